Context: an optimization exercise on an open-source flow, tuned for small area. The choices shown serve that exercise and are no tape-out recipe. Where RTL was checked, it was by simulation tests only, not by an equivalence proof against the original. The runs stand in the order in which they began. Some may have run side by side, so a run need not build on the results above it, and the first need not be the original design. Some runs may be left out. An edit can pass the tests and still lose a function that they never use. Function not checked in run 1: the RTL went through the layout flow alone. No activity file was given, so power comes from the tool's default toggle rates.

`flow/run.sh`:
```
#!/bin/bash
# synth_recipe.tcl (not shown) runs the flow's synth.tcl, then flattens the netlist and writes it again
# the make line also repeats each setting of config.mk as NAME=value (left out here)
make -C /OpenROAD-flow-scripts/flow DESIGN_CONFIG=/design/flow/config.mk WORK_HOME=/design/flow/orfs CLKGATE_MAP_FILE= SYNTH_SCRIPT=/design/flow/synth_recipe.tcl finish
```
`flow/constraint.sdc`:
```
create_clock -name core_clock -period 10.0 [get_ports {clk}]
set_input_delay 2.0000 -clock core_clock [delete_from_list [all_inputs] [get_ports {clk}]]
set_output_delay 2.0000 -clock core_clock [all_outputs]
set_load 0.01 [all_outputs]
```
`flow/design.v`:
```
module DFFR(
    clk,
    rst_n,
    d,
    q
);
parameter WIDTH = 1;
input wire clk;
input wire rst_n;
input wire [WIDTH-1:0]d;
output reg [WIDTH-1:0]q;
always@(posedge clk or negedge rst_n)begin
    if(~rst_n)begin
        q <= {WIDTH{1'b0}};
    end
    else begin
        q <= d;
    end
end
endmodule
module DFFE(
    clk,
    d,
    en,
    q
);
parameter WIDTH = 1;
input wire clk;
input wire en;
input wire [WIDTH-1:0]d;
output reg [WIDTH-1:0]q;
always@(posedge clk)begin
    if(en) begin
        q <= d;
    end
end
endmodule
module DFFRE(
    clk,
    rst_n,
    d,
    en,
    q
);
parameter WIDTH = 1;
input wire clk;
input wire rst_n;
input wire en;
input wire [WIDTH-1:0]d;
output reg [WIDTH-1:0]q;
always@(posedge clk or negedge rst_n)begin
    if(~rst_n)begin
        q <= {WIDTH{1'b0}};
    end
    else if(en) begin
        q <= d;
    end
end
endmodule
module DFFSE(
    clk,
    rst_n,
    d,
    en,
    q
);
parameter WIDTH = 1;
input wire clk;
input wire rst_n;
input wire en;
input wire [WIDTH-1:0]d;
output reg [WIDTH-1:0]q;
always@(posedge clk or negedge rst_n)begin
    if(~rst_n)begin
        q <= {WIDTH{1'b1}};
    end
    else if(en) begin
        q <= d;
    end
end
endmodule
module pe (
    clk,
    rst_n,
    in0_vld,
    in0_data,
    in1_vld,
    in1_data,
    pe_en,
    out0_vld,
    out0_data,
    out1_vld,
    out1_data,
    pe_doing,
    c1_vld,
    c1_data
);
    input clk;
    input rst_n;
    input in0_vld;
    input [7:0] in0_data;
    input in1_vld;
    input [7:0] in1_data;
    input pe_en;
    output out0_vld;
    output [7:0] out0_data;
    output out1_vld ;
    output [7:0] out1_data;
    output pe_doing;
    output c1_vld;
    output [15:0] c1_data;
    wire multi_vld;
    wire multi_busy = 1'b0;
    wire c0_vld;
    wire [15:0] c0_data;
    assign multi_vld = in0_vld & in1_vld & pe_en;
    assign c0_vld = multi_vld;
    assign c0_data = {{8{in0_data[7]}}, in0_data} * {{8{in1_data[7]}}, in1_data};
    DFFR #(.WIDTH(1)) 
    ff_c1_vld(
        .clk(clk),
        .rst_n(rst_n),
        .d(c0_vld),
        .q(c1_vld)
    );
    DFFE #(.WIDTH(16)) 
    ff_c1_data(
        .clk(clk),
        .en(c0_vld),
        .d(c0_data),
        .q(c1_data)
    );
    DFFR #(.WIDTH(1)) 
    ff_out0_vld(
        .clk(clk),
        .rst_n(rst_n),
        .d(in0_vld),
        .q(out0_vld)
    );
    DFFE #(.WIDTH(8)) 
    ff_out0_data(
        .clk(clk),
        .en(in0_vld),
        .d(in0_data),
        .q(out0_data)
    );
    DFFR #(.WIDTH(1)) 
    ff_out1_vld(
        .clk(clk),
        .rst_n(rst_n),
        .d(in1_vld),
        .q(out1_vld)
    );
    DFFE #(.WIDTH(8)) 
    ff_out1_data(
        .clk(clk),
        .en(in1_vld),
        .d(in1_data),
        .q(out1_data)
    );
    assign pe_doing = multi_busy;
endmodule
module acc(
    clk,
    rst_n,
    acc_clr,
    acc_vld,
    acc_data,
    load_vld,
    load_data,
    out_data_int16,
    out_data_int8
);
    input clk;
    input rst_n;
    input acc_clr;
    input acc_vld;
    input [15:0] acc_data;
    input load_vld;
    input [15:0] load_data;
    output [15:0] out_data_int16;
    output [7:0] out_data_int8;
    wire out_data_int16_en;
    wire [15:0] out_data_int16_nxt;
    wire [15:0] acc_sum_raw;
    wire acc_sum_of;
    wire acc_sum_uf;
    wire [15:0] acc_sum_qual;
    wire int8_direct_use_allow;
    wire int8_cast_pos_max;
    wire int8_cast_neg_min;
    assign acc_sum_raw = out_data_int16 + acc_data;
    assign acc_sum_of = ~out_data_int16[15] & ~acc_data[15] & acc_sum_raw[15];
    assign acc_sum_uf = out_data_int16[15] & acc_data[15] & ~acc_sum_raw[15];
    assign acc_sum_qual = acc_sum_of ? 16'h7fff :
                          acc_sum_uf ? 16'h8000 :
                          acc_sum_raw;
    assign out_data_int16_en = acc_clr | load_vld | acc_vld;
    assign out_data_int16_nxt = acc_clr ? 16'h0000 :
                                load_vld ? load_data :
                                acc_sum_qual;
    DFFRE #(.WIDTH(16))
    ff_out_data_int16(
        .clk(clk),
        .rst_n(rst_n),
        .en(out_data_int16_en),
        .d(out_data_int16_nxt),
        .q(out_data_int16)
    );
    assign int8_direct_use_allow = (&out_data_int16[15:7]) | ~(|out_data_int16[15:7]);
    assign int8_cast_pos_max = ~out_data_int16[15] & (|out_data_int16[15:7]);
    assign int8_cast_neg_min = out_data_int16[15] & ~(&out_data_int16[15:7]);
    assign out_data_int8 = {8{int8_direct_use_allow}} & out_data_int16[7:0]
                         | {8{int8_cast_pos_max}} & 8'h7f
                         | {8{int8_cast_neg_min}} & 8'h80;
endmodule
module mxu (
    clk,
    rst_n,
    start_vld,
    lsu_mxu_vld,
    lsu_mxu_conv_vld,
    lsu_mxu_clr,
    lsu_mxu_iram_vld,
    lsu_mxu_iram_pld,
    lsu_mxu_wram_vld,
    lsu_mxu_wram_pld,
    lsu_mxu_pool_vld,
    lsu_mxu_pool_size,
    lsu_mxu_act_vld,
    lsu_mxu_act_type,
    lsu_mxu_wfi,
    mxu_lsu_int8_row0_data,
    mxu_lsu_int16_row0_data,
    mxu_lsu_int8_row1_data,
    mxu_lsu_int16_row1_data,
    mxu_lsu_int8_row2_data,
    mxu_lsu_int16_row2_data,
    mxu_lsu_int8_row3_data,
    mxu_lsu_int16_row3_data,
    mxu_lsu_int8_row4_data,
    mxu_lsu_int16_row4_data,
    mxu_lsu_int8_row5_data,
    mxu_lsu_int16_row5_data,
    mxu_lsu_int8_row6_data,
    mxu_lsu_int16_row6_data,
    mxu_lsu_int8_row7_data,
    mxu_lsu_int16_row7_data,
    mxu_lsu_data_rdy,
    mxu_lsu_rdy,
    wfi
);
    input clk;
    input rst_n;
    input start_vld;
    input lsu_mxu_vld;
    input lsu_mxu_conv_vld;
    input lsu_mxu_clr;
    input [7:0] lsu_mxu_iram_vld;
    input [63:0] lsu_mxu_iram_pld;
    input [7:0] lsu_mxu_wram_vld;
    input [63:0] lsu_mxu_wram_pld;
    input lsu_mxu_pool_vld;
    input [1:0] lsu_mxu_pool_size;
    input lsu_mxu_act_vld;
    input [1:0] lsu_mxu_act_type;
    input lsu_mxu_wfi;
    output [63:0] mxu_lsu_int8_row0_data;
    output [127:0] mxu_lsu_int16_row0_data;
    output [63:0] mxu_lsu_int8_row1_data;
    output [127:0] mxu_lsu_int16_row1_data;
    output [63:0] mxu_lsu_int8_row2_data;
    output [127:0] mxu_lsu_int16_row2_data;
    output [63:0] mxu_lsu_int8_row3_data;
    output [127:0] mxu_lsu_int16_row3_data;
    output [63:0] mxu_lsu_int8_row4_data;
    output [127:0] mxu_lsu_int16_row4_data;
    output [63:0] mxu_lsu_int8_row5_data;
    output [127:0] mxu_lsu_int16_row5_data;
    output [63:0] mxu_lsu_int8_row6_data;
    output [127:0] mxu_lsu_int16_row6_data;
    output [63:0] mxu_lsu_int8_row7_data;
    output [127:0] mxu_lsu_int16_row7_data;
    output mxu_lsu_data_rdy;
    output mxu_lsu_rdy;
    output wfi;
    wire lsu_mxu_vld_qual;
    wire mxu_vld;
    wire mxu_vld_nxt;
    wire mxu_done;
    wire acc_clr_qual;
    wire [7:0] c1_vld [7:0];
    wire [127:0] c1_data [7:0];
    wire mxu_act_vld;
    wire [7:0] act_vld [7:0];
    wire [127:0] act_data [7:0];
    wire act_busy;
    wire mxu_conv_awake_cnt_en;
    wire [2:0] mxu_conv_awake_cnt;
    wire [2:0] mxu_conv_awake_cnt_nxt;
    wire [2:0] mxu_conv_awake_cnt_minus;
    wire wfi_en;
    wire wfi_nxt;
    wire [7:0] sys_arr_row_data_rdy;
    wire [7:0] sys_arr_row_busy;
    wire [7:0] pe_doing [7:0];
    wire [127:0] int16_data [7:0];
    wire [63:0] int8_data [7:0];
    assign sys_arr_row_data_rdy[0] = ~(|c1_vld[0]) & ~(|act_vld[0]) & ~(|pe_doing[0]);
    assign sys_arr_row_busy[0] = (|c1_vld[0]) | (|pe_doing[0]);
    assign sys_arr_row_data_rdy[1] = ~(|c1_vld[1]) & ~(|act_vld[1]) & ~(|pe_doing[1]);
    assign sys_arr_row_busy[1] = (|c1_vld[1]) | (|pe_doing[1]);
    assign sys_arr_row_data_rdy[2] = ~(|c1_vld[2]) & ~(|act_vld[2]) & ~(|pe_doing[2]);
    assign sys_arr_row_busy[2] = (|c1_vld[2]) | (|pe_doing[2]);
    assign sys_arr_row_data_rdy[3] = ~(|c1_vld[3]) & ~(|act_vld[3]) & ~(|pe_doing[3]);
    assign sys_arr_row_busy[3] = (|c1_vld[3]) | (|pe_doing[3]);
    assign sys_arr_row_data_rdy[4] = ~(|c1_vld[4]) & ~(|act_vld[4]) & ~(|pe_doing[4]);
    assign sys_arr_row_busy[4] = (|c1_vld[4]) | (|pe_doing[4]);
    assign sys_arr_row_data_rdy[5] = ~(|c1_vld[5]) & ~(|act_vld[5]) & ~(|pe_doing[5]);
    assign sys_arr_row_busy[5] = (|c1_vld[5]) | (|pe_doing[5]);
    assign sys_arr_row_data_rdy[6] = ~(|c1_vld[6]) & ~(|act_vld[6]) & ~(|pe_doing[6]);
    assign sys_arr_row_busy[6] = (|c1_vld[6]) | (|pe_doing[6]);
    assign sys_arr_row_data_rdy[7] = ~(|c1_vld[7]) & ~(|act_vld[7]) & ~(|pe_doing[7]);
    assign sys_arr_row_busy[7] = (|c1_vld[7]) | (|pe_doing[7]);
    assign lsu_mxu_vld_qual = lsu_mxu_vld & mxu_lsu_rdy;
    assign mxu_vld_nxt = lsu_mxu_vld_qual | mxu_vld & ~mxu_done;
    assign mxu_done = ~(|mxu_conv_awake_cnt) & ~(|sys_arr_row_busy);
    assign mxu_lsu_rdy = mxu_done | ~mxu_vld;
    assign mxu_lsu_data_rdy = (&sys_arr_row_data_rdy) & ~act_busy;
    DFFR #(.WIDTH(1))
    ff_mxu_vld(
        .clk(clk),
        .rst_n(rst_n),
        .d(mxu_vld_nxt),
        .q(mxu_vld)
    );
    assign acc_clr_qual = lsu_mxu_clr & lsu_mxu_vld_qual & lsu_mxu_conv_vld;
    assign mxu_act_vld = lsu_mxu_act_vld & lsu_mxu_vld_qual;
    assign mxu_conv_awake_cnt_en = (|mxu_conv_awake_cnt) | lsu_mxu_vld_qual & lsu_mxu_conv_vld;
    assign mxu_conv_awake_cnt_minus = mxu_conv_awake_cnt - 3'b1;
    assign mxu_conv_awake_cnt_nxt = (|({lsu_mxu_iram_vld, lsu_mxu_wram_vld})) ? 3'b111 : mxu_conv_awake_cnt_minus;
    DFFRE #(.WIDTH(3))
    ff_mxu_conv_awake_cnt(
        .clk(clk),
        .rst_n(rst_n),
        .en(mxu_conv_awake_cnt_en),
        .d(mxu_conv_awake_cnt_nxt),
        .q(mxu_conv_awake_cnt)
    );
    assign wfi_en = lsu_mxu_vld_qual | start_vld;
    assign wfi_nxt = ~start_vld & lsu_mxu_wfi;
    DFFSE #(.WIDTH(1))
    ff_wfi(
        .clk(clk),
        .rst_n(rst_n),
        .en(wfi_en),
        .d(wfi_nxt),
        .q(wfi)
    );
    wire [7:0] sys_arr_row0_vld;
    wire [63:0] sys_arr_row0_data;
    wire [7:0] sys_arr_row1_vld;
    wire [63:0] sys_arr_row1_data;
    wire [7:0] sys_arr_row2_vld;
    wire [63:0] sys_arr_row2_data;
    wire [7:0] sys_arr_row3_vld;
    wire [63:0] sys_arr_row3_data;
    wire [7:0] sys_arr_row4_vld;
    wire [63:0] sys_arr_row4_data;
    wire [7:0] sys_arr_row5_vld;
    wire [63:0] sys_arr_row5_data;
    wire [7:0] sys_arr_row6_vld;
    wire [63:0] sys_arr_row6_data;
    wire [7:0] sys_arr_row7_vld;
    wire [63:0] sys_arr_row7_data;
    wire [7:0] sys_arr_row8_vld;
    wire [63:0] sys_arr_row8_data;
    wire [7:0] sys_arr_col0_vld;
    wire [63:0] sys_arr_col0_data;
    wire [7:0] sys_arr_col1_vld;
    wire [63:0] sys_arr_col1_data;
    wire [7:0] sys_arr_col2_vld;
    wire [63:0] sys_arr_col2_data;
    wire [7:0] sys_arr_col3_vld;
    wire [63:0] sys_arr_col3_data;
    wire [7:0] sys_arr_col4_vld;
    wire [63:0] sys_arr_col4_data;
    wire [7:0] sys_arr_col5_vld;
    wire [63:0] sys_arr_col5_data;
    wire [7:0] sys_arr_col6_vld;
    wire [63:0] sys_arr_col6_data;
    wire [7:0] sys_arr_col7_vld;
    wire [63:0] sys_arr_col7_data;
    wire [7:0] sys_arr_col8_vld;
    wire [63:0] sys_arr_col8_data;
    assign sys_arr_row0_vld  = lsu_mxu_iram_vld;
    assign sys_arr_row0_data = lsu_mxu_iram_pld;
    assign sys_arr_col0_vld  = lsu_mxu_wram_vld;
    assign sys_arr_col0_data = lsu_mxu_wram_pld;
    pe u_pe_row0_col0 (
        .clk(clk),
        .rst_n(rst_n),
        .in0_vld(sys_arr_row0_vld[0]),
        .in0_data(sys_arr_row0_data[7:0]),
        .in1_vld(sys_arr_col0_vld[0]),
        .in1_data(sys_arr_col0_data[7:0]),
        .pe_en(mxu_vld),
        .out0_vld(sys_arr_row1_vld[0]),
        .out0_data(sys_arr_row1_data[7:0]),
        .out1_vld(sys_arr_col1_vld[0]),
        .out1_data(sys_arr_col1_data[7:0]),
        .pe_doing(pe_doing[0][0]),
        .c1_vld(c1_vld[0][0]),
        .c1_data(c1_data[0][15:0])
    );
    pe u_pe_row0_col1 (
        .clk(clk),
        .rst_n(rst_n),
        .in0_vld(sys_arr_row0_vld[1]),
        .in0_data(sys_arr_row0_data[15:8]),
        .in1_vld(sys_arr_col1_vld[0]),
        .in1_data(sys_arr_col1_data[7:0]),
        .pe_en(mxu_vld),
        .out0_vld(sys_arr_row1_vld[1]),
        .out0_data(sys_arr_row1_data[15:8]),
        .out1_vld(sys_arr_col2_vld[0]),
        .out1_data(sys_arr_col2_data[7:0]),
        .pe_doing(pe_doing[0][1]),
        .c1_vld(c1_vld[0][1]),
        .c1_data(c1_data[0][31:16])
    );
    pe u_pe_row0_col2 (
        .clk(clk),
        .rst_n(rst_n),
        .in0_vld(sys_arr_row0_vld[2]),
        .in0_data(sys_arr_row0_data[23:16]),
        .in1_vld(sys_arr_col2_vld[0]),
        .in1_data(sys_arr_col2_data[7:0]),
        .pe_en(mxu_vld),
        .out0_vld(sys_arr_row1_vld[2]),
        .out0_data(sys_arr_row1_data[23:16]),
        .out1_vld(sys_arr_col3_vld[0]),
        .out1_data(sys_arr_col3_data[7:0]),
        .pe_doing(pe_doing[0][2]),
        .c1_vld(c1_vld[0][2]),
        .c1_data(c1_data[0][47:32])
    );
    pe u_pe_row0_col3 (
        .clk(clk),
        .rst_n(rst_n),
        .in0_vld(sys_arr_row0_vld[3]),
        .in0_data(sys_arr_row0_data[31:24]),
        .in1_vld(sys_arr_col3_vld[0]),
        .in1_data(sys_arr_col3_data[7:0]),
        .pe_en(mxu_vld),
        .out0_vld(sys_arr_row1_vld[3]),
        .out0_data(sys_arr_row1_data[31:24]),
        .out1_vld(sys_arr_col4_vld[0]),
        .out1_data(sys_arr_col4_data[7:0]),
        .pe_doing(pe_doing[0][3]),
        .c1_vld(c1_vld[0][3]),
        .c1_data(c1_data[0][63:48])
    );
    pe u_pe_row0_col4 (
        .clk(clk),
        .rst_n(rst_n),
        .in0_vld(sys_arr_row0_vld[4]),
        .in0_data(sys_arr_row0_data[39:32]),
        .in1_vld(sys_arr_col4_vld[0]),
        .in1_data(sys_arr_col4_data[7:0]),
        .pe_en(mxu_vld),
        .out0_vld(sys_arr_row1_vld[4]),
        .out0_data(sys_arr_row1_data[39:32]),
        .out1_vld(sys_arr_col5_vld[0]),
        .out1_data(sys_arr_col5_data[7:0]),
        .pe_doing(pe_doing[0][4]),
        .c1_vld(c1_vld[0][4]),
        .c1_data(c1_data[0][79:64])
    );
    pe u_pe_row0_col5 (
        .clk(clk),
        .rst_n(rst_n),
        .in0_vld(sys_arr_row0_vld[5]),
        .in0_data(sys_arr_row0_data[47:40]),
        .in1_vld(sys_arr_col5_vld[0]),
        .in1_data(sys_arr_col5_data[7:0]),
        .pe_en(mxu_vld),
        .out0_vld(sys_arr_row1_vld[5]),
        .out0_data(sys_arr_row1_data[47:40]),
        .out1_vld(sys_arr_col6_vld[0]),
        .out1_data(sys_arr_col6_data[7:0]),
        .pe_doing(pe_doing[0][5]),
        .c1_vld(c1_vld[0][5]),
        .c1_data(c1_data[0][95:80])
    );
    pe u_pe_row0_col6 (
        .clk(clk),
        .rst_n(rst_n),
        .in0_vld(sys_arr_row0_vld[6]),
        .in0_data(sys_arr_row0_data[55:48]),
        .in1_vld(sys_arr_col6_vld[0]),
        .in1_data(sys_arr_col6_data[7:0]),
        .pe_en(mxu_vld),
        .out0_vld(sys_arr_row1_vld[6]),
        .out0_data(sys_arr_row1_data[55:48]),
        .out1_vld(sys_arr_col7_vld[0]),
        .out1_data(sys_arr_col7_data[7:0]),
        .pe_doing(pe_doing[0][6]),
        .c1_vld(c1_vld[0][6]),
        .c1_data(c1_data[0][111:96])
    );
    pe u_pe_row0_col7 (
        .clk(clk),
        .rst_n(rst_n),
        .in0_vld(sys_arr_row0_vld[7]),
        .in0_data(sys_arr_row0_data[63:56]),
        .in1_vld(sys_arr_col7_vld[0]),
        .in1_data(sys_arr_col7_data[7:0]),
        .pe_en(mxu_vld),
        .out0_vld(sys_arr_row1_vld[7]),
        .out0_data(sys_arr_row1_data[63:56]),
        .out1_vld(sys_arr_col8_vld[0]),
        .out1_data(sys_arr_col8_data[7:0]),
        .pe_doing(pe_doing[0][7]),
        .c1_vld(c1_vld[0][7]),
        .c1_data(c1_data[0][127:112])
    );
    pe u_pe_row1_col0 (
        .clk(clk),
        .rst_n(rst_n),
        .in0_vld(sys_arr_row1_vld[0]),
        .in0_data(sys_arr_row1_data[7:0]),
        .in1_vld(sys_arr_col0_vld[1]),
        .in1_data(sys_arr_col0_data[15:8]),
        .pe_en(mxu_vld),
        .out0_vld(sys_arr_row2_vld[0]),
        .out0_data(sys_arr_row2_data[7:0]),
        .out1_vld(sys_arr_col1_vld[1]),
        .out1_data(sys_arr_col1_data[15:8]),
        .pe_doing(pe_doing[1][0]),
        .c1_vld(c1_vld[1][0]),
        .c1_data(c1_data[1][15:0])
    );
    pe u_pe_row1_col1 (
        .clk(clk),
        .rst_n(rst_n),
        .in0_vld(sys_arr_row1_vld[1]),
        .in0_data(sys_arr_row1_data[15:8]),
        .in1_vld(sys_arr_col1_vld[1]),
        .in1_data(sys_arr_col1_data[15:8]),
        .pe_en(mxu_vld),
        .out0_vld(sys_arr_row2_vld[1]),
        .out0_data(sys_arr_row2_data[15:8]),
        .out1_vld(sys_arr_col2_vld[1]),
        .out1_data(sys_arr_col2_data[15:8]),
        .pe_doing(pe_doing[1][1]),
        .c1_vld(c1_vld[1][1]),
        .c1_data(c1_data[1][31:16])
    );
    pe u_pe_row1_col2 (
        .clk(clk),
        .rst_n(rst_n),
        .in0_vld(sys_arr_row1_vld[2]),
        .in0_data(sys_arr_row1_data[23:16]),
        .in1_vld(sys_arr_col2_vld[1]),
        .in1_data(sys_arr_col2_data[15:8]),
        .pe_en(mxu_vld),
        .out0_vld(sys_arr_row2_vld[2]),
        .out0_data(sys_arr_row2_data[23:16]),
        .out1_vld(sys_arr_col3_vld[1]),
        .out1_data(sys_arr_col3_data[15:8]),
        .pe_doing(pe_doing[1][2]),
        .c1_vld(c1_vld[1][2]),
        .c1_data(c1_data[1][47:32])
    );
    pe u_pe_row1_col3 (
        .clk(clk),
        .rst_n(rst_n),
        .in0_vld(sys_arr_row1_vld[3]),
        .in0_data(sys_arr_row1_data[31:24]),
        .in1_vld(sys_arr_col3_vld[1]),
        .in1_data(sys_arr_col3_data[15:8]),
        .pe_en(mxu_vld),
        .out0_vld(sys_arr_row2_vld[3]),
        .out0_data(sys_arr_row2_data[31:24]),
        .out1_vld(sys_arr_col4_vld[1]),
        .out1_data(sys_arr_col4_data[15:8]),
        .pe_doing(pe_doing[1][3]),
        .c1_vld(c1_vld[1][3]),
        .c1_data(c1_data[1][63:48])
    );
    pe u_pe_row1_col4 (
        .clk(clk),
        .rst_n(rst_n),
        .in0_vld(sys_arr_row1_vld[4]),
        .in0_data(sys_arr_row1_data[39:32]),
        .in1_vld(sys_arr_col4_vld[1]),
        .in1_data(sys_arr_col4_data[15:8]),
        .pe_en(mxu_vld),
        .out0_vld(sys_arr_row2_vld[4]),
        .out0_data(sys_arr_row2_data[39:32]),
        .out1_vld(sys_arr_col5_vld[1]),
        .out1_data(sys_arr_col5_data[15:8]),
        .pe_doing(pe_doing[1][4]),
        .c1_vld(c1_vld[1][4]),
        .c1_data(c1_data[1][79:64])
    );
    pe u_pe_row1_col5 (
        .clk(clk),
        .rst_n(rst_n),
        .in0_vld(sys_arr_row1_vld[5]),
        .in0_data(sys_arr_row1_data[47:40]),
        .in1_vld(sys_arr_col5_vld[1]),
        .in1_data(sys_arr_col5_data[15:8]),
        .pe_en(mxu_vld),
        .out0_vld(sys_arr_row2_vld[5]),
        .out0_data(sys_arr_row2_data[47:40]),
        .out1_vld(sys_arr_col6_vld[1]),
        .out1_data(sys_arr_col6_data[15:8]),
        .pe_doing(pe_doing[1][5]),
        .c1_vld(c1_vld[1][5]),
        .c1_data(c1_data[1][95:80])
    );
    pe u_pe_row1_col6 (
        .clk(clk),
        .rst_n(rst_n),
        .in0_vld(sys_arr_row1_vld[6]),
        .in0_data(sys_arr_row1_data[55:48]),
        .in1_vld(sys_arr_col6_vld[1]),
        .in1_data(sys_arr_col6_data[15:8]),
        .pe_en(mxu_vld),
        .out0_vld(sys_arr_row2_vld[6]),
        .out0_data(sys_arr_row2_data[55:48]),
        .out1_vld(sys_arr_col7_vld[1]),
        .out1_data(sys_arr_col7_data[15:8]),
        .pe_doing(pe_doing[1][6]),
        .c1_vld(c1_vld[1][6]),
        .c1_data(c1_data[1][111:96])
    );
    pe u_pe_row1_col7 (
        .clk(clk),
        .rst_n(rst_n),
        .in0_vld(sys_arr_row1_vld[7]),
        .in0_data(sys_arr_row1_data[63:56]),
        .in1_vld(sys_arr_col7_vld[1]),
        .in1_data(sys_arr_col7_data[15:8]),
        .pe_en(mxu_vld),
        .out0_vld(sys_arr_row2_vld[7]),
        .out0_data(sys_arr_row2_data[63:56]),
        .out1_vld(sys_arr_col8_vld[1]),
        .out1_data(sys_arr_col8_data[15:8]),
        .pe_doing(pe_doing[1][7]),
        .c1_vld(c1_vld[1][7]),
        .c1_data(c1_data[1][127:112])
    );
    pe u_pe_row2_col0 (
        .clk(clk),
        .rst_n(rst_n),
        .in0_vld(sys_arr_row2_vld[0]),
        .in0_data(sys_arr_row2_data[7:0]),
        .in1_vld(sys_arr_col0_vld[2]),
        .in1_data(sys_arr_col0_data[23:16]),
        .pe_en(mxu_vld),
        .out0_vld(sys_arr_row3_vld[0]),
        .out0_data(sys_arr_row3_data[7:0]),
        .out1_vld(sys_arr_col1_vld[2]),
        .out1_data(sys_arr_col1_data[23:16]),
        .pe_doing(pe_doing[2][0]),
        .c1_vld(c1_vld[2][0]),
        .c1_data(c1_data[2][15:0])
    );
    pe u_pe_row2_col1 (
        .clk(clk),
        .rst_n(rst_n),
        .in0_vld(sys_arr_row2_vld[1]),
        .in0_data(sys_arr_row2_data[15:8]),
        .in1_vld(sys_arr_col1_vld[2]),
        .in1_data(sys_arr_col1_data[23:16]),
        .pe_en(mxu_vld),
        .out0_vld(sys_arr_row3_vld[1]),
        .out0_data(sys_arr_row3_data[15:8]),
        .out1_vld(sys_arr_col2_vld[2]),
        .out1_data(sys_arr_col2_data[23:16]),
        .pe_doing(pe_doing[2][1]),
        .c1_vld(c1_vld[2][1]),
        .c1_data(c1_data[2][31:16])
    );
    pe u_pe_row2_col2 (
        .clk(clk),
        .rst_n(rst_n),
        .in0_vld(sys_arr_row2_vld[2]),
        .in0_data(sys_arr_row2_data[23:16]),
        .in1_vld(sys_arr_col2_vld[2]),
        .in1_data(sys_arr_col2_data[23:16]),
        .pe_en(mxu_vld),
        .out0_vld(sys_arr_row3_vld[2]),
        .out0_data(sys_arr_row3_data[23:16]),
        .out1_vld(sys_arr_col3_vld[2]),
        .out1_data(sys_arr_col3_data[23:16]),
        .pe_doing(pe_doing[2][2]),
        .c1_vld(c1_vld[2][2]),
        .c1_data(c1_data[2][47:32])
    );
    pe u_pe_row2_col3 (
        .clk(clk),
        .rst_n(rst_n),
        .in0_vld(sys_arr_row2_vld[3]),
        .in0_data(sys_arr_row2_data[31:24]),
        .in1_vld(sys_arr_col3_vld[2]),
        .in1_data(sys_arr_col3_data[23:16]),
        .pe_en(mxu_vld),
        .out0_vld(sys_arr_row3_vld[3]),
        .out0_data(sys_arr_row3_data[31:24]),
        .out1_vld(sys_arr_col4_vld[2]),
        .out1_data(sys_arr_col4_data[23:16]),
        .pe_doing(pe_doing[2][3]),
        .c1_vld(c1_vld[2][3]),
        .c1_data(c1_data[2][63:48])
    );
    pe u_pe_row2_col4 (
        .clk(clk),
        .rst_n(rst_n),
        .in0_vld(sys_arr_row2_vld[4]),
        .in0_data(sys_arr_row2_data[39:32]),
        .in1_vld(sys_arr_col4_vld[2]),
        .in1_data(sys_arr_col4_data[23:16]),
        .pe_en(mxu_vld),
        .out0_vld(sys_arr_row3_vld[4]),
        .out0_data(sys_arr_row3_data[39:32]),
        .out1_vld(sys_arr_col5_vld[2]),
        .out1_data(sys_arr_col5_data[23:16]),
        .pe_doing(pe_doing[2][4]),
        .c1_vld(c1_vld[2][4]),
        .c1_data(c1_data[2][79:64])
    );
    pe u_pe_row2_col5 (
        .clk(clk),
        .rst_n(rst_n),
        .in0_vld(sys_arr_row2_vld[5]),
        .in0_data(sys_arr_row2_data[47:40]),
        .in1_vld(sys_arr_col5_vld[2]),
        .in1_data(sys_arr_col5_data[23:16]),
        .pe_en(mxu_vld),
        .out0_vld(sys_arr_row3_vld[5]),
        .out0_data(sys_arr_row3_data[47:40]),
        .out1_vld(sys_arr_col6_vld[2]),
        .out1_data(sys_arr_col6_data[23:16]),
        .pe_doing(pe_doing[2][5]),
        .c1_vld(c1_vld[2][5]),
        .c1_data(c1_data[2][95:80])
    );
    pe u_pe_row2_col6 (
        .clk(clk),
        .rst_n(rst_n),
        .in0_vld(sys_arr_row2_vld[6]),
        .in0_data(sys_arr_row2_data[55:48]),
        .in1_vld(sys_arr_col6_vld[2]),
        .in1_data(sys_arr_col6_data[23:16]),
        .pe_en(mxu_vld),
        .out0_vld(sys_arr_row3_vld[6]),
        .out0_data(sys_arr_row3_data[55:48]),
        .out1_vld(sys_arr_col7_vld[2]),
        .out1_data(sys_arr_col7_data[23:16]),
        .pe_doing(pe_doing[2][6]),
        .c1_vld(c1_vld[2][6]),
        .c1_data(c1_data[2][111:96])
    );
    pe u_pe_row2_col7 (
        .clk(clk),
        .rst_n(rst_n),
        .in0_vld(sys_arr_row2_vld[7]),
        .in0_data(sys_arr_row2_data[63:56]),
        .in1_vld(sys_arr_col7_vld[2]),
        .in1_data(sys_arr_col7_data[23:16]),
        .pe_en(mxu_vld),
        .out0_vld(sys_arr_row3_vld[7]),
        .out0_data(sys_arr_row3_data[63:56]),
        .out1_vld(sys_arr_col8_vld[2]),
        .out1_data(sys_arr_col8_data[23:16]),
        .pe_doing(pe_doing[2][7]),
        .c1_vld(c1_vld[2][7]),
        .c1_data(c1_data[2][127:112])
    );
    pe u_pe_row3_col0 (
        .clk(clk),
        .rst_n(rst_n),
        .in0_vld(sys_arr_row3_vld[0]),
        .in0_data(sys_arr_row3_data[7:0]),
        .in1_vld(sys_arr_col0_vld[3]),
        .in1_data(sys_arr_col0_data[31:24]),
        .pe_en(mxu_vld),
        .out0_vld(sys_arr_row4_vld[0]),
        .out0_data(sys_arr_row4_data[7:0]),
        .out1_vld(sys_arr_col1_vld[3]),
        .out1_data(sys_arr_col1_data[31:24]),
        .pe_doing(pe_doing[3][0]),
        .c1_vld(c1_vld[3][0]),
        .c1_data(c1_data[3][15:0])
    );
    pe u_pe_row3_col1 (
        .clk(clk),
        .rst_n(rst_n),
        .in0_vld(sys_arr_row3_vld[1]),
        .in0_data(sys_arr_row3_data[15:8]),
        .in1_vld(sys_arr_col1_vld[3]),
        .in1_data(sys_arr_col1_data[31:24]),
        .pe_en(mxu_vld),
        .out0_vld(sys_arr_row4_vld[1]),
        .out0_data(sys_arr_row4_data[15:8]),
        .out1_vld(sys_arr_col2_vld[3]),
        .out1_data(sys_arr_col2_data[31:24]),
        .pe_doing(pe_doing[3][1]),
        .c1_vld(c1_vld[3][1]),
        .c1_data(c1_data[3][31:16])
    );
    pe u_pe_row3_col2 (
        .clk(clk),
        .rst_n(rst_n),
        .in0_vld(sys_arr_row3_vld[2]),
        .in0_data(sys_arr_row3_data[23:16]),
        .in1_vld(sys_arr_col2_vld[3]),
        .in1_data(sys_arr_col2_data[31:24]),
        .pe_en(mxu_vld),
        .out0_vld(sys_arr_row4_vld[2]),
        .out0_data(sys_arr_row4_data[23:16]),
        .out1_vld(sys_arr_col3_vld[3]),
        .out1_data(sys_arr_col3_data[31:24]),
        .pe_doing(pe_doing[3][2]),
        .c1_vld(c1_vld[3][2]),
        .c1_data(c1_data[3][47:32])
    );
    pe u_pe_row3_col3 (
        .clk(clk),
        .rst_n(rst_n),
        .in0_vld(sys_arr_row3_vld[3]),
        .in0_data(sys_arr_row3_data[31:24]),
        .in1_vld(sys_arr_col3_vld[3]),
        .in1_data(sys_arr_col3_data[31:24]),
        .pe_en(mxu_vld),
        .out0_vld(sys_arr_row4_vld[3]),
        .out0_data(sys_arr_row4_data[31:24]),
        .out1_vld(sys_arr_col4_vld[3]),
        .out1_data(sys_arr_col4_data[31:24]),
        .pe_doing(pe_doing[3][3]),
        .c1_vld(c1_vld[3][3]),
        .c1_data(c1_data[3][63:48])
    );
    pe u_pe_row3_col4 (
        .clk(clk),
        .rst_n(rst_n),
        .in0_vld(sys_arr_row3_vld[4]),
        .in0_data(sys_arr_row3_data[39:32]),
        .in1_vld(sys_arr_col4_vld[3]),
        .in1_data(sys_arr_col4_data[31:24]),
        .pe_en(mxu_vld),
        .out0_vld(sys_arr_row4_vld[4]),
        .out0_data(sys_arr_row4_data[39:32]),
        .out1_vld(sys_arr_col5_vld[3]),
        .out1_data(sys_arr_col5_data[31:24]),
        .pe_doing(pe_doing[3][4]),
        .c1_vld(c1_vld[3][4]),
        .c1_data(c1_data[3][79:64])
    );
    pe u_pe_row3_col5 (
        .clk(clk),
        .rst_n(rst_n),
        .in0_vld(sys_arr_row3_vld[5]),
        .in0_data(sys_arr_row3_data[47:40]),
        .in1_vld(sys_arr_col5_vld[3]),
        .in1_data(sys_arr_col5_data[31:24]),
        .pe_en(mxu_vld),
        .out0_vld(sys_arr_row4_vld[5]),
        .out0_data(sys_arr_row4_data[47:40]),
        .out1_vld(sys_arr_col6_vld[3]),
        .out1_data(sys_arr_col6_data[31:24]),
        .pe_doing(pe_doing[3][5]),
        .c1_vld(c1_vld[3][5]),
        .c1_data(c1_data[3][95:80])
    );
    pe u_pe_row3_col6 (
        .clk(clk),
        .rst_n(rst_n),
        .in0_vld(sys_arr_row3_vld[6]),
        .in0_data(sys_arr_row3_data[55:48]),
        .in1_vld(sys_arr_col6_vld[3]),
        .in1_data(sys_arr_col6_data[31:24]),
        .pe_en(mxu_vld),
        .out0_vld(sys_arr_row4_vld[6]),
        .out0_data(sys_arr_row4_data[55:48]),
        .out1_vld(sys_arr_col7_vld[3]),
        .out1_data(sys_arr_col7_data[31:24]),
        .pe_doing(pe_doing[3][6]),
        .c1_vld(c1_vld[3][6]),
        .c1_data(c1_data[3][111:96])
    );
    pe u_pe_row3_col7 (
        .clk(clk),
        .rst_n(rst_n),
        .in0_vld(sys_arr_row3_vld[7]),
        .in0_data(sys_arr_row3_data[63:56]),
        .in1_vld(sys_arr_col7_vld[3]),
        .in1_data(sys_arr_col7_data[31:24]),
        .pe_en(mxu_vld),
        .out0_vld(sys_arr_row4_vld[7]),
        .out0_data(sys_arr_row4_data[63:56]),
        .out1_vld(sys_arr_col8_vld[3]),
        .out1_data(sys_arr_col8_data[31:24]),
        .pe_doing(pe_doing[3][7]),
        .c1_vld(c1_vld[3][7]),
        .c1_data(c1_data[3][127:112])
    );
    pe u_pe_row4_col0 (
        .clk(clk),
        .rst_n(rst_n),
        .in0_vld(sys_arr_row4_vld[0]),
        .in0_data(sys_arr_row4_data[7:0]),
        .in1_vld(sys_arr_col0_vld[4]),
        .in1_data(sys_arr_col0_data[39:32]),
        .pe_en(mxu_vld),
        .out0_vld(sys_arr_row5_vld[0]),
        .out0_data(sys_arr_row5_data[7:0]),
        .out1_vld(sys_arr_col1_vld[4]),
        .out1_data(sys_arr_col1_data[39:32]),
        .pe_doing(pe_doing[4][0]),
        .c1_vld(c1_vld[4][0]),
        .c1_data(c1_data[4][15:0])
    );
    pe u_pe_row4_col1 (
        .clk(clk),
        .rst_n(rst_n),
        .in0_vld(sys_arr_row4_vld[1]),
        .in0_data(sys_arr_row4_data[15:8]),
        .in1_vld(sys_arr_col1_vld[4]),
        .in1_data(sys_arr_col1_data[39:32]),
        .pe_en(mxu_vld),
        .out0_vld(sys_arr_row5_vld[1]),
        .out0_data(sys_arr_row5_data[15:8]),
        .out1_vld(sys_arr_col2_vld[4]),
        .out1_data(sys_arr_col2_data[39:32]),
        .pe_doing(pe_doing[4][1]),
        .c1_vld(c1_vld[4][1]),
        .c1_data(c1_data[4][31:16])
    );
    pe u_pe_row4_col2 (
        .clk(clk),
        .rst_n(rst_n),
        .in0_vld(sys_arr_row4_vld[2]),
        .in0_data(sys_arr_row4_data[23:16]),
        .in1_vld(sys_arr_col2_vld[4]),
        .in1_data(sys_arr_col2_data[39:32]),
        .pe_en(mxu_vld),
        .out0_vld(sys_arr_row5_vld[2]),
        .out0_data(sys_arr_row5_data[23:16]),
        .out1_vld(sys_arr_col3_vld[4]),
        .out1_data(sys_arr_col3_data[39:32]),
        .pe_doing(pe_doing[4][2]),
        .c1_vld(c1_vld[4][2]),
        .c1_data(c1_data[4][47:32])
    );
    pe u_pe_row4_col3 (
        .clk(clk),
        .rst_n(rst_n),
        .in0_vld(sys_arr_row4_vld[3]),
        .in0_data(sys_arr_row4_data[31:24]),
        .in1_vld(sys_arr_col3_vld[4]),
        .in1_data(sys_arr_col3_data[39:32]),
        .pe_en(mxu_vld),
        .out0_vld(sys_arr_row5_vld[3]),
        .out0_data(sys_arr_row5_data[31:24]),
        .out1_vld(sys_arr_col4_vld[4]),
        .out1_data(sys_arr_col4_data[39:32]),
        .pe_doing(pe_doing[4][3]),
        .c1_vld(c1_vld[4][3]),
        .c1_data(c1_data[4][63:48])
    );
    pe u_pe_row4_col4 (
        .clk(clk),
        .rst_n(rst_n),
        .in0_vld(sys_arr_row4_vld[4]),
        .in0_data(sys_arr_row4_data[39:32]),
        .in1_vld(sys_arr_col4_vld[4]),
        .in1_data(sys_arr_col4_data[39:32]),
        .pe_en(mxu_vld),
        .out0_vld(sys_arr_row5_vld[4]),
        .out0_data(sys_arr_row5_data[39:32]),
        .out1_vld(sys_arr_col5_vld[4]),
        .out1_data(sys_arr_col5_data[39:32]),
        .pe_doing(pe_doing[4][4]),
        .c1_vld(c1_vld[4][4]),
        .c1_data(c1_data[4][79:64])
    );
    pe u_pe_row4_col5 (
        .clk(clk),
        .rst_n(rst_n),
        .in0_vld(sys_arr_row4_vld[5]),
        .in0_data(sys_arr_row4_data[47:40]),
        .in1_vld(sys_arr_col5_vld[4]),
        .in1_data(sys_arr_col5_data[39:32]),
        .pe_en(mxu_vld),
        .out0_vld(sys_arr_row5_vld[5]),
        .out0_data(sys_arr_row5_data[47:40]),
        .out1_vld(sys_arr_col6_vld[4]),
        .out1_data(sys_arr_col6_data[39:32]),
        .pe_doing(pe_doing[4][5]),
        .c1_vld(c1_vld[4][5]),
        .c1_data(c1_data[4][95:80])
    );
    pe u_pe_row4_col6 (
        .clk(clk),
        .rst_n(rst_n),
        .in0_vld(sys_arr_row4_vld[6]),
        .in0_data(sys_arr_row4_data[55:48]),
        .in1_vld(sys_arr_col6_vld[4]),
        .in1_data(sys_arr_col6_data[39:32]),
        .pe_en(mxu_vld),
        .out0_vld(sys_arr_row5_vld[6]),
        .out0_data(sys_arr_row5_data[55:48]),
        .out1_vld(sys_arr_col7_vld[4]),
        .out1_data(sys_arr_col7_data[39:32]),
        .pe_doing(pe_doing[4][6]),
        .c1_vld(c1_vld[4][6]),
        .c1_data(c1_data[4][111:96])
    );
    pe u_pe_row4_col7 (
        .clk(clk),
        .rst_n(rst_n),
        .in0_vld(sys_arr_row4_vld[7]),
        .in0_data(sys_arr_row4_data[63:56]),
        .in1_vld(sys_arr_col7_vld[4]),
        .in1_data(sys_arr_col7_data[39:32]),
        .pe_en(mxu_vld),
        .out0_vld(sys_arr_row5_vld[7]),
        .out0_data(sys_arr_row5_data[63:56]),
        .out1_vld(sys_arr_col8_vld[4]),
        .out1_data(sys_arr_col8_data[39:32]),
        .pe_doing(pe_doing[4][7]),
        .c1_vld(c1_vld[4][7]),
        .c1_data(c1_data[4][127:112])
    );
    pe u_pe_row5_col0 (
        .clk(clk),
        .rst_n(rst_n),
        .in0_vld(sys_arr_row5_vld[0]),
        .in0_data(sys_arr_row5_data[7:0]),
        .in1_vld(sys_arr_col0_vld[5]),
        .in1_data(sys_arr_col0_data[47:40]),
        .pe_en(mxu_vld),
        .out0_vld(sys_arr_row6_vld[0]),
        .out0_data(sys_arr_row6_data[7:0]),
        .out1_vld(sys_arr_col1_vld[5]),
        .out1_data(sys_arr_col1_data[47:40]),
        .pe_doing(pe_doing[5][0]),
        .c1_vld(c1_vld[5][0]),
        .c1_data(c1_data[5][15:0])
    );
    pe u_pe_row5_col1 (
        .clk(clk),
        .rst_n(rst_n),
        .in0_vld(sys_arr_row5_vld[1]),
        .in0_data(sys_arr_row5_data[15:8]),
        .in1_vld(sys_arr_col1_vld[5]),
        .in1_data(sys_arr_col1_data[47:40]),
        .pe_en(mxu_vld),
        .out0_vld(sys_arr_row6_vld[1]),
        .out0_data(sys_arr_row6_data[15:8]),
        .out1_vld(sys_arr_col2_vld[5]),
        .out1_data(sys_arr_col2_data[47:40]),
        .pe_doing(pe_doing[5][1]),
        .c1_vld(c1_vld[5][1]),
        .c1_data(c1_data[5][31:16])
    );
    pe u_pe_row5_col2 (
        .clk(clk),
        .rst_n(rst_n),
        .in0_vld(sys_arr_row5_vld[2]),
        .in0_data(sys_arr_row5_data[23:16]),
        .in1_vld(sys_arr_col2_vld[5]),
        .in1_data(sys_arr_col2_data[47:40]),
        .pe_en(mxu_vld),
        .out0_vld(sys_arr_row6_vld[2]),
        .out0_data(sys_arr_row6_data[23:16]),
        .out1_vld(sys_arr_col3_vld[5]),
        .out1_data(sys_arr_col3_data[47:40]),
        .pe_doing(pe_doing[5][2]),
        .c1_vld(c1_vld[5][2]),
        .c1_data(c1_data[5][47:32])
    );
    pe u_pe_row5_col3 (
        .clk(clk),
        .rst_n(rst_n),
        .in0_vld(sys_arr_row5_vld[3]),
        .in0_data(sys_arr_row5_data[31:24]),
        .in1_vld(sys_arr_col3_vld[5]),
        .in1_data(sys_arr_col3_data[47:40]),
        .pe_en(mxu_vld),
        .out0_vld(sys_arr_row6_vld[3]),
        .out0_data(sys_arr_row6_data[31:24]),
        .out1_vld(sys_arr_col4_vld[5]),
        .out1_data(sys_arr_col4_data[47:40]),
        .pe_doing(pe_doing[5][3]),
        .c1_vld(c1_vld[5][3]),
        .c1_data(c1_data[5][63:48])
    );
    pe u_pe_row5_col4 (
        .clk(clk),
        .rst_n(rst_n),
        .in0_vld(sys_arr_row5_vld[4]),
        .in0_data(sys_arr_row5_data[39:32]),
        .in1_vld(sys_arr_col4_vld[5]),
        .in1_data(sys_arr_col4_data[47:40]),
        .pe_en(mxu_vld),
        .out0_vld(sys_arr_row6_vld[4]),
        .out0_data(sys_arr_row6_data[39:32]),
        .out1_vld(sys_arr_col5_vld[5]),
        .out1_data(sys_arr_col5_data[47:40]),
        .pe_doing(pe_doing[5][4]),
        .c1_vld(c1_vld[5][4]),
        .c1_data(c1_data[5][79:64])
    );
    pe u_pe_row5_col5 (
        .clk(clk),
        .rst_n(rst_n),
        .in0_vld(sys_arr_row5_vld[5]),
        .in0_data(sys_arr_row5_data[47:40]),
        .in1_vld(sys_arr_col5_vld[5]),
        .in1_data(sys_arr_col5_data[47:40]),
        .pe_en(mxu_vld),
        .out0_vld(sys_arr_row6_vld[5]),
        .out0_data(sys_arr_row6_data[47:40]),
        .out1_vld(sys_arr_col6_vld[5]),
        .out1_data(sys_arr_col6_data[47:40]),
        .pe_doing(pe_doing[5][5]),
        .c1_vld(c1_vld[5][5]),
        .c1_data(c1_data[5][95:80])
    );
    pe u_pe_row5_col6 (
        .clk(clk),
        .rst_n(rst_n),
        .in0_vld(sys_arr_row5_vld[6]),
        .in0_data(sys_arr_row5_data[55:48]),
        .in1_vld(sys_arr_col6_vld[5]),
        .in1_data(sys_arr_col6_data[47:40]),
        .pe_en(mxu_vld),
        .out0_vld(sys_arr_row6_vld[6]),
        .out0_data(sys_arr_row6_data[55:48]),
        .out1_vld(sys_arr_col7_vld[5]),
        .out1_data(sys_arr_col7_data[47:40]),
        .pe_doing(pe_doing[5][6]),
        .c1_vld(c1_vld[5][6]),
        .c1_data(c1_data[5][111:96])
    );
    pe u_pe_row5_col7 (
        .clk(clk),
        .rst_n(rst_n),
        .in0_vld(sys_arr_row5_vld[7]),
        .in0_data(sys_arr_row5_data[63:56]),
        .in1_vld(sys_arr_col7_vld[5]),
        .in1_data(sys_arr_col7_data[47:40]),
        .pe_en(mxu_vld),
        .out0_vld(sys_arr_row6_vld[7]),
        .out0_data(sys_arr_row6_data[63:56]),
        .out1_vld(sys_arr_col8_vld[5]),
        .out1_data(sys_arr_col8_data[47:40]),
        .pe_doing(pe_doing[5][7]),
        .c1_vld(c1_vld[5][7]),
        .c1_data(c1_data[5][127:112])
    );
    pe u_pe_row6_col0 (
        .clk(clk),
        .rst_n(rst_n),
        .in0_vld(sys_arr_row6_vld[0]),
        .in0_data(sys_arr_row6_data[7:0]),
        .in1_vld(sys_arr_col0_vld[6]),
        .in1_data(sys_arr_col0_data[55:48]),
        .pe_en(mxu_vld),
        .out0_vld(sys_arr_row7_vld[0]),
        .out0_data(sys_arr_row7_data[7:0]),
        .out1_vld(sys_arr_col1_vld[6]),
        .out1_data(sys_arr_col1_data[55:48]),
        .pe_doing(pe_doing[6][0]),
        .c1_vld(c1_vld[6][0]),
        .c1_data(c1_data[6][15:0])
    );
    pe u_pe_row6_col1 (
        .clk(clk),
        .rst_n(rst_n),
        .in0_vld(sys_arr_row6_vld[1]),
        .in0_data(sys_arr_row6_data[15:8]),
        .in1_vld(sys_arr_col1_vld[6]),
        .in1_data(sys_arr_col1_data[55:48]),
        .pe_en(mxu_vld),
        .out0_vld(sys_arr_row7_vld[1]),
        .out0_data(sys_arr_row7_data[15:8]),
        .out1_vld(sys_arr_col2_vld[6]),
        .out1_data(sys_arr_col2_data[55:48]),
        .pe_doing(pe_doing[6][1]),
        .c1_vld(c1_vld[6][1]),
        .c1_data(c1_data[6][31:16])
    );
    pe u_pe_row6_col2 (
        .clk(clk),
        .rst_n(rst_n),
        .in0_vld(sys_arr_row6_vld[2]),
        .in0_data(sys_arr_row6_data[23:16]),
        .in1_vld(sys_arr_col2_vld[6]),
        .in1_data(sys_arr_col2_data[55:48]),
        .pe_en(mxu_vld),
        .out0_vld(sys_arr_row7_vld[2]),
        .out0_data(sys_arr_row7_data[23:16]),
        .out1_vld(sys_arr_col3_vld[6]),
        .out1_data(sys_arr_col3_data[55:48]),
        .pe_doing(pe_doing[6][2]),
        .c1_vld(c1_vld[6][2]),
        .c1_data(c1_data[6][47:32])
    );
    pe u_pe_row6_col3 (
        .clk(clk),
        .rst_n(rst_n),
        .in0_vld(sys_arr_row6_vld[3]),
        .in0_data(sys_arr_row6_data[31:24]),
        .in1_vld(sys_arr_col3_vld[6]),
        .in1_data(sys_arr_col3_data[55:48]),
        .pe_en(mxu_vld),
        .out0_vld(sys_arr_row7_vld[3]),
        .out0_data(sys_arr_row7_data[31:24]),
        .out1_vld(sys_arr_col4_vld[6]),
        .out1_data(sys_arr_col4_data[55:48]),
        .pe_doing(pe_doing[6][3]),
        .c1_vld(c1_vld[6][3]),
        .c1_data(c1_data[6][63:48])
    );
    pe u_pe_row6_col4 (
        .clk(clk),
        .rst_n(rst_n),
        .in0_vld(sys_arr_row6_vld[4]),
        .in0_data(sys_arr_row6_data[39:32]),
        .in1_vld(sys_arr_col4_vld[6]),
        .in1_data(sys_arr_col4_data[55:48]),
        .pe_en(mxu_vld),
        .out0_vld(sys_arr_row7_vld[4]),
        .out0_data(sys_arr_row7_data[39:32]),
        .out1_vld(sys_arr_col5_vld[6]),
        .out1_data(sys_arr_col5_data[55:48]),
        .pe_doing(pe_doing[6][4]),
        .c1_vld(c1_vld[6][4]),
        .c1_data(c1_data[6][79:64])
    );
    pe u_pe_row6_col5 (
        .clk(clk),
        .rst_n(rst_n),
        .in0_vld(sys_arr_row6_vld[5]),
        .in0_data(sys_arr_row6_data[47:40]),
        .in1_vld(sys_arr_col5_vld[6]),
        .in1_data(sys_arr_col5_data[55:48]),
        .pe_en(mxu_vld),
        .out0_vld(sys_arr_row7_vld[5]),
        .out0_data(sys_arr_row7_data[47:40]),
        .out1_vld(sys_arr_col6_vld[6]),
        .out1_data(sys_arr_col6_data[55:48]),
        .pe_doing(pe_doing[6][5]),
        .c1_vld(c1_vld[6][5]),
        .c1_data(c1_data[6][95:80])
    );
    pe u_pe_row6_col6 (
        .clk(clk),
        .rst_n(rst_n),
        .in0_vld(sys_arr_row6_vld[6]),
        .in0_data(sys_arr_row6_data[55:48]),
        .in1_vld(sys_arr_col6_vld[6]),
        .in1_data(sys_arr_col6_data[55:48]),
        .pe_en(mxu_vld),
        .out0_vld(sys_arr_row7_vld[6]),
        .out0_data(sys_arr_row7_data[55:48]),
        .out1_vld(sys_arr_col7_vld[6]),
        .out1_data(sys_arr_col7_data[55:48]),
        .pe_doing(pe_doing[6][6]),
        .c1_vld(c1_vld[6][6]),
        .c1_data(c1_data[6][111:96])
    );
    pe u_pe_row6_col7 (
        .clk(clk),
        .rst_n(rst_n),
        .in0_vld(sys_arr_row6_vld[7]),
        .in0_data(sys_arr_row6_data[63:56]),
        .in1_vld(sys_arr_col7_vld[6]),
        .in1_data(sys_arr_col7_data[55:48]),
        .pe_en(mxu_vld),
        .out0_vld(sys_arr_row7_vld[7]),
        .out0_data(sys_arr_row7_data[63:56]),
        .out1_vld(sys_arr_col8_vld[6]),
        .out1_data(sys_arr_col8_data[55:48]),
        .pe_doing(pe_doing[6][7]),
        .c1_vld(c1_vld[6][7]),
        .c1_data(c1_data[6][127:112])
    );
    pe u_pe_row7_col0 (
        .clk(clk),
        .rst_n(rst_n),
        .in0_vld(sys_arr_row7_vld[0]),
        .in0_data(sys_arr_row7_data[7:0]),
        .in1_vld(sys_arr_col0_vld[7]),
        .in1_data(sys_arr_col0_data[63:56]),
        .pe_en(mxu_vld),
        .out0_vld(sys_arr_row8_vld[0]),
        .out0_data(sys_arr_row8_data[7:0]),
        .out1_vld(sys_arr_col1_vld[7]),
        .out1_data(sys_arr_col1_data[63:56]),
        .pe_doing(pe_doing[7][0]),
        .c1_vld(c1_vld[7][0]),
        .c1_data(c1_data[7][15:0])
    );
    pe u_pe_row7_col1 (
        .clk(clk),
        .rst_n(rst_n),
        .in0_vld(sys_arr_row7_vld[1]),
        .in0_data(sys_arr_row7_data[15:8]),
        .in1_vld(sys_arr_col1_vld[7]),
        .in1_data(sys_arr_col1_data[63:56]),
        .pe_en(mxu_vld),
        .out0_vld(sys_arr_row8_vld[1]),
        .out0_data(sys_arr_row8_data[15:8]),
        .out1_vld(sys_arr_col2_vld[7]),
        .out1_data(sys_arr_col2_data[63:56]),
        .pe_doing(pe_doing[7][1]),
        .c1_vld(c1_vld[7][1]),
        .c1_data(c1_data[7][31:16])
    );
    pe u_pe_row7_col2 (
        .clk(clk),
        .rst_n(rst_n),
        .in0_vld(sys_arr_row7_vld[2]),
        .in0_data(sys_arr_row7_data[23:16]),
        .in1_vld(sys_arr_col2_vld[7]),
        .in1_data(sys_arr_col2_data[63:56]),
        .pe_en(mxu_vld),
        .out0_vld(sys_arr_row8_vld[2]),
        .out0_data(sys_arr_row8_data[23:16]),
        .out1_vld(sys_arr_col3_vld[7]),
        .out1_data(sys_arr_col3_data[63:56]),
        .pe_doing(pe_doing[7][2]),
        .c1_vld(c1_vld[7][2]),
        .c1_data(c1_data[7][47:32])
    );
    pe u_pe_row7_col3 (
        .clk(clk),
        .rst_n(rst_n),
        .in0_vld(sys_arr_row7_vld[3]),
        .in0_data(sys_arr_row7_data[31:24]),
        .in1_vld(sys_arr_col3_vld[7]),
        .in1_data(sys_arr_col3_data[63:56]),
        .pe_en(mxu_vld),
        .out0_vld(sys_arr_row8_vld[3]),
        .out0_data(sys_arr_row8_data[31:24]),
        .out1_vld(sys_arr_col4_vld[7]),
        .out1_data(sys_arr_col4_data[63:56]),
        .pe_doing(pe_doing[7][3]),
        .c1_vld(c1_vld[7][3]),
        .c1_data(c1_data[7][63:48])
    );
    pe u_pe_row7_col4 (
        .clk(clk),
        .rst_n(rst_n),
        .in0_vld(sys_arr_row7_vld[4]),
        .in0_data(sys_arr_row7_data[39:32]),
        .in1_vld(sys_arr_col4_vld[7]),
        .in1_data(sys_arr_col4_data[63:56]),
        .pe_en(mxu_vld),
        .out0_vld(sys_arr_row8_vld[4]),
        .out0_data(sys_arr_row8_data[39:32]),
        .out1_vld(sys_arr_col5_vld[7]),
        .out1_data(sys_arr_col5_data[63:56]),
        .pe_doing(pe_doing[7][4]),
        .c1_vld(c1_vld[7][4]),
        .c1_data(c1_data[7][79:64])
    );
    pe u_pe_row7_col5 (
        .clk(clk),
        .rst_n(rst_n),
        .in0_vld(sys_arr_row7_vld[5]),
        .in0_data(sys_arr_row7_data[47:40]),
        .in1_vld(sys_arr_col5_vld[7]),
        .in1_data(sys_arr_col5_data[63:56]),
        .pe_en(mxu_vld),
        .out0_vld(sys_arr_row8_vld[5]),
        .out0_data(sys_arr_row8_data[47:40]),
        .out1_vld(sys_arr_col6_vld[7]),
        .out1_data(sys_arr_col6_data[63:56]),
        .pe_doing(pe_doing[7][5]),
        .c1_vld(c1_vld[7][5]),
        .c1_data(c1_data[7][95:80])
    );
    pe u_pe_row7_col6 (
        .clk(clk),
        .rst_n(rst_n),
        .in0_vld(sys_arr_row7_vld[6]),
        .in0_data(sys_arr_row7_data[55:48]),
        .in1_vld(sys_arr_col6_vld[7]),
        .in1_data(sys_arr_col6_data[63:56]),
        .pe_en(mxu_vld),
        .out0_vld(sys_arr_row8_vld[6]),
        .out0_data(sys_arr_row8_data[55:48]),
        .out1_vld(sys_arr_col7_vld[7]),
        .out1_data(sys_arr_col7_data[63:56]),
        .pe_doing(pe_doing[7][6]),
        .c1_vld(c1_vld[7][6]),
        .c1_data(c1_data[7][111:96])
    );
    pe u_pe_row7_col7 (
        .clk(clk),
        .rst_n(rst_n),
        .in0_vld(sys_arr_row7_vld[7]),
        .in0_data(sys_arr_row7_data[63:56]),
        .in1_vld(sys_arr_col7_vld[7]),
        .in1_data(sys_arr_col7_data[63:56]),
        .pe_en(mxu_vld),
        .out0_vld(sys_arr_row8_vld[7]),
        .out0_data(sys_arr_row8_data[63:56]),
        .out1_vld(sys_arr_col8_vld[7]),
        .out1_data(sys_arr_col8_data[63:56]),
        .pe_doing(pe_doing[7][7]),
        .c1_vld(c1_vld[7][7]),
        .c1_data(c1_data[7][127:112])
    );
    acc u_acc_row0_col0 (
        .clk(clk),
        .rst_n(rst_n),
        .acc_clr(acc_clr_qual),
        .acc_vld(c1_vld[0][0]),
        .acc_data(c1_data[0][15:0]),
        .load_vld(act_vld[0][0]),
        .load_data(act_data[0][15:0]),
        .out_data_int16(mxu_lsu_int16_row0_data[15:0]),
        .out_data_int8(mxu_lsu_int8_row0_data[7:0])
    );
    acc u_acc_row0_col1 (
        .clk(clk),
        .rst_n(rst_n),
        .acc_clr(acc_clr_qual),
        .acc_vld(c1_vld[0][1]),
        .acc_data(c1_data[0][31:16]),
        .load_vld(act_vld[0][1]),
        .load_data(act_data[0][31:16]),
        .out_data_int16(mxu_lsu_int16_row0_data[31:16]),
        .out_data_int8(mxu_lsu_int8_row0_data[15:8])
    );
    acc u_acc_row0_col2 (
        .clk(clk),
        .rst_n(rst_n),
        .acc_clr(acc_clr_qual),
        .acc_vld(c1_vld[0][2]),
        .acc_data(c1_data[0][47:32]),
        .load_vld(act_vld[0][2]),
        .load_data(act_data[0][47:32]),
        .out_data_int16(mxu_lsu_int16_row0_data[47:32]),
        .out_data_int8(mxu_lsu_int8_row0_data[23:16])
    );
    acc u_acc_row0_col3 (
        .clk(clk),
        .rst_n(rst_n),
        .acc_clr(acc_clr_qual),
        .acc_vld(c1_vld[0][3]),
        .acc_data(c1_data[0][63:48]),
        .load_vld(act_vld[0][3]),
        .load_data(act_data[0][63:48]),
        .out_data_int16(mxu_lsu_int16_row0_data[63:48]),
        .out_data_int8(mxu_lsu_int8_row0_data[31:24])
    );
    acc u_acc_row0_col4 (
        .clk(clk),
        .rst_n(rst_n),
        .acc_clr(acc_clr_qual),
        .acc_vld(c1_vld[0][4]),
        .acc_data(c1_data[0][79:64]),
        .load_vld(act_vld[0][4]),
        .load_data(act_data[0][79:64]),
        .out_data_int16(mxu_lsu_int16_row0_data[79:64]),
        .out_data_int8(mxu_lsu_int8_row0_data[39:32])
    );
    acc u_acc_row0_col5 (
        .clk(clk),
        .rst_n(rst_n),
        .acc_clr(acc_clr_qual),
        .acc_vld(c1_vld[0][5]),
        .acc_data(c1_data[0][95:80]),
        .load_vld(act_vld[0][5]),
        .load_data(act_data[0][95:80]),
        .out_data_int16(mxu_lsu_int16_row0_data[95:80]),
        .out_data_int8(mxu_lsu_int8_row0_data[47:40])
    );
    acc u_acc_row0_col6 (
        .clk(clk),
        .rst_n(rst_n),
        .acc_clr(acc_clr_qual),
        .acc_vld(c1_vld[0][6]),
        .acc_data(c1_data[0][111:96]),
        .load_vld(act_vld[0][6]),
        .load_data(act_data[0][111:96]),
        .out_data_int16(mxu_lsu_int16_row0_data[111:96]),
        .out_data_int8(mxu_lsu_int8_row0_data[55:48])
    );
    acc u_acc_row0_col7 (
        .clk(clk),
        .rst_n(rst_n),
        .acc_clr(acc_clr_qual),
        .acc_vld(c1_vld[0][7]),
        .acc_data(c1_data[0][127:112]),
        .load_vld(act_vld[0][7]),
        .load_data(act_data[0][127:112]),
        .out_data_int16(mxu_lsu_int16_row0_data[127:112]),
        .out_data_int8(mxu_lsu_int8_row0_data[63:56])
    );
    acc u_acc_row1_col0 (
        .clk(clk),
        .rst_n(rst_n),
        .acc_clr(acc_clr_qual),
        .acc_vld(c1_vld[1][0]),
        .acc_data(c1_data[1][15:0]),
        .load_vld(act_vld[1][0]),
        .load_data(act_data[1][15:0]),
        .out_data_int16(mxu_lsu_int16_row1_data[15:0]),
        .out_data_int8(mxu_lsu_int8_row1_data[7:0])
    );
    acc u_acc_row1_col1 (
        .clk(clk),
        .rst_n(rst_n),
        .acc_clr(acc_clr_qual),
        .acc_vld(c1_vld[1][1]),
        .acc_data(c1_data[1][31:16]),
        .load_vld(act_vld[1][1]),
        .load_data(act_data[1][31:16]),
        .out_data_int16(mxu_lsu_int16_row1_data[31:16]),
        .out_data_int8(mxu_lsu_int8_row1_data[15:8])
    );
    acc u_acc_row1_col2 (
        .clk(clk),
        .rst_n(rst_n),
        .acc_clr(acc_clr_qual),
        .acc_vld(c1_vld[1][2]),
        .acc_data(c1_data[1][47:32]),
        .load_vld(act_vld[1][2]),
        .load_data(act_data[1][47:32]),
        .out_data_int16(mxu_lsu_int16_row1_data[47:32]),
        .out_data_int8(mxu_lsu_int8_row1_data[23:16])
    );
    acc u_acc_row1_col3 (
        .clk(clk),
        .rst_n(rst_n),
        .acc_clr(acc_clr_qual),
        .acc_vld(c1_vld[1][3]),
        .acc_data(c1_data[1][63:48]),
        .load_vld(act_vld[1][3]),
        .load_data(act_data[1][63:48]),
        .out_data_int16(mxu_lsu_int16_row1_data[63:48]),
        .out_data_int8(mxu_lsu_int8_row1_data[31:24])
    );
    acc u_acc_row1_col4 (
        .clk(clk),
        .rst_n(rst_n),
        .acc_clr(acc_clr_qual),
        .acc_vld(c1_vld[1][4]),
        .acc_data(c1_data[1][79:64]),
        .load_vld(act_vld[1][4]),
        .load_data(act_data[1][79:64]),
        .out_data_int16(mxu_lsu_int16_row1_data[79:64]),
        .out_data_int8(mxu_lsu_int8_row1_data[39:32])
    );
    acc u_acc_row1_col5 (
        .clk(clk),
        .rst_n(rst_n),
        .acc_clr(acc_clr_qual),
        .acc_vld(c1_vld[1][5]),
        .acc_data(c1_data[1][95:80]),
        .load_vld(act_vld[1][5]),
        .load_data(act_data[1][95:80]),
        .out_data_int16(mxu_lsu_int16_row1_data[95:80]),
        .out_data_int8(mxu_lsu_int8_row1_data[47:40])
    );
    acc u_acc_row1_col6 (
        .clk(clk),
        .rst_n(rst_n),
        .acc_clr(acc_clr_qual),
        .acc_vld(c1_vld[1][6]),
        .acc_data(c1_data[1][111:96]),
        .load_vld(act_vld[1][6]),
        .load_data(act_data[1][111:96]),
        .out_data_int16(mxu_lsu_int16_row1_data[111:96]),
        .out_data_int8(mxu_lsu_int8_row1_data[55:48])
    );
    acc u_acc_row1_col7 (
        .clk(clk),
        .rst_n(rst_n),
        .acc_clr(acc_clr_qual),
        .acc_vld(c1_vld[1][7]),
        .acc_data(c1_data[1][127:112]),
        .load_vld(act_vld[1][7]),
        .load_data(act_data[1][127:112]),
        .out_data_int16(mxu_lsu_int16_row1_data[127:112]),
        .out_data_int8(mxu_lsu_int8_row1_data[63:56])
    );
    acc u_acc_row2_col0 (
        .clk(clk),
        .rst_n(rst_n),
        .acc_clr(acc_clr_qual),
        .acc_vld(c1_vld[2][0]),
        .acc_data(c1_data[2][15:0]),
        .load_vld(act_vld[2][0]),
        .load_data(act_data[2][15:0]),
        .out_data_int16(mxu_lsu_int16_row2_data[15:0]),
        .out_data_int8(mxu_lsu_int8_row2_data[7:0])
    );
    acc u_acc_row2_col1 (
        .clk(clk),
        .rst_n(rst_n),
        .acc_clr(acc_clr_qual),
        .acc_vld(c1_vld[2][1]),
        .acc_data(c1_data[2][31:16]),
        .load_vld(act_vld[2][1]),
        .load_data(act_data[2][31:16]),
        .out_data_int16(mxu_lsu_int16_row2_data[31:16]),
        .out_data_int8(mxu_lsu_int8_row2_data[15:8])
    );
    acc u_acc_row2_col2 (
        .clk(clk),
        .rst_n(rst_n),
        .acc_clr(acc_clr_qual),
        .acc_vld(c1_vld[2][2]),
        .acc_data(c1_data[2][47:32]),
        .load_vld(act_vld[2][2]),
        .load_data(act_data[2][47:32]),
        .out_data_int16(mxu_lsu_int16_row2_data[47:32]),
        .out_data_int8(mxu_lsu_int8_row2_data[23:16])
    );
    acc u_acc_row2_col3 (
        .clk(clk),
        .rst_n(rst_n),
        .acc_clr(acc_clr_qual),
        .acc_vld(c1_vld[2][3]),
        .acc_data(c1_data[2][63:48]),
        .load_vld(act_vld[2][3]),
        .load_data(act_data[2][63:48]),
        .out_data_int16(mxu_lsu_int16_row2_data[63:48]),
        .out_data_int8(mxu_lsu_int8_row2_data[31:24])
    );
    acc u_acc_row2_col4 (
        .clk(clk),
        .rst_n(rst_n),
        .acc_clr(acc_clr_qual),
        .acc_vld(c1_vld[2][4]),
        .acc_data(c1_data[2][79:64]),
        .load_vld(act_vld[2][4]),
        .load_data(act_data[2][79:64]),
        .out_data_int16(mxu_lsu_int16_row2_data[79:64]),
        .out_data_int8(mxu_lsu_int8_row2_data[39:32])
    );
    acc u_acc_row2_col5 (
        .clk(clk),
        .rst_n(rst_n),
        .acc_clr(acc_clr_qual),
        .acc_vld(c1_vld[2][5]),
        .acc_data(c1_data[2][95:80]),
        .load_vld(act_vld[2][5]),
        .load_data(act_data[2][95:80]),
        .out_data_int16(mxu_lsu_int16_row2_data[95:80]),
        .out_data_int8(mxu_lsu_int8_row2_data[47:40])
    );
    acc u_acc_row2_col6 (
        .clk(clk),
        .rst_n(rst_n),
        .acc_clr(acc_clr_qual),
        .acc_vld(c1_vld[2][6]),
        .acc_data(c1_data[2][111:96]),
        .load_vld(act_vld[2][6]),
        .load_data(act_data[2][111:96]),
        .out_data_int16(mxu_lsu_int16_row2_data[111:96]),
        .out_data_int8(mxu_lsu_int8_row2_data[55:48])
    );
    acc u_acc_row2_col7 (
        .clk(clk),
        .rst_n(rst_n),
        .acc_clr(acc_clr_qual),
        .acc_vld(c1_vld[2][7]),
        .acc_data(c1_data[2][127:112]),
        .load_vld(act_vld[2][7]),
        .load_data(act_data[2][127:112]),
        .out_data_int16(mxu_lsu_int16_row2_data[127:112]),
        .out_data_int8(mxu_lsu_int8_row2_data[63:56])
    );
    acc u_acc_row3_col0 (
        .clk(clk),
        .rst_n(rst_n),
        .acc_clr(acc_clr_qual),
        .acc_vld(c1_vld[3][0]),
        .acc_data(c1_data[3][15:0]),
        .load_vld(act_vld[3][0]),
        .load_data(act_data[3][15:0]),
        .out_data_int16(mxu_lsu_int16_row3_data[15:0]),
        .out_data_int8(mxu_lsu_int8_row3_data[7:0])
    );
    acc u_acc_row3_col1 (
        .clk(clk),
        .rst_n(rst_n),
        .acc_clr(acc_clr_qual),
        .acc_vld(c1_vld[3][1]),
        .acc_data(c1_data[3][31:16]),
        .load_vld(act_vld[3][1]),
        .load_data(act_data[3][31:16]),
        .out_data_int16(mxu_lsu_int16_row3_data[31:16]),
        .out_data_int8(mxu_lsu_int8_row3_data[15:8])
    );
    acc u_acc_row3_col2 (
        .clk(clk),
        .rst_n(rst_n),
        .acc_clr(acc_clr_qual),
        .acc_vld(c1_vld[3][2]),
        .acc_data(c1_data[3][47:32]),
        .load_vld(act_vld[3][2]),
        .load_data(act_data[3][47:32]),
        .out_data_int16(mxu_lsu_int16_row3_data[47:32]),
        .out_data_int8(mxu_lsu_int8_row3_data[23:16])
    );
    acc u_acc_row3_col3 (
        .clk(clk),
        .rst_n(rst_n),
        .acc_clr(acc_clr_qual),
        .acc_vld(c1_vld[3][3]),
        .acc_data(c1_data[3][63:48]),
        .load_vld(act_vld[3][3]),
        .load_data(act_data[3][63:48]),
        .out_data_int16(mxu_lsu_int16_row3_data[63:48]),
        .out_data_int8(mxu_lsu_int8_row3_data[31:24])
    );
    acc u_acc_row3_col4 (
        .clk(clk),
        .rst_n(rst_n),
        .acc_clr(acc_clr_qual),
        .acc_vld(c1_vld[3][4]),
        .acc_data(c1_data[3][79:64]),
        .load_vld(act_vld[3][4]),
        .load_data(act_data[3][79:64]),
        .out_data_int16(mxu_lsu_int16_row3_data[79:64]),
        .out_data_int8(mxu_lsu_int8_row3_data[39:32])
    );
    acc u_acc_row3_col5 (
        .clk(clk),
        .rst_n(rst_n),
        .acc_clr(acc_clr_qual),
        .acc_vld(c1_vld[3][5]),
        .acc_data(c1_data[3][95:80]),
        .load_vld(act_vld[3][5]),
        .load_data(act_data[3][95:80]),
        .out_data_int16(mxu_lsu_int16_row3_data[95:80]),
        .out_data_int8(mxu_lsu_int8_row3_data[47:40])
    );
    acc u_acc_row3_col6 (
        .clk(clk),
        .rst_n(rst_n),
        .acc_clr(acc_clr_qual),
        .acc_vld(c1_vld[3][6]),
        .acc_data(c1_data[3][111:96]),
        .load_vld(act_vld[3][6]),
        .load_data(act_data[3][111:96]),
        .out_data_int16(mxu_lsu_int16_row3_data[111:96]),
        .out_data_int8(mxu_lsu_int8_row3_data[55:48])
    );
    acc u_acc_row3_col7 (
        .clk(clk),
        .rst_n(rst_n),
        .acc_clr(acc_clr_qual),
        .acc_vld(c1_vld[3][7]),
        .acc_data(c1_data[3][127:112]),
        .load_vld(act_vld[3][7]),
        .load_data(act_data[3][127:112]),
        .out_data_int16(mxu_lsu_int16_row3_data[127:112]),
        .out_data_int8(mxu_lsu_int8_row3_data[63:56])
    );
    acc u_acc_row4_col0 (
        .clk(clk),
        .rst_n(rst_n),
        .acc_clr(acc_clr_qual),
        .acc_vld(c1_vld[4][0]),
        .acc_data(c1_data[4][15:0]),
        .load_vld(act_vld[4][0]),
        .load_data(act_data[4][15:0]),
        .out_data_int16(mxu_lsu_int16_row4_data[15:0]),
        .out_data_int8(mxu_lsu_int8_row4_data[7:0])
    );
    acc u_acc_row4_col1 (
        .clk(clk),
        .rst_n(rst_n),
        .acc_clr(acc_clr_qual),
        .acc_vld(c1_vld[4][1]),
        .acc_data(c1_data[4][31:16]),
        .load_vld(act_vld[4][1]),
        .load_data(act_data[4][31:16]),
        .out_data_int16(mxu_lsu_int16_row4_data[31:16]),
        .out_data_int8(mxu_lsu_int8_row4_data[15:8])
    );
    acc u_acc_row4_col2 (
        .clk(clk),
        .rst_n(rst_n),
        .acc_clr(acc_clr_qual),
        .acc_vld(c1_vld[4][2]),
        .acc_data(c1_data[4][47:32]),
        .load_vld(act_vld[4][2]),
        .load_data(act_data[4][47:32]),
        .out_data_int16(mxu_lsu_int16_row4_data[47:32]),
        .out_data_int8(mxu_lsu_int8_row4_data[23:16])
    );
    acc u_acc_row4_col3 (
        .clk(clk),
        .rst_n(rst_n),
        .acc_clr(acc_clr_qual),
        .acc_vld(c1_vld[4][3]),
        .acc_data(c1_data[4][63:48]),
        .load_vld(act_vld[4][3]),
        .load_data(act_data[4][63:48]),
        .out_data_int16(mxu_lsu_int16_row4_data[63:48]),
        .out_data_int8(mxu_lsu_int8_row4_data[31:24])
    );
    acc u_acc_row4_col4 (
        .clk(clk),
        .rst_n(rst_n),
        .acc_clr(acc_clr_qual),
        .acc_vld(c1_vld[4][4]),
        .acc_data(c1_data[4][79:64]),
        .load_vld(act_vld[4][4]),
        .load_data(act_data[4][79:64]),
        .out_data_int16(mxu_lsu_int16_row4_data[79:64]),
        .out_data_int8(mxu_lsu_int8_row4_data[39:32])
    );
    acc u_acc_row4_col5 (
        .clk(clk),
        .rst_n(rst_n),
        .acc_clr(acc_clr_qual),
        .acc_vld(c1_vld[4][5]),
        .acc_data(c1_data[4][95:80]),
        .load_vld(act_vld[4][5]),
        .load_data(act_data[4][95:80]),
        .out_data_int16(mxu_lsu_int16_row4_data[95:80]),
        .out_data_int8(mxu_lsu_int8_row4_data[47:40])
    );
    acc u_acc_row4_col6 (
        .clk(clk),
        .rst_n(rst_n),
        .acc_clr(acc_clr_qual),
        .acc_vld(c1_vld[4][6]),
        .acc_data(c1_data[4][111:96]),
        .load_vld(act_vld[4][6]),
        .load_data(act_data[4][111:96]),
        .out_data_int16(mxu_lsu_int16_row4_data[111:96]),
        .out_data_int8(mxu_lsu_int8_row4_data[55:48])
    );
    acc u_acc_row4_col7 (
        .clk(clk),
        .rst_n(rst_n),
        .acc_clr(acc_clr_qual),
        .acc_vld(c1_vld[4][7]),
        .acc_data(c1_data[4][127:112]),
        .load_vld(act_vld[4][7]),
        .load_data(act_data[4][127:112]),
        .out_data_int16(mxu_lsu_int16_row4_data[127:112]),
        .out_data_int8(mxu_lsu_int8_row4_data[63:56])
    );
    acc u_acc_row5_col0 (
        .clk(clk),
        .rst_n(rst_n),
        .acc_clr(acc_clr_qual),
        .acc_vld(c1_vld[5][0]),
        .acc_data(c1_data[5][15:0]),
        .load_vld(act_vld[5][0]),
        .load_data(act_data[5][15:0]),
        .out_data_int16(mxu_lsu_int16_row5_data[15:0]),
        .out_data_int8(mxu_lsu_int8_row5_data[7:0])
    );
    acc u_acc_row5_col1 (
        .clk(clk),
        .rst_n(rst_n),
        .acc_clr(acc_clr_qual),
        .acc_vld(c1_vld[5][1]),
        .acc_data(c1_data[5][31:16]),
        .load_vld(act_vld[5][1]),
        .load_data(act_data[5][31:16]),
        .out_data_int16(mxu_lsu_int16_row5_data[31:16]),
        .out_data_int8(mxu_lsu_int8_row5_data[15:8])
    );
    acc u_acc_row5_col2 (
        .clk(clk),
        .rst_n(rst_n),
        .acc_clr(acc_clr_qual),
        .acc_vld(c1_vld[5][2]),
        .acc_data(c1_data[5][47:32]),
        .load_vld(act_vld[5][2]),
        .load_data(act_data[5][47:32]),
        .out_data_int16(mxu_lsu_int16_row5_data[47:32]),
        .out_data_int8(mxu_lsu_int8_row5_data[23:16])
    );
    acc u_acc_row5_col3 (
        .clk(clk),
        .rst_n(rst_n),
        .acc_clr(acc_clr_qual),
        .acc_vld(c1_vld[5][3]),
        .acc_data(c1_data[5][63:48]),
        .load_vld(act_vld[5][3]),
        .load_data(act_data[5][63:48]),
        .out_data_int16(mxu_lsu_int16_row5_data[63:48]),
        .out_data_int8(mxu_lsu_int8_row5_data[31:24])
    );
    acc u_acc_row5_col4 (
        .clk(clk),
        .rst_n(rst_n),
        .acc_clr(acc_clr_qual),
        .acc_vld(c1_vld[5][4]),
        .acc_data(c1_data[5][79:64]),
        .load_vld(act_vld[5][4]),
        .load_data(act_data[5][79:64]),
        .out_data_int16(mxu_lsu_int16_row5_data[79:64]),
        .out_data_int8(mxu_lsu_int8_row5_data[39:32])
    );
    acc u_acc_row5_col5 (
        .clk(clk),
        .rst_n(rst_n),
        .acc_clr(acc_clr_qual),
        .acc_vld(c1_vld[5][5]),
        .acc_data(c1_data[5][95:80]),
        .load_vld(act_vld[5][5]),
        .load_data(act_data[5][95:80]),
        .out_data_int16(mxu_lsu_int16_row5_data[95:80]),
        .out_data_int8(mxu_lsu_int8_row5_data[47:40])
    );
    acc u_acc_row5_col6 (
        .clk(clk),
        .rst_n(rst_n),
        .acc_clr(acc_clr_qual),
        .acc_vld(c1_vld[5][6]),
        .acc_data(c1_data[5][111:96]),
        .load_vld(act_vld[5][6]),
        .load_data(act_data[5][111:96]),
        .out_data_int16(mxu_lsu_int16_row5_data[111:96]),
        .out_data_int8(mxu_lsu_int8_row5_data[55:48])
    );
    acc u_acc_row5_col7 (
        .clk(clk),
        .rst_n(rst_n),
        .acc_clr(acc_clr_qual),
        .acc_vld(c1_vld[5][7]),
        .acc_data(c1_data[5][127:112]),
        .load_vld(act_vld[5][7]),
        .load_data(act_data[5][127:112]),
        .out_data_int16(mxu_lsu_int16_row5_data[127:112]),
        .out_data_int8(mxu_lsu_int8_row5_data[63:56])
    );
    acc u_acc_row6_col0 (
        .clk(clk),
        .rst_n(rst_n),
        .acc_clr(acc_clr_qual),
        .acc_vld(c1_vld[6][0]),
        .acc_data(c1_data[6][15:0]),
        .load_vld(act_vld[6][0]),
        .load_data(act_data[6][15:0]),
        .out_data_int16(mxu_lsu_int16_row6_data[15:0]),
        .out_data_int8(mxu_lsu_int8_row6_data[7:0])
    );
    acc u_acc_row6_col1 (
        .clk(clk),
        .rst_n(rst_n),
        .acc_clr(acc_clr_qual),
        .acc_vld(c1_vld[6][1]),
        .acc_data(c1_data[6][31:16]),
        .load_vld(act_vld[6][1]),
        .load_data(act_data[6][31:16]),
        .out_data_int16(mxu_lsu_int16_row6_data[31:16]),
        .out_data_int8(mxu_lsu_int8_row6_data[15:8])
    );
    acc u_acc_row6_col2 (
        .clk(clk),
        .rst_n(rst_n),
        .acc_clr(acc_clr_qual),
        .acc_vld(c1_vld[6][2]),
        .acc_data(c1_data[6][47:32]),
        .load_vld(act_vld[6][2]),
        .load_data(act_data[6][47:32]),
        .out_data_int16(mxu_lsu_int16_row6_data[47:32]),
        .out_data_int8(mxu_lsu_int8_row6_data[23:16])
    );
    acc u_acc_row6_col3 (
        .clk(clk),
        .rst_n(rst_n),
        .acc_clr(acc_clr_qual),
        .acc_vld(c1_vld[6][3]),
        .acc_data(c1_data[6][63:48]),
        .load_vld(act_vld[6][3]),
        .load_data(act_data[6][63:48]),
        .out_data_int16(mxu_lsu_int16_row6_data[63:48]),
        .out_data_int8(mxu_lsu_int8_row6_data[31:24])
    );
    acc u_acc_row6_col4 (
        .clk(clk),
        .rst_n(rst_n),
        .acc_clr(acc_clr_qual),
        .acc_vld(c1_vld[6][4]),
        .acc_data(c1_data[6][79:64]),
        .load_vld(act_vld[6][4]),
        .load_data(act_data[6][79:64]),
        .out_data_int16(mxu_lsu_int16_row6_data[79:64]),
        .out_data_int8(mxu_lsu_int8_row6_data[39:32])
    );
    acc u_acc_row6_col5 (
        .clk(clk),
        .rst_n(rst_n),
        .acc_clr(acc_clr_qual),
        .acc_vld(c1_vld[6][5]),
        .acc_data(c1_data[6][95:80]),
        .load_vld(act_vld[6][5]),
        .load_data(act_data[6][95:80]),
        .out_data_int16(mxu_lsu_int16_row6_data[95:80]),
        .out_data_int8(mxu_lsu_int8_row6_data[47:40])
    );
    acc u_acc_row6_col6 (
        .clk(clk),
        .rst_n(rst_n),
        .acc_clr(acc_clr_qual),
        .acc_vld(c1_vld[6][6]),
        .acc_data(c1_data[6][111:96]),
        .load_vld(act_vld[6][6]),
        .load_data(act_data[6][111:96]),
        .out_data_int16(mxu_lsu_int16_row6_data[111:96]),
        .out_data_int8(mxu_lsu_int8_row6_data[55:48])
    );
    acc u_acc_row6_col7 (
        .clk(clk),
        .rst_n(rst_n),
        .acc_clr(acc_clr_qual),
        .acc_vld(c1_vld[6][7]),
        .acc_data(c1_data[6][127:112]),
        .load_vld(act_vld[6][7]),
        .load_data(act_data[6][127:112]),
        .out_data_int16(mxu_lsu_int16_row6_data[127:112]),
        .out_data_int8(mxu_lsu_int8_row6_data[63:56])
    );
    acc u_acc_row7_col0 (
        .clk(clk),
        .rst_n(rst_n),
        .acc_clr(acc_clr_qual),
        .acc_vld(c1_vld[7][0]),
        .acc_data(c1_data[7][15:0]),
        .load_vld(act_vld[7][0]),
        .load_data(act_data[7][15:0]),
        .out_data_int16(mxu_lsu_int16_row7_data[15:0]),
        .out_data_int8(mxu_lsu_int8_row7_data[7:0])
    );
    acc u_acc_row7_col1 (
        .clk(clk),
        .rst_n(rst_n),
        .acc_clr(acc_clr_qual),
        .acc_vld(c1_vld[7][1]),
        .acc_data(c1_data[7][31:16]),
        .load_vld(act_vld[7][1]),
        .load_data(act_data[7][31:16]),
        .out_data_int16(mxu_lsu_int16_row7_data[31:16]),
        .out_data_int8(mxu_lsu_int8_row7_data[15:8])
    );
    acc u_acc_row7_col2 (
        .clk(clk),
        .rst_n(rst_n),
        .acc_clr(acc_clr_qual),
        .acc_vld(c1_vld[7][2]),
        .acc_data(c1_data[7][47:32]),
        .load_vld(act_vld[7][2]),
        .load_data(act_data[7][47:32]),
        .out_data_int16(mxu_lsu_int16_row7_data[47:32]),
        .out_data_int8(mxu_lsu_int8_row7_data[23:16])
    );
    acc u_acc_row7_col3 (
        .clk(clk),
        .rst_n(rst_n),
        .acc_clr(acc_clr_qual),
        .acc_vld(c1_vld[7][3]),
        .acc_data(c1_data[7][63:48]),
        .load_vld(act_vld[7][3]),
        .load_data(act_data[7][63:48]),
        .out_data_int16(mxu_lsu_int16_row7_data[63:48]),
        .out_data_int8(mxu_lsu_int8_row7_data[31:24])
    );
    acc u_acc_row7_col4 (
        .clk(clk),
        .rst_n(rst_n),
        .acc_clr(acc_clr_qual),
        .acc_vld(c1_vld[7][4]),
        .acc_data(c1_data[7][79:64]),
        .load_vld(act_vld[7][4]),
        .load_data(act_data[7][79:64]),
        .out_data_int16(mxu_lsu_int16_row7_data[79:64]),
        .out_data_int8(mxu_lsu_int8_row7_data[39:32])
    );
    acc u_acc_row7_col5 (
        .clk(clk),
        .rst_n(rst_n),
        .acc_clr(acc_clr_qual),
        .acc_vld(c1_vld[7][5]),
        .acc_data(c1_data[7][95:80]),
        .load_vld(act_vld[7][5]),
        .load_data(act_data[7][95:80]),
        .out_data_int16(mxu_lsu_int16_row7_data[95:80]),
        .out_data_int8(mxu_lsu_int8_row7_data[47:40])
    );
    acc u_acc_row7_col6 (
        .clk(clk),
        .rst_n(rst_n),
        .acc_clr(acc_clr_qual),
        .acc_vld(c1_vld[7][6]),
        .acc_data(c1_data[7][111:96]),
        .load_vld(act_vld[7][6]),
        .load_data(act_data[7][111:96]),
        .out_data_int16(mxu_lsu_int16_row7_data[111:96]),
        .out_data_int8(mxu_lsu_int8_row7_data[55:48])
    );
    acc u_acc_row7_col7 (
        .clk(clk),
        .rst_n(rst_n),
        .acc_clr(acc_clr_qual),
        .acc_vld(c1_vld[7][7]),
        .acc_data(c1_data[7][127:112]),
        .load_vld(act_vld[7][7]),
        .load_data(act_data[7][127:112]),
        .out_data_int16(mxu_lsu_int16_row7_data[127:112]),
        .out_data_int8(mxu_lsu_int8_row7_data[63:56])
    );
    assign act_busy = mxu_act_vld;
    assign act_vld[0] = {8{mxu_act_vld}};
    assign act_data[0][15:0] = mxu_lsu_int16_row0_data[15] ? 16'b0 : mxu_lsu_int16_row0_data[15:0];
    assign act_data[0][31:16] = mxu_lsu_int16_row0_data[31] ? 16'b0 : mxu_lsu_int16_row0_data[31:16];
    assign act_data[0][47:32] = mxu_lsu_int16_row0_data[47] ? 16'b0 : mxu_lsu_int16_row0_data[47:32];
    assign act_data[0][63:48] = mxu_lsu_int16_row0_data[63] ? 16'b0 : mxu_lsu_int16_row0_data[63:48];
    assign act_data[0][79:64] = mxu_lsu_int16_row0_data[79] ? 16'b0 : mxu_lsu_int16_row0_data[79:64];
    assign act_data[0][95:80] = mxu_lsu_int16_row0_data[95] ? 16'b0 : mxu_lsu_int16_row0_data[95:80];
    assign act_data[0][111:96] = mxu_lsu_int16_row0_data[111] ? 16'b0 : mxu_lsu_int16_row0_data[111:96];
    assign act_data[0][127:112] = mxu_lsu_int16_row0_data[127] ? 16'b0 : mxu_lsu_int16_row0_data[127:112];
    assign act_vld[1] = {8{mxu_act_vld}};
    assign act_data[1][15:0] = mxu_lsu_int16_row1_data[15] ? 16'b0 : mxu_lsu_int16_row1_data[15:0];
    assign act_data[1][31:16] = mxu_lsu_int16_row1_data[31] ? 16'b0 : mxu_lsu_int16_row1_data[31:16];
    assign act_data[1][47:32] = mxu_lsu_int16_row1_data[47] ? 16'b0 : mxu_lsu_int16_row1_data[47:32];
    assign act_data[1][63:48] = mxu_lsu_int16_row1_data[63] ? 16'b0 : mxu_lsu_int16_row1_data[63:48];
    assign act_data[1][79:64] = mxu_lsu_int16_row1_data[79] ? 16'b0 : mxu_lsu_int16_row1_data[79:64];
    assign act_data[1][95:80] = mxu_lsu_int16_row1_data[95] ? 16'b0 : mxu_lsu_int16_row1_data[95:80];
    assign act_data[1][111:96] = mxu_lsu_int16_row1_data[111] ? 16'b0 : mxu_lsu_int16_row1_data[111:96];
    assign act_data[1][127:112] = mxu_lsu_int16_row1_data[127] ? 16'b0 : mxu_lsu_int16_row1_data[127:112];
    assign act_vld[2] = {8{mxu_act_vld}};
    assign act_data[2][15:0] = mxu_lsu_int16_row2_data[15] ? 16'b0 : mxu_lsu_int16_row2_data[15:0];
    assign act_data[2][31:16] = mxu_lsu_int16_row2_data[31] ? 16'b0 : mxu_lsu_int16_row2_data[31:16];
    assign act_data[2][47:32] = mxu_lsu_int16_row2_data[47] ? 16'b0 : mxu_lsu_int16_row2_data[47:32];
    assign act_data[2][63:48] = mxu_lsu_int16_row2_data[63] ? 16'b0 : mxu_lsu_int16_row2_data[63:48];
    assign act_data[2][79:64] = mxu_lsu_int16_row2_data[79] ? 16'b0 : mxu_lsu_int16_row2_data[79:64];
    assign act_data[2][95:80] = mxu_lsu_int16_row2_data[95] ? 16'b0 : mxu_lsu_int16_row2_data[95:80];
    assign act_data[2][111:96] = mxu_lsu_int16_row2_data[111] ? 16'b0 : mxu_lsu_int16_row2_data[111:96];
    assign act_data[2][127:112] = mxu_lsu_int16_row2_data[127] ? 16'b0 : mxu_lsu_int16_row2_data[127:112];
    assign act_vld[3] = {8{mxu_act_vld}};
    assign act_data[3][15:0] = mxu_lsu_int16_row3_data[15] ? 16'b0 : mxu_lsu_int16_row3_data[15:0];
    assign act_data[3][31:16] = mxu_lsu_int16_row3_data[31] ? 16'b0 : mxu_lsu_int16_row3_data[31:16];
    assign act_data[3][47:32] = mxu_lsu_int16_row3_data[47] ? 16'b0 : mxu_lsu_int16_row3_data[47:32];
    assign act_data[3][63:48] = mxu_lsu_int16_row3_data[63] ? 16'b0 : mxu_lsu_int16_row3_data[63:48];
    assign act_data[3][79:64] = mxu_lsu_int16_row3_data[79] ? 16'b0 : mxu_lsu_int16_row3_data[79:64];
    assign act_data[3][95:80] = mxu_lsu_int16_row3_data[95] ? 16'b0 : mxu_lsu_int16_row3_data[95:80];
    assign act_data[3][111:96] = mxu_lsu_int16_row3_data[111] ? 16'b0 : mxu_lsu_int16_row3_data[111:96];
    assign act_data[3][127:112] = mxu_lsu_int16_row3_data[127] ? 16'b0 : mxu_lsu_int16_row3_data[127:112];
    assign act_vld[4] = {8{mxu_act_vld}};
    assign act_data[4][15:0] = mxu_lsu_int16_row4_data[15] ? 16'b0 : mxu_lsu_int16_row4_data[15:0];
    assign act_data[4][31:16] = mxu_lsu_int16_row4_data[31] ? 16'b0 : mxu_lsu_int16_row4_data[31:16];
    assign act_data[4][47:32] = mxu_lsu_int16_row4_data[47] ? 16'b0 : mxu_lsu_int16_row4_data[47:32];
    assign act_data[4][63:48] = mxu_lsu_int16_row4_data[63] ? 16'b0 : mxu_lsu_int16_row4_data[63:48];
    assign act_data[4][79:64] = mxu_lsu_int16_row4_data[79] ? 16'b0 : mxu_lsu_int16_row4_data[79:64];
    assign act_data[4][95:80] = mxu_lsu_int16_row4_data[95] ? 16'b0 : mxu_lsu_int16_row4_data[95:80];
    assign act_data[4][111:96] = mxu_lsu_int16_row4_data[111] ? 16'b0 : mxu_lsu_int16_row4_data[111:96];
    assign act_data[4][127:112] = mxu_lsu_int16_row4_data[127] ? 16'b0 : mxu_lsu_int16_row4_data[127:112];
    assign act_vld[5] = {8{mxu_act_vld}};
    assign act_data[5][15:0] = mxu_lsu_int16_row5_data[15] ? 16'b0 : mxu_lsu_int16_row5_data[15:0];
    assign act_data[5][31:16] = mxu_lsu_int16_row5_data[31] ? 16'b0 : mxu_lsu_int16_row5_data[31:16];
    assign act_data[5][47:32] = mxu_lsu_int16_row5_data[47] ? 16'b0 : mxu_lsu_int16_row5_data[47:32];
    assign act_data[5][63:48] = mxu_lsu_int16_row5_data[63] ? 16'b0 : mxu_lsu_int16_row5_data[63:48];
    assign act_data[5][79:64] = mxu_lsu_int16_row5_data[79] ? 16'b0 : mxu_lsu_int16_row5_data[79:64];
    assign act_data[5][95:80] = mxu_lsu_int16_row5_data[95] ? 16'b0 : mxu_lsu_int16_row5_data[95:80];
    assign act_data[5][111:96] = mxu_lsu_int16_row5_data[111] ? 16'b0 : mxu_lsu_int16_row5_data[111:96];
    assign act_data[5][127:112] = mxu_lsu_int16_row5_data[127] ? 16'b0 : mxu_lsu_int16_row5_data[127:112];
    assign act_vld[6] = {8{mxu_act_vld}};
    assign act_data[6][15:0] = mxu_lsu_int16_row6_data[15] ? 16'b0 : mxu_lsu_int16_row6_data[15:0];
    assign act_data[6][31:16] = mxu_lsu_int16_row6_data[31] ? 16'b0 : mxu_lsu_int16_row6_data[31:16];
    assign act_data[6][47:32] = mxu_lsu_int16_row6_data[47] ? 16'b0 : mxu_lsu_int16_row6_data[47:32];
    assign act_data[6][63:48] = mxu_lsu_int16_row6_data[63] ? 16'b0 : mxu_lsu_int16_row6_data[63:48];
    assign act_data[6][79:64] = mxu_lsu_int16_row6_data[79] ? 16'b0 : mxu_lsu_int16_row6_data[79:64];
    assign act_data[6][95:80] = mxu_lsu_int16_row6_data[95] ? 16'b0 : mxu_lsu_int16_row6_data[95:80];
    assign act_data[6][111:96] = mxu_lsu_int16_row6_data[111] ? 16'b0 : mxu_lsu_int16_row6_data[111:96];
    assign act_data[6][127:112] = mxu_lsu_int16_row6_data[127] ? 16'b0 : mxu_lsu_int16_row6_data[127:112];
    assign act_vld[7] = {8{mxu_act_vld}};
    assign act_data[7][15:0] = mxu_lsu_int16_row7_data[15] ? 16'b0 : mxu_lsu_int16_row7_data[15:0];
    assign act_data[7][31:16] = mxu_lsu_int16_row7_data[31] ? 16'b0 : mxu_lsu_int16_row7_data[31:16];
    assign act_data[7][47:32] = mxu_lsu_int16_row7_data[47] ? 16'b0 : mxu_lsu_int16_row7_data[47:32];
    assign act_data[7][63:48] = mxu_lsu_int16_row7_data[63] ? 16'b0 : mxu_lsu_int16_row7_data[63:48];
    assign act_data[7][79:64] = mxu_lsu_int16_row7_data[79] ? 16'b0 : mxu_lsu_int16_row7_data[79:64];
    assign act_data[7][95:80] = mxu_lsu_int16_row7_data[95] ? 16'b0 : mxu_lsu_int16_row7_data[95:80];
    assign act_data[7][111:96] = mxu_lsu_int16_row7_data[111] ? 16'b0 : mxu_lsu_int16_row7_data[111:96];
    assign act_data[7][127:112] = mxu_lsu_int16_row7_data[127] ? 16'b0 : mxu_lsu_int16_row7_data[127:112];
endmodule
```
`flow/config.mk`:
```
export PLATFORM = sky130hd
export DESIGN_NAME = mxu
export DESIGN_NICKNAME = mxu
export VERILOG_FILES = /design/flow/design.v
export SDC_FILE = /design/flow/constraint.sdc
export NUM_CORES = 4
export LEC_CHECK = 0
export CAP_MARGIN = 20
export CORE_MARGIN = 2
export CORE_UTILIZATION = 40
export SLEW_MARGIN = 20
```
==> results.txt, run 1 <==
Status: complete, no violations
Synthesis-to-layout area growth: 13.6%
Share of the synthesized area in the top cell type: 22.8%
DRC: 0
Slew HR: 26.2%
Hold/Removal Path Class: reg -> reg
Syn nets: 38390
WL final: 941 mm
Count of pins over their slew limit: 0
Count of state elements after synthesis: 3125
Initial core utilization: 40.1%
Crit share post-route: 76.1%
Top cells by area, synth: fa_1 (23%), edfxtp_1 (18%), ha_1 (12%), dfrtp_1 (9.6%), inv_1 (7.2%)
Worst EP required: 8.00 ns
All-Layer GR Usage: 23.5%
Most frequent cells in the layout: inv_1 (6014), fa_1 (3584), ha_1 (2946)
Flop-to-flop setup slack: 3.36 ns
Post-synth EDFFs: 1920
Sequential cell area: 87800 sq um
PD cells: 288 nW/um^2
Finished Cell Area: 358000 sq um
Clock skew: 0.0947 ns
Post-CTS Resized: 0
CP max stage cell: clkdlybuf4s50_1
Share of cells above drive strength 1: 3.03%
Buffers & Inverters on Critical Path: 1
Hold-fix buffers, CTS: 0
Vias in the first global route: 240392
Port-buffer cells: 1690
Crit-path cells: nor4_2, nand4_1, or4_4, o21ai_4, clkdlybuf4s50_1
Chip Height: 892 microns
Worst stage delay on the critical path: 1.00 ns
Max-Cap Viols: 0
Cell family with most CP delay: simple AND/OR/NAND/NOR gates
CTS tree: built
First-pass GRT wire length: 1450 mm
1st-pass router iterations: 6
Unrepaired setup endpoints after global routing: false
Syn Inst Count: 31703
Number of buffers created by CTS: 391
Root buf cell: clkbuf_16
Post-layout minimum cycle time: 7.61 ns
CP Launch Type: flop
Vias: 231094
Peak VDD IR: 0.000204 V
Met3 WL: 56.7 mm
Worst EP arrival: 5.61 ns
Worst Tran Pin Value: 1.10 ns
H-tree levels: 5
CP startpoint: u_pe_row6_col0.ff_c1_vld.q
Post-synth ARST share: 38.6%
Maximum clock path buffer count: 4
Leakage: 164 nW
DIE AREA: 795000 sq um
Crit end category: output pin
Largest net degree at the start of global routing: 112
R2r endpoint: u_acc_row1_col3.ff_out_data_int16.q[12]
Congestion Overflow GR: 0
Core Area: 787000 sq um
Fmax: 131 MHz
Setup crit end: mxu_lsu_rdy
Area leader, netlist: fa_1
Dpl cell area: 344000 sq um
Std-Cell Rows: 326
WS Path Type: reg -> out
I/O pin total: 1696
Per-cell routed wire length: 21.2 microns
Commonest non-fill, non-tap cell in the layout: inv_1
Distinct cell type count after synthesis: 93
Uppermost routed layer: met5
Netlist Area Pre-Place: 315000 sq um
Met2 wire length: 449 mm
Antenna-violating nets left: 0
Clock Sink Count: 3125
Post-DP HPWL: 769 mm
DR iter-0 viols: 14085
Clock latency (worst-skew pair): 1.09 ns
Synth warnings: 7
Clk pin slew, worst setup/hold paths: 0.06 ns
Final setup fails: 0
Via/cell ratio: 5.21
Main synth FF type: edfxtp_1
Worst setup margin: 2.39 ns
Layout Nets: 40171
Hold violation total from the final report: 0
Post-Place Setup Slack: 2.43 ns
M1 WL: 379 mm
# fillers: 73637
Routability cong.: 0.918
Multi-input logic area: 203000 sq um
Post-CTS setup buffer count: 0
Reg-to-Reg Start: u_pe_row6_col0.ff_c1_vld.q
Antenna violations before repair: 91
Seq/Total Area, Yosys: 27.9%
Synth Area per Inst: 9.94 sq um
WHS Path Cells: 2
Final setup TNS: 0 ns
Critical path depth: 5
Die width: 892 microns
Reg2Reg Depth: 11
CP max FO: 7
-- per-layer routing --
metal  vias to the layer above  global-route usage (%)
met5                         -                       0
met4                        52                    11.8
met3                      1450                    4.25
li1                     107727                       -
met1                    116234                    29.0
met2                      5631                    39.6
-- worst min path at each step --
| stage | from | to | slack [ns] |
|---|---|---|---|
| finish | ff_wfi.q | ff_wfi.q | 0.48 |
| global route | ff_wfi.q | ff_wfi.q | 0.49 |
| CTS | ff_wfi.q | ff_wfi.q | 0.48 |
| detailed placement | ff_wfi.q | ff_wfi.q | 0.47 |
| global placement | ff_wfi.q | ff_wfi.q | 0.46 |
| floorplan | u_pe_row4_col5.ff_c1_vld.q | u_acc_row4_col5.ff_out_data_int16.q[15] | 0.47 |
-- Yosys cell counts (63+ instances only) --
master     number
inv_1        6014
fa_1         3584
ha_1         2946
and2_1       2766
nand2_1      2242
edfxtp_1     1920
a21oi_1      1519
o21ai_0      1380
xnor2_1      1357
dfrtp_1      1204
nor2_1       1059
a21o_1        826
nor2b_1       623
nand3_1       374
nor3_1        285
clkbuf_1      250
nand4_1       236
a21boi_0      224
nand2b_1      212
xor2_1        189
nor4_1        179
o21a_1        172
and3_1        155
o21bai_1      134
o21ai_1       132
a221o_1       115
o2111ai_1     104
o31ai_1        91
o211ai_1       89
a31oi_1        88
buf_2          86
mux2i_1        86
mux2_2         71
or3_1          71
o22ai_1        63
-- where the power goes --
| group | internal (mW) | switching (mW) |
|---|---|---|
| clock network | 8.78 | 6.31 |
| registers | 18.7 | 6.13 |
| logic | 29.0 | 34.4 |
-- area by class of cell --
| type | count | area share (%) |
|---|---|---|
| Timing Repair Buffer | 1779 | 4.96 |
| Clock buffer | 494 | 2.95 |
| Multi-Input combinational cell | 22173 | 56.7 |
| Inverter | 6014 | 6.30 |
| Antenna cell | 50 | 0.0349 |
| Sequential cell | 3125 | 24.5 |
| Tap cell | 10496 | 3.67 |
| Clock inverter | 245 | 0.849 |
-- per-stage QoR --
step	util, %	instances	total power [mW]	hold WS, ns
3_3_place_gp	43.8	43585	86.7	0.465
2_1_floorplan	-	31703	66.3	0.466
4_1_cts	45.5	44324	104	0.477
6_report	45.5	44376	103	0.477
5_1_grt	45.5	44352	112	0.491
3_5_place_dp	43.8	43585	87.9	0.468
-- worst min-delay path, delay by kind of cell, from the launching register on --
family | cells | cell delay (ns)
flops | 1 | 0.37
simple gates | 1 | 0.05
compound gates | 1 | 0.05
-- logic make-up after synthesis --
group / count (synthesis) / synth area share (%)
flip-flops: 3125 / 27.9
XOR/XNOR: 1546 / 4.30
AO/OA/AOI/OAI: 5570 / 11.3
AND/OR/NAND/NOR: 8370 / 13.8
multiplexers: 157 / 0.527
buffers and inverters: 6405 / 7.76
adder cells (fa/ha/maj): 6530 / 34.5
==> inputs of run 2 (changes only) <==
==> flow/design.v (replaced) <==
module DFFR(
    clk,
    rst_n,
    d,
    q
);
parameter WIDTH = 1;
input wire clk;
input wire rst_n;
input wire [WIDTH-1:0]d;
output reg [WIDTH-1:0]q;
always@(posedge clk or negedge rst_n)begin
    if(~rst_n)begin
        q <= {WIDTH{1'b0}};
    end
    else begin
        q <= d;
    end
end
endmodule
module DFFE(
    clk,
    d,
    en,
    q
);
parameter WIDTH = 1;
input wire clk;
input wire en;
input wire [WIDTH-1:0]d;
output reg [WIDTH-1:0]q;
always@(posedge clk)begin
    if(en) begin
        q <= d;
    end
end
endmodule
module DFFRE(
    clk,
    rst_n,
    d,
    en,
    q
);
parameter WIDTH = 1;
input wire clk;
input wire rst_n;
input wire en;
input wire [WIDTH-1:0]d;
output reg [WIDTH-1:0]q;
always@(posedge clk or negedge rst_n)begin
    if(~rst_n)begin
        q <= {WIDTH{1'b0}};
    end
    else if(en) begin
        q <= d;
    end
end
endmodule
module DFFSE(
    clk,
    rst_n,
    d,
    en,
    q
);
parameter WIDTH = 1;
input wire clk;
input wire rst_n;
input wire en;
input wire [WIDTH-1:0]d;
output reg [WIDTH-1:0]q;
always@(posedge clk or negedge rst_n)begin
    if(~rst_n)begin
        q <= {WIDTH{1'b1}};
    end
    else if(en) begin
        q <= d;
    end
end
endmodule
module pe (
    acc_q,
    add_en,
    in0_data,
    in1_data,
    sum_qual
);
    input [15:0] acc_q;
    input add_en;
    input [7:0] in0_data;
    input [7:0] in1_data;
    output [15:0] sum_qual;
    wire [7:0] a = in0_data & {8{add_en}};
    wire [7:0] b = in1_data;
    wire [16:0] sum_raw;
    wire pp1;
    wire pp2;
    wire pp3;
    wire pp4;
    wire pp5;
    wire pp6;
    wire pp7;
    wire pp8;
    wire pp9;
    wire pp10;
    wire pp11;
    wire pp12;
    wire pp13;
    wire pp14;
    wire pp15;
    wire pp16;
    wire pp17;
    wire pp18;
    wire pp19;
    wire pp20;
    wire pp21;
    wire pp22;
    wire pp23;
    wire pp24;
    wire pp25;
    wire pp26;
    wire pp27;
    wire pp28;
    wire pp29;
    wire pp30;
    wire pp31;
    wire pp32;
    wire pp33;
    wire pp34;
    wire pp35;
    wire pp36;
    wire pp37;
    wire pp38;
    wire pp39;
    wire pp40;
    wire pp41;
    wire pp42;
    wire pp43;
    wire pp44;
    wire pp45;
    wire pp46;
    wire pp47;
    wire pp48;
    wire pp49;
    wire pp50;
    wire pp51;
    wire pp52;
    wire pp53;
    wire pp54;
    wire pp55;
    wire pp56;
    wire pp57;
    wire pp58;
    wire pp59;
    wire pp60;
    wire pp61;
    wire pp62;
    wire pp63;
    wire pp64;
    wire pp65;
    wire s66;
    wire c67;
    wire s68;
    wire c69;
    wire s70;
    wire c71;
    wire s72;
    wire c73;
    wire s74;
    wire c75;
    wire s76;
    wire c77;
    wire s78;
    wire c79;
    wire s80;
    wire c81;
    wire s82;
    wire c83;
    wire s84;
    wire c85;
    wire s86;
    wire c87;
    wire s88;
    wire c89;
    wire s90;
    wire c91;
    wire s92;
    wire c93;
    wire s94;
    wire c95;
    wire s96;
    wire c97;
    wire s98;
    wire c99;
    wire s100;
    wire c101;
    wire s102;
    wire c103;
    wire s104;
    wire c105;
    wire s106;
    wire c107;
    wire s108;
    wire c109;
    wire s110;
    wire c111;
    wire s112;
    wire c113;
    wire s114;
    wire c115;
    wire s116;
    wire c117;
    wire s118;
    wire c119;
    wire s120;
    wire c121;
    wire s122;
    wire c123;
    wire s124;
    wire c125;
    wire s126;
    wire c127;
    wire s128;
    wire c129;
    wire s130;
    wire c131;
    wire s132;
    wire c133;
    wire s134;
    wire c135;
    wire s136;
    wire c137;
    wire s138;
    wire c139;
    wire s140;
    wire c141;
    wire s142;
    wire c143;
    wire s144;
    wire c145;
    wire s146;
    wire c147;
    wire s148;
    wire c149;
    wire s150;
    wire c151;
    wire s152;
    wire c153;
    wire s154;
    wire c155;
    wire s156;
    wire c157;
    wire s158;
    wire c159;
    wire s160;
    wire c161;
    wire s162;
    wire c163;
    wire s164;
    wire c165;
    wire s166;
    wire c167;
    wire s168;
    wire c169;
    wire s170;
    wire c171;
    wire s172;
    wire c173;
    wire s174;
    wire c175;
    wire s176;
    wire c177;
    wire s178;
    wire c179;
    wire s180;
    wire c181;
    wire s182;
    wire c183;
    wire s184;
    wire c185;
    wire s186;
    wire c187;
    wire s188;
    wire c189;
    wire s190;
    wire c191;
    wire s192;
    wire c193;
    wire s194;
    wire c195;
    wire s196;
    wire c197;
    wire s198;
    wire c199;
    wire s200;
    wire c201;
    wire s202;
    wire c203;
    wire s204;
    wire c205;
    wire s206;
    wire c207;
    wire s208;
    wire c209;
    wire s210;
    wire c211;
    wire s212;
    wire c213;
    wire s214;
    wire c215;
    wire s216;
    wire c217;
    wire s218;
    wire c219;
    wire s220;
    wire c221;
    wire s222;
    wire c223;
    wire s224;
    wire c225;
    assign pp1 = a[0] & b[0];
    assign pp2 = a[0] & b[1];
    assign pp3 = a[0] & b[2];
    assign pp4 = a[0] & b[3];
    assign pp5 = a[0] & b[4];
    assign pp6 = a[0] & b[5];
    assign pp7 = a[0] & b[6];
    assign pp8 = ~(a[0] & b[7]);
    assign pp9 = a[1] & b[0];
    assign pp10 = a[1] & b[1];
    assign pp11 = a[1] & b[2];
    assign pp12 = a[1] & b[3];
    assign pp13 = a[1] & b[4];
    assign pp14 = a[1] & b[5];
    assign pp15 = a[1] & b[6];
    assign pp16 = ~(a[1] & b[7]);
    assign pp17 = a[2] & b[0];
    assign pp18 = a[2] & b[1];
    assign pp19 = a[2] & b[2];
    assign pp20 = a[2] & b[3];
    assign pp21 = a[2] & b[4];
    assign pp22 = a[2] & b[5];
    assign pp23 = a[2] & b[6];
    assign pp24 = ~(a[2] & b[7]);
    assign pp25 = a[3] & b[0];
    assign pp26 = a[3] & b[1];
    assign pp27 = a[3] & b[2];
    assign pp28 = a[3] & b[3];
    assign pp29 = a[3] & b[4];
    assign pp30 = a[3] & b[5];
    assign pp31 = a[3] & b[6];
    assign pp32 = ~(a[3] & b[7]);
    assign pp33 = a[4] & b[0];
    assign pp34 = a[4] & b[1];
    assign pp35 = a[4] & b[2];
    assign pp36 = a[4] & b[3];
    assign pp37 = a[4] & b[4];
    assign pp38 = a[4] & b[5];
    assign pp39 = a[4] & b[6];
    assign pp40 = ~(a[4] & b[7]);
    assign pp41 = a[5] & b[0];
    assign pp42 = a[5] & b[1];
    assign pp43 = a[5] & b[2];
    assign pp44 = a[5] & b[3];
    assign pp45 = a[5] & b[4];
    assign pp46 = a[5] & b[5];
    assign pp47 = a[5] & b[6];
    assign pp48 = ~(a[5] & b[7]);
    assign pp49 = a[6] & b[0];
    assign pp50 = a[6] & b[1];
    assign pp51 = a[6] & b[2];
    assign pp52 = a[6] & b[3];
    assign pp53 = a[6] & b[4];
    assign pp54 = a[6] & b[5];
    assign pp55 = a[6] & b[6];
    assign pp56 = ~(a[6] & b[7]);
    assign pp57 = ~(a[7] & b[0]);
    assign pp58 = ~(a[7] & b[1]);
    assign pp59 = a[7] & b[1];
    assign pp60 = ~(a[7] & b[2]);
    assign pp61 = ~(a[7] & b[3]);
    assign pp62 = ~(a[7] & b[4]);
    assign pp63 = ~(a[7] & b[5]);
    assign pp64 = ~(a[7] & b[6]);
    assign pp65 = a[7] & b[7];
    assign s66 = pp6 ^ pp13;
    assign c67 = pp6 & pp13;
    assign s68 = pp7 ^ pp14 ^ pp21;
    assign c69 = (pp7 & pp14) | (pp21 & (pp7 ^ pp14));
    assign s70 = pp28 ^ pp35;
    assign c71 = pp28 & pp35;
    assign s72 = pp8 ^ pp15 ^ pp22;
    assign c73 = (pp8 & pp15) | (pp22 & (pp8 ^ pp15));
    assign s74 = pp29 ^ pp36 ^ pp43;
    assign c75 = (pp29 & pp36) | (pp43 & (pp29 ^ pp36));
    assign s76 = pp50 ^ pp57;
    assign c77 = pp50 & pp57;
    assign s78 = pp16 ^ pp23 ^ pp30;
    assign c79 = (pp16 & pp23) | (pp30 & (pp16 ^ pp23));
    assign s80 = pp37 ^ pp44 ^ pp51;
    assign c81 = (pp37 & pp44) | (pp51 & (pp37 ^ pp44));
    assign s82 = pp59 ^ acc_q[8];
    assign c83 = pp59 & acc_q[8];
    assign s84 = pp24 ^ pp31 ^ pp38;
    assign c85 = (pp24 & pp31) | (pp38 & (pp24 ^ pp31));
    assign s86 = pp45 ^ pp52 ^ pp58;
    assign c87 = (pp45 & pp52) | (pp58 & (pp45 ^ pp52));
    assign s88 = pp60 ^ acc_q[9];
    assign c89 = pp60 & acc_q[9];
    assign s90 = pp32 ^ pp39 ^ pp46;
    assign c91 = (pp32 & pp39) | (pp46 & (pp32 ^ pp39));
    assign s92 = pp53 ^ pp61;
    assign c93 = pp53 & pp61;
    assign s94 = pp40 ^ pp47;
    assign c95 = pp40 & pp47;
    assign s96 = pp4 ^ pp11;
    assign c97 = pp4 & pp11;
    assign s98 = pp5 ^ pp12 ^ pp19;
    assign c99 = (pp5 & pp12) | (pp19 & (pp5 ^ pp12));
    assign s100 = pp26 ^ pp33;
    assign c101 = pp26 & pp33;
    assign s102 = pp20 ^ pp27 ^ pp34;
    assign c103 = (pp20 & pp27) | (pp34 & (pp20 ^ pp27));
    assign s104 = pp41 ^ acc_q[5] ^ s66;
    assign c105 = (pp41 & acc_q[5]) | (s66 & (pp41 ^ acc_q[5]));
    assign s106 = pp42 ^ pp49 ^ acc_q[6];
    assign c107 = (pp42 & pp49) | (acc_q[6] & (pp42 ^ pp49));
    assign s108 = s68 ^ s70 ^ c67;
    assign c109 = (s68 & s70) | (c67 & (s68 ^ s70));
    assign s110 = acc_q[7] ^ s72 ^ s74;
    assign c111 = (acc_q[7] & s72) | (s74 & (acc_q[7] ^ s72));
    assign s112 = s76 ^ c69 ^ c71;
    assign c113 = (s76 & c69) | (c71 & (s76 ^ c69));
    assign s114 = s78 ^ s80 ^ s82;
    assign c115 = (s78 & s80) | (s82 & (s78 ^ s80));
    assign s116 = c73 ^ c75 ^ c77;
    assign c117 = (c73 & c75) | (c77 & (c73 ^ c75));
    assign s118 = s84 ^ s86 ^ s88;
    assign c119 = (s84 & s86) | (s88 & (s84 ^ s86));
    assign s120 = c79 ^ c81 ^ c83;
    assign c121 = (c79 & c81) | (c83 & (c79 ^ c81));
    assign s122 = acc_q[10] ^ s90 ^ s92;
    assign c123 = (acc_q[10] & s90) | (s92 & (acc_q[10] ^ s90));
    assign s124 = c85 ^ c87 ^ c89;
    assign c125 = (c85 & c87) | (c89 & (c85 ^ c87));
    assign s126 = pp54 ^ pp62 ^ acc_q[11];
    assign c127 = (pp54 & pp62) | (acc_q[11] & (pp54 ^ pp62));
    assign s128 = s94 ^ c91 ^ c93;
    assign c129 = (s94 & c91) | (c93 & (s94 ^ c91));
    assign s130 = pp48 ^ pp55 ^ pp63;
    assign c131 = (pp48 & pp55) | (pp63 & (pp48 ^ pp55));
    assign s132 = acc_q[12] ^ c95;
    assign c133 = acc_q[12] & c95;
    assign s134 = pp56 ^ pp64;
    assign c135 = pp56 & pp64;
    assign s136 = pp3 ^ pp10;
    assign c137 = pp3 & pp10;
    assign s138 = pp18 ^ pp25 ^ acc_q[3];
    assign c139 = (pp18 & pp25) | (acc_q[3] & (pp18 ^ pp25));
    assign s140 = acc_q[4] ^ s98 ^ s100;
    assign c141 = (acc_q[4] & s98) | (s100 & (acc_q[4] ^ s98));
    assign s142 = s102 ^ s104 ^ c99;
    assign c143 = (s102 & s104) | (c99 & (s102 ^ s104));
    assign s144 = s106 ^ s108 ^ c103;
    assign c145 = (s106 & s108) | (c103 & (s106 ^ s108));
    assign s146 = s110 ^ s112 ^ c107;
    assign c147 = (s110 & s112) | (c107 & (s110 ^ s112));
    assign s148 = s114 ^ s116 ^ c111;
    assign c149 = (s114 & s116) | (c111 & (s114 ^ s116));
    assign s150 = s118 ^ s120 ^ c115;
    assign c151 = (s118 & s120) | (c115 & (s118 ^ s120));
    assign s152 = s122 ^ s124 ^ c119;
    assign c153 = (s122 & s124) | (c119 & (s122 ^ s124));
    assign s154 = s126 ^ s128 ^ c123;
    assign c155 = (s126 & s128) | (c123 & (s126 ^ s128));
    assign s156 = s130 ^ s132 ^ c127;
    assign c157 = (s130 & s132) | (c127 & (s130 ^ s132));
    assign s158 = acc_q[13] ^ s134 ^ c131;
    assign c159 = (acc_q[13] & s134) | (c131 & (acc_q[13] ^ s134));
    assign s160 = pp65 ^ acc_q[14];
    assign c161 = pp65 & acc_q[14];
    assign s162 = pp2 ^ pp9;
    assign c163 = pp2 & pp9;
    assign s164 = pp17 ^ acc_q[2] ^ s136;
    assign c165 = (pp17 & acc_q[2]) | (s136 & (pp17 ^ acc_q[2]));
    assign s166 = s96 ^ s138 ^ c137;
    assign c167 = (s96 & s138) | (c137 & (s96 ^ s138));
    assign s168 = c97 ^ s140 ^ c139;
    assign c169 = (c97 & s140) | (c139 & (c97 ^ s140));
    assign s170 = c101 ^ s142 ^ c141;
    assign c171 = (c101 & s142) | (c141 & (c101 ^ s142));
    assign s172 = c105 ^ s144 ^ c143;
    assign c173 = (c105 & s144) | (c143 & (c105 ^ s144));
    assign s174 = c109 ^ s146 ^ c145;
    assign c175 = (c109 & s146) | (c145 & (c109 ^ s146));
    assign s176 = c113 ^ s148 ^ c147;
    assign c177 = (c113 & s148) | (c147 & (c113 ^ s148));
    assign s178 = c117 ^ s150 ^ c149;
    assign c179 = (c117 & s150) | (c149 & (c117 ^ s150));
    assign s180 = c121 ^ s152 ^ c151;
    assign c181 = (c121 & s152) | (c151 & (c121 ^ s152));
    assign s182 = c125 ^ s154 ^ c153;
    assign c183 = (c125 & s154) | (c153 & (c125 ^ s154));
    assign s184 = c129 ^ s156 ^ c155;
    assign c185 = (c129 & s156) | (c155 & (c129 ^ s156));
    assign s186 = c133 ^ s158 ^ c157;
    assign c187 = (c133 & s158) | (c157 & (c133 ^ s158));
    assign s188 = c135 ^ s160 ^ c159;
    assign c189 = (c135 & s160) | (c159 & (c135 ^ s160));
    assign s190 = ~acc_q[15] ^ c161;
    assign c191 = ~acc_q[15] & c161;
    assign s192 = pp1 ^ acc_q[0];
    assign c193 = pp1 & acc_q[0];
    assign s194 = acc_q[1] ^ s162 ^ c193;
    assign c195 = (acc_q[1] & s162) | (c193 & (acc_q[1] ^ s162));
    assign s196 = s164 ^ c163 ^ c195;
    assign c197 = (s164 & c163) | (c195 & (s164 ^ c163));
    assign s198 = s166 ^ c165 ^ c197;
    assign c199 = (s166 & c165) | (c197 & (s166 ^ c165));
    assign s200 = s168 ^ c167 ^ c199;
    assign c201 = (s168 & c167) | (c199 & (s168 ^ c167));
    assign s202 = s170 ^ c169 ^ c201;
    assign c203 = (s170 & c169) | (c201 & (s170 ^ c169));
    assign s204 = s172 ^ c171 ^ c203;
    assign c205 = (s172 & c171) | (c203 & (s172 ^ c171));
    assign s206 = s174 ^ c173 ^ c205;
    assign c207 = (s174 & c173) | (c205 & (s174 ^ c173));
    assign s208 = s176 ^ c175 ^ c207;
    assign c209 = (s176 & c175) | (c207 & (s176 ^ c175));
    assign s210 = s178 ^ c177 ^ c209;
    assign c211 = (s178 & c177) | (c209 & (s178 ^ c177));
    assign s212 = s180 ^ c179 ^ c211;
    assign c213 = (s180 & c179) | (c211 & (s180 ^ c179));
    assign s214 = s182 ^ c181 ^ c213;
    assign c215 = (s182 & c181) | (c213 & (s182 ^ c181));
    assign s216 = s184 ^ c183 ^ c215;
    assign c217 = (s184 & c183) | (c215 & (s184 ^ c183));
    assign s218 = s186 ^ c185 ^ c217;
    assign c219 = (s186 & c185) | (c217 & (s186 ^ c185));
    assign s220 = s188 ^ c187 ^ c219;
    assign c221 = (s188 & c187) | (c219 & (s188 ^ c187));
    assign s222 = s190 ^ c189 ^ c221;
    assign c223 = (s190 & c189) | (c221 & (s190 ^ c189));
    assign s224 = 1'b1 ^ c191 ^ c223;
    assign c225 = (1'b1 & c191) | (c223 & (1'b1 ^ c191));
    assign sum_raw[0] = s192;
    assign sum_raw[1] = s194;
    assign sum_raw[2] = s196;
    assign sum_raw[3] = s198;
    assign sum_raw[4] = s200;
    assign sum_raw[5] = s202;
    assign sum_raw[6] = s204;
    assign sum_raw[7] = s206;
    assign sum_raw[8] = s208;
    assign sum_raw[9] = s210;
    assign sum_raw[10] = s212;
    assign sum_raw[11] = s214;
    assign sum_raw[12] = s216;
    assign sum_raw[13] = s218;
    assign sum_raw[14] = s220;
    assign sum_raw[15] = s222;
    assign sum_raw[16] = s224;
    assign sum_qual = (sum_raw[16:15] == 2'b01) ? 16'h7fff :
                      (sum_raw[16:15] == 2'b10) ? 16'h8000 :
                      sum_raw[15:0];
endmodule
module acc(
    clk,
    rst_n,
    acc_clr,
    acc_vld,
    load_vld,
    in0_data,
    in1_data,
    out_data_int16,
    out_data_int8
);
    input clk;
    input rst_n;
    input acc_clr;
    input acc_vld;
    input load_vld;
    input [7:0] in0_data;
    input [7:0] in1_data;
    output reg [15:0] out_data_int16;
    output [7:0] out_data_int8;
    wire [15:0] sum_qual;
    wire int8_direct_use_allow;
    pe u_pe (
        .acc_q(out_data_int16),
        .add_en(acc_vld & ~load_vld),
        .in0_data(in0_data),
        .in1_data(in1_data),
        .sum_qual(sum_qual)
    );
    always @(posedge clk or negedge rst_n) begin
        if (~rst_n)
            out_data_int16 <= 16'h0000;
        else if (acc_clr | load_vld & out_data_int16[15])
            out_data_int16 <= 16'h0000;
        else
            out_data_int16 <= sum_qual;
    end
    assign int8_direct_use_allow = (&out_data_int16[15:7]) | ~(|out_data_int16[15:7]);
    assign out_data_int8 = int8_direct_use_allow ? out_data_int16[7:0] :
                           out_data_int16[15] ? 8'h80 : 8'h7f;
endmodule
module mxu (
    clk,
    rst_n,
    start_vld,
    lsu_mxu_vld,
    lsu_mxu_conv_vld,
    lsu_mxu_clr,
    lsu_mxu_iram_vld,
    lsu_mxu_iram_pld,
    lsu_mxu_wram_vld,
    lsu_mxu_wram_pld,
    lsu_mxu_pool_vld,
    lsu_mxu_pool_size,
    lsu_mxu_act_vld,
    lsu_mxu_act_type,
    lsu_mxu_wfi,
    mxu_lsu_int8_row0_data,
    mxu_lsu_int16_row0_data,
    mxu_lsu_int8_row1_data,
    mxu_lsu_int16_row1_data,
    mxu_lsu_int8_row2_data,
    mxu_lsu_int16_row2_data,
    mxu_lsu_int8_row3_data,
    mxu_lsu_int16_row3_data,
    mxu_lsu_int8_row4_data,
    mxu_lsu_int16_row4_data,
    mxu_lsu_int8_row5_data,
    mxu_lsu_int16_row5_data,
    mxu_lsu_int8_row6_data,
    mxu_lsu_int16_row6_data,
    mxu_lsu_int8_row7_data,
    mxu_lsu_int16_row7_data,
    mxu_lsu_data_rdy,
    mxu_lsu_rdy,
    wfi
);
    input clk;
    input rst_n;
    input start_vld;
    input lsu_mxu_vld;
    input lsu_mxu_conv_vld;
    input lsu_mxu_clr;
    input [7:0] lsu_mxu_iram_vld;
    input [63:0] lsu_mxu_iram_pld;
    input [7:0] lsu_mxu_wram_vld;
    input [63:0] lsu_mxu_wram_pld;
    input lsu_mxu_pool_vld;
    input [1:0] lsu_mxu_pool_size;
    input lsu_mxu_act_vld;
    input [1:0] lsu_mxu_act_type;
    input lsu_mxu_wfi;
    output [63:0] mxu_lsu_int8_row0_data;
    output [127:0] mxu_lsu_int16_row0_data;
    output [63:0] mxu_lsu_int8_row1_data;
    output [127:0] mxu_lsu_int16_row1_data;
    output [63:0] mxu_lsu_int8_row2_data;
    output [127:0] mxu_lsu_int16_row2_data;
    output [63:0] mxu_lsu_int8_row3_data;
    output [127:0] mxu_lsu_int16_row3_data;
    output [63:0] mxu_lsu_int8_row4_data;
    output [127:0] mxu_lsu_int16_row4_data;
    output [63:0] mxu_lsu_int8_row5_data;
    output [127:0] mxu_lsu_int16_row5_data;
    output [63:0] mxu_lsu_int8_row6_data;
    output [127:0] mxu_lsu_int16_row6_data;
    output [63:0] mxu_lsu_int8_row7_data;
    output [127:0] mxu_lsu_int16_row7_data;
    output mxu_lsu_data_rdy;
    output mxu_lsu_rdy;
    output wfi;
    genvar r, c;
    wire lsu_mxu_vld_qual;
    wire mxu_done;
    wire acc_clr_qual;
    wire mxu_act_vld;
    wire any_c1_vld;
    reg mxu_vld;
    reg mxu_vld_d;
    reg any_c1_vld_q;
    reg [2:0] mxu_conv_awake_cnt;
    reg wfi_q;
    reg [7:0] iram_vld_q [1:8];
    reg [63:0] iram_pld_q [1:8];
    reg [7:0] wram_vld_q [1:8];
    reg [63:0] wram_pld_q [1:8];
    integer k;
    always @(posedge clk or negedge rst_n) begin
        if (~rst_n) begin
            for (k = 1; k <= 8; k = k + 1) begin
                iram_vld_q[k] <= 8'h00;
                wram_vld_q[k] <= 8'h00;
            end
        end else begin
            iram_vld_q[1] <= lsu_mxu_iram_vld;
            wram_vld_q[1] <= lsu_mxu_wram_vld;
            for (k = 2; k <= 8; k = k + 1) begin
                iram_vld_q[k] <= iram_vld_q[k-1];
                wram_vld_q[k] <= wram_vld_q[k-1];
            end
        end
    end
    always @(posedge clk) begin
        iram_pld_q[1] <= lsu_mxu_iram_pld;
        wram_pld_q[1] <= lsu_mxu_wram_pld;
        for (k = 2; k <= 8; k = k + 1) begin
            iram_pld_q[k] <= iram_pld_q[k-1];
            wram_pld_q[k] <= wram_pld_q[k-1];
        end
    end
    assign lsu_mxu_vld_qual = lsu_mxu_vld & mxu_lsu_rdy;
    assign mxu_done = ~(|mxu_conv_awake_cnt) & ~any_c1_vld;
    assign mxu_lsu_rdy = mxu_done | ~mxu_vld;
    assign mxu_lsu_data_rdy = ~any_c1_vld & ~mxu_act_vld;
    assign acc_clr_qual = lsu_mxu_clr & lsu_mxu_vld_qual & lsu_mxu_conv_vld;
    assign mxu_act_vld = lsu_mxu_act_vld & lsu_mxu_vld_qual;
    assign wfi = wfi_q;
    always @(posedge clk or negedge rst_n) begin
        if (~rst_n) begin
            mxu_vld <= 1'b0;
            mxu_vld_d <= 1'b0;
            any_c1_vld_q <= 1'b0;
            mxu_conv_awake_cnt <= 3'b000;
            wfi_q <= 1'b1;
        end else begin
            mxu_vld <= lsu_mxu_vld_qual | mxu_vld & ~mxu_done;
            mxu_vld_d <= mxu_vld;
            any_c1_vld_q <= |c0_vld;
            if ((|mxu_conv_awake_cnt) | lsu_mxu_vld_qual & lsu_mxu_conv_vld)
                mxu_conv_awake_cnt <= (|{lsu_mxu_iram_vld, lsu_mxu_wram_vld}) ? 3'b111 : mxu_conv_awake_cnt - 3'b001;
            if (lsu_mxu_vld_qual | start_vld)
                wfi_q <= ~start_vld & lsu_mxu_wfi;
        end
    end
    wire [63:0] c0_vld;
    wire [63:0] c1_vld;
    wire [127:0] int16_data [0:7];
    wire [63:0] int8_data [0:7];
    generate
        for (r = 0; r < 8; r = r + 1) begin : g_row
            for (c = 0; c < 8; c = c + 1) begin : g_col
                if (r == 0 && c == 0) begin : g_c0_in
                    assign c0_vld[8*r+c] = lsu_mxu_iram_vld[c] & lsu_mxu_wram_vld[r] & mxu_vld;
                end else if (r == 0) begin : g_c0_top
                    assign c0_vld[8*r+c] = lsu_mxu_iram_vld[c] & wram_vld_q[c][r] & mxu_vld;
                end else if (c == 0) begin : g_c0_left
                    assign c0_vld[8*r+c] = iram_vld_q[r][c] & lsu_mxu_wram_vld[r] & mxu_vld;
                end else begin : g_c0_mid
                    assign c0_vld[8*r+c] = iram_vld_q[r][c] & wram_vld_q[c][r] & mxu_vld;
                end
                assign c1_vld[8*r+c] = iram_vld_q[r+1][c] & wram_vld_q[c+1][r] & mxu_vld_d;
                acc u_acc (
                    .clk(clk),
                    .rst_n(rst_n),
                    .acc_clr(acc_clr_qual),
                    .acc_vld(c1_vld[8*r+c]),
                    .load_vld(mxu_act_vld),
                    .in0_data(iram_pld_q[r+1][8*c+7:8*c]),
                    .in1_data(wram_pld_q[c+1][8*r+7:8*r]),
                    .out_data_int16(int16_data[r][16*c+15:16*c]),
                    .out_data_int8(int8_data[r][8*c+7:8*c])
                );
            end
        end
    endgenerate
    assign any_c1_vld = any_c1_vld_q;
    assign mxu_lsu_int16_row0_data = int16_data[0];
    assign mxu_lsu_int16_row1_data = int16_data[1];
    assign mxu_lsu_int16_row2_data = int16_data[2];
    assign mxu_lsu_int16_row3_data = int16_data[3];
    assign mxu_lsu_int16_row4_data = int16_data[4];
    assign mxu_lsu_int16_row5_data = int16_data[5];
    assign mxu_lsu_int16_row6_data = int16_data[6];
    assign mxu_lsu_int16_row7_data = int16_data[7];
    assign mxu_lsu_int8_row0_data = int8_data[0];
    assign mxu_lsu_int8_row1_data = int8_data[1];
    assign mxu_lsu_int8_row2_data = int8_data[2];
    assign mxu_lsu_int8_row3_data = int8_data[3];
    assign mxu_lsu_int8_row4_data = int8_data[4];
    assign mxu_lsu_int8_row5_data = int8_data[5];
    assign mxu_lsu_int8_row6_data = int8_data[6];
    assign mxu_lsu_int8_row7_data = int8_data[7];
endmodule
==> flow/flow/run.sh (new file) <==
#!/bin/bash
# The standard layout (standard.sh, ORFS from synthesis to finish)
# with two changes, none of which touches the registers:
#  - Yosys's synth skips its early ABC pass (-noabc), so the carry-save
#    adder trees written in rtl/pe.v reach extract_fa as written; the later
#    ABC mapping of the remaining logic still runs;
#  - the port buffers are buf_1 cells;
# Every tool's output goes to a log file in this folder.
set -euo pipefail
bash standard.sh \
  SYNTH_ARGS=-noabc \
  "BUFFER_PORTS_ARGS=-buffer_cell sky130_fd_sc_hd__buf_1" \
  finish > make_finish.log 2>&1
==> flow/standard.sh (new file) <==
#!/bin/bash
# synth_recipe.tcl (not shown) runs the flow's synth.tcl, then flattens the netlist and writes it again
# the make line also repeats each setting of config.mk as NAME=value (left out here)
make -C /OpenROAD-flow-scripts/flow DESIGN_CONFIG=/design/flow/config.mk WORK_HOME=/design/flow/orfs CLKGATE_MAP_FILE= SYNTH_SCRIPT=/design/flow/synth_recipe.tcl "${@:-finish}"
--- a/flow/config.mk
+++ b/flow/config.mk
@@ -5,7 +5,9 @@
 export SDC_FILE = /design/flow/constraint.sdc
 export NUM_CORES = 4
 export LEC_CHECK = 0
+export ABC_AREA = 1
 export CAP_MARGIN = 20
 export CORE_MARGIN = 2
-export CORE_UTILIZATION = 40
+export CORE_UTILIZATION = 55
+export PLACE_DENSITY = 0.65
 export SLEW_MARGIN = 20
removed: flow/run.sh
==> run 2 against run 1 <==
Against the previous run:
- still clean on timing, DRC and antenna
- worst setup slack got worse by 2.2 ns
- register-to-register slack got worse by 2.7 ns
- first-iteration DRC count is 2.9% lower
- clock power is 32% lower
- design area shrank 39%
- area after synthesis fell by 39%
- clock skew is 0.048 ns lower
- critical path type is now in -> reg
- largest cell class unchanged
- largest power group unchanged
==> results.txt, run 2 <==
DIE AREA: 353000 sq um (-56%)
Synth Area per Inst: 10.4 sq um (+4.7%)
Peak VDD IR: 0.000397 V (+95%)
Routability cong.: 1.04 (+13%)
H-tree levels: 5 (unchanged)
GR met2 Demand/Resource: 59.3% (+20 points)
Final setup TNS: 0 ns (unchanged)
GR peak layer: met2
First-pass GRT wire length: 1020 mm (-30%)
Slew HR: 24.0% (-2.2 points)
CP max stage cell: fa_1
Count of state elements after synthesis: 2183 (-30%)
Crit share post-route: 97.7% (+22 points)
Placed Cells: 25091 (-42%)
Fmax: 102 MHz (-22%)
Largest net degree at the start of global routing: 145 (+29%)
Area leader, netlist: fa_1
Congestion Overflow GR: 0 (unchanged)
Layout Nets: 25998 (-35%)
CTS tree: built
Share of the synthesized area in the top cell type: 42.1% (+19 points)
DR iter-0 viols: 13670 (-2.9%)
Antenna violations before repair: 59 (-35%)
Clock latency (worst-skew pair): 0.96 ns (-0.13 ns)
Syn Inst Count: 18406 (-42%)
Vias: 147510 (-36%)
Hold violation total from the final report: 0 (unchanged)
Dpl cell area: 209000 sq um (-39%)
Post-synth EDFFs: 0 (-100%)
Leakage: 105 nW (-36%)
Final setup fails: 0 (unchanged)
Worst setup margin: 0.232 ns (-2.15 ns)
Post-Place Setup Slack: -1.02 ns (-3.45 ns)
Share of cells above drive strength 1: 8.38% (+5.4 points)
Sw Ratio: 49.4% (+4.1 points)
Worst path most repeated cell: fa_1
Per-cell routed wire length: 26.8 microns (+27%)
CP max FO: 24 (+17)
Unrepaired setup endpoints after global routing: true
PD cells: 353 nW/um^2 (+22%)
Synth warnings: 10 (+3)
Buffers & Inverters on Critical Path: 8 (+7)
Sequential power share: 22.5% (-1.5 points)
WL final: 688 mm (-27%)
Hold/Removal Path Class: reg -> reg
Most frequent cells in the layout: nor2_1 (4316), fa_1 (4032), inv_1 (1700)
Syn nets: 23620 (-38%)
Via/cell ratio: 5.76 (+11%)
Top post-synthesis cells by count: nor2_1 (4430), fa_1 (4032), inv_1 (1700)
Worst EP arrival: 10.56 ns (+4.95 ns)
Post-synth ARST share: 53.1% (+15 points)
Main synth FF type: dfrtp_1
Crit end category: flop
Hold-fix buffers, CTS: 0 (unchanged)
Clock skew: 0.0466 ns (-0.0481 ns)
GR Layer Usage met3: 11.1% (+6.9 points)
Largest Register: g_row.g_col.u_acc.out_data_int16
Max FFs per register: 1024
Total power: 77.3 mW (-25%)
DRC: 0 (unchanged)
Clk pin slew, worst setup/hold paths: 0.06 ns (about the same)
Post-CTS setup buffer count: 0 (unchanged)
Number of buffers created by CTS: 268 (-31%)
Cell family with most CP delay: adder cells
Seq/Total Area, Yosys: 25.8% (-2.0 points)
Finished Cell Area: 219000 sq um (-39%)
Antenna-violating nets left: 0 (unchanged)
I/O pin total: 1696 (unchanged)
CP Launch Type: input pin
Clock Power Share: 13.3% (-1.3 points)
Vias in the first global route: 154229 (-36%)
Count leader, synth: nor2_1
All-Layer GR Usage: 39.7% (+16 points)
Pint: 39.1 mW (-31%)
Synthesis-to-layout area growth: 14.3%
Gate power share: 64.2% (+2.8 points)
Root buf cell: clkbuf_16
Commonest non-fill, non-tap cell in the layout: nor2_1
Chip Height: 594 microns (-33%)
Max-Cap Viols: 0 (unchanged)
Fin util: 63.2% (+18 points)
1st-pass router iterations: 7 (+1)
Flop-to-flop setup slack: 0.67 ns (-2.69 ns)
Distinct cell type count after synthesis: 28 (-70%)
Std-Cell Rows: 216 (-34%)
Worst Tran Pin Value: 1.14 ns (+0.0372 ns)
Netlist Area Pre-Place: 192000 sq um (-39%)
Sequential cell area: 49500 sq um (-44%)
Multi-input logic area: 134000 sq um (-34%)
Port-buffer cells: 1690 (unchanged)
Largest regs: g_row.g_col.u_acc.out_data_int16 (1024), iram_pld_q (512), wram_pld_q (512)
# fillers: 29132 (-60%)
Core Area: 346000 sq um (-56%)
Worst EP required: 10.79 ns (+2.79 ns)
Hold Worst Slack: 0.347 ns (-0.130 ns)
Worst stage delay on the critical path: 0.48 ns (-0.52 ns)
Clock Sink Count: 2183 (-30%)
Post-layout minimum cycle time: 9.77 ns (+2.15 ns)
Top cells by area, synth: fa_1 (42%), dfrtp_1 (15%), dfxtp_1 (11%), nor2_1 (8.7%), ha_1 (6.7%)
Count of pins over their slew limit: 0 (unchanged)
Post-Layout Cell Count: 25625 (-42%)
Initial core utilization: 55.3% (+15 points)
Maximum clock path buffer count: 4 (unchanged)
Die width: 594 microns (-33%)
GRT met1 Usage: 48.4% (+19 points)
Post-DP HPWL: 572 mm (-26%)
WS Path Type: in -> reg
Status: complete, no violations
Switching Power: 38.2 mW (-18%)
-- run 2: cell families (layout without fill, tap and decap cells) --
logic type	count (synthesis)	in the layout	share of synthesized area, %
compound gates	990	990	2.59
xor+xnor	65	65	0.297
fa+ha+maj	5057	5057	48.8
buf+inv	2290	4891	4.79
flops	2183	2183	25.8
other cells	0	40	0
simple gates	7821	7821	17.6
-- run 2: final cells by class --
type	count	area share, %
antenna	40	0.0457
clock buffer	365	3.50
clock inverter	128	0.681
inverter	1703	2.92
multi-input combinational	13933	61.1
sequential	2183	22.6
tap	4578	2.61
timing repair buffer	2695	6.57
-- run 2: final timing paths --
path                                        from                                   endpoint  depth (start not counted)
min                            wram_pld_q[6][60]                          wram_pld_q[7][60]                          0
max in group asynchronous                  rst_n  g_row[1].g_col[2].u_acc.out_data_int16[2]                          3
min in group asynchronous                  rst_n  g_row[4].g_col[6].u_acc.out_data_int16[1]                          1
max                              lsu_mxu_act_vld  g_row[7].g_col[4].u_acc.out_data_int16[7]                         31
max reg2reg                mxu_conv_awake_cnt[0]  g_row[7].g_col[4].u_acc.out_data_int16[7]                         33
min reg2reg                    wram_pld_q[6][60]                          wram_pld_q[7][60]                          0
-- run 2: repair_timing --
action / CTS / global route
gates cloned: 0 / 1
endpoints found under the setup margin: 18 / 945
resized for setup: 6 / 166
pin swaps: 0 / 0
hold endpoints to repair: 0 / 0
-- run 2: layer usage --
metal / part of all wire, % / vias up / wire [microns]
met4: 10 / 40 / 70700
met3: 9.8 / 1708 / 67100
met2: 44 / 6963 / 305000
li1: - / 63535 / -
met1: 36 / 75264 / 244000
met5: 0.036 / - / 248
-- run 2: power by group through the flow --
| stage | logic (mW) | clock network [mW] | registers, mW |
|---|---|---|---|
| finish | 49.7 | 10.3 | 17.4 |
| global route | 57.4 | 10.7 | 17.5 |
| CTS | 48.9 | 10.4 | 17.2 |
| detailed placement | 48.2 | 0 | 17.4 |
| global placement | 47.2 | 0 | 17.4 |
| floorplan | 33.1 | 0 | 15.6 |
==> inputs of run 3 (changes only) <==
--- a/flow/design.v
+++ b/flow/design.v
@@ -84,16 +84,23 @@
     add_en,
     in0_data,
     in1_data,
-    sum_qual
+    sum_low,
+    sum_top,
+    sum_sat,
+    sat_bit
 );
     input [15:0] acc_q;
     input add_en;
     input [7:0] in0_data;
     input [7:0] in1_data;
-    output [15:0] sum_qual;
+    output [14:0] sum_low;
+    output sum_top;
+    output sum_sat;
+    output sat_bit;
     wire [7:0] a = in0_data & {8{add_en}};
     wire [7:0] b = in1_data;
     wire [16:0] sum_raw;
+    wire c15, g15, p15, k16;
     wire pp1;
     wire pp2;
     wire pp3;
@@ -315,10 +322,6 @@
     wire c219;
     wire s220;
     wire c221;
-    wire s222;
-    wire c223;
-    wire s224;
-    wire c225;
     assign pp1 = a[0] & b[0];
     assign pp2 = a[0] & b[1];
     assign pp3 = a[0] & b[2];
@@ -540,10 +543,14 @@
     assign c219 = (s186 & c185) | (c217 & (s186 ^ c185));
     assign s220 = s188 ^ c187 ^ c219;
     assign c221 = (s188 & c187) | (c219 & (s188 ^ c187));
-    assign s222 = s190 ^ c189 ^ c221;
-    assign c223 = (s190 & c189) | (c221 & (s190 ^ c189));
-    assign s224 = 1'b1 ^ c191 ^ c223;
-    assign c225 = (1'b1 & c191) | (c223 & (1'b1 ^ c191));
+    assign c15 = c221;
+    assign g15 = s190 & c189;
+    assign p15 = s190 | c189;
+    assign k16 = 1'b1 ^ c191;
+    assign sum_raw[15] = s190 ^ c189 ^ c15;
+    assign sum_raw[16] = k16 ^ (c15 ? p15 : g15);
+    assign sum_sat = c15 ? ~(k16 ^ g15) : (k16 ^ p15);
+    assign sat_bit = c15 ? ~(k16 ^ p15) : ~(k16 ^ g15);
     assign sum_raw[0] = s192;
     assign sum_raw[1] = s194;
     assign sum_raw[2] = s196;
@@ -559,11 +566,8 @@
     assign sum_raw[12] = s216;
     assign sum_raw[13] = s218;
     assign sum_raw[14] = s220;
-    assign sum_raw[15] = s222;
-    assign sum_raw[16] = s224;
-    assign sum_qual = (sum_raw[16:15] == 2'b01) ? 16'h7fff :
-                      (sum_raw[16:15] == 2'b10) ? 16'h8000 :
-                      sum_raw[15:0];
+    assign sum_low = sum_raw[14:0];
+    assign sum_top = sum_raw[16];
 endmodule
 module acc(
     clk,
@@ -585,22 +589,34 @@
     input [7:0] in1_data;
     output reg [15:0] out_data_int16;
     output [7:0] out_data_int8;
-    wire [15:0] sum_qual;
+    wire [14:0] sum_low;
+    wire sum_top;
+    wire sum_sat;
+    wire sat_bit;
+    wire keep_zero;
+    wire take_sum;
+    wire sat_val;
     wire int8_direct_use_allow;
     pe u_pe (
         .acc_q(out_data_int16),
         .add_en(acc_vld & ~load_vld),
         .in0_data(in0_data),
         .in1_data(in1_data),
-        .sum_qual(sum_qual)
+        .sum_low(sum_low),
+        .sum_top(sum_top),
+        .sum_sat(sum_sat),
+        .sat_bit(sat_bit)
     );
+    assign keep_zero = acc_clr | load_vld & out_data_int16[15];
+    assign take_sum = ~keep_zero & ~sum_sat;
+    assign sat_val = ~keep_zero & sum_sat & sat_bit;
     always @(posedge clk or negedge rst_n) begin
         if (~rst_n)
             out_data_int16 <= 16'h0000;
-        else if (acc_clr | load_vld & out_data_int16[15])
-            out_data_int16 <= 16'h0000;
-        else
-            out_data_int16 <= sum_qual;
+        else begin
+            out_data_int16[14:0] <= {15{take_sum}} & sum_low | {15{sat_val}};
+            out_data_int16[15] <= ~keep_zero & sum_top;
+        end
     end
     assign int8_direct_use_allow = (&out_data_int16[15:7]) | ~(|out_data_int16[15:7]);
     assign out_data_int8 = int8_direct_use_allow ? out_data_int16[7:0] :
@@ -686,6 +702,9 @@
     reg mxu_vld_d;
     reg any_c1_vld_q;
     reg [2:0] mxu_conv_awake_cnt;
+    reg mxu_conv_awake_cnt_zero;
+    wire mxu_conv_awake_cnt_en;
+    wire [2:0] mxu_conv_awake_cnt_nxt;
     reg wfi_q;
     reg [7:0] iram_vld_q [1:8];
     reg [63:0] iram_pld_q [1:8];
@@ -716,25 +735,30 @@
         end
     end
     assign lsu_mxu_vld_qual = lsu_mxu_vld & mxu_lsu_rdy;
-    assign mxu_done = ~(|mxu_conv_awake_cnt) & ~any_c1_vld;
+    assign mxu_done = mxu_conv_awake_cnt_zero & ~any_c1_vld;
     assign mxu_lsu_rdy = mxu_done | ~mxu_vld;
     assign mxu_lsu_data_rdy = ~any_c1_vld & ~mxu_act_vld;
     assign acc_clr_qual = lsu_mxu_clr & lsu_mxu_vld_qual & lsu_mxu_conv_vld;
     assign mxu_act_vld = lsu_mxu_act_vld & lsu_mxu_vld_qual;
     assign wfi = wfi_q;
+    assign mxu_conv_awake_cnt_en = (|mxu_conv_awake_cnt) | lsu_mxu_vld_qual & lsu_mxu_conv_vld;
+    assign mxu_conv_awake_cnt_nxt = ~mxu_conv_awake_cnt_en ? mxu_conv_awake_cnt :
+                                    (|{lsu_mxu_iram_vld, lsu_mxu_wram_vld}) ? 3'b111 :
+                                    mxu_conv_awake_cnt - 3'b001;
     always @(posedge clk or negedge rst_n) begin
         if (~rst_n) begin
             mxu_vld <= 1'b0;
             mxu_vld_d <= 1'b0;
             any_c1_vld_q <= 1'b0;
             mxu_conv_awake_cnt <= 3'b000;
+            mxu_conv_awake_cnt_zero <= 1'b1;
             wfi_q <= 1'b1;
         end else begin
             mxu_vld <= lsu_mxu_vld_qual | mxu_vld & ~mxu_done;
             mxu_vld_d <= mxu_vld;
             any_c1_vld_q <= |c0_vld;
-            if ((|mxu_conv_awake_cnt) | lsu_mxu_vld_qual & lsu_mxu_conv_vld)
-                mxu_conv_awake_cnt <= (|{lsu_mxu_iram_vld, lsu_mxu_wram_vld}) ? 3'b111 : mxu_conv_awake_cnt - 3'b001;
+            mxu_conv_awake_cnt <= mxu_conv_awake_cnt_nxt;
+            mxu_conv_awake_cnt_zero <= ~(|mxu_conv_awake_cnt_nxt);
             if (lsu_mxu_vld_qual | start_vld)
                 wfi_q <= ~start_vld & lsu_mxu_wfi;
         end
==> flow/flow/run.sh (replaced) <==
#!/bin/bash
# The standard layout (standard.sh, ORFS from synthesis to finish)
# with three changes, none of which touches the registers:
#  - Yosys's synth skips its early ABC pass (-noabc), so the carry-save
#    adder trees written in rtl/pe.v reach extract_fa as written; the later
#    ABC mapping of the remaining logic still runs;
#  - the port buffers are buf_1 cells;
#  - clock tree synthesis inserts no dummy loads and clusters up to 25
#    sinks within 100 um under each leaf buffer.
# Every tool's output goes to a log file in this folder.
set -euo pipefail
bash standard.sh \
  SYNTH_ARGS=-noabc \
  "BUFFER_PORTS_ARGS=-buffer_cell sky130_fd_sc_hd__buf_1" \
  "CTS_ARGS=-sink_clustering_enable -repair_clock_nets -dont_use_dummy_load -sink_clustering_size 25 -sink_clustering_max_diameter 100" \
  finish > make_finish.log 2>&1
--- a/flow/config.mk
+++ b/flow/config.mk
@@ -8,6 +8,6 @@
 export ABC_AREA = 1
 export CAP_MARGIN = 20
 export CORE_MARGIN = 2
-export CORE_UTILIZATION = 55
-export PLACE_DENSITY = 0.65
+export CORE_UTILIZATION = 62
+export PLACE_DENSITY = 0.7
 export SLEW_MARGIN = 20
==> run 3 against run 2 <==
Against the previous run:
- combinational power is 7.0% lower
- routed wire length is 5.3% lower
- cell count is 0.39% higher
- global-route usage up 3.1 points
- sequential cell count increased by 1
- non-clock buffer count fell by 25
- clock power decreased by 46%
==> results.txt, run 3 <==
Slew HR: 16.0% (-8.0 points)
Via/cell ratio: 5.71 (-0.83%)
Syn Inst Count: 19118 (+3.9%)
Post-Place Setup Slack: -0.471 ns (+0.546 ns)
WHS Path Cells: 0 (unchanged)
Reg2Reg Depth: 32 (-3.0%)
Count of pins over their slew limit: 0 (unchanged)
Std-Cell Rows: 203 (-6.0%)
CP Launch Type: input pin
Antenna-violating nets left: 0 (unchanged)
WS Path Type: in -> reg
CTS tree: built
Clk pin slew, worst setup/hold paths: 0.09 ns (+0.03 ns)
Worst setup margin: 0.373 ns (+0.141 ns)
Share of the synthesized area in the top cell type: 41.8% (-0.38 points)
WL final: 651 mm (-5.3%)
Final setup fails: 0 (unchanged)
All-Layer GR Usage: 42.8% (+3.1 points)
Post-CTS Resized: 0 (-6)
Worst Tran Pin Value: 1.25 ns (+0.112 ns)
Synth warnings: 10 (unchanged)
Distinct cell type count after synthesis: 32 (+14%)
Fmax: 104 MHz (+1.5%)
Share of cells above drive strength 1: 6.41% (-2.0 points)
I/O pin total: 1696 (unchanged)
Maximum clock path buffer count: 4 (unchanged)
Hold/Removal Path Class: reg -> reg
Area leader, netlist: fa_1
Root buf cell: clkbuf_16
Count leader, synth: nand2_1
Clock Sink Count: 2184 (+0.046%)
Commonest non-fill, non-tap cell in the layout: nand2_1
Max-Cap Viols: 0 (unchanged)
Chip Height: 558 microns (-6.1%)
Peak VDD IR: 0.000407 V (+2.4%)
First-pass GRT wire length: 965 mm (-5.4%)
Worst EP required: 10.79 ns (about the same)
Leakage: 110 nW (+4.1%)
PD cells: 324 nW/um^2 (-8.2%)
Post-synth EDFFs: 0 (unchanged)
Status: complete, no violations
Dpl cell area: 209000 sq um (-0.15%)
Hold violation total from the final report: 0 (unchanged)
Initial core utilization: 62.3% (+7.0 points)
Unrepaired setup endpoints after global routing: false
Most frequent cells in the layout: nand2_1 (4049), fa_1 (3968), nor2_1 (3488)
Antenna violations before repair: 43 (-27%)
Post-synth ARST share: 53.1% (about the same)
Vias: 146867 (-0.44%)
Largest Register: g_row.g_col.u_acc.out_data_int16
Largest regs: g_row.g_col.u_acc.out_data_int16 (1024), iram_pld_q (512), wram_pld_q (512)
Hold-fix buffers, CTS: 0 (unchanged)
Routability cong.: 1.05 (+0.87%)
Synthesis-to-layout area growth: 11.5%
Core Area: 306000 sq um (-12%)
Worst path most repeated cell: fa_1
CP max stage cell: fa_1
DR iter-0 viols: 13509 (-1.2%)
H-tree levels: 4 (-1)
Largest net degree at the start of global routing: 141 (-2.8%)
Post-CTS setup buffer count: 0 (unchanged)
Post-DP HPWL: 550 mm (-3.9%)
Clock latency (worst-skew pair): 0.91 ns (-0.05 ns)
Port-buffer cells: 1690 (unchanged)
Crit share post-route: 96.3% (-1.4 points)
Synth Area per Inst: 9.95 sq um (-4.4%)
Worst stage delay on the critical path: 0.47 ns (about the same)
Vias in the first global route: 150811 (-2.2%)
Seq/Total Area, Yosys: 26.0% (+0.19 points)
Post-layout minimum cycle time: 9.63 ns (-0.141 ns)
1st-pass router iterations: 7 (unchanged)
Finished Cell Area: 212000 sq um (-3.1%)
Per-cell routed wire length: 25.3 microns (-5.7%)
Congestion Overflow GR: 0 (unchanged)
DIE AREA: 311000 sq um (-12%)
Clock skew: 0.0599 ns (+0.0133 ns)
Worst EP arrival: 10.42 ns (-0.14 ns)
Top cells by area, synth: fa_1 (42%), dfrtp_1 (15%), dfxtp_1 (11%), nand2_1 (8.0%), nor2_1 (6.9%)
Main synth FF type: dfrtp_1
DRC: 0 (unchanged)
Netlist Area Pre-Place: 190000 sq um (-0.69%)
Count of state elements after synthesis: 2184 (+0.046%)
Crit end category: flop
Syn nets: 24268 (+2.7%)
Layout Nets: 26755 (+2.9%)
CP max FO: 18 (-25%)
Number of buffers created by CTS: 138 (-49%)
Die width: 558 microns (-6.1%)
Max FFs per register: 1024 (unchanged)
Top post-synthesis cells by count: nand2_1 (4050), fa_1 (3968), nor2_1 (3488)
run 3: changes by cell type in the layout (fill, tap and decap cells not counted), moves of 62 or more:
cell       before   now
inv_1        1700  1921
nand2_1      1396  4049
nor2_1       4316  3488
o21ai_0       961    98
nand3_1       561  1096
nand3_2        88     0
nor2_2         71     0
buf_4         962   900
nand4_1      1198   334
clkbuf_16     281   138
fa_1         4032  3968
inv_2           1   198
run 3: area by class of cell:
type | count | area (sq um)
Clock buffer | 138 | 3450
Fill cell | 24077 | 93400
Antenna cell | 23 | 57.6
Multi-Input combinational cell | 14481 | 131000
Sequential cell | 2184 | 49500
Tap cell | 4100 | 5130
Timing Repair Buffer | 2670 | 14700
Inverter | 2130 | 8000
run 3: kinds of logic after synthesis:
group | count (synthesis) | share of synthesized area [%]
AO/OA/AOI/OAI | 235 | 0.703
XOR/XNOR | 52 | 0.239
adder cells (fa/ha/maj) | 4993 | 48.5
buffers and inverters | 2453 | 4.96
flip-flops | 2184 | 26.0
AND/OR/NAND/NOR | 9201 | 19.6
run 3: routing by layer:
layer / share of wire, % / track usage [%] / wire (microns) / vias to the layer above
met5: 0.048 / 0.324 / 310 / -
met4: 9.8 / 33.6 / 64100 / 28
met3: 11 / 14.2 / 74400 / 1704
met2: 43 / 62.4 / 283000 / 7299
met1: 35 / 52.7 / 230000 / 74323
li1: - / - / - / 63513
run 3: critical path: cells and delay by family:
kind / cells / cell delay [ns]
AO/OA/AOI/OAI: 2 / 0.23
adder cells (fa/ha/maj): 15 / 5.99
buffers and inverters: 8 / 1.02
AND/OR/NAND/NOR: 9 / 1.15
run 3: worst paths after layout:
| kind | startpoint | slack, ns | end |
|---|---|---|---|
| setup / recovery | lsu_mxu_vld | 0.37 | g_row[5].g_col[4].u_acc.out_data_int16[8] |
| hold / removal | wram_pld_q[7][1] | 0.32 | wram_pld_q[8][1] |
| setup reg to reg | mxu_conv_awake_cnt_zero | 1.25 | g_row[5].g_col[4].u_acc.out_data_int16[8] |
| hold reg to reg | wram_pld_q[7][1] | 0.32 | wram_pld_q[8][1] |
| max in group asynchronous | rst_n | 6.72 | g_row[7].g_col[5].u_acc.out_data_int16[11] |
| min in group asynchronous | rst_n | 1.17 | g_row[5].g_col[2].u_acc.out_data_int16[3] |
run 3: where the power goes:
part           internal, mW  switching (mW)  total, mW
clock network          2.47            3.14       5.60
registers              12.0            5.02       17.0
logic                  19.6            26.6       46.2
total                  34.0            34.8       68.7
run 3: metrics by stage:
stage          setup TNS (ns)  std cells  hold slack [ns]  utilization [%]  power, mW
2_1_floorplan               0      19118            0.331                -       46.4
3_3_place_gp          -179.92      25565            0.334             68.3       61.2
3_5_place_dp          -261.74      25565            0.335             68.3       62.5
4_1_cts                     0      25703            0.326             69.4       68.5
5_1_grt                     0      25709            0.334             69.4       75.9
6_report                    0      25726            0.322             69.4       68.7
==> inputs of run 4 (changes only) <==
--- a/flow/design.v
+++ b/flow/design.v
@@ -329,7 +329,7 @@
     assign pp5 = a[0] & b[4];
     assign pp6 = a[0] & b[5];
     assign pp7 = a[0] & b[6];
-    assign pp8 = ~(a[0] & b[7]);
+    assign pp8 = ~a[0] | ~b[7];
     assign pp9 = a[1] & b[0];
     assign pp10 = a[1] & b[1];
     assign pp11 = a[1] & b[2];
@@ -337,7 +337,7 @@
     assign pp13 = a[1] & b[4];
     assign pp14 = a[1] & b[5];
     assign pp15 = a[1] & b[6];
-    assign pp16 = ~(a[1] & b[7]);
+    assign pp16 = ~a[1] | ~b[7];
     assign pp17 = a[2] & b[0];
     assign pp18 = a[2] & b[1];
     assign pp19 = a[2] & b[2];
@@ -345,7 +345,7 @@
     assign pp21 = a[2] & b[4];
     assign pp22 = a[2] & b[5];
     assign pp23 = a[2] & b[6];
-    assign pp24 = ~(a[2] & b[7]);
+    assign pp24 = ~a[2] | ~b[7];
     assign pp25 = a[3] & b[0];
     assign pp26 = a[3] & b[1];
     assign pp27 = a[3] & b[2];
@@ -353,7 +353,7 @@
     assign pp29 = a[3] & b[4];
     assign pp30 = a[3] & b[5];
     assign pp31 = a[3] & b[6];
-    assign pp32 = ~(a[3] & b[7]);
+    assign pp32 = ~a[3] | ~b[7];
     assign pp33 = a[4] & b[0];
     assign pp34 = a[4] & b[1];
     assign pp35 = a[4] & b[2];
@@ -361,7 +361,7 @@
     assign pp37 = a[4] & b[4];
     assign pp38 = a[4] & b[5];
     assign pp39 = a[4] & b[6];
-    assign pp40 = ~(a[4] & b[7]);
+    assign pp40 = ~a[4] | ~b[7];
     assign pp41 = a[5] & b[0];
     assign pp42 = a[5] & b[1];
     assign pp43 = a[5] & b[2];
@@ -369,7 +369,7 @@
     assign pp45 = a[5] & b[4];
     assign pp46 = a[5] & b[5];
     assign pp47 = a[5] & b[6];
-    assign pp48 = ~(a[5] & b[7]);
+    assign pp48 = ~a[5] | ~b[7];
     assign pp49 = a[6] & b[0];
     assign pp50 = a[6] & b[1];
     assign pp51 = a[6] & b[2];
@@ -377,15 +377,15 @@
     assign pp53 = a[6] & b[4];
     assign pp54 = a[6] & b[5];
     assign pp55 = a[6] & b[6];
-    assign pp56 = ~(a[6] & b[7]);
-    assign pp57 = ~(a[7] & b[0]);
-    assign pp58 = ~(a[7] & b[1]);
+    assign pp56 = ~a[6] | ~b[7];
+    assign pp57 = ~a[7] | ~b[0];
+    assign pp58 = ~a[7] | ~b[1];
     assign pp59 = a[7] & b[1];
-    assign pp60 = ~(a[7] & b[2]);
-    assign pp61 = ~(a[7] & b[3]);
-    assign pp62 = ~(a[7] & b[4]);
-    assign pp63 = ~(a[7] & b[5]);
-    assign pp64 = ~(a[7] & b[6]);
+    assign pp60 = ~a[7] | ~b[2];
+    assign pp61 = ~a[7] | ~b[3];
+    assign pp62 = ~a[7] | ~b[4];
+    assign pp63 = ~a[7] | ~b[5];
+    assign pp64 = ~a[7] | ~b[6];
     assign pp65 = a[7] & b[7];
     assign s66 = pp6 ^ pp13;
     assign c67 = pp6 & pp13;
--- a/flow/config.mk
+++ b/flow/config.mk
@@ -9,5 +9,6 @@
 export CAP_MARGIN = 20
 export CORE_MARGIN = 2
 export CORE_UTILIZATION = 62
+export GPL_TIMING_DRIVEN = 0
 export PLACE_DENSITY = 0.7
 export SLEW_MARGIN = 20
==> run 4 against run 3 <==
Against the previous run:
- sequential share of layout area increased by 0.90 points
- synthesized cell count down 5.1%
- utilization down 1.8 points
- sequential power about the same
- count of clock-buffer cells in the layout unchanged
- sequential cell count did not move
- register-to-register slack worse by 0.52 ns
- via count shrank 3.6%
- die area down 1.3%
- first-iteration DRC count decreased by 9.3%
- worst setup slack worse by 0.080 ns
- critical endpoint is now g_row[1].g_col[0].u_acc.out_data_int16[2]
==> results.txt, run 4 <==
Status: complete, no violations
Per-cell routed wire length: 26.3 microns (+3.9%)
CP max FO: 10 (-8)
Max-Cap Viols: 0 (unchanged)
Count of pins over their slew limit: 0 (unchanged)
PD cells: 331 nW/um^2 (+2.3%)
Root buf cell: clkbuf_16
I/O pin total: 1696 (unchanged)
Post-synth ARST share: 53.1% (unchanged)
Synth warnings: 10 (unchanged)
CTS tree: built
Syn Inst Count: 18137 (-5.1%)
Number of buffers created by CTS: 138 (unchanged)
Unrepaired setup endpoints after global routing: true
CP max stage cell: fa_1
Share of cells above drive strength 1: 4.63% (-1.8 points)
Clock skew: 0.0825 ns (+0.0225 ns)
Finished Cell Area: 204000 sq um (-3.7%)
Area leader, netlist: fa_1
Post-synth EDFFs: 0 (unchanged)
Worst Tran Pin Value: 1.26 ns (+0.00518 ns)
Crit end category: flop
Final setup fails: 0 (unchanged)
Multiplexer share of the synthesized area: 0% (unchanged)
Worst EP arrival: 10.45 ns (+0.03 ns)
Distinct cell type count after synthesis: 31 (-3.1%)
Antenna violations before repair: 51 (+19%)
WL final: 631 mm (-3.1%)
DR iter-0 viols: 12248 (-9.3%)
Clk pin slew, worst setup/hold paths: 0.09 ns (about the same)
Via/cell ratio: 5.89 (+3.3%)
All-Layer GR Usage: 42.1% (-0.74 points)
Port-buffer cells: 1690 (unchanged)
Count of state elements after synthesis: 2184 (unchanged)
Std-Cell Rows: 202 (-0.49%)
Main synth FF type: dfrtp_1
H-tree levels: 4 (unchanged)
Layout Nets: 25165 (-5.9%)
DIE AREA: 307000 sq um (-1.3%)
Vias in the first global route: 147023 (-2.5%)
XOR/XNOR Fraction of Synth Area: 0.280% (+0.041 points)
1st-pass router iterations: 9 (+2)
Most frequent cells in the layout: fa_1 (3967), nor2_1 (3690), nand2_1 (3221)
Hold-fix buffers, CTS: 0 (unchanged)
DRC: 0 (unchanged)
Antenna-violating nets left: 0 (unchanged)
Synth Area per Inst: 10.3 sq um (+4.0%)
Count leader, synth: fa_1
Initial core utilization: 62.1% (-0.13 points)
Routability cong.: 1.01 (-3.6%)
Worst path most repeated cell: fa_1
Netlist Area Pre-Place: 188000 sq um (-1.4%)
Post-layout minimum cycle time: 9.71 ns (+0.0797 ns)
Largest Register: g_row.g_col.u_acc.out_data_int16
Syn nets: 23287 (-4.0%)
Fmax: 103 MHz (-0.82%)
Largest regs: g_row.g_col.u_acc.out_data_int16 (1024), iram_pld_q (512), wram_pld_q (512)
Dpl cell area: 200000 sq um (-4.2%)
Flop-to-flop setup slack: 0.73 ns (-0.52 ns)
Seq/Total Area, Yosys: 26.4% (+0.36 points)
Compound-Gate Fraction of Synth Area: 0.686% (-0.017 points)
Worst EP required: 10.75 ns (-0.04 ns)
Leakage: 100 nW (-8.3%)
Slew HR: 15.7% (-0.35 points)
Die width: 554 microns (-0.67%)
Synthesis-to-layout area growth: 8.84%
Simple-gate area share of the yosys netlist: 20.2% (+0.63 points)
WS Path Type: in -> reg
Core Area: 302000 sq um (-1.2%)
Vias: 141550 (-3.6%)
Total power: 67.7 mW (-1.5%)
Adder-Cell Fraction of Synth Area: 49.2% (+0.67 points)
Congestion Overflow GR: 0 (unchanged)
Largest net degree at the start of global routing: 36 (-74%)
CP Launch Type: input pin
Post-DP HPWL: 532 mm (-3.2%)
Peak VDD IR: 0.000280 V (-31%)
Max FFs per register: 1024 (unchanged)
Crit share post-route: 97.1% (+0.80 points)
Top post-synthesis cells by count: fa_1 (3968), nor2_1 (3694), nand2_1 (3366)
Hold violation total from the final report: 0 (unchanged)
Worst stage delay on the critical path: 0.54 ns (+0.07 ns)
Share of the synthesized area in the top cell type: 42.3% (+0.57 points)
Commonest non-fill, non-tap cell in the layout: fa_1
Top cells by area, synth: fa_1 (42%), dfrtp_1 (15%), dfxtp_1 (11%), nor2_1 (7.4%), ha_1 (6.8%)
Hold/Removal Path Class: reg -> reg
Largest family of logic cells by synthesized area: adder cells
Clock latency (worst-skew pair): 0.90 ns (about the same)
Maximum clock path buffer count: 4 (unchanged)
Chip Height: 554 microns (-0.67%)
Clock Sink Count: 2184 (unchanged)
First-pass GRT wire length: 942 mm (-2.4%)
-- run 4: per-stage QoR --
step                      TNS, ns  cells  hold WS [ns]  worst slack (ns)  util, %
after detailed placement  -754.37  23852         0.337             -1.28     66.2
after global routing       -0.238  24003         0.319           -0.0307     67.6
after global placement          -  23805         0.331            -59.11     65.9
after floorplan                 0  18137         0.329             0.282        -
final                           0  24013         0.319             0.294     67.6
after CTS                  -0.127  23990         0.321           -0.0213     67.4
-- run 4: repair_timing --
action                                  4_1_cts  5_1_grt
pin swaps                                     0        1
resized for setup                            55      298
endpoints found under the setup margin      221      896
gates cloned                                  0        1
buffers inserted                              0        5
-- run 4: final timing paths --
| check | start | end | depth (start not counted) |
|---|---|---|---|
| setup / recovery | lsu_mxu_vld | g_row[1].g_col[0].u_acc.out_data_int16[2] | 33 |
| hold / removal | wram_pld_q[3][23] | wram_pld_q[4][23] | 0 |
| setup reg to reg | mxu_vld_d | g_row[0].g_col[6].u_acc.out_data_int16[9] | 32 |
| hold reg to reg | wram_pld_q[3][23] | wram_pld_q[4][23] | 0 |
| max in group asynchronous | rst_n | g_row[7].g_col[7].u_acc.out_data_int16[2] | 11 |
| min in group asynchronous | rst_n | g_row[1].g_col[0].u_acc.out_data_int16[5] | 1 |
-- run 4: layer usage --
layer  vias up  global-route usage [%]  part of all wire (%)
li1      60655                       -                     -
met1     72182                    52.2                    35
met2      7026                    60.9                    43
met3      1641                    15.2                    12
met4        46                    31.2                   9.5
met5         -                       0                 0.052
-- run 4: logic make-up (layout without fill, tap and decap cells) --
| kind of cell | after synthesis | after routing |
|---|---|---|
| compound gates | 225 | 225 |
| simple gates | 9189 | 9189 |
| fa+ha+maj | 4993 | 4993 |
| flops | 2184 | 2184 |
| buf+inv | 1486 | 3362 |
| xor+xnor | 60 | 60 |
| other cells | 0 | 22 |
-- run 4: critical path, delay by kind of cell --
kind	cells	cell delay (ns)
compound gates	2	0.13
fa+ha+maj	14	5.96
buf+inv	7	1.05
simple gates	10	1.25
-- run 4: final cells by class --
type                    instances  area [sq um]
repair buffers               1743          7390
plain buffers                 445          2450
inverters                    1036          3900
well taps                    3978          4980
flip-flops and latches       2184         49500
diodes                         22          55.1
multi-input cells           14467        133000
clock buffers                 138          3450
fillers                     24146         97800
-- run 4: where the power goes --
group          internal (mW)  total [mW]  switching [mW]
logic                   18.8        45.2            26.4
registers               11.9        17.0            5.03
clock network           2.46        5.60            3.14
==> inputs of run 5 (changes only) <==
--- a/flow/config.mk
+++ b/flow/config.mk
@@ -9,6 +9,5 @@
 export CAP_MARGIN = 20
 export CORE_MARGIN = 2
 export CORE_UTILIZATION = 62
-export GPL_TIMING_DRIVEN = 0
 export PLACE_DENSITY = 0.7
 export SLEW_MARGIN = 20
==> run 5 against run 4 <==
Against the previous run:
- cell count up 1.8%
- sequential cell count is the same
- register-to-register slack better by 0.34 ns
- non-clock buffer count grew 433
- highest routed layer unchanged
- total power is 0.33% higher
- via count increased by 1.2%
- routed wire length shrank 1.5%
- critical path type unchanged
- first-iteration DRC count is 14% higher
- utilization up 1.2 points
- sequential share of layout area decreased by 0.42 points
- area after synthesis did not move
==> results.txt, run 5 <==
M1 WL: 221 mm (-0.23%)
Most frequent cells in the layout: fa_1 (3968), nor2_1 (3693), nand2_1 (3362)
Std-Cell Rows: 202 (unchanged)
Post-DP HPWL: 519 mm (-2.5%)
Share of cells above drive strength 1: 6.55% (+1.9 points)
Via/cell ratio: 5.86 (-0.53%)
Largest family of logic cells by synthesized area: adder cells
Count of state elements after synthesis: 2184 (unchanged)
Clock Sink Count: 2184 (unchanged)
Post-Layout Cell Count: 24438 (+1.8%)
Chip Height: 554 microns (unchanged)
Largest Register: g_row.g_col.u_acc.out_data_int16
Routability cong.: 1.01 (-0.12%)
Clock latency (worst-skew pair): 0.91 ns (about the same)
All-Layer GR Usage: 41.6% (-0.49 points)
Leakage: 103 nW (+2.6%)
Commonest non-fill, non-tap cell in the layout: fa_1
Synthesis-to-layout area growth: 10.8%
Synth Area per Inst: 10.3 sq um (unchanged)
Met2 wire length: 273 mm (-0.16%)
DRC: 0 (unchanged)
Worst Tran Pin Value: 1.06 ns (-0.202 ns)
DIE AREA: 307000 sq um (unchanged)
Vias: 143298 (+1.2%)
Post-CTS setup buffer count: 0 (unchanged)
WS Path Type: in -> reg
CP Launch Type: input pin
Hold Worst Slack: 0.350 ns (+0.0317 ns)
Number of buffers created by CTS: 136 (-1.4%)
Cell family with most CP delay: adder cells
Share of the synthesized area in the top cell type: 42.3% (unchanged)
Worst stage delay on the critical path: 0.47 ns (-0.07 ns)
Largest net degree at the start of global routing: 143 (+300%)
PD cells: 327 nW/um^2 (-1.4%)
Hold/Removal Path Class: reg -> reg
Core Area: 302000 sq um (unchanged)
Port-buffer cells: 1690 (unchanged)
Unrepaired setup endpoints after global routing: false
CP max FO: 15 (+5)
Clk pin slew, worst setup/hold paths: 0.08 ns (about the same)
Synth warnings: 10 (unchanged)
Top cells by area, synth: fa_1 (42%), dfrtp_1 (15%), dfxtp_1 (11%), nor2_1 (7.4%), ha_1 (6.8%)
Clock skew: 0.105 ns (+0.0225 ns)
Met3 WL: 73.1 mm (-4.2%)
Count of pins over their slew limit: 0 (unchanged)
Compound-Gate Fraction of Synth Area: 0.686% (unchanged)
Maximum clock path buffer count: 4 (unchanged)
Top post-synthesis cells by count: fa_1 (3968), nor2_1 (3694), nand2_1 (3366)
Status: complete, no violations
Fmax: 103 MHz (about the same)
DR iter-0 viols: 13971 (+14%)
First-pass GRT wire length: 938 mm (-0.42%)
Root buf cell: clkbuf_16
Crit share post-route: 97.0% (about the same)
Initial core utilization: 62.1% (unchanged)
Area leader, netlist: fa_1
Worst path most repeated cell: fa_1
Total power: 67.9 mW (+0.33%)
CTS tree: built
Hold-fix buffers, CTS: 0 (unchanged)
Post-synth EDFFs: 0 (unchanged)
Clock Power Share: 8.2% (about the same)
Max FFs per register: 1024 (unchanged)
Gate power share: 66.7% (about the same)
Sequential power share: 25.1% (about the same)
Hold violation total from the final report: 0 (unchanged)
Crit end category: flop
Die width: 554 microns (unchanged)
Largest regs: g_row.g_col.u_acc.out_data_int16 (1024), iram_pld_q (512), wram_pld_q (512)
Sw Ratio: 50.6% (-0.43 points)
Seq/Total Area, Yosys: 26.4% (unchanged)
Worst EP arrival: 10.53 ns (+0.08 ns)
Simple-gate area share of the yosys netlist: 20.2% (unchanged)
H-tree levels: 4 (unchanged)
Max-Cap Viols: 0 (unchanged)
I/O pin total: 1696 (unchanged)
Peak VDD IR: 0.000504 V (+80%)
WL final: 621 mm (-1.5%)
Syn nets: 23287 (unchanged)
# fillers: 23809 (-1.4%)
Buffers & Inverters on Critical Path: 7 (unchanged)
Slew HR: 29.7% (+14 points)
Uppermost routed layer: met5
Syn Inst Count: 18137 (unchanged)
Pint: 33.6 mW (+1.2%)
Antenna violations before repair: 30 (-41%)
CP max stage cell: fa_1
Vias in the first global route: 148381 (+0.92%)
Netlist Area Pre-Place: 188000 sq um (unchanged)
XOR/XNOR Fraction of Synth Area: 0.280% (unchanged)
Adder-Cell Fraction of Synth Area: 49.2% (unchanged)
Per-cell routed wire length: 25.4 microns (-3.2%)
Dpl cell area: 204000 sq um (+2.2%)
Placed Cells: 24285 (+1.8%)
Worst EP required: 10.82 ns (+0.07 ns)
Post-layout minimum cycle time: 9.70 ns (-0.00354 ns)
Multiplexer share of the synthesized area: 0% (unchanged)
Switching Power: 34.4 mW (-0.52%)
Antenna-violating nets left: 0 (unchanged)
Distinct cell type count after synthesis: 31 (unchanged)
Post-synth ARST share: 53.1% (unchanged)
Final setup fails: 0 (unchanged)
Finished Cell Area: 208000 sq um (+1.8%)
Main synth FF type: dfrtp_1
Congestion Overflow GR: 0 (unchanged)
Layout Nets: 25596 (+1.7%)
Count leader, synth: fa_1
1st-pass router iterations: 7 (-2)
==> run 5: what timing repair did <==
item                                    4_1_cts  5_1_grt
hold endpoints to repair                      0        0
gates resized for setup                       0        5
endpoints found under the setup margin        0       18
==> run 5: logic make-up (layout without fill, tap and decap cells) <==
family                   after synthesis  count (layout)
AND/OR/NAND/NOR                     9189            9189
buffers and inverters               1486            3793
XOR/XNOR                              60              60
adder cells (fa/ha/maj)             4993            4993
other                                  0              16
flip-flops                          2184            2184
AO/OA/AOI/OAI                        225             225
==> run 5: power groups by stage <==
stage | registers (mW) | clock network (mW) | logic [mW]
after floorplan | 15.3 | 0 | 30.8
after global placement | 17.0 | 0 | 43.6
after detailed placement | 17.0 | 0 | 44.8
after CTS | 16.8 | 5.64 | 45.2
after global routing | 17.2 | 5.92 | 51.8
final | 17.1 | 5.56 | 45.3
==> run 5: metal layers <==
| metal | vias to the layer above | GRT usage [%] |
|---|---|---|
| met4 | 28 | 28.4 |
| met5 | - | 0 |
| met1 | 73078 | 52.3 |
| li1 | 61456 | - |
| met3 | 1540 | 14.3 |
| met2 | 7196 | 61.0 |
==> run 5: cell type report <==
class | count | area (sq um) | share of cell area [%]
Antenna cell | 16 | 40.0 | 0.0193
Multi-Input combinational cell | 14467 | 132000 | 63.5
Sequential cell | 2184 | 49500 | 23.8
Clock buffer | 136 | 3400 | 1.64
Tap cell | 3978 | 4980 | 2.39
Inverter | 1036 | 3890 | 1.87
Timing Repair Buffer | 2621 | 14000 | 6.75
==> run 5: final timing paths <==
check	from	end	slack, ns	cells past startpoint
worst max-delay path	lsu_mxu_vld	g_row[7].g_col[1].u_acc.out_data_int16[0]	0.30	33
worst min-delay path	wram_pld_q[5][1]	wram_pld_q[6][1]	0.35	0
worst max register to register	mxu_vld_d	g_row[2].g_col[0].u_acc.out_data_int16[4]	1.07	28
worst min register to register	wram_pld_q[5][1]	wram_pld_q[6][1]	0.35	0
max in group asynchronous	rst_n	g_row[6].g_col[7].u_acc.out_data_int16[4]	6.92	3
min in group asynchronous	rst_n	g_row[1].g_col[2].u_acc.out_data_int16[11]	1.09	1
==> run 5: through the flow <==
| step | TNS [ns] | util, % | setup slack [ns] |
|---|---|---|---|
| after floorplan | 0 | - | 0.282 |
| after global placement | -180.74 | 67.7 | -0.435 |
| after detailed placement | -266.20 | 67.7 | -0.611 |
| after CTS | 0 | 68.8 | 0.359 |
| after global routing | 0 | 68.8 | 0.00623 |
| final | 0 | 68.8 | 0.297 |
==> inputs of run 6 (changes only) <==
--- a/flow/config.mk
+++ b/flow/config.mk
@@ -8,6 +8,7 @@
 export ABC_AREA = 1
 export CAP_MARGIN = 20
 export CORE_MARGIN = 2
-export CORE_UTILIZATION = 62
-export PLACE_DENSITY = 0.7
+export CORE_UTILIZATION = 70
+export GPL_TIMING_DRIVEN = 0
+export PLACE_DENSITY = 0.78
 export SLEW_MARGIN = 20
==> run 6 against run 5 <==
Against the previous run:
- utilization up 7.2 points
- highest routed layer unchanged
- sequential power about the same
- design area decreased by 2.3%
- critical path depth rose by 2
- combinational power up 2%
- maximum frequency is 0.61% lower
- hold slack worse by 0.027 ns
- largest power group unchanged
- largest cell class unchanged
- global-route usage is 6.3 points higher
==> results.txt, run 6 <==
Area leader, netlist: fa_1
Worst Tran Pin Value: 1.15 ns (+0.0933 ns)
Main synth FF type: dfrtp_1
Antenna-violating nets left: 0 (unchanged)
WL final: 634 mm (+2.0%)
Clock skew: 0.0592 ns (-0.0458 ns)
First-pass GRT wire length: 944 mm (+0.67%)
Vias: 145311 (+1.4%)
Per-cell routed wire length: 26.9 microns (+5.7%)
Layout Nets: 25142 (-1.8%)
Cell family with most CP delay: adder cells
1st-pass router iterations: 6 (-1)
Multi-input logic area: 133000 sq um (+0.40%)
Count of state elements after synthesis: 2184 (unchanged)
Number of buffers created by CTS: 113 (-17%)
R2r endpoint: g_row[0].g_col[6].u_acc.out_data_int16[4]
Synthesis-to-layout area growth: 8.28%
Hold Worst Slack: 0.323 ns (-0.0272 ns)
# fillers: 18857 (-21%)
H-tree levels: 3 (-1)
Peak VDD IR: 0.000472 V (-6.4%)
Worst EP required: 10.72 ns (-0.10 ns)
Largest regs: g_row.g_col.u_acc.out_data_int16 (1024), iram_pld_q (512), wram_pld_q (512)
Post-synth EDFFs: 0 (unchanged)
Largest net degree at the start of global routing: 33 (-77%)
Post-layout minimum cycle time: 9.76 ns (+0.0599 ns)
Synth Area per Inst: 10.3 sq um (unchanged)
Hold path startpoint: iram_pld_q[4][7]
Post-Layout Cell Count: 23585 (-3.5%)
Clock Power Share: 7.4% (-0.8 points)
Distinct cell type count after synthesis: 31 (unchanged)
WS Path Type: in -> reg
Placed Cells: 23426 (-3.5%)
Hold/Removal Path Class: reg -> reg
Hold violation total from the final report: 0 (unchanged)
Clk pin slew, worst setup/hold paths: 0.10 ns (+0.02 ns)
Count of pins over their slew limit: 0 (unchanged)
All-Layer GR Usage: 47.9% (+6.3 points)
Commonest non-fill, non-tap cell in the layout: fa_1
Synth warnings: 10 (unchanged)
Post-synth ARST share: 53.1% (unchanged)
Leakage: 100 nW (-2.8%)
Congestion Overflow GR: 0 (unchanged)
Slew HR: 23.8% (-5.9 points)
Status: complete, no violations
CP max FO: 10 (-5)
Max FFs per register: 1024 (unchanged)
Count leader, synth: fa_1
Flop-to-flop setup slack: 0.70 ns (-0.37 ns)
Vias in the first global route: 149822 (+0.97%)
Share of the synthesized area in the top cell type: 42.3% (unchanged)
Top post-synthesis cells by count: fa_1 (3968), nor2_1 (3694), nand2_1 (3366)
Share of cells above drive strength 1: 4.59% (-2.0 points)
Clock Sink Count: 2184 (unchanged)
CTS tree: built
Reg-to-Reg Start: mxu_vld_d
Routability cong.: 1.04 (+3.0%)
Port-buffer cells: 1690 (unchanged)
Fmax: 102 MHz (-0.61%)
Worst path most repeated cell: fa_1
Clock latency (worst-skew pair): 0.87 ns (-0.04 ns)
Final setup fails: 0 (unchanged)
WHS Path Cells: 0 (unchanged)
Root buf cell: clkbuf_16
I/O pin total: 1696 (unchanged)
Sw Ratio: 51.6% (+0.98 points)
Syn nets: 23287 (unchanged)
Worst stage delay on the critical path: 0.47 ns (about the same)
Initial core utilization: 70.2% (+8.1 points)
Hold EP: iram_pld_q[5][7]
Reg2Reg Depth: 32 (+14%)
Antenna violations before repair: 76 (+150%)
Chip Height: 522 microns (-5.8%)
Std-Cell Rows: 190 (-5.9%)
DR iter-0 viols: 14364 (+2.8%)
PD cells: 334 nW/um^2 (+2.3%)
Sequential power share: 24.9% (-0.2 points)
Seq/Total Area, Yosys: 26.4% (unchanged)
Crit share post-route: 97.6% (+0.60 points)
Syn Inst Count: 18137 (unchanged)
Core Area: 267000 sq um (-12%)
Post-DP HPWL: 529 mm (+1.9%)
Die width: 522 microns (-5.8%)
Top cells by area, synth: fa_1 (42%), dfrtp_1 (15%), dfxtp_1 (11%), nor2_1 (7.4%), ha_1 (6.8%)
Buffers & Inverters on Critical Path: 8 (+1)
Switching Power: 35.0 mW (+2.0%)
CP max stage cell: fa_1
Sequential cell area: 49500 sq um (about the same)
Max-Cap Viols: 0 (unchanged)
Maximum clock path buffer count: 3 (-1)
Via/cell ratio: 6.16 (+5.1%)
Most frequent cells in the layout: fa_1 (3968), nor2_1 (3691), nand2_1 (3207)
Gate power share: 67.8% (+1.1 points)
DIE AREA: 272000 sq um (-11%)
DRC: 0 (unchanged)
Netlist Area Pre-Place: 188000 sq um (unchanged)
Worst EP arrival: 10.48 ns (-0.05 ns)
Crit end category: flop
Pint: 32.9 mW (-2.0%)
Largest Register: g_row.g_col.u_acc.out_data_int16
Unrepaired setup endpoints after global routing: true
CP Launch Type: input pin
[run 6: changes by cell type in the layout (fill, tap and decap cells not counted), sizes merged]
cell	delta
clkinvlp	+4
diode	+27
buf	-602
inv	-4
clkbuf	+148
[run 6: stage by stage]
step	setup TNS, ns	util (%)	power [mW]	instance area (sq um)	setup slack, ns
CTS	-0.131	75.8	66.9	202000	-0.0146
floorplan	0	-	46.1	188000	0.282
global route	-2.89	76.0	74.3	203000	-0.101
global placement	-	74.3	59.7	198000	-57.93
detailed placement	-781.87	74.6	61.4	199000	-1.30
finish	0	76.1	67.9	203000	0.237
[run 6: worst register-to-register path: cells and delay by family (launching register included)]
kind | cells | cell delay [ns]
buffers and inverters | 6 | 1.52
AOI/OAI and AO/OA | 2 | 0.22
DFF | 1 | 0.38
and+or+nand+nor | 9 | 1.17
adders and majority gates | 15 | 5.94
[run 6: worst max-delay path by stage]
stage | startpoint | to | slack [ns] | cells past startpoint
CTS | lsu_mxu_vld | g_row[6].g_col[5].u_acc.out_data_int16[10] | -0.01 | 33
global route | lsu_mxu_vld | g_row[6].g_col[5].u_acc.out_data_int16[8] | -0.10 | 34
finish | lsu_mxu_vld | g_row[1].g_col[1].u_acc.out_data_int16[1] | 0.24 | 35
floorplan | lsu_mxu_vld | g_row[0].g_col[6].u_acc.out_data_int16[14] | 0.28 | 33
detailed placement | lsu_mxu_vld | g_row[0].g_col[6].u_acc.out_data_int16[4] | -1.30 | 34
global placement | rst_n | g_row[6].g_col[7].u_acc.out_data_int16[4] | -57.93 | 1
[run 6: cells by family after synthesis]
family / share of synthesized area, %
fa+ha+maj: 49.2
compound gates: 0.686
simple gates: 20.2
buf+inv: 3.28
flops: 26.4
xor+xnor: 0.280
[run 6: area by class of cell]
| type | count | area share [%] |
|---|---|---|
| Multi-Input combinational cell | 14467 | 65.2 |
| Sequential cell | 2184 | 24.4 |
| Timing Repair Buffer | 1745 | 3.63 |
| Tap cell | 3552 | 2.19 |
| Inverter | 1036 | 1.92 |
| Clock buffer | 113 | 1.39 |
| Buffer | 445 | 1.21 |
| Antenna cell | 43 | 0.0529 |
[run 6: power groups by stage]
stage	Combinational, mW	Sequential [mW]	Clock (mW)
6_report	46.0	16.9	5.01
2_1_floorplan	30.8	15.3	0
3_5_place_dp	44.6	16.8	0
5_1_grt	52.1	16.9	5.31
4_1_cts	45.3	16.6	5.01
3_3_place_gp	42.9	16.7	0
[run 6: timing repair]
item,CTS,global route
resized for setup,88,279
buffers inserted,0,8
hold buffers,0,0
endpoints found under the setup margin,384,912
pin swaps,0,2
[run 6: routing by layer]
layer / global-route usage (%) / part of all wire (%)
met1: 57.0 / 32
met2: 67.0 / 42
met5: 0 / 0.071
met4: 43.0 / 12
met3: 19.5 / 14
==> inputs of run 7 (changes only) <==
==> flow/flow/run.sh (replaced) <==
#!/bin/bash
# The standard layout (standard.sh, ORFS from synthesis to finish)
# with three changes, none of which touches the registers:
#  - Yosys's synth skips its early ABC pass (-noabc), so the carry-save
#    adder trees written in rtl/pe.v reach extract_fa as written; the later
#    ABC mapping of the remaining logic still runs;
#  - the port buffers are buf_1 cells;
#  - clock tree synthesis inserts no dummy loads and clusters up to 12
#    sinks within 100 um under each leaf buffer, with clkbuf_8 buffers.
# Every tool's output goes to a log file in this folder.
set -euo pipefail
bash standard.sh \
  SYNTH_ARGS=-noabc \
  "BUFFER_PORTS_ARGS=-buffer_cell sky130_fd_sc_hd__buf_1" \
  "CTS_ARGS=-sink_clustering_enable -repair_clock_nets -dont_use_dummy_load -sink_clustering_size 12 -sink_clustering_max_diameter 100 -buf_list sky130_fd_sc_hd__clkbuf_8" \
  finish > make_finish.log 2>&1
--- a/flow/config.mk
+++ b/flow/config.mk
@@ -8,7 +8,7 @@
 export ABC_AREA = 1
 export CAP_MARGIN = 20
 export CORE_MARGIN = 2
-export CORE_UTILIZATION = 70
+export CORE_UTILIZATION = 66
 export GPL_TIMING_DRIVEN = 0
-export PLACE_DENSITY = 0.78
+export PLACE_DENSITY = 0.74
 export SLEW_MARGIN = 20
==> run 7 against run 6 <==
Against the previous run:
- still clean
- utilization is 4.2 points lower
- non-clock buffer count is 4 lower
- worst setup slack better by 0.062 ns
- routed wire length is 0.97% lower
- clock skew is 0.0081 ns higher
- critical path depth is 4 lower
- combinational power is 2% lower
- cell count is 1.1% higher
- sequential cell count stayed put
- sequential share of layout area hardly changed
- hold slack better by 0.0056 ns
- maximum frequency is 0.64% higher
- largest power group unchanged
==> results.txt, run 7 <==
Uppermost routed layer: met5
Die width: 537 microns (+3.0%)
Post-layout minimum cycle time: 9.70 ns (-0.0618 ns)
Chip Height: 537 microns (+3.0%)
Clock latency (worst-skew pair): 1.09 ns (+0.22 ns)
Syn nets: 23287 (unchanged)
Syn Inst Count: 18137 (unchanged)
Met3 WL: 81.5 mm (-5.6%)
Std-Cell Rows: 195 (+2.6%)
Port-buffer cells: 1690 (unchanged)
Flop-to-flop setup slack: 0.79 ns (+0.09 ns)
Largest regs: g_row.g_col.u_acc.out_data_int16 (1024), iram_pld_q (512), wram_pld_q (512)
Top post-synthesis cells by count: fa_1 (3968), nor2_1 (3694), nand2_1 (3366)
Main synth FF type: dfrtp_1
Synthesis-to-layout area growth: 8.12%
Maximum clock path buffer count: 4 (+1)
Clk pin slew, worst setup/hold paths: 0.10 ns (about the same)
Status: complete, no violations
Post-synth ARST share: 53.1% (unchanged)
Post-DP HPWL: 523 mm (-1.1%)
I/O pin total: 1696 (unchanged)
Hold violation total from the final report: 0 (unchanged)
Commonest non-fill, non-tap cell in the layout: fa_1
Routability cong.: 1.04 (+0.38%)
Crit share post-route: 97.0% (-0.62 points)
Top cells by area, synth: fa_1 (42%), dfrtp_1 (15%), dfxtp_1 (11%), nor2_1 (7.4%), ha_1 (6.8%)
Synth Area per Inst: 10.3 sq um (unchanged)
# fillers: 21447 (+14%)
Worst EP required: 10.94 ns (+0.22 ns)
All-Layer GR Usage: 44.7% (-3.2 points)
Largest Register: g_row.g_col.u_acc.out_data_int16
WS Path Type: in -> reg
Worst path most repeated cell: fa_1
Worst stage delay on the critical path: 0.55 ns (+0.08 ns)
CP startpoint: lsu_mxu_vld
Initial core utilization: 66.4% (-3.8 points)
Seq/Total Area, Yosys: 26.4% (unchanged)
Worst EP arrival: 10.64 ns (+0.16 ns)
Clock Sink Count: 2184 (unchanged)
Antenna violations before repair: 50 (-34%)
H-tree levels: 4 (+1)
CP max FO: 10 (unchanged)
Root buf cell: clkbuf_8
DR iter-0 viols: 13758 (-4.2%)
Per-cell routed wire length: 26.3 microns (-2.1%)
Largest net degree at the start of global routing: 36 (+9.1%)
WL final: 628 mm (-0.97%)
CP max stage cell: fa_1
PD cells: 331 nW/um^2 (-0.93%)
R2r endpoint: g_row[1].g_col[2].u_acc.out_data_int16[14]
Vias: 143039 (-1.6%)
Vias in the first global route: 147057 (-1.8%)
Fmax: 103 MHz (+0.64%)
Layout Nets: 25229 (+0.35%)
1st-pass router iterations: 8 (+2)
Netlist Area Pre-Place: 188000 sq um (unchanged)
Fin util: 71.8% (-4.2 points)
First-pass GRT wire length: 936 mm (-0.91%)
Total power: 67.2 mW (-1.1%)
Most frequent cells in the layout: fa_1 (3968), nor2_1 (3693), nand2_1 (3283)
Reg-to-Reg Start: mxu_conv_awake_cnt_zero
Crit end category: flop
Worst Tran Pin Value: 1.08 ns (-0.0639 ns)
Leakage: 100 nW (about the same)
Count leader, synth: fa_1
Share of cells above drive strength 1: 4.43% (-0.15 points)
Slew HR: 27.2% (+3.5 points)
Count of pins over their slew limit: 0 (unchanged)
DRC: 0 (unchanged)
DIE AREA: 289000 sq um (+6.0%)
Reg2Reg Depth: 30 (-6.3%)
Hold-fix buffers, CTS: 0 (unchanged)
CP Launch Type: input pin
Via/cell ratio: 6.00 (-2.7%)
Post-synth EDFFs: 0 (unchanged)
Area leader, netlist: fa_1
Hold/Removal Path Class: reg -> reg
Share of the synthesized area in the top cell type: 42.3% (unchanged)
M1 WL: 213 mm (+3.8%)
Met2 wire length: 267 mm (-0.78%)
Setup crit end: g_row[1].g_col[2].u_acc.out_data_int16[14]
Clock skew: 0.0673 ns (+0.00814 ns)
Number of buffers created by CTS: 204 (+81%)
Unrepaired setup endpoints after global routing: true
Max-Cap Viols: 0 (unchanged)
Max FFs per register: 1024 (unchanged)
Count of state elements after synthesis: 2184 (unchanged)
Distinct cell type count after synthesis: 31 (unchanged)
Peak VDD IR: 0.000381 V (-19%)
Hold Worst Slack: 0.329 ns (+0.00560 ns)
Antenna-violating nets left: 0 (unchanged)
Final setup fails: 0 (unchanged)
CTS tree: built
Synth warnings: 10 (unchanged)
Core Area: 283000 sq um (+5.7%)
Congestion Overflow GR: 0 (unchanged)
## run 7: final cells by class
type | count | area, sq um | share of cell area, %
Buffer | 448 | 2340 | 1.15
Timing Repair Buffer | 1738 | 7330 | 3.61
Sequential cell | 2184 | 49500 | 24.4
Clock buffer | 204 | 2810 | 1.38
Inverter | 1036 | 3890 | 1.92
Multi-Input combinational cell | 14467 | 132000 | 65.2
Antenna cell | 33 | 82.6 | 0.0407
Tap cell | 3743 | 4680 | 2.31
## run 7: logic make-up (layout without fill, tap and decap cells)
kind of cell	Yosys count	count (layout)	synth area share (%)
simple gates	9189	9189	20.2
fa+ha+maj	4993	4993	49.2
flops	2184	2184	26.4
buf+inv	1486	3426	3.28
compound gates	225	225	0.686
xor+xnor	60	60	0.280
other cells	0	33	0
## run 7: worst max-delay path: cells and delay by family
kind | cells | cell delay (ns)
compound gates | 2 | 0.39
fa+ha+maj | 14 | 5.97
buf+inv | 6 | 0.96
simple gates | 9 | 1.28
## run 7: repair_timing
item	CTS	global route
setup endpoints to repair	29	696
buffers inserted	0	2
gates resized for setup	3	203
## run 7: worst min-delay path by stage
stage / start / slack, ns / end / depth (start not counted)
5_1_grt: wram_pld_q[1][31] / 0.34 / wram_pld_q[2][31] / 0
4_1_cts: wram_pld_q[3][47] / 0.33 / wram_pld_q[4][47] / 0
2_1_floorplan: wram_pld_q[1][15] / 0.33 / wram_pld_q[2][15] / 0
3_5_place_dp: wram_pld_q[1][31] / 0.33 / wram_pld_q[2][31] / 0
6_report: wram_pld_q[3][47] / 0.33 / wram_pld_q[4][47] / 0
3_3_place_gp: wram_pld_q[6][15] / 0.33 / wram_pld_q[7][15] / 0
## run 7: per-layer routing
| layer | vias to the layer above | global-route usage [%] |
|---|---|---|
| li1 | 60726 | - |
| met3 | 1870 | 17.3 |
| met1 | 72427 | 54.6 |
| met5 | - | 0.658 |
| met4 | 46 | 36.9 |
| met2 | 7970 | 63.1 |
## run 7: stage by stage
step                worst slack, ns  area [sq um]  cells  setup TNS [ns]
global placement             -58.63        199000  23570               -
detailed placement            -1.20        200000  23616         -754.75
global route                -0.0154        203000  23836         -0.0565
finish                        0.299        203000  23853               0
floorplan                     0.282        188000  18137               0
CTS                          0.0475        203000  23820               0
## run 7: power breakdown
| group | total (mW) | leakage (nW) | switching, mW | internal [mW] |
|---|---|---|---|---|
| registers | 17.0 | 22.6 | 5.04 | 11.9 |
| logic | 45.2 | 76.0 | 26.5 | 18.7 |
| clock network | 5.00 | 1.47 | 3.19 | 1.81 |
==> inputs of run 8 (changes only) <==
==> flow/flow/run.sh (replaced) <==
#!/bin/bash
# The standard layout (standard.sh, ORFS from synthesis to finish)
# with three changes, none of which touches the registers:
#  - Yosys's synth skips its early ABC pass (-noabc), so the carry-save
#    adder trees written in rtl/pe.v reach extract_fa as written; the later
#    ABC mapping of the remaining logic still runs;
#  - the port buffers are buf_1 cells;
#  - clock tree synthesis inserts no dummy loads and clusters up to 25
#    sinks within 100 um under each leaf buffer.
# Every tool's output goes to a log file in this folder.
set -euo pipefail
bash standard.sh \
  SYNTH_ARGS=-noabc \
  "BUFFER_PORTS_ARGS=-buffer_cell sky130_fd_sc_hd__buf_1" \
  "CTS_ARGS=-sink_clustering_enable -repair_clock_nets -dont_use_dummy_load -sink_clustering_size 25 -sink_clustering_max_diameter 100" \
  finish > make_finish.log 2>&1
--- a/flow/config.mk
+++ b/flow/config.mk
@@ -8,7 +8,7 @@
 export ABC_AREA = 1
 export CAP_MARGIN = 20
 export CORE_MARGIN = 2
-export CORE_UTILIZATION = 66
+export CORE_UTILIZATION = 58
 export GPL_TIMING_DRIVEN = 0
-export PLACE_DENSITY = 0.74
+export PLACE_DENSITY = 0.66
 export SLEW_MARGIN = 20
==> run 8 against run 7 <==
Against the previous run:
- cell count rose by 2.1%
- register-to-register slack got worse by 0.08 ns
- sequential cell count did not move
- largest power group unchanged
- total power rose by 0.27%
- largest cell class unchanged
- via count fell by 1.7%
- critical path type unchanged
- clock power rose by 11%
- utilization fell by 8.1 points
- sequential power barely moved
- first-iteration DRC count fell by 16%
==> results.txt, run 8 <==
Clock skew: 0.0780 ns (+0.0107 ns)
Syn nets: 23287 (unchanged)
Clock Sink Count: 2184 (unchanged)
Reg-to-Reg Start: mxu_vld_d
Port-buffer cells: 1690 (unchanged)
WL final: 625 mm (-0.40%)
CP max stage cell: fa_1
Unrepaired setup endpoints after global routing: true
H-tree levels: 4 (unchanged)
Slew HR: 17.7% (-9.5 points)
Synth Area per Inst: 10.3 sq um (unchanged)
Per-cell routed wire length: 25.7 microns (-2.4%)
Chip Height: 573 microns (+6.6%)
Main synth FF type: dfrtp_1
Via/cell ratio: 5.77 (-3.7%)
Placed Cells: 24182 (+2.4%)
Final setup fails: 0 (unchanged)
Count of pins over their slew limit: 0 (unchanged)
Clock latency (worst-skew pair): 0.90 ns (-0.19 ns)
Netlist Area Pre-Place: 188000 sq um (unchanged)
# fillers: 27313 (+27%)
Post-Layout Cell Count: 24352 (+2.1%)
Top cells by area, synth: fa_1 (42%), dfrtp_1 (15%), dfxtp_1 (11%), nor2_1 (7.4%), ha_1 (6.8%)
Post-synth EDFFs: 0 (unchanged)
WS Path Type: in -> reg
Congestion Overflow GR: 0 (unchanged)
Fmax: 102 MHz (-0.74%)
Worst stage delay on the critical path: 0.46 ns (-0.09 ns)
Initial core utilization: 58.4% (-8.0 points)
Peak VDD IR: 0.000312 V (-18%)
WHS Path Cells: 0 (unchanged)
Most frequent cells in the layout: fa_1 (3967), nor2_1 (3684), nand2_1 (3233)
Hold path startpoint: iram_pld_q[1][31]
Worst EP arrival: 10.51 ns (-0.13 ns)
Maximum clock path buffer count: 4 (unchanged)
Area leader, netlist: fa_1
Antenna-violating nets left: 0 (unchanged)
Share of cells above drive strength 1: 4.64% (+0.20 points)
Count leader, synth: fa_1
DIE AREA: 328000 sq um (+14%)
1st-pass router iterations: 7 (-1)
Max-Cap Viols: 0 (unchanged)
Commonest non-fill, non-tap cell in the layout: fa_1
Synth warnings: 10 (unchanged)
Total power: 67.4 mW (+0.27%)
Worst EP required: 10.74 ns (-0.20 ns)
CP max FO: 10 (unchanged)
Top post-synthesis cells by count: fa_1 (3968), nor2_1 (3694), nand2_1 (3366)
Worst path most repeated cell: fa_1
Clk pin slew, worst setup/hold paths: 0.10 ns (about the same)
Root buf cell: clkbuf_16
Die width: 573 microns (+6.6%)
Worst Tran Pin Value: 1.23 ns (+0.142 ns)
Share of the synthesized area in the top cell type: 42.3% (unchanged)
Number of buffers created by CTS: 137 (-33%)
Hold/Removal Path Class: reg -> reg
First-pass GRT wire length: 941 mm (+0.55%)
Fin util: 63.7% (-8.1 points)
Post-DP HPWL: 532 mm (+1.8%)
R2r endpoint: g_row[6].g_col[1].u_acc.out_data_int16[8]
Flop-to-flop setup slack: 0.71 ns (-0.08 ns)
Distinct cell type count after synthesis: 31 (unchanged)
Std-Cell Rows: 208 (+6.7%)
Finished Cell Area: 205000 sq um (+0.86%)
Vias in the first global route: 146600 (-0.31%)
Post-layout minimum cycle time: 9.77 ns (+0.0724 ns)
Final setup TNS: 0 ns (unchanged)
Crit share post-route: 97.7% (+0.72 points)
Synthesis-to-layout area growth: 9.04%
Largest Register: g_row.g_col.u_acc.out_data_int16
Syn Inst Count: 18137 (unchanged)
Dpl cell area: 200000 sq um (+0.39%)
CP Launch Type: input pin
Count of state elements after synthesis: 2184 (unchanged)
Hold violation total from the final report: 0 (unchanged)
CP startpoint: lsu_mxu_vld
Largest regs: g_row.g_col.u_acc.out_data_int16 (1024), iram_pld_q (512), wram_pld_q (512)
Leakage: 100 nW (+0.31%)
Post-synth ARST share: 53.1% (unchanged)
Seq/Total Area, Yosys: 26.4% (unchanged)
Hold EP: iram_pld_q[2][31]
DR iter-0 viols: 11568 (-16%)
DRC: 0 (unchanged)
Vias: 140566 (-1.7%)
Antenna violations before repair: 47 (-6.0%)
All-Layer GR Usage: 39.0% (-5.8 points)
Layout Nets: 25168 (-0.24%)
I/O pin total: 1696 (unchanged)
Reg2Reg Depth: 32 (+6.7%)
Core Area: 321000 sq um (+14%)
Routability cong.: 1.01 (-3.2%)
Max FFs per register: 1024 (unchanged)
PD cells: 329 nW/um^2 (-0.58%)
Largest net degree at the start of global routing: 34 (-5.6%)
Hold-fix buffers, CTS: 0 (unchanged)
CTS tree: built
Status: complete, no violations
Crit end category: flop
[run 8: cell types whose count changed in the layout (fill, tap and decap cells not counted), moves of 10 or more]
| cell | before | now |
|---|---|---|
| inv_1 | 972 | 947 |
| nand2_2 | 280 | 323 |
| buf_2 | 118 | 100 |
| inv_2 | 63 | 85 |
| clkbuf_16 | 0 | 137 |
| clkbuf_8 | 204 | 0 |
| clkbuf_1 | 106 | 94 |
| nand2_1 | 3283 | 3233 |
| clkbuf_2 | 51 | 63 |
| clkbuf_4 | 5 | 15 |
[run 8: final cells by class]
type	count	area, sq um	area share, %
clock buffer	137	3430	1.68
timing repair buffer	1746	7430	3.63
antenna	31	77.6	0.0379
tap	4305	5390	2.63
buffer	446	2420	1.18
multi-input combinational	14467	132000	64.7
sequential	2184	49500	24.2
inverter	1036	3900	1.91
[run 8: metal layers]
| metal | vias up | global-route usage [%] | share of wire [%] |
|---|---|---|---|
| li1 | 60660 | - | - |
| met1 | 72372 | 48.8 | 37 |
| met2 | 6180 | 58.3 | 45 |
| met3 | 1328 | 11.7 | 10 |
| met4 | 26 | 27.1 | 8.7 |
| met5 | - | 0 | 0.029 |
[run 8: kinds of logic after synthesis]
family | count (synthesis) | synth area share (%)
XOR/XNOR | 60 | 0.280
adder cells (fa/ha/maj) | 4993 | 49.2
buffers and inverters | 1486 | 3.28
AO/OA/AOI/OAI | 225 | 0.686
flip-flops | 2184 | 26.4
AND/OR/NAND/NOR | 9189 | 20.2
[run 8: stage by stage]
stage	setup WS [ns]	hold slack, ns
6_report	0.227	0.324
3_5_place_dp	-1.45	0.337
5_1_grt	-0.0494	0.324
3_3_place_gp	-59.81	0.334
2_1_floorplan	0.282	0.329
4_1_cts	0.00794	0.320
[run 8: power breakdown]
part	switching [mW]	total [mW]	leakage (nW)	internal, mW
sequential	5.02	16.9	22.6	11.9
combinational	26.0	44.9	76.1	18.8
clock	3.12	5.57	1.69	2.45
[run 8: worst max-delay path by stage]
| stage | endpoint | cells past startpoint |
|---|---|---|
| 6_report | g_row[7].g_col[7].u_acc.out_data_int16[5] | 34 |
| 3_5_place_dp | g_row[1].g_col[4].u_acc.out_data_int16[3] | 34 |
| 4_1_cts | g_row[4].g_col[6].u_acc.out_data_int16[3] | 34 |
| 2_1_floorplan | g_row[0].g_col[6].u_acc.out_data_int16[14] | 33 |
| 3_3_place_gp | g_row[7].g_col[7].u_acc.out_data_int16[4] | 1 |
| 5_1_grt | g_row[6].g_col[1].u_acc.out_data_int16[8] | 34 |
[run 8: what timing repair did]
item,CTS,global route
setup buffers,0,6
endpoints found under the setup margin,345,880
hold endpoints to repair,0,0
resized for setup,57,282
[run 8: critical path: cells and delay by family]
kind,cells,cell delay (ns)
buffers and inverters,7,1.04
adders and majority gates,15,5.91
AOI/OAI and AO/OA,2,0.21
and+or+nand+nor,10,1.30

## separate check: timing with driven ports
In the flow no input, the clock included, has a driving cell. The finished layouts below were timed again as built, in two steps. Step 1 sets driving cells, clkbuf_16 on the clock port and buf_2 on the other inputs (assumed; they add their load-dependent delay and slew). Step 2 moves the port delays by t, midway between the first and last clock arrival at a register: inputs arrive t later, outputs are due t later. That takes back most of the time a late clock gives input paths. Slacks: ideal / step 1 / step 2; pairs: ideal / step 1.
| run | t, ns | setup slack, ns | hold WS [ns] | latest minus earliest clock arrival (ns) |
|---|---|---|---|---|
| run 1 | 1.190 | 2.386 / 2.240 / 2.400 | 0.477 / 0.477 / 0.477 | 0.097 / 0.098 |
| run 2 | 1.046 | 0.232 / 0.320 / -0.726 | 0.347 / 0.347 / 0.347 | 0.056 / 0.056 |
| run 3 | 0.998 | 0.373 / 0.476 / -0.522 | 0.322 / 0.322 / 0.322 | 0.071 / 0.072 |
| run 4 | 0.979 | 0.294 / 0.221 / -0.758 | 0.319 / 0.319 / 0.319 | 0.085 / 0.084 |
| run 5 | 0.976 | 0.297 / 0.388 / -0.588 | 0.350 / 0.350 / 0.350 | 0.107 / 0.108 |
| run 6 | 0.947 | 0.237 / 0.166 / -0.780 | 0.323 / 0.323 / 0.323 | 0.076 / 0.077 |
| run 7 | 1.181 | 0.299 / 0.197 / -0.985 | 0.329 / 0.329 / 0.329 | 0.082 / 0.083 |
| run 8 | 0.975 | 0.227 / 0.165 / -0.809 | 0.324 / 0.324 / 0.324 | 0.083 / 0.083 |
Met with ideal ports but missed after step 2: setup timing in 7 of these runs. The setup slack of run 7, which loses most, moves by -0.102 ns with the drivers and by -1.284 ns with both steps.
